From an optimization exercise on the open Yosys and OpenROAD flow, aimed at small area, a short achievable clock period and few clock cycles; shortcuts taken in it are not production practice. In this exercise RTL edits were held to simulation tests only and were not proved equivalent to the original. Runs are listed by start time; runs that overlapped did not see each other's results, and the first one shown may already differ from the original design. The series may have gaps, and a smaller design here may also do less where the tests do not look.

$ cat flow/config.mk
export PLATFORM = sky130hd
export DESIGN_NAME = MiniSRC
export DESIGN_NICKNAME = MiniSRC
export VERILOG_FILES = /design/flow/design.v
export SDC_FILE = /design/flow/constraint.sdc
export NUM_CORES = 4
export LEC_CHECK = 0
export CAP_MARGIN = 20
export CORE_MARGIN = 2
export CORE_UTILIZATION = 40
export SLEW_MARGIN = 20
$ cat flow/constraint.sdc
create_clock -name core_clock -period 36.0 [get_ports {clk}]
set_input_delay 7.2000 -clock core_clock [delete_from_list [all_inputs] [get_ports {clk}]]
set_output_delay 7.2000 -clock core_clock [all_outputs]
set_load 0.01 [all_outputs]
$ cat flow/design.v
module Register_32 #(parameter INITIAL_VAL = 32'b0) (
	input clr,
	input clk,
	input enable,
	input [31:0] D,
	output reg [31:0] Q
);
	always @(posedge clk or posedge clr) 
		begin
			if (clr) begin
				Q <= 32'b0;
			end
			else if (enable) begin
				Q <= D;
			end
		end
endmodule
module Register_64 #(parameter INITIAL_VAL = 64'b0) (
	input clr,
	input clk,
	input enable,
	input [63:0] D,
	output reg [63:0] Q
);
	always @(posedge clk or posedge clr) 
		begin
			if (clr) begin
				Q = 64'b0;
			end
			else if (enable) begin
				Q = D;
			end
		end
endmodule
module MDR(input [31:0] BusMuxOut, Mdatain, input Read, clr, clk, MDRin, output [31:0] MDRout);
	wire [31:0] mux_out;
	assign mux_out = Read == 1 ? Mdatain : BusMuxOut;
	Register_32 MDR_reg(clr, clk, MDRin, mux_out, MDRout);
endmodule
module Z(input [63:0] Zdatain, input Zlowout, Zhighout, clr, clk, Zin, output [31:0] Zlowdataout, Zhighdataout);
	wire [63:0] Zdataout;
	Register_64 reg_64 (clr, clk, Zin, Zdatain, Zdataout);
	assign Zlowdataout = Zdataout[31:0];
	assign Zhighdataout = Zdataout[63:32];
endmodule
module PC #(parameter INITIAL_VAL = 32'b0) (input [31:0] data, input inc, clk, clr, in, output [31:0] reg_out);
	wire [31:0] reg_in;
	wire reg_enable;
	assign reg_enable = in | inc; 
	assign reg_in = inc == 1 ? reg_out + 1 : data;
	Register_32 #(INITIAL_VAL) register(clr, clk, reg_enable, reg_in, reg_out);
endmodule
module CON_FF(input [31:0] IR_bits, BusMuxOut, output CON);
	wire [3:0] decoder_out;
	wire eq, neq, geq, lt, nor_out, or_out; 
	Decoder_2_4 decoder(IR_bits[20:19], decoder_out);
	assign nor_out = ~|BusMuxOut;
	assign eq = nor_out & decoder_out[0]; 
	assign neq = ~nor_out & decoder_out[1];
	assign geq = ~BusMuxOut[31] & decoder_out[2];
	assign lt = BusMuxOut[31] & decoder_out[3];
	assign CON = (eq | neq) | (geq | lt); 	
endmodule
module Decoder_2_4(input [1:0] in, output reg [3:0] out);
	always @(*) begin
		case (in)
			2'b00: out = 4'b0001;
			2'b01: out = 4'b0010;
			2'b10: out = 4'b0100;
			2'b11: out = 4'b1000;
		endcase
	end
endmodule
module Decoder_4_16(input [3:0] in, output reg [15:0] out);
	always @(*) begin
		case (in)
			4'b0000: out = 16'b0000000000000001;
			4'b0001: out = 16'b0000000000000010;
			4'b0010: out = 16'b0000000000000100;
			4'b0011: out = 16'b0000000000001000;
			4'b0100: out = 16'b0000000000010000;
			4'b0101: out = 16'b0000000000100000;
			4'b0110: out = 16'b0000000001000000;
			4'b0111: out = 16'b0000000010000000;
			4'b1000: out = 16'b0000000100000000;
			4'b1001: out = 16'b0000001000000000;
			4'b1010: out = 16'b0000010000000000;
			4'b1011: out = 16'b0000100000000000;
			4'b1100: out = 16'b0001000000000000;
			4'b1101: out = 16'b0010000000000000;
			4'b1110: out = 16'b0100000000000000;
			4'b1111: out = 16'b1000000000000000;
		endcase
	end
endmodule
module Select_Encode(
input [31:0] IR_bits, 
input Gra, Grb, Grc, Rin,  
input Rout, BAout, 
output [15:0] register_outs, register_ins,
output [31:0] C_sign_extended
);
	wire [3:0] Ra, Rb, Rc, and_a;
	wire [3:0] and_b, and_c, or_out; 
	wire [15:0] decoder_out; 
	assign Ra = IR_bits[26:23];
	assign Rb = IR_bits[22:19];
	assign Rc = IR_bits[18:15];
	assign C_sign_extended = {{14{IR_bits[17]}}, IR_bits[17:0]};
	assign and_a = Ra & {4{Gra}}; 
	assign and_b = Rb & {4{Grb}}; 
	assign and_c = Rc & {4{Grc}}; 
	assign or_out = and_a | and_b | and_c;  
	Decoder_4_16 decoder(or_out, decoder_out);
	wire gate_bus_enabled;
	assign gate_bus_enabled = BAout | Rout;
	assign register_ins = {16{Rin}} & decoder_out; 
	assign register_outs = {16{gate_bus_enabled}} & decoder_out; 
endmodule
module Encoder_32_5 (input [31:0] in, output reg[4:0] out);
	always@(*) begin
		casez(in)
		32'b00000000000000000000000000000001 : out <= 5'b00000;
		32'b00000000000000000000000000000010 : out <= 5'b00001;
		32'b00000000000000000000000000000100 : out <= 5'b00010;
		32'b00000000000000000000000000001000 : out <= 5'b00011;
		32'b00000000000000000000000000010000 : out <= 5'b00100;
		32'b00000000000000000000000000100000 : out <= 5'b00101;
		32'b00000000000000000000000001000000 : out <= 5'b00110;
		32'b00000000000000000000000010000000 : out <= 5'b00111;
		32'b00000000000000000000000100000000 : out <= 5'b01000;
		32'b00000000000000000000001000000000 : out <= 5'b01001;
		32'b00000000000000000000010000000000 : out <= 5'b01010;
		32'b00000000000000000000100000000000 : out <= 5'b01011;
		32'b00000000000000000001000000000000 : out <= 5'b01100;
		32'b00000000000000000010000000000000 : out <= 5'b01101;
		32'b00000000000000000100000000000000 : out <= 5'b01110;
		32'b00000000000000001000000000000000 : out <= 5'b01111;
		32'b00000000000000010000000000000000 : out <= 5'b10000;
		32'b00000000000000100000000000000000 : out <= 5'b10001;
		32'b00000000000001000000000000000000 : out <= 5'b10010;
		32'b00000000000010000000000000000000 : out <= 5'b10011;
		32'b00000000000100000000000000000000 : out <= 5'b10100;
		32'b00000000001000000000000000000000 : out <= 5'b10101;
		32'b00000000010000000000000000000000 : out <= 5'b10110;
		32'b00000000100000000000000000000000 : out <= 5'b10111;
		32'b00000001000000000000000000000000 : out <= 5'b11000;
		32'b00000010000000000000000000000000 : out <= 5'b11001;
		32'b00000100000000000000000000000000 : out <= 5'b11010;
		32'b00001000000000000000000000000000 : out <= 5'b11011;
		32'b00010000000000000000000000000000 : out <= 5'b11100;
		32'b00100000000000000000000000000000 : out <= 5'b11101;
		32'b01000000000000000000000000000000 : out <= 5'b11110;
		32'b10000000000000000000000000000000 : out <= 5'b11111;
		default: out <= 5'b00000;
		endcase
	end
endmodule
module Multiplexer_32_1 (
	input [4:0] select,
 	input [31:0] in0, in1, in2, in3, in4, in5, in6, in7, in8, in9, 
	in10, in11, in12, in13, in14, in15, in16, in17, in18, in19, in20, 
	in21, in22, in23, in24, in25, in26, in27, in28, in29, in30, in31,
	output reg [31:0] MuxOut
);
	always@(*) begin
		case(select)
			5'd0 : MuxOut <= in0;
			5'd1 : MuxOut <= in1;
			5'd2 : MuxOut <= in2;
			5'd3 : MuxOut <= in3;
			5'd4 : MuxOut <= in4;
			5'd5 : MuxOut <= in5;
			5'd6 : MuxOut <= in6;
			5'd7 : MuxOut <= in7;
			5'd8 : MuxOut <= in8;
			5'd9 : MuxOut <= in9;
			5'd10 : MuxOut <= in10;
			5'd11 : MuxOut <= in11;
			5'd12 : MuxOut <= in12;
			5'd13 : MuxOut <= in13;
			5'd14 : MuxOut <= in14;
			5'd15 : MuxOut <= in15;
			5'd16 : MuxOut <= in16;
			5'd17 : MuxOut <= in17;
			5'd18 : MuxOut <= in18;
			5'd19 : MuxOut <= in19;
			5'd20 : MuxOut <= in20;
			5'd21 : MuxOut <= in21;
			5'd22 : MuxOut <= in22;
			5'd23 : MuxOut <= in23;
			5'd24 : MuxOut <= in24;
			5'd25 : MuxOut <= in25;
			5'd26 : MuxOut <= in26;
			5'd27 : MuxOut <= in27;
			5'd28 : MuxOut <= in28;
			5'd29 : MuxOut <= in29;
			5'd30 : MuxOut <= in30;
			5'd31 : MuxOut <= in31;
			default: MuxOut <= 32'b0;
		endcase
	end
endmodule
module Alu_Add_32 (
	input [31:0] x,
	input [31:0] y,
	input wire Cin,
	output wire [31:0] S
);
	wire [31:0] carries;
	assign carries[0] = Cin;
	generate
		genvar i;
		for (i = 0; i < 32; i = i + 1) begin: loop
			if (i == 31) begin 
				full_adder fa(carries[i], x[i], y[i], S[i]);
			end
			else begin
				full_adder fa(carries[i], x[i], y[i], S[i], carries[i+1]);
			end
		end
	endgenerate
endmodule
module full_adder(
	input Cin,
	input x,
	input y,
	output S,
	output Cout
);
	wire S1;
	wire Cout1;
	wire Cout2;
	wire C2;
	half_adder X (x, y, S1, Cout1);
	half_adder Y (Cin, S1, S, Cout2);
	assign Cout = Cout1|Cout2;
endmodule
module half_adder (
	input x,
	input y,
	output S,
	output C
);
	assign S = x^y;
	assign C = x&y;
endmodule
module Alu_Neg_32(input [31:0] X, output [31:0] Y);
	wire [31:0] t;
	Alu_Not_32 inv(X, t);
	Alu_Add_32 add(t, 32'b1, 1'b0, Y);
endmodule
module Alu_Not_32(input [31:0] X, output [31:0] Y);
	generate
		genvar i;
		for (i = 0; i < 32; i = i + 1) begin: loop
			assign Y[i] = !X[i];
		end
	endgenerate
endmodule
module Alu_Subtract_32 (
	input wire [31:0] X,
	input wire [31:0] Y,
	output wire [31:0] Z
);
	wire [31:0] t;
	Alu_Neg_32 neg(Y, t);
	Alu_Add_32 add(X, t, 1'b0, Z);
endmodule
module Alu_And_32(
	input wire [31:0] Ra,
	input wire [31:0] Rb,
	output wire [31:0] Rz
);
	assign Rz = Ra & Rb;
endmodule
module Alu_Or_32(
	input wire [31:0] Ra,
	input wire [31:0] Rb,
	output wire [31:0] Rz
);
	assign Rz = Ra | Rb;
endmodule
module Alu_Shift_Left_32(input [31:0] X, input [31:0] shift, output [31:0] Y);
	assign Y = X << shift; 
endmodule
module Alu_Shift_Right_32(input [31:0] X, input [31:0] shift, output [31:0] Y);
	assign Y = X >> shift; 
endmodule
module Alu_Shift_Right_Arith_32(input [31:0] X, input [31:0] shift, output [31:0] Y);
	wire [31:0] temp;
	assign temp = X[31] == 1 ? 32'HFFFFFFFF : 32'b0;
	assign Y = (X >> shift) | (temp << (32 - shift));  
endmodule
module Alu_Rotate_Left_32 (
	input [31:0] in,
	input [31:0] shift,
	output [31:0] out
);
	assign out = (in << shift) | (in >> (32 - shift));
endmodule
module Alu_Rotate_Right_32 (
	input [31:0] in,
	input [31:0] shift,
	output [31:0] out
);
	assign out = (in >> shift) | (in << (32 - shift));
endmodule
module Alu_Mul_SB_Ext(input A, A_2, P_in, S, C_in, H, D, output P_out, C_out);
	wire cas_in;
	assign cas_in = S ? A_2 : A;
	assign P_out = P_in ^ (cas_in & H) ^ (C_in & H);
	assign C_out = (P_in ^ D) & (cas_in | C_in) | (cas_in & C_in);
endmodule
module Alu_Mul_CB_Ext(input [2:0] X, output reg H, S, D);
	always @(X) begin
		case(X)
			3'b000: begin	
				H <= 0; S <= 0; D <=0;  
			end
			3'b001: begin
			H <= 1; S <= 0; D <= 0; 
			end
			3'b010: begin
				H <= 1; S <= 0; D <= 0; 
			end
			3'b011: begin
				H <= 1; S <= 1; D <= 0; 
			end
			3'b100: begin
				H <= 1; S <= 1; D <= 1; 
			end
			3'b101: begin
				H <= 1; S <= 0; D <= 1; 
			end
			3'b110: begin
				H <= 1; S <= 0; D <= 1; 
			end
			3'b111: begin
				H <= 0; S <=0; D <= 0;
			end	
		endcase
	end
endmodule
module Alu_Mul_Row_Ext(input [31:0] A, input [2:0] X, input [33:0] prev, output [33:0] t);
	wire S, H, D;
	Alu_Mul_CB_Ext cb(X, H, S, D);
	wire [34:0] carry;
	generate 
		genvar i;
		for (i = 0; i < 34; i = i + 1) begin: loop
			if (i == 0) begin
				Alu_Mul_SB_Ext sb(A[i], 1'b0, prev[i], S, 1'b0, H, D, t[i], carry[i]);
			end
			else if (i >= 31) begin
				Alu_Mul_SB_Ext sb(A[31], i >= 32 ? A[31] :  A[30], prev[i], S, carry[i-1], H, D, t[i], carry[i]);
			end
			else begin
				Alu_Mul_SB_Ext sb(A[i], A[i - 1], prev[i], S, carry[i-1], H, D, t[i], carry[i]);
			end
		end
	endgenerate
endmodule
module Alu_Mul_32_Ext (input [31:0] A, X, output [63:0] O);
	wire [33:0] t1, t2, t3, t4, t5, t6, t7, t8, t9, t10, t11, t12, t13, t14, t15, t16;
	Alu_Mul_Row_Ext r1(A, {X[1:0], 1'b0}, 34'b0, t1);
	assign O[1:0] = t1[1:0];
	Alu_Mul_Row_Ext r2(A, X[3:1], {t1[33], t1[33], t1[33], t1[32:2]}, t2);
	assign O[3:2] = t2[1:0];
	Alu_Mul_Row_Ext r3(A, X[5:3], {t2[33], t2[33], t2[33], t2[32:2]}, t3);
	assign O[5:4] = t3[1:0];
	Alu_Mul_Row_Ext r4(A, X[7:5], {t3[33], t3[33], t3[33], t3[32:2]}, t4);
	assign O[7:6] = t4[1:0];
	Alu_Mul_Row_Ext r5(A, X[9:7], {t4[33], t4[33], t4[33], t4[32:2]}, t5);
	assign O[9:8] = t5[1:0];
	Alu_Mul_Row_Ext r6(A, X[11:9], {t5[33], t5[33], t5[33], t5[32:2]}, t6);
	assign O[11:10] = t6[1:0];
	Alu_Mul_Row_Ext r7(A, X[13:11], {t6[33], t6[33], t6[33], t6[32:2]}, t7);
	assign O[13:12] = t7[1:0];
	Alu_Mul_Row_Ext r8(A, X[15:13], {t7[33], t7[33], t7[33], t7[32:2]}, t8);
	assign O[15:14] = t8[1:0];
	Alu_Mul_Row_Ext r9(A, X[17:15], {t8[33], t8[33], t8[33], t8[32:2]}, t9);
	assign O[17:16] = t9[1:0];
	Alu_Mul_Row_Ext r10(A, X[19:17], {t9[33], t9[33], t9[33], t9[32:2]}, t10);
	assign O[19:18] = t10[1:0];
	Alu_Mul_Row_Ext r11(A, X[21:19], {t10[33], t10[33], t10[33], t10[32:2]}, t11);
	assign O[21:20] = t11[1:0];
	Alu_Mul_Row_Ext r12(A, X[23:21], {t11[33], t11[33], t11[33], t11[32:2]}, t12);
	assign O[23:22] = t12[1:0];
	Alu_Mul_Row_Ext r13(A, X[25:23], {t12[33], t12[33], t12[33], t12[32:2]}, t13);
	assign O[25:24] = t13[1:0];
	Alu_Mul_Row_Ext r14(A, X[27:25], {t13[33], t13[33], t13[33], t13[32:2]}, t14);
	assign O[27:26] = t14[1:0];
	Alu_Mul_Row_Ext r15(A, X[29:27], {t14[33], t14[33], t14[33], t14[32:2]}, t15);
	assign O[29:28] = t15[1:0];
	Alu_Mul_Row_Ext r16(A, X[31:29], {t15[33], t15[33], t15[33], t15[32:2]}, t16);
	assign O[63:30] = t16;
endmodule
module Alu_Div_32(input [31:0] dividend, divisor, input clk, clr, rst, rdy, output reg done, 
output [31:0] remainder, output [31:0] quotient);
	reg [31:0] Q;
	reg [32:0] A;
	reg [31:0] M;
	reg[5:0] count;
	reg temp;
	assign remainder[31:0] = A[31:0];
	assign quotient = Q;
	reg [32:0] A_n;
	reg [31:0] M_n, Q_n;
	reg [5:0] count_n;
	reg done_n;
	always @(posedge clk or posedge clr) begin
		if (clr) begin
			A <= 33'b0; M <= 32'b0; Q <= 32'b0; done <= 0; count <= 6'd32;
		end else begin
			A <= A_n; M <= M_n; Q <= Q_n; done <= done_n; count <= count_n;
		end
	end
	always @(*) begin
		A_n = A; M_n = M; Q_n = Q; count_n = count; done_n = done; temp = 1'b0;
		if (rst == 1) begin 
			A_n = 33'b0;
			M_n = 32'b0;
			Q_n = 32'b0;
			done_n = 0;
			temp = 0; 
			count_n = 6'd32;
		end
		else if (rdy) begin
			if (count_n == 32) begin 
				M_n = divisor;
				Q_n = dividend;
				if (M_n[31] == 1) begin 
					M_n = ~M_n + 1;
				end
				if (Q_n[31] == 1) begin 
					Q_n = ~Q_n + 1;
				end
			end 
			if (count_n > 0) begin
				temp = Q_n[31];
				A_n = A_n << 1;
				Q_n = Q_n << 1;
				A_n[0] = temp; 
				if (A_n[32] == 0) begin
					A_n = A_n + (~M_n + 1);
				end else begin
					A_n = A_n + M_n;  
				end
				Q_n[0] = !A_n[32];
				count_n = count_n - 6'b1;
			end else begin
				if (done_n == 0) begin
					if (A_n[32] == 1) begin
						A_n = A_n + M_n;
					end
					if (dividend[31] ^ divisor[31] == 1) begin
						Q_n = ~Q_n + 1;
					end
				end
				done_n = 1;
			end
		end
	end
endmodule
module ALU(
	input AND, OR, ADD, SUB, MUL, DIV, SHR, 
	input SHL, ROR, ROL, NEG, NOT, SHRA, BRANCH,
	input clk, clr, div_rst, con,
	input [31:0] A, input [31:0] B, 
	output reg [63:0] C,
	output div_done
);
	wire [31:0] sub_out, ror_out, rol_out, or_out, and_out, add_out; 
	wire [31:0] div_out_lo, div_out_hi, not_out, neg_out, shr_out, shl_out, shra_out;
	wire [63:0] mul_out; 
	always @(*) begin 
		C[63:0] = 32'b0;
		if (AND == 1) begin 
			C[31:0] = and_out;
		end
		else if (OR == 1) begin
			C[31:0] = or_out;
		end
		else if (ADD == 1) begin
			C[31:0] = add_out;
		end
		else if (SUB == 1) begin
			C[31:0] = sub_out;
		end
		else if (MUL == 1) begin
			C = mul_out;
		end
		else if (DIV == 1) begin
			C[31:0] = div_out_lo;
			C[63:32] = div_out_hi;
		end
		else if (SHR == 1) begin
			C[31:0] = shr_out;
		end
		else if (SHL == 1) begin
			C[31:0] = shl_out;
		end
		else if (ROR == 1) begin
			C[31:0] = ror_out;
			C[63:32] = 32'b0;
		end
		else if (ROL == 1) begin
			C[31:0] = rol_out;
		end
		else if (NEG == 1) begin
			C[31:0] = neg_out;
		end
		else if (NOT == 1) begin
			C[31:0] = not_out;
		end
		else if (SHRA == 1) begin 
			C[31:0] = shra_out;
		end
		else if (BRANCH == 1) begin
			if (con) begin
				C[31:0] = add_out; 
			end 
			else begin
				C[31:0] = A;
			end
		end
	end
	Alu_Subtract_32 subtract (A, B, sub_out);
	Alu_Rotate_Right_32 rotate_right(A, B, ror_out);
	Alu_Rotate_Left_32 rotate_left(A, B, rol_out);
	Alu_Or_32 or_32(A, B, or_out);
	Alu_And_32 and_32 (A, B, and_out);
	Alu_Add_32 add(A, B,   1'b0, add_out);
	Alu_Div_32 div(A, B, clk, clr, div_rst, DIV, div_done, div_out_hi, div_out_lo);
	Alu_Mul_32_Ext mul(A, B, mul_out);
	Alu_Not_32 not_32(B, not_out);
	Alu_Neg_32 neg(B, neg_out);
	Alu_Shift_Right_32 shift_right(A, B, shr_out);
	Alu_Shift_Left_32 shift_left(A, B, shl_out);
	Alu_Shift_Right_Arith_32 shift_right_a(A, B, shra_out);
endmodule
module Control(
input clk, Reset, div_done,
input [4:0] opcode_next,
output reg Run,
output reg PCout, MDRout, Zhighout, Zlowout, HIin, LOin,
output reg MDRin, MARin, div_rst,
output reg Zin, Yin, IRin, PCin, Read, Write, IncPC,
output reg BAout, InPortout, OutPortin,
output reg Gra, Grb, Grc, Rin, Rout, Cout, CONin,
output reg HIout, LOout,
output reg AND, OR, ADD, SUB, MUL, DIV, SHR, 
output reg SHL, ROR, ROL, NEG, NOT, SHRA, BRANCH,
output reg R15in,
output reg [7:0] present_state
);
	parameter reset_state = 8'd0, fetch0 = 8'd1, fetch1 = 8'd2, fetch2 = 8'd3;
	parameter add3 = 8'd4, add4 = 8'd5, add5 = 8'd6; 
	parameter sub3 = 8'd7, sub4 = 8'd8, sub5 = 8'd9; 
	parameter and3 = 8'd10, and4 = 8'd11, and5 = 8'd12;
	parameter or3 = 8'd13, or4 = 8'd14, or5 = 8'd15; 
	parameter shr3 = 8'd16, shr4 = 8'd17, shr5 = 8'd18;
	parameter shra3 = 8'd19, shra4 = 8'd20, shra5 = 8'd21;
	parameter shl3 = 8'd22, shl4 = 8'd23, shl5 = 8'd24;
	parameter ror3 = 8'd25, ror4 = 8'd26, ror5 = 8'd27; 
	parameter rol3 = 8'd28, rol4 = 8'd29, rol5 = 8'd30;
	parameter addi3 = 8'd31, addi4 = 8'd32, addi5 = 8'd33;
	parameter andi3 = 8'd34, andi4 = 8'd35, andi5 = 8'd36;
	parameter ori3 = 8'd37, ori4 = 8'd38, ori5 = 8'd39;
	parameter mul3 = 8'd40, mul4 = 8'd41, mul5 = 8'd42,  mul6 = 8'd43;
	parameter div3 = 8'd44, div4 = 8'd45, div5 = 8'd46,  div6 = 8'd47, div7 = 8'd48;
	parameter neg3 = 8'd49, neg4 = 8'd50;
	parameter not3 = 8'd51, not4 = 8'd52;
	parameter br3 = 8'd53, br4 = 8'd54, br5 = 8'd55, br6 = 8'd56;
	parameter ld3 = 8'd57, ld4 = 8'd58, ld5 = 8'd59, ld6 = 8'd60, ld7 = 8'd61;
	parameter ldi3 = 8'd62, ldi4 = 8'd63, ldi5 = 8'd64;
	parameter st3 = 8'd65, st4 = 8'd66, st5 = 8'd67, st6 = 8'd68, st7 = 8'd69;
	parameter jr3 = 8'd70;
	parameter jal3 = 8'd71, jal4 = 8'd72, jal5 = 8'd73;
	parameter in3 = 8'd74;
	parameter out3 = 8'd75;
	parameter mfhi3 = 8'd76;
	parameter mflo3 = 8'd77;
	parameter halt3 = 8'd78;
	reg [7:0] next_state;
	always @(*) begin
		next_state = present_state;
		case(present_state)
			reset_state : next_state = fetch0;
			fetch0 : next_state = fetch1;
			fetch1 : next_state = fetch2; 
			fetch2: begin
				case (opcode_next)
				5'b00011: next_state = add3; 
				5'b00100: next_state = sub3;
				5'b00101: next_state = and3;
				5'b00110: next_state = or3;
				5'b00111: next_state = shr3;
				5'b01000: next_state = shra3;
				5'b01001: next_state = shl3;
				5'b01010: next_state = ror3;
				5'b01011: next_state = rol3;
				5'b01100: next_state = addi3;
				5'b01101: next_state = andi3;
				5'b01110: next_state = ori3;
				5'b01111: next_state = mul3;
				5'b10000: next_state = div3;
				5'b10001: next_state = neg3;
				5'b10010: next_state = not3;
				5'b10011: next_state = br3;
				5'b00000: next_state = ld3;
				5'b00001: next_state = ldi3;
				5'b00010: next_state = st3;
				5'b10100: next_state = jr3;
				5'b10101: next_state = jal3;
				5'b10110: next_state = in3;
				5'b10111: next_state = out3;
				5'b11000: next_state = mfhi3;
				5'b11001: next_state = mflo3;
				5'b11010: next_state = reset_state;
				5'b11011: next_state = halt3;
				endcase
			end
			add3: next_state = add4;
			add4: next_state = add5;
			add5: next_state = reset_state;
			sub3: next_state = sub4;
			sub4: next_state = sub5;
			sub5: next_state = reset_state; 
			and3: next_state = and4;
			and4: next_state = and5;
			and5: next_state = reset_state;
			or3: next_state = or4;
			or4: next_state = or5;
			or5: next_state = reset_state;
			shr3: next_state = shr4;
			shr4: next_state = shr5;
			shr5: next_state = reset_state;
			shra3: next_state = shra4;
			shra4: next_state = shra5;
			shra5: next_state = reset_state;
			shl3: next_state = shl4;
			shl4: next_state = shl5;
			shl5: next_state = reset_state;
			ror3: next_state = ror4;
			ror4: next_state = ror5;
			ror5: next_state = reset_state;
			rol3: next_state = rol4;
			rol4: next_state = rol5;
			rol5: next_state = reset_state;
			addi3: next_state = addi4;
			addi4: next_state = addi5;
			addi5: next_state = reset_state;
			andi3: next_state = andi4;
			andi4: next_state = andi5;
			andi5: next_state = reset_state;
			ori3: next_state = ori4;
			ori4: next_state = ori5;
			ori5: next_state = reset_state;
			mul3: next_state = mul4;
			mul4: next_state = mul5;
			mul5: next_state = mul6;
			mul6: next_state = reset_state;
			div3: next_state = div4;
			div4: begin
					if (div_done) begin
						next_state = div5;
					end
				end
			div5: next_state = div6;
			div6: next_state = div7;
			div7: next_state = reset_state;	
			neg3: next_state = neg4;
			neg4: next_state = reset_state;
			not3: next_state = not4;
			not4: next_state = reset_state;
			br3: next_state = br4;
			br4: next_state = br5;
			br5: next_state = br6;
			br6: next_state = reset_state;
			ld3: next_state = ld4;
			ld4: next_state = ld5;
			ld5: next_state = ld6;
			ld6: next_state = ld7;
			ld7: next_state = reset_state;
			ldi3: next_state = ldi4;
			ldi4: next_state = ldi5;
			ldi5: next_state = reset_state;
			st3: next_state = st4;
			st4: next_state = st5;
			st5: next_state = st6;
			st6: next_state = st7;
			st7: next_state = reset_state;
			jr3: next_state = reset_state;
			jal3: next_state = jal4;
			jal4: next_state = jal5;
			jal5: next_state = reset_state;
			in3: next_state = reset_state;
			out3: next_state = reset_state;
			mfhi3: next_state = reset_state;
			mflo3: next_state = reset_state;
		endcase
	end
	always @(posedge clk or posedge Reset) begin
		if (Reset == 1) begin
			present_state <= reset_state;
			PCout <= 0; MDRout <= 0; Zhighout <= 0; Zlowout <= 0;
			HIout <= 0; LOout <= 0; MDRin <= 0; MARin <= 0;
			div_rst <= 0; Zin <= 0; Yin <= 0; HIin <=0; LOin <= 0;
			IRin <= 0; PCin <= 0; Read <= 0; Write <= 0; IncPC <= 0;
			BAout <= 0; InPortout <= 0; OutPortin <= 0; Gra <= 0;
			Grb <= 0; Grc <= 0; Rin <= 0; Rout <= 0; Cout <= 0;
			CONin <= 0; AND <= 0; OR <= 0; ADD <= 0; SUB <= 0;
			MUL <= 0; DIV <= 0; SHR <= 0; SHL <= 0; ROR <= 0;
			ROL <= 0; NEG <= 0; NOT <= 0; SHRA <= 0; BRANCH <= 0;
			R15in <= 0; Run <= 1;
		end
		else begin
			present_state <= next_state;
			case(next_state)
				reset_state: begin
					PCout <= 0; MDRout <= 0; Zhighout <= 0; Zlowout <= 0;
					HIout <= 0; LOout <= 0; MDRin <= 0; MARin <= 0;
					div_rst <= 0; Zin <= 0; Yin <= 0; HIin <=0; LOin <= 0;
					IRin <= 0; PCin <= 0; Read <= 0; Write <= 0; IncPC <= 0;
					BAout <= 0; InPortout <= 0; OutPortin <= 0; Gra <= 0;
					Grb <= 0; Grc <= 0; Rin <= 0; Rout <= 0; Cout <= 0;
					CONin <= 0; AND <= 0; OR <= 0; ADD <= 0; SUB <= 0;
					MUL <= 0; DIV <= 0; SHR <= 0; SHL <= 0; ROR <= 0;
					ROL <= 0; NEG <= 0; NOT <= 0; SHRA <= 0; BRANCH <= 0;
					R15in <= 0; Run <= 1;
				end
				fetch0: begin
					PCout<= 1; MARin <= 1; 
				end
				fetch1: begin
					PCout <= 0; MARin <= 0;
					IncPC <= 1; Read <= 1; 
					MDRin <= 1;
				end
				fetch2: begin
					MDRin <= 0; Read <= 0;
					IncPC <= 0; 
					MDRout<= 1; IRin <= 1;
				end
				add3: begin
					MDRout <= 0; IRin <= 0;
					Grb <= 1; Rout <= 1; Yin <= 1;
				end
				add4: begin 
					Grb <= 0; Yin <= 0;
					Grc <= 1; ADD <= 1; Zin <= 1; 
				end
				add5: begin
					Grc <= 0; ADD <= 0; Zin <= 0; Rout <= 0;
					Zlowout <= 1; Gra <= 1; Rin <= 1;
				end
				sub3: begin
					MDRout <= 0; IRin <= 0;
					Grb <= 1; Rout <= 1; Yin <= 1;
				end
				sub4: begin 
					Grb <= 0; Yin <= 0;
					Grc <= 1; SUB <= 1; Zin <= 1; 
				end
				sub5: begin
					Grc <= 0; SUB <= 0; Zin <= 0; Rout <= 0;
					Zlowout <= 1; Gra <= 1; Rin <= 1;
				end
				and3: begin
					MDRout <= 0; IRin <= 0;
					Grb <= 1; Rout <= 1; Yin <= 1;
				end
				and4: begin 
					Grb <= 0; Yin <= 0;
					Grc <= 1; AND <= 1; Zin <= 1; 
				end
				and5: begin
					Grc <= 0; AND <= 0; Zin <= 0; Rout <= 0;
					Zlowout <= 1; Gra <= 1; Rin <= 1;
				end
				or3: begin
					MDRout <= 0; IRin <= 0;
					Grb <= 1; Rout <= 1; Yin <= 1;
				end
				or4: begin 
					Grb <= 0; Yin <= 0;
					Grc <= 1; OR <= 1; Zin <= 1; 
				end
				or5: begin
					Grc <= 0; OR <= 0; Zin <= 0; Rout <= 0;
					Zlowout <= 1; Gra <= 1; Rin <= 1;
				end
				shr3: begin
					MDRout <= 0; IRin <= 0;
					Grb <= 1; Rout <= 1; Yin <= 1;
				end
				shr4: begin 
					Grb <= 0; Yin <= 0;
					Grc <= 1; SHR <= 1; Zin <= 1; 
				end
				shr5: begin
					Grc <= 0; SHR <= 0; Zin <= 0; Rout <= 0;
					Zlowout <= 1; Gra <= 1; Rin <= 1;
				end
				shra3: begin
					MDRout <= 0; IRin <= 0;
					Grb <= 1; Rout <= 1; Yin <= 1;
				end
				shra4: begin 
					Grb <= 0; Yin <= 0;
					Grc <= 1; SHRA <= 1; Zin <= 1; 
				end
				shra5: begin
					Grc <= 0; SHRA <= 0; Zin <= 0; Rout <= 0;
					Zlowout <= 1; Gra <= 1; Rin <= 1;
				end	
				shl3: begin
					MDRout <= 0; IRin <= 0;
					Grb <= 1; Rout <= 1; Yin <= 1;
				end
				shl4: begin 
					Grb <= 0; Yin <= 0;
					Grc <= 1; SHL <= 1; Zin <= 1; 
				end
				shl5: begin
					Grc <= 0; SHL <= 0; Zin <= 0; Rout <= 0;
					Zlowout <= 1; Gra <= 1; Rin <= 1;
				end
				ror3: begin
					MDRout <= 0; IRin <= 0;
					Grb <= 1; Rout <= 1; Yin <= 1;
				end
				ror4: begin 
					Grb <= 0; Yin <= 0;
					Grc <= 1; ROR <= 1; Zin <= 1; 
				end
				ror5: begin
					Grc <= 0; ROR <= 0; Zin <= 0; Rout <= 0;
					Zlowout <= 1; Gra <= 1; Rin <= 1;
				end
				rol3: begin
					MDRout <= 0; IRin <= 0;
					Grb <= 1; Rout <= 1; Yin <= 1;
				end
				rol4: begin 
					Grb <= 0; Yin <= 0;
					Grc <= 1; ROL <= 1; Zin <= 1; 
				end
				rol5: begin
					Grc <= 0; ROL <= 0; Zin <= 0; Rout <= 0;
					Zlowout <= 1; Gra <= 1; Rin <= 1;
				end
				addi3: begin
					MDRout <= 0; IRin <= 0;
					Grb <= 1; Rout <= 1; Yin <= 1;
				end
				addi4: begin 
					Grb <= 0; Rout <= 0; Yin <= 0;
					Cout <= 1; ADD <= 1; Zin <= 1;
				end
				addi5: begin
					Cout <= 0; ADD <= 0; Zin <= 0;
					Zlowout <= 1; Gra <= 1; Rin <= 1;
				end
				andi3: begin
					MDRout <= 0; IRin <= 0;
					Grb <= 1; Rout <= 1; Yin <= 1;
				end
				andi4: begin 
					Grb <= 0; Rout <= 0; Yin <= 0;
					Cout <= 1; AND <= 1; Zin <= 1;
				end
				andi5: begin
					Cout <= 0; AND <= 0; Zin <= 0;
					Zlowout <= 1; Gra <= 1; Rin <= 1;
				end
				ori3: begin
					MDRout <= 0; IRin <= 0;
					Grb <= 1; Rout <= 1; Yin <= 1;
				end
				ori4: begin 
					Grb <= 0; Rout <= 0; Yin <= 0;
					Cout <= 1; OR <= 1; Zin <= 1;
				end
				ori5: begin
					Cout <= 0; OR <= 0; Zin <= 0;
					Zlowout <= 1; Gra <= 1; Rin <= 1;
				end
				mul3: begin
					MDRout <= 0; IRin <= 0;
					Gra <= 1; Rout <= 1; Yin <= 1;
				end
				mul4: begin 
					Gra <= 0; Yin <= 0;
					Grb <= 1; MUL <= 1; Zin <= 1;
				end
				mul5: begin
					Rout <= 0; MUL <= 0; Zin <= 0; Grb <= 0;
					Zlowout <= 1; LOin <= 1;
				end
				mul6: begin
					Zlowout <= 0; LOin <= 0;
					Zhighout <= 1; HIin <= 1;
				end				
				div3: begin
					MDRout <= 0; IRin <= 0;
					Gra <= 1; Rout <= 1; Yin <= 1;
				end
				div4: begin 
					Gra <= 0; Yin <= 0;
					Grb <= 1; DIV <= 1; 
				end
				div5: begin
					Zin <= 1;
				end
				div6: begin
					Rout <= 0;  Grb <= 0; 
					DIV <= 0; Zin <= 0;  
					div_rst <= 1;
					Zlowout <= 1; LOin <= 1;
				end
				div7: begin
					div_rst <= 0;
					Zlowout <= 0; LOin <= 0;
					Zhighout <= 1; HIin <= 1;
				end
				neg3: begin
					MDRout <= 0; IRin <= 0; 
					Grb <= 1; Rout <= 1; NEG <= 1;
					Zin <= 1;
				end
				neg4: begin 
					Grb <= 0; Rout <= 0; NEG <= 0; Zin <= 0;
					Gra <= 1; Rin <= 1; Zlowout <=1;
				end
				not3: begin
					MDRout <= 0; IRin <= 0; 
					Grb <= 1; Rout <= 1; NOT <= 1;
					Zin <= 1;
				end
				not4: begin 
					Grb <= 0; Rout <= 0; NOT <= 0; Zin <= 0;
					Gra <= 1; Rin <= 1; Zlowout <=1;
				end
				br3: begin
					MDRout <= 0; IRin <= 0; 
					Gra <= 1; Rout <= 1; CONin <= 1;
				end
				br4: begin 
					Gra <= 0; Rout <= 0; CONin <= 0;
					PCout <= 1; Yin <= 1;
				end
				br5: begin 
					PCout <= 0; Yin <= 0;
					Cout <= 1; BRANCH <= 1; Zin <= 1;
				end
				br6: begin 
					Cout <= 0; BRANCH <= 0; Zin <= 0;
					Zlowout <= 1; PCin <= 1;
				end
				ld3: begin
					MDRout <= 0; IRin <= 0; 
					Grb <= 1; BAout <= 1; Yin <= 1;
				end
				ld4: begin 
					Grb <= 0; BAout <= 0; Yin <= 0;
					Cout <= 1; ADD <= 1; Zin <= 1;
				end
				ld5: begin 
					Cout <= 0; ADD <= 0; Zin <= 0;
					Zlowout <= 1; MARin <= 1;
				end
				ld6: begin 
					Zlowout <= 0; MARin <= 0;
					Read <= 1; MDRin <= 1;
				end
				ld7: begin 
					Read <= 0; MDRin <= 0;
					MDRout <= 1; Gra <= 1; Rin <= 1; 
				end
				ldi3: begin
					MDRout <= 0; IRin <= 0; 
					Grb <= 1; BAout <= 1; Yin <= 1;
				end
				ldi4: begin 
					Grb <= 0; BAout <= 0; Yin <= 0;
					Cout <= 1; ADD <= 1; Zin <= 1;
				end
				ldi5: begin 
					Cout <= 0; ADD <= 0; Zin <= 0;
					Zlowout <= 1; Gra <= 1; Rin <= 1;
				end
				st3: begin
					IRin <= 0; MDRout <= 0;
					Grb <= 1; BAout <= 1; Yin <= 1;
				end
				st4: begin 
					Grb <= 0; BAout <= 0; Yin <= 0; 
					Cout <= 1; ADD <= 1; Zin <= 1;
				end
				st5: begin 
					Cout <= 0; ADD <= 0; Zin <= 0;
					Zlowout <= 1; MARin <= 1;
				end
				st6: begin 
					Zlowout <= 0; MARin <= 0;
					MDRin <= 1; Gra <= 1; BAout <= 1; 
				end
				st7: begin 
					MDRin <= 0; Gra <= 0; BAout <= 0;
					MDRout <= 1; Write <= 1;
				end
				jr3: begin
					IRin <= 0; MDRout <= 0;
					Gra <= 1; Rout <= 1; PCin <= 1;
				end
				jal3: begin
					IRin <= 0; MDRout <= 0;
				end
				jal4: begin
					R15in <= 1; PCout <= 1;
				end
				jal5: begin
					PCout <= 0; R15in <= 0;
					Gra <=1; Rout <= 1; PCin <= 1;
				end
				in3: begin
					MDRout<= 0; IRin <= 0;
					Gra <= 1; Rin <= 1; InPortout <= 1;
				end
				out3: begin
					MDRout<= 0; IRin <= 0;
					Gra <= 1; Rout <= 1; OutPortin <= 1;
				end
				mfhi3: begin
					MDRout<= 0; IRin <= 0;
					HIout <= 1; Gra <= 1; Rin <= 1;
				end
				mflo3: begin
					MDRout<= 0; IRin <= 0;
					LOout <= 1; Gra <= 1; Rin <= 1;
				end
				halt3: begin
					Run <= 0;
				end
			endcase
		end
	end
endmodule
module MiniSRC (
input clr, clk,
input  [31:0] mem_rdata,
output [8:0]  mem_addr,
output [31:0] mem_wdata,
output        mem_we,
input  [31:0] in_port,
output [31:0] out_port,
output        out_we,
output run
);
	wire [31:0] R0dataout, R1dataout, R2dataout;
	wire [31:0] R3dataout, R4dataout, R5dataout;
	wire [31:0] R6dataout, R7dataout, R8dataout;
	wire [31:0] R9dataout, R10dataout, R11dataout;
	wire [31:0] R12dataout, R13dataout, R14dataout;
	wire [31:0] R15dataout;
	wire [31:0] HIdataout, LOdataout;
	wire [31:0] IRdataout, BusMuxOut, Zlowdataout;
	wire [31:0] Zhighdataout, Ydataout, PCdataout;
	wire [31:0] MARdataout, MDRdataout;
	wire [31:0] InPortdataout, OutPortdataout;
	wire [63:0] ALUdataout;
	wire [15:0] register_outs;
	wire [15:0] register_ins;
	wire [31:0] RAMdataout, C_sign_extended;
	wire [7:0] present_state;
	wire Run;
	wire PCout, MDRout, Zhighout, Zlowout, HIin, LOin;
	wire MDRin, MARin, div_rst, div_done;
	wire Zin, Yin, IRin, PCin, Read, Write, IncPC;
	wire BAout, InPortout, OutPortin;
	wire Gra, Grb, Grc, Rin, Rout, Cout, CONin;
	wire HIout, LOout;
	wire AND, OR, ADD, SUB, MUL, DIV, SHR; 
	wire SHL, ROR, ROL, NEG, NOT, SHRA, BRANCH;
	wire R15in;
	wire [4:0] BusEncoderOut;
	wire CONdataout;
	wire [31:0] R0OutputToBusMuxIn;
	assign R0dataout = R0OutputToBusMuxIn & {32{!BAout}};
	wire CONout; 
	Select_Encode select_encode(IRdataout, Gra, Grb, Grc, Rin, 
		Rout, BAout, register_outs, register_ins, C_sign_extended);
	Register_32 R0(clr, clk, register_ins[0], BusMuxOut, R0OutputToBusMuxIn);
	Register_32 R1(clr, clk, register_ins[1], BusMuxOut, R1dataout);
	Register_32 R2(clr, clk, register_ins[2], BusMuxOut, R2dataout);
	Register_32 R3(clr, clk, register_ins[3], BusMuxOut, R3dataout);
	Register_32 R4(clr, clk, register_ins[4], BusMuxOut, R4dataout);
	Register_32 R5(clr, clk, register_ins[5], BusMuxOut, R5dataout);
	Register_32 R6(clr, clk, register_ins[6], BusMuxOut, R6dataout);
	Register_32 R7(clr, clk, register_ins[7], BusMuxOut, R7dataout);
	Register_32 R8(clr, clk, register_ins[8], BusMuxOut, R8dataout);
	Register_32 R9(clr, clk, register_ins[9], BusMuxOut, R9dataout);
	Register_32 R10(clr, clk, register_ins[10], BusMuxOut, R10dataout);
	Register_32 R11(clr, clk, register_ins[11], BusMuxOut, R11dataout);
	Register_32 R12(clr, clk, register_ins[12], BusMuxOut, R12dataout);
	Register_32 R13(clr, clk, register_ins[13], BusMuxOut, R13dataout);
	Register_32 R14(clr, clk, register_ins[14], BusMuxOut, R14dataout);
	Register_32 R15(clr, clk, register_ins[15] | R15in, BusMuxOut, R15dataout);
	Register_32 Y(clr, clk, Yin, BusMuxOut, Ydataout);
	Register_32 IR(clr, clk, IRin, BusMuxOut, IRdataout);
	Register_32 MAR(clr, clk, MARin, BusMuxOut, MARdataout);
	MDR MDR_reg(BusMuxOut, RAMdataout, Read, clr, clk, MDRin, MDRdataout);
	Register_32 HI(clr, clk, HIin, BusMuxOut, HIdataout);
	Register_32 LO(clr, clk, LOin, BusMuxOut, LOdataout);
	Z z_reg(ALUdataout, Zlowout, Zhighout, clr, clk, Zin, Zlowdataout, Zhighdataout);
	PC pc(BusMuxOut, IncPC, clk, clr, PCin, PCdataout);
	Register_32 InputPort(clr, clk, 1'b1, in_port, InPortdataout);
	Register_32 OutputPort(clr, clk, OutPortin, BusMuxOut, OutPortdataout);
	Register_32 CON(clr, clk, CONin, CONout, CONdataout);   
	assign RAMdataout = mem_rdata;
	assign mem_addr = MARdataout[8:0];
	assign mem_wdata = MDRdataout;
	assign mem_we = Write & !Read;
	assign out_port = OutPortdataout;
	assign out_we = OutPortin;
	assign run = Run;
	ALU alu(AND, OR, ADD, SUB, MUL, DIV, SHR, SHL, ROR, ROL, NEG, NOT, SHRA, 
			BRANCH, clk, clr, div_rst, CONdataout, Ydataout, BusMuxOut, ALUdataout, div_done);
	CON_FF con_ff(IRdataout, BusMuxOut, CONout);
	Encoder_32_5 BusEncoder({8'b0, LOout, HIout, Cout, InPortout, MDRout, PCout, Zlowout, Zhighout, register_outs}, BusEncoderOut);
	Multiplexer_32_1 BusMux(BusEncoderOut, R0dataout, R1dataout, R2dataout, R3dataout, R4dataout, 
	R5dataout, R6dataout, R7dataout, R8dataout, R9dataout, R10dataout, R11dataout, 
	R12dataout, R13dataout, R14dataout, R15dataout, Zhighdataout, Zlowdataout, PCdataout, 
	MDRdataout, InPortdataout, C_sign_extended, HIdataout, LOdataout, 32'b0, 32'b0, 32'b0, 32'b0, 32'b0, 32'b0, 32'b0, 32'b0, BusMuxOut);
	Control control(
		clk, clr, div_done, BusMuxOut[31:27], Run,
		PCout, MDRout, Zhighout, Zlowout, HIin, LOin,
		MDRin, MARin, div_rst,
		Zin, Yin, IRin, PCin, Read, Write, IncPC,
		BAout, InPortout, OutPortin,
		Gra, Grb, Grc, Rin, Rout, Cout, CONin,
		HIout, LOout,
		AND, OR, ADD, SUB, MUL, DIV, SHR, 
		SHL, ROR, ROL, NEG, NOT, SHRA, BRANCH,
		R15in, present_state
	);
endmodule
$ cat flow/run.sh
#!/bin/bash
# synth_recipe.tcl (not shown) runs the flow's synth.tcl, then flattens the netlist and writes it again
# the make line also repeats each setting of config.mk as NAME=value (left out here)
make -C /OpenROAD-flow-scripts/flow DESIGN_CONFIG=/design/flow/config.mk WORK_HOME=/design/flow/orfs CLKGATE_MAP_FILE= SYNTH_SCRIPT=/design/flow/synth_recipe.tcl finish
==> metrics.md, run 1 <==
| Metric | Value |
|---|---|
| Synth warn | 13 |
| Highest achievable clock rate | 29.2 MHz |
| Clock skew | 0.0565 ns |
| Via count | 131000 |
| Reg-to-Reg End | z_reg.reg_64.Q[62] |
| CP Launch Type | flip-flop |
| Final Max Slew Viols | 0 |
| Worst r2r src | control.LOout |
| Critical-path top delay cell | nor3_1 |
| Share of layout cells above drive strength 1 | 9.89% |
| Antenna violations before repair | 21 |
| Die height | 548 um |
| Post-route ant nets | 0 |
| Distinct cell type count after synthesis | 153 |
| First-pass GRT wire length | 804000 um |
| CP Max Fanout | 30 |
| Synth top area share | 20.9% |
| Total area of sequential cells | 0.0249 mm^2 |
| Critical Path Most Common Cell | maj3_2 |
| Vias/cell | 6.54 |
| Drt first pass iters | 9 |
| Setup TNS | 0 ns |
| Setup crit end kind | flip-flop |
| Synth Instances | 16500 |
| Gr usage total | 35.1% |
| Initial Utilization | 40.3% |
| Clock Sinks | 992 |
| DRC | 0 |
| GR Layer Usage met3 | 6.81% |
| Max clock buf depth | 3 |
| Seq cells post-synth | 992 |
| CTS Buf Count | 108 |
| Hold Path Class | reg -> reg |
| Avg Cell Area, Syn | 7.18 um^2 |
| CTS root buf | clkbuf_16 |
| Filler cell count | 30100 |
| GR Layer Usage met2 | 52.4% |
| Final wirelength | 553000 um |
| Period utilization | 95.2% |
| Max_cap viols | 0 |
| Hold path depth | 2 |
| Max reg flops | 64 |
| Die ar. | 0.301 mm^2 |
| Site row count | 199 |
| Grt ovf | 0 |
| CP startpoint | control.LOout |
| Final Hold Viols | 0 |
| Final-stage net count | 16300 |
| Vias in the first global route | 117000 |
| Ys flop type | dfrtp_1 |
| Final HPWL DP | 393000 um |
| Synthesis-to-layout area growth | 9.72% |
| Min cycle time layout | 34.28 ns |
| Outcome | finished clean |
| GPL Wtd Cong | 1.08 |
| Core footprint | 0.294 mm^2 |
| R2r worst-path depth | 126 |
| Synth top area cells | dfrtp_1 21%, a21oi_1 7.7%, nor2_1 7.3% |
| Met1 usage | 46.4% |
| Sequential share of the synthesized area | 21.0% |
| DR iter-0 viols | 15800 |
| Die Width | 548 um |
| Largest Register | z_reg.reg_64.Q |
| Most Crowded Layer GR | met2 |
| Ys async rst share | 100% |
| Multi-input logic area | 0.0897 mm^2 |
| Number of synthesized flops with an enable pin | 0 |
| Setup CP Type | reg -> reg |
| Biggest regs | z_reg.reg_64.Q x64, alu.div.A x33 |
| I/O pin cnt | 142 |
| CTS tree | built |
| Largest net degree at the start of global routing | 133 |
| CTS clock-pin slew for the worst setup and hold paths | 0.07 ns |
| Worst slew pin tran | 1.28 ns |
| R2R setup slack | 1.72 ns |
| CP arrival | 34.95 ns |
| Cell taking the most area after synthesis | dfrtp_1 |
| Clock latency (worst-skew pair) | 0.79 ns |
| Area of the mapped netlist | 0.118 mm^2 |
| Slowest stage delay, CP | 0.85 ns |
| Crit path to | z_reg.reg_64.Q[62] |
| Mapped Nets | 16800 |
| Rel. slew slack | 14.4% |
| # setup viols final | 0 |
| Port bufs | 141 |
| CTS Hold Bufs | 0 |
| Routed len/inst | 27.6 um |
| Worst EP required | 36.67 ns |
| H-tree levels | 3 |
per-layer routing:
metal	vias to the layer above	wire length [um]	share of wire, %
li1	59600	-	-
met1	62600	223000	40
met2	7168	231000	42
met3	1501	58500	11
met4	14	40400	7.3
met5	-	91	0.016
stage by stage:
| stage | worst slack [ns] | std cells | hold slack, ns | util [%] | cell area (um^2) |
|---|---|---|---|---|---|
| finish | 1.72 | 20000 | 0.479 | 44.2 | 130000 |
| global route | -0.122 | 20000 | 0.505 | 44.2 | 130000 |
| detailed placement | 0.490 | 19800 | 0.467 | 42.4 | 125000 |
| CTS | 0.406 | 20000 | 0.481 | 43.7 | 128000 |
| global placement | 0.935 | 19800 | 0.458 | 42.3 | 125000 |
| floorplan | 0.894 | 16500 | 0.435 | - | 118000 |
logic make-up (layout without fill, tap and decap cells):
group / count (synthesis) / after routing / synth area share, %
xor+xnor: 1188 / 1188 / 9.25
mux: 572 / 572 / 5.04
buf+inv: 1574 / 1162 / 5.08
other cells: 0 / 5 / 0
flops: 992 / 992 / 21.0
simple gates: 5859 / 5859 / 22.3
compound gates: 5872 / 5872 / 32.7
fa+ha+maj: 437 / 437 / 4.69
worst min-delay path by stage:
| stage | start | endpoint | slack, ns |
|---|---|---|---|
| finish | R9.Q[1] | R9.Q[1] | 0.48 |
| global route | R9.Q[8] | R9.Q[8] | 0.51 |
| CTS | R9.Q[1] | R9.Q[1] | 0.48 |
| detailed placement | R9.Q[1] | R9.Q[1] | 0.47 |
| global placement | R9.Q[1] | R9.Q[1] | 0.46 |
| floorplan | control.CONin | CON.Q[0] | 0.43 |
cell type report:
type	instances	area share, %
multi-input cells	13900	69.0
flip-flops and latches	992	19.2
repair buffers	678	4.25
well taps	3919	3.77
clock buffers	139	2.30
inverters	281	0.824
clock inverters	64	0.660
diodes	5	0.00962
placed cells by master (no fill, tap or decap), types with 192 or more instances in the layout:
cell and instances:
mux2i_1 426, dfrtp_1 938, nor2_1 2258, xnor2_1 943, a31oi_1 202, o211ai_1 210, inv_1 229, nand2_1 1583
ha_1 192, o21ai_0 946, nand3_1 437, buf_4 522, nor3_1 374, a211oi_1 314, a21oi_1 1792, a21o_1 292
worst max-delay path: cells and delay by family, from the launching register on:
kind | cells | cell delay [ns]
xor+xnor | 17 | 2.98
simple gates | 31 | 9.02
mux | 6 | 1.89
compound gates | 48 | 11.60
fa+ha+maj | 18 | 6.52
buf+inv | 6 | 1.59
flops | 1 | 0.48
synthesized netlist by cell type, drive strengths merged, types with 85 or more instances:
master / n
a31oi: 215
nand3: 446
xnor2: 1001
o21ai: 1150
and3: 158
a22oi: 192
o21a: 130
buf: 265
or3: 154
o22ai: 148
a221oi: 127
nor4: 108
o211ai: 213
xor2: 165
nand4: 135
or2: 91
a21oi: 1835
a22o: 85
maj3: 179
inv: 257
ha: 195
nand2: 1589
clkbuf: 1028
o31ai: 142
a211oi: 328
nor2: 2316
nor3: 417
dfrtp: 990
a21o: 293
mux2i: 433
and2: 144
mux2: 133
timing repair:
item                                    CTS  global route
endpoints found under the setup margin    0            13
gates resized for setup                   0           196
setup buffers                             0            45
Testbench counts, summed over its fixed seeds: cycles 796,135.
Power of run 1 is left out: the tool's default activity adds up to more than one toggle a clock period on the data nets, which glitch-free logic cannot reach.
==> run 2, diff against run 1 <==
==> flow/design.v (replaced) <==
module MiniSRC (
input clr, clk,
input  [31:0] mem_rdata,
output [8:0]  mem_addr,
output [31:0] mem_wdata,
output        mem_we,
input  [31:0] in_port,
output [31:0] out_port,
output        out_we,
output run
);
	reg [31:0] pc;           
	reg [31:0] ir;           
	reg        irv;          
	reg        halted;
	reg        memc;         
	reg        mwe;          
	reg [3:0]  mra;          
	reg [8:0]  mar;
	reg [31:0] mdr;
	reg [31:0] outr;
	reg [15:0] rv;           
	wire [4:0] op = ir[31:27];
	wire [3:0] ra = ir[26:23];
	wire [3:0] rb = ir[22:19];
	wire [3:0] rc = ir[18:15];
	wire [31:0] C = {{14{ir[17]}}, ir[17:0]};
	wire op_ld   = op == 5'b00000;
	wire op_ldi  = op == 5'b00001;
	wire op_st   = op == 5'b00010;
	wire op_add  = op == 5'b00011;
	wire op_sub  = op == 5'b00100;
	wire op_and  = op == 5'b00101;
	wire op_or   = op == 5'b00110;
	wire op_shr  = op == 5'b00111;
	wire op_shra = op == 5'b01000;
	wire op_shl  = op == 5'b01001;
	wire op_ror  = op == 5'b01010;
	wire op_rol  = op == 5'b01011;
	wire op_addi = op == 5'b01100;
	wire op_andi = op == 5'b01101;
	wire op_ori  = op == 5'b01110;
	wire op_mul  = op == 5'b01111;
	wire op_div  = op == 5'b10000;
	wire op_neg  = op == 5'b10001;
	wire op_not  = op == 5'b10010;
	wire op_br   = op == 5'b10011;
	wire op_jr   = op == 5'b10100;
	wire op_jal  = op == 5'b10101;
	wire op_in   = op == 5'b10110;
	wire op_out  = op == 5'b10111;
	wire op_mfhi = op == 5'b11000;
	wire op_mflo = op == 5'b11001;
	wire op_halt = op == 5'b11011;
	wire three_reg = (op >= 5'b00011) && (op <= 5'b01011);
	wire use_c     = op_ld | op_ldi | op_st | op_addi | op_andi | op_ori;
	wire base_zero = (op_ld | op_ldi | op_st) && (rb == 4'd0);
	wire [3:0] ad2 = three_reg ? rc : ra;
	wire [31:0] r1, r2;
	wire        we;
	wire [3:0]  widx;
	wire [31:0] wdata;
	RegFile regfile(clk, we, widx, wdata, rv, rb, ad2, r1, r2);
	wire [31:0] a  = base_zero ? 32'b0 : r1;         
	wire [31:0] bo = use_c ? C : r2;
	wire [31:0] hi, neg_lo;
	wire busy;
	wire ex    = irv & ~memc & ~halted;
	wire hazard = op_mul | op_div | op_mfhi | op_mflo;
	wire go    = ex & ~(busy & hazard);
	wire sub_op = op_sub | op_neg;
	wire [31:0] add_x = op_neg ? 32'b0 : a;
	wire [31:0] add_y = op_neg ? a : bo;
	wire [31:0] sum = add_x + (sub_op ? ~add_y : add_y) + {31'b0, sub_op};
	wire [31:0] sh_v;
	Shifter shifter(a, r2, op_shl | op_rol, op_shra, op_ror | op_rol, sh_v);
	reg [31:0] xres;
	always @(*) begin
		case (op)
			5'b00101, 5'b01101: xres = a & bo;
			5'b00110, 5'b01110: xres = a | bo;
			5'b00111, 5'b01000, 5'b01001, 5'b01010, 5'b01011: xres = sh_v;
			5'b10010: xres = ~a;
			5'b10110: xres = in_port;
			5'b11000: xres = hi;
			5'b11001: xres = neg_lo;
			5'b10101: xres = pc;
			default:  xres = sum;
		endcase
	end
	wire wr_x = op_ldi | three_reg | op_addi | op_andi | op_ori | op_neg |
	            op_not | op_in | op_mfhi | op_mflo | op_jal;
	assign we    = (go & wr_x) | (memc & ~mwe);
	assign widx  = memc ? mra : (op_jal ? 4'd15 : ra);
	assign wdata = memc ? mem_rdata : xres;
	wire zero = (r2 == 32'b0);
	reg cond;
	always @(*) begin
		case (ir[20:19])
			2'b00: cond = zero;
			2'b01: cond = ~zero;
			2'b10: cond = ~r2[31];
			default: cond = r2[31];
		endcase
	end
	wire [31:0] btarget = pc + C;
	wire redirect = go & ((op_br & cond) | op_jr | op_jal);
	wire [31:0] rtarget = op_br ? btarget : (op_jal && ra == 4'd15) ? pc : r2;
	wire fetch = ~halted & ~memc & (~irv | go);
	always @(posedge clk or posedge clr) begin
		if (clr) begin
			pc <= 32'b0; irv <= 1'b0; halted <= 1'b0; memc <= 1'b0; mwe <= 1'b0;
			outr <= 32'b0; rv <= 16'b0;
		end else begin
			memc <= 1'b0;
			mwe <= 1'b0;
			if (we) rv[widx] <= 1'b1;
			if (go) begin
				if (op_ld | op_st) begin
					memc <= 1'b1;
					mwe <= op_st;
				end
				if (op_out) outr <= r2;
				if (op_halt) halted <= 1'b1;
			end
			if (redirect) begin
				pc <= rtarget;
				irv <= 1'b0;
			end else if (fetch) begin
				pc <= pc + 32'd1;
				irv <= 1'b1;
			end
		end
	end
	always @(posedge clk) begin
		if (fetch) ir <= mem_rdata;
		if (go & (op_ld | op_st)) begin
			mar <= sum[8:0];
			mra <= ra;
			mdr <= (ra == 4'd0) ? 32'b0 : r2;
		end
	end
	assign mem_addr  = memc ? mar : pc[8:0];
	assign mem_wdata = mdr;
	assign mem_we    = mwe;
	assign out_port  = outr;
	assign out_we    = go & op_out;
	assign run       = ~halted;
	MulDiv muldiv(clk, clr, go & op_mul, go & op_div, r2, r1, hi, neg_lo, busy);
endmodule
module Shifter(input [31:0] x, input [31:0] n, input left, arith, rotate,
	output [31:0] y);
	wire [4:0] amt = n[4:0];
	wire ge32 = |n[31:5];
	wire eq32 = (n[31:5] == 27'd1) && (amt == 5'd0);
	wire gt32 = ge32 & ~eq32;
	wire [4:0] ramt = left ? (5'd0 - amt) : amt;
	wire [31:0] s0 = ramt[0] ? {x[0], x[31:1]} : x;
	wire [31:0] s1 = ramt[1] ? {s0[1:0], s0[31:2]} : s0;
	wire [31:0] s2 = ramt[2] ? {s1[3:0], s1[31:4]} : s1;
	wire [31:0] s3 = ramt[3] ? {s2[7:0], s2[31:8]} : s2;
	wire [31:0] rot = ramt[4] ? {s3[15:0], s3[31:16]} : s3;
	wire [31:0] mr = 32'hFFFFFFFF >> amt;
	wire [31:0] ml = 32'hFFFFFFFF << amt;
	wire [31:0] mask = rotate ? 32'hFFFFFFFF : left ? ml : mr;
	wire [31:0] fill = {32{arith & x[31]}} & ~mr;
	wire zero = (rotate | arith) ? gt32 : ge32;
	assign y = zero ? 32'b0 : (arith & eq32) ? {32{x[31]}} : ((rot & mask) | fill);
endmodule
module RegFile(input clk, input we, input [3:0] widx, input [31:0] wdata,
	input [15:0] rv, input [3:0] ad1, ad2, output reg [31:0] r1, r2);
	reg [31:0] rf [0:15];
	always @(posedge clk) if (we) rf[widx] <= wdata;
	wire [15:0] s1 = (16'b1 << ad1) & rv;
	wire [15:0] s2 = (16'b1 << ad2) & rv;
	integer i;
	always @(*) begin
		r1 = 32'b0; r2 = 32'b0;
		for (i = 0; i < 16; i = i + 1) begin
			r1 = r1 | (rf[i] & {32{s1[i]}});
			r2 = r2 | (rf[i] & {32{s2[i]}});
		end
	end
endmodule
module MulDiv(input clk, clr, start_mul, start_div, input [31:0] dx, dy,
	output reg [31:0] hi, output [31:0] lo_rd, output busy);
	reg [31:0] lo;
	reg [31:0] md;           
	reg        qx;           
	reg        bprev;        
	reg        mdiv;         
	reg        dneg;         
	reg        negq;         
	reg [5:0]  cnt;
	assign busy = cnt != 6'd0;
	assign lo_rd = negq ? (~lo + 32'd1) : lo;
	localparam MK = 2;               
	localparam DS = 3;               
	localparam MCYC = 16 / MK;
	localparam DCYC = (33 + DS - 1) / DS;
	wire [31:0] dx_abs = dx[31] ? (~dx + 32'd1) : dx;
	wire [31:0] m_hi, m_lo;
	wire        m_bp = lo[2*MK-1];
	wire [2*MK:0] mbits = {lo[2*MK-1:0], bprev};
	wire signed [33:0] md2 = {md[31], md, 1'b0};
	wire signed [33:0] md1 = {{2{md[31]}}, md};
	reg signed [33+2*MK:0] macc;
	reg signed [33:0] pp;
	integer j;
	always @(*) begin
		macc = {{(2*MK+2){hi[31]}}, hi};
		for (j = 0; j < MK; j = j + 1) begin
			case (mbits[2*j +: 3])
				3'b001, 3'b010: pp = md1;
				3'b011:         pp = md2;
				3'b100:         pp = -md2;
				3'b101, 3'b110: pp = -md1;
				default:        pp = 34'sd0;
			endcase
			macc = macc + ({{(2*MK){pp[33]}}, pp} <<< (2 * j));
		end
	end
	assign m_hi = macc[2*MK +: 32];
	assign m_lo = {macc[2*MK-1:0], lo[31:2*MK]};
	reg [31:0] d_rem, d_q;
	reg        d_qx;
	reg [31:0] t;
	reg [32:0] diff;
	integer k;
	always @(*) begin
		d_rem = hi; d_q = lo; d_qx = qx;
		for (k = 0; k < DS; k = k + 1) begin
			t = {d_rem[30:0], d_qx};
			diff = dneg ? ({1'b0, t} + {1'b1, md}) : ({1'b0, t} - {1'b0, md});
			d_qx = d_q[31];
			d_q = {d_q[30:0], ~diff[32]};
			d_rem = diff[32] ? t : diff[31:0];
		end
	end
	always @(posedge clk or posedge clr) begin
		if (clr) begin
			hi <= 32'b0; lo <= 32'b0; cnt <= 6'd0; negq <= 1'b0;
			mdiv <= 1'b0; dneg <= 1'b0; bprev <= 1'b0; qx <= 1'b0;
		end else if (start_mul) begin
			hi <= 32'b0; lo <= dy; bprev <= 1'b0;
			mdiv <= 1'b0; negq <= 1'b0; cnt <= MCYC;
		end else if (start_div) begin
			hi <= 32'b0; lo <= dx_abs; qx <= 1'b0;
			dneg <= dy[31]; negq <= dx[31] ^ dy[31];
			mdiv <= 1'b1; cnt <= DCYC;
		end else if (busy) begin
			cnt <= cnt - 6'd1;
			if (mdiv) begin
				hi <= d_rem; lo <= d_q; qx <= d_qx;
			end else begin
				hi <= m_hi; lo <= m_lo; bprev <= m_bp;
			end
		end
	end
	always @(posedge clk) begin
		if (start_mul) md <= dx;
		else if (start_div) md <= dy;
	end
endmodule
==> run 2 against run 1 <==
  * Still clean
  * Flip-flop and latch count is 212 lower
  * Register-to-register slack better by 18 ns
  * Non-clock buffer count is 268 lower
  * Global-route usage is 5.0 points higher
  * Sequential share of layout area is 15 points higher
  * Critical path depth is 80 lower
  * Worst setup slack better by 18 ns
  * Via count is 53% lower
  * Clock skew is 0.0096 ns higher
  * Die area is 49% lower
  * Largest cell class unchanged
==> metrics.md, run 2 <==
| Metric | Value |
|---|---|
| Setup TNS | 0 ns (unchanged) |
| Die ar. | 0.153 mm^2 (-49%) |
| Routed len/inst | 35.9 um (+30%) |
| DRC | 0 (unchanged) |
| Number of synthesized flops with an enable pin | 621 (+621) |
| Clock skew | 0.0662 ns (+0.00963 ns) |
| CP top delay family | compound AO/OA/AOI/OAI gates |
| Largest net degree at the start of global routing | 82 (-38%) |
| Final wirelength | 316000 um (-43%) |
| CP bufs+invs | 3 (-3) |
| Final Max Slew Viols | 0 (unchanged) |
| Grt ovf | 0 (unchanged) |
| Synth Instances | 6750 (-59%) |
| Place WS | 20.16 ns (+19.67 ns) |
| Ys async rst share | 20.4% (-80 points) |
| Gr usage total | 40.1% (+5.0 points) |
| Clock Sinks | 780 (-21%) |
| Area of the mapped netlist | 0.0598 mm^2 (-50%) |
| Count leader, synth | nand2_1 |
| Port bufs | 141 (unchanged) |
| Via count | 61700 (-53%) |
| GPL Wtd Cong | 1.05 (-2.6%) |
| Critical-path top delay cell | nor3_1 |
| R2R setup slack | 19.90 ns (+18.18 ns) |
| Share of layout cells above drive strength 1 | 9.79% (-0.10 points) |
| Max_cap viols | 0 (unchanged) |
| Site row count | 141 (-29%) |
| Worst slew pin tran | 1.25 ns (-0.0318 ns) |
| Vias/cell | 7.01 (+7.2%) |
| H-tree levels | 3 (unchanged) |
| Reg-to-Reg End | muldiv.hi[10] |
| Vias in the first global route | 56600 (-52%) |
| Outcome | finished clean |
| Worst r2r src | muldiv.md[0] |
| CTS Buf Count | 90 (-17%) |
| Worst EP required | 36.65 ns (-0.02 ns) |
| First-pass GRT wire length | 437000 um (-46%) |
| # Post-CTS Setup Buffers | 0 (unchanged) |
| Synthesis-to-layout area growth | 12.4% |
| Seq cells post-synth | 780 (-21%) |
| Final-stage net count | 7087 (-57%) |
| Period utilization | 44.7% (-51 points) |
| CP Max Fanout | 52 (+73%) |
| Critical Path Most Common Cell | o21ai_0 |
| Drt first pass iters | 10 (+1) |
| Hold path depth | 1 (-1) |
| Die height | 391 um (-29%) |
| Final HPWL DP | 220000 um (-44%) |
| CTS clock-pin slew for the worst setup and hold paths | 0.06 ns (about the same) |
| Min cycle time layout | 16.10 ns (-18.18 ns) |
| Hold endpoint | muldiv.cnt[2] |
| Unrepaired setup endpoints after global routing | no |
| Min setup slack post-route | 19.90 ns (+18.18 ns) |
| Hold Path Class | reg -> reg |
| CP Launch Type | flip-flop |
| Post-route ant nets | 0 (unchanged) |
| CTS Hold Bufs | 0 (unchanged) |
| Largest Register | regfile.rf |
| Clock latency (worst-skew pair) | 0.77 ns (-0.02 ns) |
| Most common cell after layout, fill and taps aside | nand2_1 |
| CP arrival | 16.74 ns (-18.21 ns) |
| Setup CP Type | reg -> reg |
| Highest achievable clock rate | 62.1 MHz (+110%) |
| Core footprint | 0.148 mm^2 (-50%) |
| Ys flop type | edfxtp_1 |
| Rel. slew slack | 15.6% (+1.2 points) |
| CTS tree | built |
| Max clock buf depth | 3 (unchanged) |
| Synth warn | 3 (-10) |
| Max reg flops | 512 (+700%) |
| Sequential share of the synthesized area | 37.9% (+17 points) |
| Worst Hold Launch | muldiv.cnt[2] |
| Synth top area cells | edfxtp_1 31%, dfrtp_1 6.7%, a21oi_1 5.5% |
| Avg Cell Area, Syn | 8.85 um^2 (+23%) |
| Antenna violations before repair | 26 (+24%) |
| Post_cts resized | 0 (unchanged) |
| CTS root buf | clkbuf_16 |
| # setup viols final | 0 (unchanged) |
| Mapped Nets | 7060 (-58%) |
| Cell taking the most area after synthesis | edfxtp_1 |
| Synth top area share | 31.2% (+10 points) |
| Initial Utilization | 40.4% (+0.12 points) |
| Post-synth top cells | 805 x nand2_1, 658 x a21oi_1, 621 x edfxtp_1 |
| Slowest stage delay, CP | 0.63 ns (-0.22 ns) |
| Die Width | 391 um (-29%) |
| DR iter-0 viols | 10200 (-36%) |
| R2r worst-path depth | 46 (-63%) |
| I/O pin cnt | 142 (unchanged) |
| Final Hold Viols | 0 (unchanged) |
| Distinct cell type count after synthesis | 125 (-18%) |
| Commonest non-fill, non-tap cells in the layout | 805 x nand2_1, 654 x a21oi_1, 621 x edfxtp_1 |
| Setup crit end kind | flip-flop |
## run 2: changes by cell type in the layout (fill, tap and decap cells not counted), moves of 588 or more
cell / previous run / this run
a21oi_1: 1792 / 654
dfrtp_1: 938 / 150
nor2_1: 2258 / 579
xnor2_1: 943 / 212
edfxtp_1: 0 / 621
o21ai_0: 946 / 358
nand2_1: 1583 / 805
## run 2: area by class of cell
type / count / area (um^2)
Sequential cell: 780 / 22600
Multi-Input combinational cell: 5385 / 35100
Clock buffer: 120 / 2460
Inverter: 110 / 418
Tap cell: 1930 / 2410
Clock inverter: 50 / 652
Antenna cell: 17 / 42.5
Fill cell: 14300 / 80800
Timing Repair Buffer: 410 / 3440
## run 2: through the flow
step                      std cells  area, um^2  util (%)  hold WS, ns
after CTS                      8783       67100      45.3        0.500
after global routing           8787       67200      45.4        0.520
after global placement         8613       64000      43.2        0.486
after floorplan                6750       59800         -        0.421
after detailed placement       8613       64000      43.2        0.492
final                          8802       67200      45.4        0.498
## run 2: per-layer routing
metal,vias to the layer above,track usage [%],routed length (um)
li1,25700,-,-
met3,1370,13.1,43100
met2,4936,56.9,128000
met4,16,27.9,26900
met1,29700,51.3,118000
met5,-,0.223,115
## run 2: cells by family after synthesis
group,synth area share [%]
and+or+nand+nor,18.1
adders and majority gates,5.20
xor gates and xnor gates,4.86
AOI/OAI and AO/OA,25.3
buffers and inverters,4.17
DFF,37.9
muxes,4.53
## run 2: worst max-delay path by stage
stage,depth (start not counted),startpoint,endpoint
after CTS,46,muldiv.md[0],muldiv.hi[10]
final,46,muldiv.md[0],muldiv.hi[10]
after global placement,46,muldiv.md[0],muldiv.hi[10]
after floorplan,49,muldiv.md[0],muldiv.hi[8]
after detailed placement,46,muldiv.md[0],muldiv.hi[10]
after global routing,46,muldiv.md[8],muldiv.hi[10]
Testbench counts for the RTL of run 2, summed over its fixed seeds: cycles 149,418.
Power of run 2 is left out for the same reason.
==> run 3, diff against run 2 <==
--- a/flow/design.v
+++ b/flow/design.v
@@ -1,3 +1,60 @@
+module AddRC #(parameter W = 32) (input [W-1:0] a, b, input cin,
+	output reg [W-1:0] s, output reg cout);
+	reg c;
+	integer i;
+	always @(*) begin
+		c = cin;
+		for (i = 0; i < W; i = i + 1) begin
+			s[i] = a[i] ^ b[i] ^ c;
+			c = (a[i] & b[i]) | (c & (a[i] ^ b[i]));
+		end
+		cout = c;
+	end
+endmodule
+module IncRC #(parameter W = 32) (input [W-1:0] a, input cin, output reg [W-1:0] s);
+	reg c;
+	integer i;
+	always @(*) begin
+		c = cin;
+		for (i = 0; i < W; i = i + 1) begin
+			s[i] = a[i] ^ c;
+			c = a[i] & c;
+		end
+	end
+endmodule
+module AddSk #(parameter W = 32) (input [W-1:0] a, b, input cin,
+	output reg [W-1:0] s, output reg cout);
+	localparam L = (W <= 2) ? 1 : (W <= 4) ? 2 : (W <= 8) ? 3 : (W <= 16) ? 4 : (W <= 32) ? 5 : (W <= 64) ? 6 : 7;
+	reg [W-1:0] G, P;
+	integer l, i, j;
+	always @(*) begin
+		P = a ^ b;
+		G = a & b;
+		G[0] = G[0] | (P[0] & cin);
+		for (l = 0; l < L; l = l + 1)
+			for (i = 0; i < W; i = i + 1)
+				if ((i >> l) & 1) begin
+					j = ((i >> l) << l) - 1;
+					G[i] = G[i] | (P[i] & G[j]);
+					P[i] = P[i] & P[j];
+				end
+		s = (a ^ b) ^ {G[W-2:0], cin};
+		cout = G[W-1];
+	end
+endmodule
+module IncCL #(parameter W = 32) (input [W-1:0] a, input cin, output reg [W-1:0] s);
+	reg c, cg;
+	integer i;
+	always @(*) begin
+		cg = cin;
+		for (i = 0; i < W; i = i + 1) begin
+			if (i % 4 == 0) c = cg;
+			s[i] = a[i] ^ c;
+			c = a[i] & c;
+			if (i % 4 == 3) cg = cg & (&a[i -: 4]);
+		end
+	end
+endmodule
 module MiniSRC (
 input clr, clk,
 input  [31:0] mem_rdata,
@@ -13,6 +70,7 @@
 	reg [31:0] ir;           
 	reg        irv;          
 	reg        halted;
+	reg        xo;           
 	reg        memc;         
 	reg        mwe;          
 	reg [3:0]  mra;          
@@ -52,8 +110,9 @@
 	wire op_mfhi = op == 5'b11000;
 	wire op_mflo = op == 5'b11001;
 	wire op_halt = op == 5'b11011;
-	wire three_reg = (op >= 5'b00011) && (op <= 5'b01011);
-	wire use_c     = op_ld | op_ldi | op_st | op_addi | op_andi | op_ori;
+	wire three_reg = op_add | op_sub | op_and | op_or | op_shr | op_shra |
+	                 op_shl | op_ror | op_rol;
+	wire use_c     = op_ld | op_ldi | op_st | op_addi | op_andi | op_ori | op_br;
 	wire base_zero = (op_ld | op_ldi | op_st) && (rb == 4'd0);
 	wire [3:0] ad2 = three_reg ? rc : ra;
 	wire [31:0] r1, r2;
@@ -69,9 +128,11 @@
 	wire hazard = op_mul | op_div | op_mfhi | op_mflo;
 	wire go    = ex & ~(busy & hazard);
 	wire sub_op = op_sub | op_neg;
-	wire [31:0] add_x = op_neg ? 32'b0 : a;
+	wire [31:0] add_x = op_br ? pc : op_neg ? 32'b0 : a;
 	wire [31:0] add_y = op_neg ? a : bo;
-	wire [31:0] sum = add_x + (sub_op ? ~add_y : add_y) + {31'b0, sub_op};
+	wire [31:0] sum;
+	wire sum_co;
+	AddSk #(32) alu_add(add_x, sub_op ? ~add_y : add_y, sub_op, sum, sum_co);
 	wire [31:0] sh_v;
 	Shifter shifter(a, r2, op_shl | op_rol, op_shra, op_ror | op_rol, sh_v);
 	reg [31:0] xres;
@@ -103,13 +164,15 @@
 			default: cond = r2[31];
 		endcase
 	end
-	wire [31:0] btarget = pc + C;
+	wire [31:0] btarget = sum;
 	wire redirect = go & ((op_br & cond) | op_jr | op_jal);
 	wire [31:0] rtarget = op_br ? btarget : (op_jal && ra == 4'd15) ? pc : r2;
 	wire fetch = ~halted & ~memc & (~irv | go);
+	wire [31:0] pc_inc;
+	IncRC #(32) pc_add(pc, 1'b1, pc_inc);
 	always @(posedge clk or posedge clr) begin
 		if (clr) begin
-			pc <= 32'b0; irv <= 1'b0; halted <= 1'b0; memc <= 1'b0; mwe <= 1'b0;
+			pc <= 32'b0; irv <= 1'b0; xo <= 1'b0; halted <= 1'b0; memc <= 1'b0; mwe <= 1'b0;
 			outr <= 32'b0; rv <= 16'b0;
 		end else begin
 			memc <= 1'b0;
@@ -126,9 +189,11 @@
 			if (redirect) begin
 				pc <= rtarget;
 				irv <= 1'b0;
+				xo <= 1'b0;
 			end else if (fetch) begin
-				pc <= pc + 32'd1;
+				pc <= pc_inc;
 				irv <= 1'b1;
+				xo <= mem_rdata[31:27] == 5'b10111;
 			end
 		end
 	end
@@ -144,7 +209,7 @@
 	assign mem_wdata = mdr;
 	assign mem_we    = mwe;
 	assign out_port  = outr;
-	assign out_we    = go & op_out;
+	assign out_we    = xo & ~memc & ~halted;
 	assign run       = ~halted;
 	MulDiv muldiv(clk, clr, go & op_mul, go & op_div, r2, r1, hi, neg_lo, busy);
 endmodule
@@ -184,81 +249,97 @@
 endmodule
 module MulDiv(input clk, clr, start_mul, start_div, input [31:0] dx, dy,
 	output reg [31:0] hi, output [31:0] lo_rd, output busy);
-	reg [31:0] lo;
+	localparam DS = 2;                       
+	localparam DCYC = (32 + DS - 1) / DS;    
+	localparam EXT = DS * DCYC - 32;         
+	reg [31+EXT:0] dqr;      
+	wire [31:0] lo = dqr[31:0];
 	reg [31:0] md;           
-	reg        qx;           
 	reg        bprev;        
 	reg        mdiv;         
 	reg        dneg;         
 	reg        negq;         
-	reg [5:0]  cnt;
-	assign busy = cnt != 6'd0;
-	assign lo_rd = negq ? (~lo + 32'd1) : lo;
-	localparam MK = 2;               
-	localparam DS = 3;               
-	localparam MCYC = 16 / MK;
-	localparam DCYC = (33 + DS - 1) / DS;
-	wire [31:0] dx_abs = dx[31] ? (~dx + 32'd1) : dx;
-	wire [31:0] m_hi, m_lo;
-	wire        m_bp = lo[2*MK-1];
-	wire [2*MK:0] mbits = {lo[2*MK-1:0], bprev};
-	wire signed [33:0] md2 = {md[31], md, 1'b0};
-	wire signed [33:0] md1 = {{2{md[31]}}, md};
-	reg signed [33+2*MK:0] macc;
-	reg signed [33:0] pp;
-	integer j;
-	always @(*) begin
-		macc = {{(2*MK+2){hi[31]}}, hi};
-		for (j = 0; j < MK; j = j + 1) begin
-			case (mbits[2*j +: 3])
-				3'b001, 3'b010: pp = md1;
-				3'b011:         pp = md2;
-				3'b100:         pp = -md2;
-				3'b101, 3'b110: pp = -md1;
-				default:        pp = 34'sd0;
-			endcase
-			macc = macc + ({{(2*MK){pp[33]}}, pp} <<< (2 * j));
+	reg [3:0]  cnt;
+	reg        act;
+	reg        dfirst;       
+	assign busy = act;
+	IncRC #(32) lo_neg(lo ^ {32{negq}}, negq, lo_rd);
+	wire [31:0] dx_abs;
+	IncCL #(32) dx_neg(dx ^ {32{dx[31] & start_div}}, dx[31] & start_div, dx_abs);
+	wire [2:0] dg0 = {lo[1:0], bprev};
+	wire [2:0] dg1 = lo[3:1];
+	wire [33:0] pp0, pp1;
+	wire n0, n1;
+	Booth b0(md, dg0, pp0, n0);
+	Booth b1(md, dg1, pp1, n1);
+	wire [37:0] o1 = {{6{hi[31]}}, hi};
+	wire [37:0] o2 = {{4{pp0[33]}}, pp0};
+	wire [37:0] o3 = {{2{pp1[33]}}, pp1, n1, n1};    
+	wire [37:0] cs_s = o1 ^ o2 ^ o3;
+	wire [37:0] cs_c = (o1 & o2) | (o1 & o3) | (o2 & o3);
+	wire [37:0] t2;
+	wire c2;
+	AddSk #(38) ma(cs_s, {cs_c[36:0], n0}, n1, t2, c2);
+	wire [31:0] m_hi = t2[35:4];
+	wire [31:0] m_lo = {t2[3:0], lo[31:4]};
+	wire [31:0] dr [0:DS];
+	wire [31+EXT:0] dq [0:DS];
+	assign dr[0] = hi;
+	assign dq[0] = dqr;
+	genvar k;
+	generate
+		for (k = 0; k < DS; k = k + 1) begin : dstep
+			wire qb;
+			DivStep st(dr[k], dq[k][31+EXT], md, dneg, dr[k+1], qb);
+			assign dq[k+1] = {dq[k][30+EXT:0], qb};
 		end
-	end
-	assign m_hi = macc[2*MK +: 32];
-	assign m_lo = {macc[2*MK-1:0], lo[31:2*MK]};
-	reg [31:0] d_rem, d_q;
-	reg        d_qx;
-	reg [31:0] t;
-	reg [32:0] diff;
-	integer k;
-	always @(*) begin
-		d_rem = hi; d_q = lo; d_qx = qx;
-		for (k = 0; k < DS; k = k + 1) begin
-			t = {d_rem[30:0], d_qx};
-			diff = dneg ? ({1'b0, t} + {1'b1, md}) : ({1'b0, t} - {1'b0, md});
-			d_qx = d_q[31];
-			d_q = {d_q[30:0], ~diff[32]};
-			d_rem = diff[32] ? t : diff[31:0];
-		end
-	end
+	endgenerate
+	wire [31:0] cmp_s;
+	wire xge;                
+	AddSk #(32) cmp(lo, dneg ? md : ~md, ~dneg, cmp_s, xge);
+	wire yzero = md == 32'b0;
+	wire dearly = dfirst & (yzero | ~xge);
 	always @(posedge clk or posedge clr) begin
 		if (clr) begin
-			hi <= 32'b0; lo <= 32'b0; cnt <= 6'd0; negq <= 1'b0;
-			mdiv <= 1'b0; dneg <= 1'b0; bprev <= 1'b0; qx <= 1'b0;
-		end else if (start_mul) begin
-			hi <= 32'b0; lo <= dy; bprev <= 1'b0;
-			mdiv <= 1'b0; negq <= 1'b0; cnt <= MCYC;
-		end else if (start_div) begin
-			hi <= 32'b0; lo <= dx_abs; qx <= 1'b0;
-			dneg <= dy[31]; negq <= dx[31] ^ dy[31];
-			mdiv <= 1'b1; cnt <= DCYC;
-		end else if (busy) begin
-			cnt <= cnt - 6'd1;
+			dfirst <= 1'b0;
+			hi <= 32'b0; dqr <= 0; cnt <= 4'd0; act <= 1'b0; negq <= 1'b0;
+			mdiv <= 1'b0; dneg <= 1'b0; bprev <= 1'b0;
+		end else if (start_mul | start_div) begin
+			hi <= 32'b0; dqr <= dx_abs; bprev <= 1'b0;
+			dneg <= dy[31]; negq <= start_div & (dx[31] ^ dy[31]);
+			mdiv <= start_div; act <= 1'b1; dfirst <= start_div;
+			cnt <= start_div ? DCYC - 1 : 4'd7;
+		end else if (dearly) begin
+			dfirst <= 1'b0; act <= 1'b0; cnt <= 4'd0;
+			hi <= lo; dqr <= {(32+EXT){yzero}};
+		end else if (act) begin
+			dfirst <= 1'b0;
+			cnt <= cnt - 4'd1;
+			if (cnt == 4'd0) act <= 1'b0;
 			if (mdiv) begin
-				hi <= d_rem; lo <= d_q; qx <= d_qx;
+				hi <= dr[DS]; dqr <= dq[DS];
 			end else begin
-				hi <= m_hi; lo <= m_lo; bprev <= m_bp;
+				hi <= m_hi; dqr[31:0] <= m_lo; bprev <= lo[3];
 			end
 		end
 	end
 	always @(posedge clk) begin
-		if (start_mul) md <= dx;
-		else if (start_div) md <= dy;
+		if (start_mul | start_div) md <= dy;
 	end
 endmodule
+module Booth(input [31:0] m, input [2:0] b, output [33:0] p, output n);
+	wire one = b[1] ^ b[0];
+	wire two = (b == 3'b011) | (b == 3'b100);
+	assign n = b[2] & ~(b[1] & b[0]);
+	wire [33:0] x = ({34{one}} & {{2{m[31]}}, m}) | ({34{two}} & {m[31], m, 1'b0});
+	assign p = x ^ {34{n}};
+endmodule
+module DivStep(input [31:0] rem, input bin, input [31:0] d, input dneg,
+	output [31:0] rem_o, output qb);
+	wire [31:0] t = {rem[30:0], bin};
+	wire [31:0] diff;
+	wire co;
+	AddSk #(32) sub(t, dneg ? d : ~d, ~dneg, diff, co);
+	assign qb = co;
+	assign rem_o = co ? diff : t;
+endmodule
--- a/flow/config.mk
+++ b/flow/config.mk
@@ -5,7 +5,8 @@
 export SDC_FILE = /design/flow/constraint.sdc
 export NUM_CORES = 4
 export LEC_CHECK = 0
+export ABC_AREA = 1
 export CAP_MARGIN = 20
 export CORE_MARGIN = 2
-export CORE_UTILIZATION = 40
+export CORE_UTILIZATION = 55
 export SLEW_MARGIN = 20
==> run 3 against run 2 <==
  * Still clean
  * Via count fell by 13%
  * Flip-flop and latch count did not move
  * Worst hold slack got worse by 0.012 ns
  * Clock skew fell by 0.0063 ns
  * Global-route usage rose by 9.0 points
  * Sequential share of layout area rose by 4.5 points
  * Clock-buffer cell count fell by 6
  * Worst setup slack improved by 6.2 ns
  * Critical path depth fell by 7
  * Register-to-register slack improved by 6.2 ns
  * Wire length fell by 22%
  * Utilization rose by 17 points
  * Largest cell class unchanged
==> metrics.md, run 3 <==
| Metric | Value |
|---|---|
| CP arrival | 10.20 ns (-6.54 ns) |
| Highest achievable clock rate | 101 MHz (+62%) |
| Avg Cell Area, Syn | 8.12 um^2 (-8.3%) |
| Clock Sinks | 780 (unchanged) |
| CTS tree | built |
| Critical Path Most Common Cell | nand2_1 |
| R2r worst-path depth | 39 (-15%) |
| Filler cell count | 8494 (-40%) |
| Setup crit end kind | flip-flop |
| CP Max Fanout | 18 (-65%) |
| Worst Hold Launch | outr[23] |
| Post_cts resized | 0 (unchanged) |
| CTS Hold Bufs | 0 (unchanged) |
| Seq cells post-synth | 780 (unchanged) |
| Synthesis-to-layout area growth | 11.5% |
| I/O pin cnt | 142 (unchanged) |
| DR iter-0 viols | 9439 (-7.2%) |
| Outcome | finished clean |
| Max clock buf depth | 3 (unchanged) |
| Final wirelength | 247000 um (-22%) |
| Synth Instances | 6544 (-3.1%) |
| Max reg flops | 512 (unchanged) |
| Clock latency (worst-skew pair) | 0.70 ns (-0.07 ns) |
| Reg-to-Reg End | regfile.rf[4][21] |
| Die ar. | 0.0991 mm^2 (-35%) |
| Post-route ant nets | 0 (unchanged) |
| Min cycle time layout | 9.93 ns (-6.16 ns) |
| Synth warn | 7 (+4) |
| Most Crowded Layer GR | met2 |
| Final Hold Viols | 0 (unchanged) |
| Max_cap viols | 0 (unchanged) |
| Slowest stage delay, CP | 0.72 ns (+0.09 ns) |
| Share of layout cells above drive strength 1 | 6.89% (-2.9 points) |
| Vias in the first global route | 50000 (-12%) |
| Post-synth top cells | 1562 x nand2_1, 897 x nand3_1, 621 x edfxtp_1 |
| Critical-path top delay cell | nor2_2 |
| Gr usage total | 49.1% (+9.0 points) |
| GPL Wtd Cong | 1.07 (+2.0%) |
| Count leader, synth | nand2_1 |
| H-tree levels | 3 (unchanged) |
| Antenna violations before repair | 13 (-50%) |
| CTS clock-pin slew for the worst setup and hold paths | 0.07 ns (about the same) |
| Port bufs | 141 (unchanged) |
| Rel. slew slack | 17.5% (+1.9 points) |
| Setup TNS | 0 ns (unchanged) |
| Unrepaired setup endpoints after global routing | no |
| Vias/cell | 6.78 (-3.4%) |
| Period utilization | 27.6% (-17 points) |
| Distinct cell type count after synthesis | 62 (-50%) |
| Final HPWL DP | 168000 um (-24%) |
| Ys async rst share | 20.4% (unchanged) |
| Hold Path Class | reg -> reg |
| Worst r2r src | ir[27] |
| Final Max Slew Viols | 0 (unchanged) |
| Core footprint | 0.0953 mm^2 (-36%) |
| Die Width | 315 um (-19%) |
| Final-stage net count | 6968 (-1.7%) |
| Drt first pass iters | 7 (-3) |
| Worst EP required | 36.27 ns (-0.38 ns) |
| Worst slew pin tran | 1.24 ns (-0.0155 ns) |
| # Post-CTS Setup Buffers | 0 (unchanged) |
| CP top delay family | simple AND/OR/NAND/NOR gates |
| Mapped Nets | 6919 (-2.0%) |
| Hold path depth | 2 (+1) |
| Via count | 53800 (-13%) |
| Ys flop type | edfxtp_1 |
| Largest Register | regfile.rf |
| Initial Utilization | 55.7% (+15 points) |
| Met1 usage | 61.3% (+10 points) |
| Area of the mapped netlist | 0.0531 mm^2 (-11%) |
| Sequential share of the synthesized area | 42.6% (+4.7 points) |
| GR Layer Usage met3 | 17.8% (+4.7 points) |
| Synth top area share | 35.1% (+3.9 points) |
| CTS Buf Count | 87 (-3.3%) |
| R2R setup slack | 26.07 ns (+6.16 ns) |
| Site row count | 113 (-20%) |
| DRC | 0 (unchanged) |
| CP bufs+invs | 7 (+4) |
| Synth top area cells | edfxtp_1 35%, nand2_1 11%, nand3_1 8.5% |
| Die height | 315 um (-19%) |
| CTS root buf | clkbuf_16 |
| First-pass GRT wire length | 349000 um (-20%) |
| # setup viols final | 0 (unchanged) |
| Largest net degree at the start of global routing | 79 (-3.7%) |
| CP Launch Type | flip-flop |
| Commonest non-fill, non-tap cells in the layout | 1561 x nand2_1, 897 x nand3_1, 621 x edfxtp_1 |
| Cell taking the most area after synthesis | edfxtp_1 |
| Clock skew | 0.0598 ns (-0.00634 ns) |
| Most common cell after layout, fill and taps aside | nand2_1 |
| Grt ovf | 0 (unchanged) |
| Hold endpoint | outr[23] |
| Routed len/inst | 31.1 um (-13%) |
| Number of synthesized flops with an enable pin | 621 (unchanged) |
| Setup CP Type | reg -> reg |
| GR Layer Usage met2 | 69.4% (+13 points) |
[run 3: changes by cell type in the layout (fill, tap and decap cells not counted), moves of 91 or more]
cell	change
a21o_1	-91
a21oi_1	-417
and2_1	-96
buf_4	-101
inv_1	+417
mux2i_1	-177
nand2_1	+756
nand3_1	+718
nor2_1	-196
o21ai_0	+167
o22ai_1	-96
xnor2_1	-149
[run 3: how the worst max path moves through the flow]
stage / slack, ns / start / cells past startpoint / end
2_1_floorplan: 24.51 / clr / 1 / halted
3_3_place_gp: 26.10 / in_port[12] / 9 / regfile.rf[10][12]
3_5_place_dp: 26.12 / in_port[6] / 9 / regfile.rf[0][6]
4_1_cts: 26.43 / memc / 3 / out_we
5_1_grt: 25.96 / muldiv.dneg / 44 / muldiv.hi[5]
6_report: 26.07 / ir[27] / 39 / regfile.rf[4][21]
[run 3: layer usage]
metal / up-vias / wire (um)
li1: 22800 / -
met1: 25000 / 84600
met2: 4671 / 98800
met3: 1263 / 40000
met4: 8 / 23400
met5: - / 59
[run 3: area by class of cell]
| cell class | instances | area, um^2 | area share (%) |
|---|---|---|---|
| multi-input cells | 4878 | 27400 | 46.3 |
| flip-flops and latches | 780 | 22600 | 38.2 |
| repair buffers | 307 | 2660 | 4.49 |
| clock buffers | 114 | 2390 | 4.04 |
| inverters | 539 | 2030 | 3.43 |
| well taps | 1265 | 1580 | 2.67 |
| clock inverters | 44 | 487 | 0.822 |
| diodes | 8 | 20.0 | 0.0338 |
[run 3: worst register-to-register path, delay by kind of cell, from the launching register on]
kind | cells | cell delay (ns)
AND/OR/NAND/NOR | 18 | 4.12
AO/OA/AOI/OAI | 12 | 2.75
buffers and inverters | 7 | 1.70
flip-flops | 1 | 0.46
adder cells (fa/ha/maj) | 1 | 0.29
XOR/XNOR | 1 | 0.17
[run 3: cells by family after synthesis]
group,after synthesis,synth area share (%)
xor+xnor,239,3.94
simple gates,3078,24.8
fa+ha+maj,309,8.07
mux,3,0.0589
compound gates,1249,14.0
buf+inv,886,6.49
flops,780,42.6
[run 3: through the flow]
step / hold slack, ns / cells / utilization [%] / cell area [um^2] / setup slack [ns]
finish: 0.487 / 7935 / 62.2 / 59200 / 26.07
global route: 0.515 / 7927 / 62.1 / 59200 / 25.96
CTS: 0.490 / 7927 / 62.1 / 59200 / 26.43
detailed placement: 0.475 / 7769 / 59.1 / 56300 / 26.12
global placement: 0.466 / 7769 / 59.1 / 56300 / 26.10
floorplan: 0.431 / 6544 / - / 53100 / 24.51
Testbench counts for the RTL of run 3, summed over its fixed seeds: cycles 145,142.
Power of run 3 is left out for the same reason.
==> run 4, diff against run 3 <==
--- a/flow/design.v
+++ b/flow/design.v
@@ -74,7 +74,6 @@
 	reg        memc;         
 	reg        mwe;          
 	reg [3:0]  mra;          
-	reg [8:0]  mar;
 	reg [31:0] mdr;
 	reg [31:0] outr;
 	reg [15:0] rv;           
@@ -170,47 +169,45 @@
 	wire fetch = ~halted & ~memc & (~irv | go);
 	wire [31:0] pc_inc;
 	IncRC #(32) pc_add(pc, 1'b1, pc_inc);
+	wire [31:0] pc_next  = redirect ? rtarget : fetch ? pc_inc : pc;
+	wire        xo_next  = redirect ? 1'b0 : fetch ? (mem_rdata[31:27] == 5'b10111) : xo;
+	wire        memc_next = go & (op_ld | op_st);
+	wire        halt_next = halted | (go & op_halt);
+	reg  [8:0]  maddr;
+	reg         owe;
+	reg         running;
 	always @(posedge clk or posedge clr) begin
 		if (clr) begin
 			pc <= 32'b0; irv <= 1'b0; xo <= 1'b0; halted <= 1'b0; memc <= 1'b0; mwe <= 1'b0;
-			outr <= 32'b0; rv <= 16'b0;
+			outr <= 32'b0; rv <= 16'b0; maddr <= 9'b0; owe <= 1'b0; running <= 1'b1;
 		end else begin
-			memc <= 1'b0;
-			mwe <= 1'b0;
+			memc <= memc_next;
+			mwe <= go & op_st;
+			halted <= halt_next;
+			running <= ~halt_next;
+			owe <= xo_next & ~memc_next & ~halt_next;
+			xo <= xo_next;
+			pc <= pc_next;
+			maddr <= memc_next ? sum[8:0] : pc_next[8:0];
 			if (we) rv[widx] <= 1'b1;
-			if (go) begin
-				if (op_ld | op_st) begin
-					memc <= 1'b1;
-					mwe <= op_st;
-				end
-				if (op_out) outr <= r2;
-				if (op_halt) halted <= 1'b1;
-			end
-			if (redirect) begin
-				pc <= rtarget;
-				irv <= 1'b0;
-				xo <= 1'b0;
-			end else if (fetch) begin
-				pc <= pc_inc;
-				irv <= 1'b1;
-				xo <= mem_rdata[31:27] == 5'b10111;
-			end
+			if (go & op_out) outr <= r2;
+			if (redirect) irv <= 1'b0;
+			else if (fetch) irv <= 1'b1;
 		end
 	end
 	always @(posedge clk) begin
 		if (fetch) ir <= mem_rdata;
 		if (go & (op_ld | op_st)) begin
-			mar <= sum[8:0];
 			mra <= ra;
 			mdr <= (ra == 4'd0) ? 32'b0 : r2;
 		end
 	end
-	assign mem_addr  = memc ? mar : pc[8:0];
+	assign mem_addr  = maddr;
 	assign mem_wdata = mdr;
 	assign mem_we    = mwe;
 	assign out_port  = outr;
-	assign out_we    = xo & ~memc & ~halted;
-	assign run       = ~halted;
+	assign out_we    = owe;
+	assign run       = running;
 	MulDiv muldiv(clk, clr, go & op_mul, go & op_div, r2, r1, hi, neg_lo, busy);
 endmodule
 module Shifter(input [31:0] x, input [31:0] n, input left, arith, rotate,
@@ -299,6 +296,7 @@
 	AddSk #(32) cmp(lo, dneg ? md : ~md, ~dneg, cmp_s, xge);
 	wire yzero = md == 32'b0;
 	wire dearly = dfirst & (yzero | ~xge);
+	wire mskip = ~mdiv & (cnt >= 4'd3) & ((&{lo[15:0], bprev}) | ~(|{lo[15:0], bprev}));
 	always @(posedge clk or posedge clr) begin
 		if (clr) begin
 			dfirst <= 1'b0;
@@ -312,6 +310,10 @@
 		end else if (dearly) begin
 			dfirst <= 1'b0; act <= 1'b0; cnt <= 4'd0;
 			hi <= lo; dqr <= {(32+EXT){yzero}};
+		end else if (act & mskip) begin
+			cnt <= cnt - 4'd4;
+			if (cnt == 4'd3) act <= 1'b0;
+			hi <= {{16{hi[31]}}, hi[31:16]}; dqr[31:0] <= {hi[15:0], lo[31:16]};
 		end else if (act) begin
 			dfirst <= 1'b0;
 			cnt <= cnt - 4'd1;
==> flow/flow/run.sh (new file) <==
#!/bin/bash
# The standard layout (standard.sh: ORFS from synthesis to finish, with
# the standard synthesis unchanged), with one difference: the timing repair
# passes that ORFS runs after floorplan, CTS and global routing aim at
# SETUP_SLACK_MARGIN ns of slack beyond the constraint, so they size and
# buffer every path slower than 36 - 27.5 = 8.5 ns. The SDC (clock period,
# I/O delays, loads) is the standard flow's, unchanged.
set -euo pipefail
cd "$(dirname "$0")/.."
bash standard.sh SETUP_SLACK_MARGIN=27.5 finish > orfs_make.log 2>&1
==> flow/standard.sh (new file) <==
#!/bin/bash
# synth_recipe.tcl (not shown) runs the flow's synth.tcl, then flattens the netlist and writes it again
# the make line also repeats each setting of config.mk as NAME=value (left out here)
make -C /OpenROAD-flow-scripts/flow DESIGN_CONFIG=/design/flow/config.mk WORK_HOME=/design/flow/orfs CLKGATE_MAP_FILE= SYNTH_SCRIPT=/design/flow/synth_recipe.tcl "${@:-finish}"
--- a/flow/config.mk
+++ b/flow/config.mk
@@ -8,5 +8,5 @@
 export ABC_AREA = 1
 export CAP_MARGIN = 20
 export CORE_MARGIN = 2
-export CORE_UTILIZATION = 55
+export CORE_UTILIZATION = 45
 export SLEW_MARGIN = 20
removed: flow/run.sh
==> run 4 against run 3 <==
  * Die area grew 25%
  * First-iteration DRC count fell by 1.1%
  * Clock-buffer cell count down 6
  * Fmax increased by 14%
  * Global-route usage decreased by 4.9 points
==> metrics.md, run 4 <==
| Metric | Value |
|---|---|
| Rel. slew slack | 14.0% (-3.5 points) |
| Worst EP required | 36.46 ns (+0.19 ns) |
| Most common cell after layout, fill and taps aside | nand2_1 |
| Avg Cell Area, Syn | 7.80 um^2 (-3.8%) |
| R2R setup slack | 27.85 ns (+1.79 ns) |
| CTS tree | built |
| Count leader, synth | nand2_1 |
| CP arrival | 9.21 ns (-0.99 ns) |
| Antenna violations before repair | 18 (+5) |
| R2r worst-path depth | 26 (-33%) |
| Vias in the first global route | 51600 (+3.3%) |
| Cell taking the most area after synthesis | edfxtp_1 |
| CTS Buf Count | 90 (+3.4%) |
| Initial Utilization | 45.4% (-10 points) |
| Unrepaired setup endpoints after global routing | yes |
| Clock latency (worst-skew pair) | 0.77 ns (+0.07 ns) |
| Seq cells post-synth | 782 (+0.26%) |
| GPL Wtd Cong | 1.05 (-1.9%) |
| Die Width | 352 um (+12%) |
| Largest net degree at the start of global routing | 141 (+78%) |
| Mapped Nets | 7360 (+6.4%) |
| Min cycle time layout | 8.74 ns (-1.19 ns) |
| Synthesis-to-layout area growth | 14.1% |
| Distinct cell type count after synthesis | 59 (-4.8%) |
| Synth top area cells | edfxtp_1 34%, nand2_1 12%, nand3_1 8.9% |
| Vias/cell | 6.45 (-4.9%) |
| Grt ovf | 0 (unchanged) |
| Setup crit end kind | flip-flop |
| Setup TNS | 0 ns (unchanged) |
| Post-route ant nets | 0 (unchanged) |
| CP Max Fanout | 16 (-2) |
| Final-stage net count | 7451 (+6.9%) |
| Routed len/inst | 32.6 um (+4.6%) |
| Site row count | 127 (+12%) |
| Period utilization | 24.3% (-3.3 points) |
| Final Max Slew Viols | 0 (unchanged) |
| Worst Hold Launch | outr[5] |
| Gr usage total | 44.2% (-4.9 points) |
| Highest achievable clock rate | 114 MHz (+14%) |
| Share of layout cells above drive strength 1 | 9.10% (+2.2 points) |
| Clock Sinks | 782 (+0.26%) |
| Max_cap viols | 0 (unchanged) |
| Via count | 56600 (+5.2%) |
| Max reg flops | 512 (unchanged) |
| Clock skew | 0.0715 ns (+0.0117 ns) |
| Worst slew pin tran | 1.28 ns (+0.0395 ns) |
| Core footprint | 0.120 mm^2 (+26%) |
| Synth Instances | 6982 (+6.7%) |
| # setup viols final | 0 (unchanged) |
| Outcome | finished clean |
| Setup CP Type | in -> reg |
| Final wirelength | 285000 um (+16%) |
| Synth warn | 7 (unchanged) |
| Die ar. | 0.124 mm^2 (+25%) |
| Number of synthesized flops with an enable pin | 612 (-1.4%) |
| DRC | 0 (unchanged) |
| Area of the mapped netlist | 0.0545 mm^2 (+2.6%) |
| Hold endpoint | outr[5] |
| Drt first pass iters | 8 (+1) |
| Sequential share of the synthesized area | 41.5% (-1.1 points) |
| Ys async rst share | 21.7% (+1.4 points) |
| Ys flop type | edfxtp_1 |
| H-tree levels | 3 (unchanged) |
| CTS root buf | clkbuf_16 |
| Largest Register | regfile.rf |
| Hold Path Class | reg -> reg |
| CP Launch Type | input port |
| Max clock buf depth | 3 (unchanged) |
| DR iter-0 viols | 9333 (-1.1%) |
| First-pass GRT wire length | 390000 um (+12%) |
| Commonest non-fill, non-tap cells in the layout | 1687 x nand2_1, 965 x nand3_1, 612 x edfxtp_1 |
| Die height | 352 um (+12%) |
| CTS clock-pin slew for the worst setup and hold paths | 0.06 ns (about the same) |
| I/O pin cnt | 142 (unchanged) |
| Port bufs | 141 (unchanged) |
| Hold path depth | 2 (unchanged) |
| Final HPWL DP | 193000 um (+15%) |
| CTS Hold Bufs | 0 (unchanged) |
| Synth top area share | 33.7% (-1.4 points) |
| Reg-to-Reg End | regfile.rf[0][5] |
| Post-synth top cells | 1733 x nand2_1, 974 x nand3_1, 612 x edfxtp_1 |
| Worst r2r src | ir[31] |
| Final Hold Viols | 0 (unchanged) |
run 4: worst max path at each step:
| stage | from | slack (ns) | cells after the start | end |
|---|---|---|---|---|
| floorplan | clr | 26.63 | 1 | halted |
| global placement | in_port[20] | 25.91 | 9 | regfile.rf[10][20] |
| detailed placement | in_port[20] | 25.92 | 9 | regfile.rf[10][20] |
| CTS | in_port[14] | 27.35 | 7 | regfile.rf[7][14] |
| global route | in_port[27] | 27.36 | 9 | regfile.rf[14][27] |
| finish | in_port[27] | 27.26 | 9 | regfile.rf[12][27] |
run 4: kinds of logic (layout without fill, tap and decap cells):
kind of cell    after synthesis  count (layout)  synth area share, %
xor+xnor                    232             232                 3.73
buf+inv                     964            1125                 6.95
flops                       782             782                 41.5
fa+ha+maj                   312             312                 7.94
simple gates               3549            3557                 27.8
other cells                   0               7                    0
mux                           3               3               0.0574
compound gates             1140            1140                 12.0
run 4: per-layer routing:
| metal | vias up | track usage (%) | part of all wire, % |
|---|---|---|---|
| met2 | 4475 | 61.4 | 40 |
| met3 | 1070 | 16.3 | 15 |
| met4 | 16 | 28.5 | 8.4 |
| met5 | - | 0 | 0.031 |
| met1 | 26900 | 57.6 | 37 |
| li1 | 24100 | - | - |
run 4: stage by stage:
step           utilization [%]  hold WS, ns  setup slack, ns  cell area [um^2]  std cells
6_report                  51.8        0.479            27.26             62200       8770
5_1_grt                   51.8        0.505            27.36             62200       8764
4_1_cts                   51.3        0.484            27.35             61600       8741
3_5_place_dp              48.5        0.472            25.92             58200       8562
3_3_place_gp              48.5        0.468            25.91             58200       8562
2_1_floorplan                -        0.439            26.63             54500       6982
run 4: cell type report:
type                       count  area [um^2]
fill                       11700        57800
multi-input combinational   5244        29500
sequential                   782        22600
timing repair buffer         343         2690
clock buffer                 108         2340
inverter                     611         2300
tap                         1612         2020
clock inverter                62          731
antenna                        7         17.5
timing repair inverter         1         5.00
run 4: what timing repair did:
action                                  in CTS  in global routing
resized for setup                          438                 75
gates cloned                                 4                  6
pin swaps                                   21                 31
endpoints found under the setup margin     588                567
buffers inserted                             5                 14
run 4: worst max-delay path, stage by stage:
cell	delay, ns
clkdlybuf4s50_1	0.41
nand2_1	0.14
o21ai_0	0.18
a221oi_2	0.34
nand3_1	0.15
a311oi_2	0.32
nand2_1	0.08
nand3_1	0.17
nand2_4	0.20
Testbench counts for the RTL of run 4, summed over its fixed seeds: cycles 140,964.
Power of run 4 is left out for the same reason.
==> run 5, diff against run 4 <==
--- a/flow/design.v
+++ b/flow/design.v
@@ -112,14 +112,16 @@
 	wire three_reg = op_add | op_sub | op_and | op_or | op_shr | op_shra |
 	                 op_shl | op_ror | op_rol;
 	wire use_c     = op_ld | op_ldi | op_st | op_addi | op_andi | op_ori | op_br;
-	wire base_zero = (op_ld | op_ldi | op_st) && (rb == 4'd0);
-	wire [3:0] ad2 = three_reg ? rc : ra;
+	wire baout     = op_ld | op_ldi | op_st;    
+	wire [3:0] ad2 = three_reg ? rc : op_neg ? rb : ra;
 	wire [31:0] r1, r2;
 	wire        we;
 	wire [3:0]  widx;
 	wire [31:0] wdata;
-	RegFile regfile(clk, we, widx, wdata, rv, rb, ad2, r1, r2);
-	wire [31:0] a  = base_zero ? 32'b0 : r1;         
+	wire [15:0] rv1 = rv & {{15{~op_neg}}, ~op_neg & ~baout};
+	wire [15:0] rv2 = rv & {15'h7FFF, ~op_st};
+	RegFile regfile(clk, we, widx, wdata, rv1, rv2, rb, ad2, r1, r2);
+	wire [31:0] a  = r1;
 	wire [31:0] bo = use_c ? C : r2;
 	wire [31:0] hi, neg_lo;
 	wire busy;
@@ -127,8 +129,8 @@
 	wire hazard = op_mul | op_div | op_mfhi | op_mflo;
 	wire go    = ex & ~(busy & hazard);
 	wire sub_op = op_sub | op_neg;
-	wire [31:0] add_x = op_br ? pc : op_neg ? 32'b0 : a;
-	wire [31:0] add_y = op_neg ? a : bo;
+	wire [31:0] add_x = op_br ? pc : a;
+	wire [31:0] add_y = bo;
 	wire [31:0] sum;
 	wire sum_co;
 	AddSk #(32) alu_add(add_x, sub_op ? ~add_y : add_y, sub_op, sum, sum_co);
@@ -199,7 +201,7 @@
 		if (fetch) ir <= mem_rdata;
 		if (go & (op_ld | op_st)) begin
 			mra <= ra;
-			mdr <= (ra == 4'd0) ? 32'b0 : r2;
+			mdr <= r2;
 		end
 	end
 	assign mem_addr  = maddr;
@@ -230,11 +232,11 @@
 	assign y = zero ? 32'b0 : (arith & eq32) ? {32{x[31]}} : ((rot & mask) | fill);
 endmodule
 module RegFile(input clk, input we, input [3:0] widx, input [31:0] wdata,
-	input [15:0] rv, input [3:0] ad1, ad2, output reg [31:0] r1, r2);
+	input [15:0] rv1, rv2, input [3:0] ad1, ad2, output reg [31:0] r1, r2);
 	reg [31:0] rf [0:15];
 	always @(posedge clk) if (we) rf[widx] <= wdata;
-	wire [15:0] s1 = (16'b1 << ad1) & rv;
-	wire [15:0] s2 = (16'b1 << ad2) & rv;
+	wire [15:0] s1 = (16'b1 << ad1) & rv1;
+	wire [15:0] s2 = (16'b1 << ad2) & rv2;
 	integer i;
 	always @(*) begin
 		r1 = 32'b0; r2 = 32'b0;
==> run 5 against run 4 <==
  * Cell area shrank 1.6%
  * Worst hold slack is essentially flat
  * Synthesized cell count shrank 4.9%
  * Synthesized area shrank 1.4%
  * Wire length shrank 8.3%
  * Non-clock buffer count shrank 34
  * Clock skew shrank 0.022 ns
  * Critical path depth shrank 8
  * Still clean on timing, DRC and antenna
  * Die area shrank 1.4%
  * Register-to-register slack lost 0.36 ns
  * Worst setup slack gained 0.13 ns
==> metrics.md, run 5 <==
| Metric | Value |
|---|---|
| Reg-to-Reg End | regfile.rf[7][31] |
| DRC | 0 (unchanged) |
| Drt first pass iters | 9 (+1) |
| Final HPWL DP | 174000 um (-9.7%) |
| Ys flop type | edfxtp_1 |
| Number of synthesized flops with an enable pin | 612 (unchanged) |
| R2R setup slack | 27.49 ns (-0.36 ns) |
| DR iter-0 viols | 8876 (-4.9%) |
| Port bufs | 141 (unchanged) |
| Site row count | 126 (-0.79%) |
| Largest Register | regfile.rf |
| Post-synth top cells | 1389 x nand2_1, 860 x nand3_1, 664 x inv_1 |
| Period utilization | 23.9% (-0.35 points) |
| Die height | 350 um (-0.68%) |
| H-tree levels | 3 (unchanged) |
| Cell taking the most area after synthesis | edfxtp_1 |
| Mapped Nets | 7020 (-4.6%) |
| Hold Path Class | reg -> reg |
| Rel. slew slack | 16.1% (+2.2 points) |
| Final wirelength | 262000 um (-8.3%) |
| Vias/cell | 6.50 (+0.84%) |
| Core footprint | 0.118 mm^2 (-1.4%) |
| Largest net degree at the start of global routing | 83 (-41%) |
| Area of the mapped netlist | 0.0537 mm^2 (-1.4%) |
| CTS Hold Bufs | 0 (unchanged) |
| Post-route ant nets | 0 (unchanged) |
| Commonest non-fill, non-tap cells in the layout | 1331 x nand2_1, 840 x nand3_1, 656 x inv_1 |
| Setup crit end kind | output port |
| Count leader, synth | nand2_1 |
| CTS Buf Count | 89 (-1.1%) |
| Min cycle time layout | 8.62 ns (-0.125 ns) |
| Antenna violations before repair | 7 (-11) |
| # setup viols final | 0 (unchanged) |
| CP Max Fanout | 1 (-15) |
| I/O pin cnt | 142 (unchanged) |
| CP Launch Type | flip-flop |
| CP bufs+invs | 1 (unchanged) |
| Share of layout cells above drive strength 1 | 10.1% (+1.0 points) |
| Avg Cell Area, Syn | 8.09 um^2 (+3.7%) |
| Synth top area cells | edfxtp_1 34%, nand2_1 9.7%, nand3_1 8.0% |
| GPL Wtd Cong | 1.06 (+0.42%) |
| Levels on crit path | 1 (-8) |
| Routed len/inst | 31.4 um (-3.5%) |
| Unrepaired setup endpoints after global routing | yes |
| CTS tree | built |
| Outcome | finished clean |
| Worst Hold Launch | outr[23] |
| Ys async rst share | 21.7% (unchanged) |
| R2r worst-path depth | 30 (+15%) |
| CP cell instances | buf_2 |
| Synth top area share | 34.2% (+0.47 points) |
| Setup TNS | 0 ns (unchanged) |
| Max_cap viols | 0 (unchanged) |
| Clock Sinks | 782 (unchanged) |
| Synth Instances | 6642 (-4.9%) |
| Die Width | 350 um (-0.68%) |
| Vias in the first global route | 51200 (-0.85%) |
| CTS root buf | clkbuf_16 |
| CP arrival | 1.42 ns (-7.79 ns) |
| CP startpoint | mdr[5] |
| Final Hold Viols | 0 (unchanged) |
| Max clock buf depth | 3 (unchanged) |
| Worst slew pin tran | 1.26 ns (-0.0205 ns) |
| Via count | 54200 (-4.2%) |
| Seq cells post-synth | 782 (unchanged) |
| Grt ovf | 0 (unchanged) |
| Max reg flops | 512 (unchanged) |
| Final-stage net count | 7099 (-4.7%) |
| Die ar. | 0.122 mm^2 (-1.4%) |
| Setup CP Type | reg -> out |
| Worst r2r src | ir[28] |
| Clock latency (worst-skew pair) | 0.72 ns (-0.05 ns) |
| Gr usage total | 41.9% (-2.3 points) |
| Most common cell after layout, fill and taps aside | nand2_1 |
| CP top delay family | flip-flops |
| Final Max Slew Viols | 0 (unchanged) |
| Critical-path top delay cell | edfxtp_1 |
| Distinct cell type count after synthesis | 68 (+15%) |
| Clock skew | 0.0500 ns (-0.0215 ns) |
| Worst EP required | 28.80 ns (-7.66 ns) |
| Crit path to | mem_wdata[5] |
| CTS clock-pin slew for the worst setup and hold paths | 0.06 ns (about the same) |
| Highest achievable clock rate | 116 MHz (+1.5%) |
| Synthesis-to-layout area growth | 13.8% |
| Slowest stage delay, CP | 0.50 ns (+0.09 ns) |
| Sequential share of the synthesized area | 42.1% (+0.57 points) |
| First-pass GRT wire length | 366000 um (-6.0%) |
| Initial Utilization | 45.5% (about the same) |
| Synth warn | 7 (unchanged) |
-- run 5: kinds of logic after synthesis --
family / count (synthesis) / synth area share [%]
and+or+nand+nor: 3005 / 24.1
AOI/OAI and AO/OA: 1253 / 14.0
buffers and inverters: 1028 / 7.43
DFF: 782 / 42.1
adders and majority gates: 312 / 8.05
xor gates and xnor gates: 260 / 4.24
muxes: 2 / 0.0372
-- run 5: cell type report --
class,instances,area [um^2]
inverters,692,2620
repair buffers,309,2410
diodes,1,2.50
clock buffers,125,2540
well taps,1536,1920
multi-input cells,4847,28600
clock inverters,42,449
fillers,11200,57100
flip-flops and latches,782,22600
-- run 5: worst min-delay path by stage --
| stage | cells past startpoint | to | slack (ns) |
|---|---|---|---|
| after floorplan | 2 | rv[10] | 0.44 |
| after CTS | 2 | outr[26] | 0.48 |
| after detailed placement | 2 | outr[7] | 0.47 |
| after global placement | 2 | outr[7] | 0.46 |
| after global routing | 2 | outr[26] | 0.50 |
| final | 2 | outr[23] | 0.48 |
-- run 5: metrics by stage --
stage               hold slack [ns]  std cells  worst slack (ns)  cell area (um^2)  utilization, %
finish                        0.479       8334             27.38             61200            51.7
global route                  0.504       8333             27.39             61200            51.7
CTS                           0.483       8323             27.41             60700            51.3
detailed placement            0.472       8135             26.14             57200            48.4
global placement              0.464       8135             26.16             57200            48.4
floorplan                     0.440       6642             26.63             53800               -
-- run 5: metal layers --
layer	vias to the layer above	global-route usage, %	share of wire (%)
met5	-	0	0.023
met4	10	34.4	10
met1	25300	50.5	34
li1	23100	-	-
met2	4460	61.9	42
met3	1299	12.5	14
-- run 5: timing repair --
action                                  in CTS  in global routing
buffers inserted                            11                  5
pin swaps                                   48                 52
endpoints found under the setup margin     712                587
cloned                                      10                  5
endpoints found under the hold margin        0                  0
gates resized for setup                    475                109
Testbench counts for the RTL of run 5, summed over its fixed seeds: cycles 140,964.
Power of run 5 is left out for the same reason.
==> run 6, diff against run 5 <==
--- a/flow/design.v
+++ b/flow/design.v
@@ -143,7 +143,6 @@
 			5'b00110, 5'b01110: xres = a | bo;
 			5'b00111, 5'b01000, 5'b01001, 5'b01010, 5'b01011: xres = sh_v;
 			5'b10010: xres = ~a;
-			5'b10110: xres = in_port;
 			5'b11000: xres = hi;
 			5'b11001: xres = neg_lo;
 			5'b10101: xres = pc;
@@ -154,7 +153,7 @@
 	            op_not | op_in | op_mfhi | op_mflo | op_jal;
 	assign we    = (go & wr_x) | (memc & ~mwe);
 	assign widx  = memc ? mra : (op_jal ? 4'd15 : ra);
-	assign wdata = memc ? mem_rdata : xres;
+	assign wdata = memc ? mem_rdata : op_in ? in_port : xres;
 	wire zero = (r2 == 32'b0);
 	reg cond;
 	always @(*) begin
@@ -177,16 +176,14 @@
 	wire        halt_next = halted | (go & op_halt);
 	reg  [8:0]  maddr;
 	reg         owe;
-	reg         running;
 	always @(posedge clk or posedge clr) begin
 		if (clr) begin
 			pc <= 32'b0; irv <= 1'b0; xo <= 1'b0; halted <= 1'b0; memc <= 1'b0; mwe <= 1'b0;
-			outr <= 32'b0; rv <= 16'b0; maddr <= 9'b0; owe <= 1'b0; running <= 1'b1;
+			outr <= 32'b0; rv <= 16'b0; maddr <= 9'b0; owe <= 1'b0;
 		end else begin
 			memc <= memc_next;
 			mwe <= go & op_st;
 			halted <= halt_next;
-			running <= ~halt_next;
 			owe <= xo_next & ~memc_next & ~halt_next;
 			xo <= xo_next;
 			pc <= pc_next;
@@ -209,7 +206,7 @@
 	assign mem_we    = mwe;
 	assign out_port  = outr;
 	assign out_we    = owe;
-	assign run       = running;
+	assign run       = ~halted;
 	MulDiv muldiv(clk, clr, go & op_mul, go & op_div, r2, r1, hi, neg_lo, busy);
 endmodule
 module Shifter(input [31:0] x, input [31:0] n, input left, arith, rotate,
==> run 6 against run 5 <==
  * Still clean on timing, DRC and antenna
  * Cell area decreased by 2.4%
  * Die area decreased by 0.75%
  * Sequential share of layout area increased by 0.88 points
  * Worst setup slack improved by 0.032 ns
  * Via count decreased by 3.2%
  * Non-clock buffer count decreased by 7
  * Register-to-register slack improved by 0.28 ns
  * Wire length decreased by 3.3%
  * Clock skew increased by 0.030 ns
  * Synthesized area decreased by 0.76%
  * Fmax increased by 0.37%
  * Critical endpoint is now out_we
==> metrics.md, run 6 <==
| Metric | Value |
|---|---|
| Max clock buf depth | 3 (unchanged) |
| Count leader, synth | nand2_1 |
| Hold Path Class | reg -> reg |
| CTS tree | built |
| Max_cap viols | 0 (unchanged) |
| R2r worst-path depth | 38 (+27%) |
| CP Max Fanout | 1 (unchanged) |
| Final wirelength | 253000 um (-3.3%) |
| Die Width | 348 um (-0.37%) |
| Synth warn | 7 (unchanged) |
| Setup CP Type | reg -> out |
| Die ar. | 0.121 mm^2 (-0.75%) |
| Ys flop type | edfxtp_1 |
| Distinct cell type count after synthesis | 67 (-1.5%) |
| Site row count | 126 (unchanged) |
| Die height | 348 um (-0.37%) |
| Post-route ant nets | 0 (unchanged) |
| Max reg flops | 512 (unchanged) |
| Final Max Slew Viols | 0 (unchanged) |
| Routed len/inst | 30.1 um (-4.2%) |
| Grt ovf | 0 (unchanged) |
| Largest Register | regfile.rf |
| Number of synthesized flops with an enable pin | 612 (unchanged) |
| CP Launch Type | flip-flop |
| Rel. slew slack | 21.2% (+5.1 points) |
| CP arrival | 1.39 ns (-0.03 ns) |
| Port bufs | 141 (unchanged) |
| Hold path depth | 2 (unchanged) |
| R2R setup slack | 27.77 ns (+0.28 ns) |
| Gr usage total | 40.8% (-1.1 points) |
| Avg Cell Area, Syn | 7.98 um^2 (-1.4%) |
| Clock latency (worst-skew pair) | 0.73 ns (about the same) |
| Vias/cell | 6.23 (-4.1%) |
| GPL Wtd Cong | 1.03 (-2.9%) |
| Worst r2r src | muldiv.negq |
| CTS root buf | clkbuf_16 |
| Seq cells post-synth | 781 (-0.13%) |
| Via count | 52400 (-3.2%) |
| Synth Instances | 6687 (+0.68%) |
| H-tree levels | 3 (unchanged) |
| CP top delay family | flip-flops |
| Share of layout cells above drive strength 1 | 8.39% (-1.7 points) |
| Unrepaired setup endpoints after global routing | yes |
| Final Hold Viols | 0 (unchanged) |
| Reg-to-Reg End | regfile.rf[14][31] |
| Setup crit end kind | output port |
| Hold endpoint | outr[16] |
| Drt first pass iters | 8 (-1) |
| Synth top area cells | edfxtp_1 34%, nand2_1 14%, dfrtp_1 7.9% |
| Ys async rst share | 21.6% (-0.10 points) |
| DR iter-0 viols | 8634 (-2.7%) |
| First-pass GRT wire length | 354000 um (-3.5%) |
| WHS | 0.477 ns (-0.00260 ns) |
| Critical-path top delay cell | dfrtp_2 |
| Initial Utilization | 45.3% (-0.16 points) |
| CTS Buf Count | 90 (+1.1%) |
| CTS Hold Bufs | 0 (unchanged) |
| Synth top area share | 34.5% (+0.26 points) |
| Min cycle time layout | 8.59 ns (-0.0317 ns) |
| Commonest non-fill, non-tap cells in the layout | 1995 x nand2_1, 612 x edfxtp_1, 576 x inv_1 |
| Area of the mapped netlist | 0.0533 mm^2 (-0.76%) |
| Outcome | finished clean |
| Setup TNS | 0 ns (unchanged) |
| I/O pin cnt | 142 (unchanged) |
| CP bufs+invs | 1 (unchanged) |
| Vias in the first global route | 48300 (-5.7%) |
| DRC | 0 (unchanged) |
| Post-synth top cells | 2006 x nand2_1, 612 x edfxtp_1, 580 x inv_1 |
| Clock Sinks | 781 (-0.13%) |
| Slowest stage delay, CP | 0.51 ns (about the same) |
| # setup viols final | 0 (unchanged) |
| Synthesis-to-layout area growth | 11.9% |
| Worst EP required | 28.80 ns (about the same) |
| Antenna violations before repair | 17 (+10) |
| CTS clock-pin slew for the worst setup and hold paths | 0.06 ns (about the same) |
| Worst slew pin tran | 1.18 ns (-0.0764 ns) |
| Largest net degree at the start of global routing | 78 (-6.0%) |
| Clock skew | 0.0802 ns (+0.0301 ns) |
| Highest achievable clock rate | 116 MHz (+0.37%) |
| CP cell instances | buf_6 |
| Sequential share of the synthesized area | 42.4% (+0.27 points) |
| Worst Hold Launch | outr[16] |
| Mapped Nets | 7065 (+0.64%) |
| Filler cell count | 11400 (+1.6%) |
| Cell taking the most area after synthesis | edfxtp_1 |
| Final HPWL DP | 174000 um (-0.17%) |
| Period utilization | 23.9% (-0.088 points) |
| Final-stage net count | 7168 (+0.97%) |
| Core footprint | 0.118 mm^2 (-0.40%) |
| Most common cell after layout, fill and taps aside | nand2_1 |
run 6: worst reg2reg max path: cells and delay by family (launching register included):
family	cells	cell delay [ns]
flops	1	0.37
xor+xnor	2	0.46
simple gates	4	1.18
fa+ha+maj	30	5.51
buf+inv	1	0.27
compound gates	1	0.15
run 6: worst max-delay path by stage:
| stage | startpoint | endpoint | slack (ns) | cells past startpoint |
|---|---|---|---|---|
| floorplan | clr | halted | 26.65 | 1 |
| global placement | clr | memc | 26.73 | 3 |
| detailed placement | clr | memc | 26.71 | 3 |
| CTS | owe | out_we | 27.42 | 1 |
| global route | owe | out_we | 27.41 | 1 |
| finish | owe | out_we | 27.41 | 1 |
run 6: kinds of logic after synthesis:
| kind of cell | count (synthesis) | synth area share [%] |
|---|---|---|
| AND/OR/NAND/NOR | 3307 | 26.1 |
| AO/OA/AOI/OAI | 1101 | 12.2 |
| buffers and inverters | 913 | 6.75 |
| flip-flops | 781 | 42.4 |
| adder cells (fa/ha/maj) | 312 | 8.11 |
| XOR/XNOR | 269 | 4.42 |
| multiplexers | 4 | 0.0774 |
run 6: area by class of cell:
cell class,instances,area (um^2),area share (%)
Antenna cell,12,30.0,0.0503
Clock buffer,109,2340,3.93
Clock inverter,58,581,0.973
Inverter,621,2340,3.93
Multi-Input combinational cell,4993,27500,46.1
Sequential cell,781,22600,37.9
Tap cell,1536,1920,3.22
Timing Repair Buffer,302,2360,3.95
Timing Repair inverter,1,7.51,0.0126
run 6: routing by layer:
layer  track usage, %  routed length (um)
met5                0                 119
met1             53.4               95800
met2             59.6              105000
met3             12.5               34600
met4             24.0               17600
run 6: repair_timing:
action | 4_1_cts | 5_1_grt
endpoints found under the setup margin | 373 | 346
cloned | 2 | 0
gates resized for setup | 312 | 23
setup buffers | 4 | 3
pin swaps | 0 | 3
run 6: stage by stage:
| step | worst slack (ns) | std cells | instance area, um^2 | util (%) |
|---|---|---|---|---|
| final | 27.41 | 8413 | 59700 | 50.7 |
| after floorplan | 26.65 | 6687 | 53300 | - |
| after CTS | 27.42 | 8398 | 59600 | 50.6 |
| after global routing | 27.41 | 8401 | 59600 | 50.6 |
| after global placement | 26.73 | 8224 | 56800 | 48.3 |
| after detailed placement | 26.71 | 8225 | 56900 | 48.3 |
Testbench counts for the RTL of run 6, summed over its fixed seeds: cycles 140,964.
Power of run 6 is left out for the same reason.
==> run 7, diff against run 6 <==
--- a/flow/design.v
+++ b/flow/design.v
@@ -55,6 +55,24 @@
 		end
 	end
 endmodule
+module CarryOut #(parameter W = 32) (input [W-1:0] a, b, input cin, output cout);
+	localparam L = (W <= 2) ? 1 : (W <= 4) ? 2 : (W <= 8) ? 3 : (W <= 16) ? 4 : (W <= 32) ? 5 : (W <= 64) ? 6 : 7;
+	reg [W-1:0] G, P;
+	integer l, i, j;
+	always @(*) begin
+		P = a | b;
+		G = a & b;
+		G[0] = G[0] | (P[0] & cin);
+		for (l = 0; l < L; l = l + 1)
+			for (i = 0; i < W; i = i + 1)
+				if ((i >> l) & 1) begin
+					j = ((i >> l) << l) - 1;
+					G[i] = G[i] | (P[i] & G[j]);
+					P[i] = P[i] & P[j];
+				end
+	end
+	assign cout = G[W-1];
+endmodule
 module MiniSRC (
 input clr, clk,
 input  [31:0] mem_rdata,
@@ -290,9 +308,8 @@
 			assign dq[k+1] = {dq[k][30+EXT:0], qb};
 		end
 	endgenerate
-	wire [31:0] cmp_s;
 	wire xge;                
-	AddSk #(32) cmp(lo, dneg ? md : ~md, ~dneg, cmp_s, xge);
+	CarryOut #(32) cmp(lo, dneg ? md : ~md, ~dneg, xge);
 	wire yzero = md == 32'b0;
 	wire dearly = dfirst & (yzero | ~xge);
 	wire mskip = ~mdiv & (cnt >= 4'd3) & ((&{lo[15:0], bprev}) | ~(|{lo[15:0], bprev}));
==> flow/flow/run.sh (replaced) <==
#!/bin/bash
# The standard layout (standard.sh: ORFS from synthesis to finish), with
# two differences:
#  - synthesis runs flow/synth.tcl: synth_recipe.tcl with a different ABC
#    mapping of the logic (see that file); registers are mapped before ABC,
#    as in the standard synthesis, so they are the same cells, same names;
#  - the timing repair passes that ORFS runs after floorplan, CTS and global
#    routing aim at SETUP_SLACK_MARGIN ns of slack beyond the constraint, so
#    they size and buffer every path slower than 36 - 27.5 = 8.5 ns.
# The SDC (clock period, I/O delays, loads) is the standard flow's, unchanged.
set -euo pipefail
cd "$(dirname "$0")/.."
bash standard.sh SYNTH_SCRIPT="$PWD/flow/synth.tcl" SETUP_SLACK_MARGIN=27.5 finish > orfs_make.log 2>&1
==> flow/flow/abc_adders.script (new file) <==
# ABC script for the adder modules: ORFS abc_area.script without its
# buffering and sizing steps
strash
dch
map -B 0.9
topo
stime -c
==> flow/flow/synth.tcl (new file) <==
# synth_recipe.tcl (the standard synthesis script), except for the
# technology mapping of the logic (registers are mapped before ABC, which
# maps only the logic between them, so they are the same cells with the
# same names as in the standard synthesis):
#  - the adder modules (AddSk) are kept apart until the end and mapped with
#    flow/abc_adders.script, which keeps their carry-lookahead structure;
#  - the rest is mapped with Yosys's default ABC script, which gives
#    smaller logic than ORFS's area script.
# The design is flattened at the end, as in synth_recipe.tcl.
set flow_dir [file dirname [file normalize [info script]]]
proc synth {args} {
  yosys setattr -mod -set keep_hierarchy 1 {$paramod\\AddSk*}
  yosys synth -nofsm -noshare {*}$args
}
proc abc {args} {
  global flow_dir
  set out {}
  for {set i 0} {$i < [llength $args]} {incr i} {
    set a [lindex $args $i]
    if {$a eq "-script"} { incr i; continue }
    lappend out $a
  }
  yosys abc -script $flow_dir/abc_adders.script {*}$out {$paramod\\AddSk*}
  yosys abc {*}$out MiniSRC
}
source $::env(SCRIPTS_DIR)/synth.tcl
# left out here: clear keep_hierarchy, flatten, clean up, hide names made inside functions, write 1_2_yosys.v
--- a/flow/config.mk
+++ b/flow/config.mk
@@ -8,5 +8,5 @@
 export ABC_AREA = 1
 export CAP_MARGIN = 20
 export CORE_MARGIN = 2
-export CORE_UTILIZATION = 45
+export CORE_UTILIZATION = 50
 export SLEW_MARGIN = 20
==> run 7 against run 6 <==
  * Highest routed layer unchanged
  * Fmax shrank 0.59%
  * Largest cell class unchanged
  * Synthesized cell count shrank 19%
  * Wire length shrank 8.2%
==> metrics.md, run 7 <==
| Metric | Value |
|---|---|
| I/O pin cnt | 142 (unchanged) |
| Period utilization | 24.0% (+0.14 points) |
| Final HPWL DP | 154000 um (-11%) |
| Vias in the first global route | 45200 (-6.3%) |
| Min cycle time layout | 8.64 ns (+0.0509 ns) |
| CTS Buf Count | 86 (-4.4%) |
| CP arrival | 1.44 ns (+0.05 ns) |
| CTS tree | built |
| Final Hold Viols | 0 (unchanged) |
| R2R setup slack | 27.60 ns (-0.17 ns) |
| Max reg flops | 512 (unchanged) |
| R2r worst-path depth | 25 (-34%) |
| Clock skew | 0.0431 ns (-0.0370 ns) |
| Max clock buf depth | 3 (unchanged) |
| Place WS | 25.77 ns (-0.941 ns) |
| H-tree levels | 3 (unchanged) |
| CP cell instances | buf_6 |
| Min setup slack post-route | 27.36 ns (-0.0509 ns) |
| Cell area after layout | 0.0583 mm^2 (-2.2%) |
| Core footprint | 0.102 mm^2 (-13%) |
| Synth Instances | 5444 (-19%) |
| GPL Wtd Cong | 1.03 (+0.35%) |
| Synth warn | 8 (+1) |
| First-pass GRT wire length | 327000 um (-7.5%) |
| Unrepaired setup endpoints after global routing | yes |
| Share of layout cells above drive strength 1 | 12.3% (+3.9 points) |
| Largest Register | regfile.rf |
| Highest achievable clock rate | 116 MHz (-0.59%) |
| Worst EP required | 28.80 ns (about the same) |
| CP Max Fanout | 1 (unchanged) |
| CTS Hold Bufs | 0 (unchanged) |
| Worst Hold Launch | outr[11] |
| Setup CP Type | reg -> out |
| Final Max Slew Viols | 0 (unchanged) |
| Post-route ant nets | 0 (unchanged) |
| Rel. slew slack | 18.0% (-3.2 points) |
| Outcome | finished clean |
| DRC | 0 (unchanged) |
| Routed len/inst | 33.5 um (+11%) |
| Site row count | 117 (-7.1%) |
| Placed cell areas | 0.0552 mm^2 (-3.0%) |
| CP bufs+invs | 1 (unchanged) |
| Setup TNS | 0 ns (unchanged) |
| Hold path depth | 2 (unchanged) |
| Via count | 48400 (-7.6%) |
| Critical-path top delay cell | edfxtp_1 |
| Final-stage net count | 5843 (-18%) |
| Slowest stage delay, CP | 0.56 ns (+0.05 ns) |
| Max_cap viols | 0 (unchanged) |
| Die ar. | 0.106 mm^2 (-13%) |
| Gr usage total | 42.8% (+1.9 points) |
| Drt first pass iters | 12 (+4) |
| Die Width | 325 um (-6.7%) |
| Synthesis-to-layout area growth | 13.2% |
| Reg-to-Reg End | regfile.rf[0][19] |
| Clock latency (worst-skew pair) | 0.70 ns (-0.03 ns) |
| Vias/cell | 6.98 (+12%) |
| CP top delay family | flip-flops |
| Hold endpoint | outr[11] |
| Most common cell after layout, fill and taps aside | nand2_1 |
| # setup viols final | 0 (unchanged) |
| Commonest non-fill, non-tap cells in the layout | 734 x nand2_1, 612 x edfxtp_1, 392 x a21oi_1 |
| Antenna violations before repair | 11 (-6) |
| Initial Utilization | 50.5% (+5.2 points) |
| Clock Sinks | 781 (unchanged) |
| DR iter-0 viols | 8714 (+0.93%) |
| Die height | 325 um (-6.7%) |
| Avg Cell Area, Syn | 9.47 um^2 (+19%) |
| Area of the mapped netlist | 0.0516 mm^2 (-3.3%) |
| Final wirelength | 233000 um (-8.2%) |
| Port bufs | 141 (unchanged) |
| Grt ovf | 0 (unchanged) |
| CP Launch Type | flip-flop |
| Mapped Nets | 5796 (-18%) |
| Hold Path Class | reg -> reg |
| CTS clock-pin slew for the worst setup and hold paths | 0.06 ns (about the same) |
| Setup crit end kind | output port |
| Worst slew pin tran | 1.23 ns (+0.0454 ns) |
| Worst r2r src | ir[29] |
| CTS root buf | clkbuf_16 |
| Largest net degree at the start of global routing | 97 (+24%) |
## run 7: changes by cell type in the layout (fill, tap and decap cells not counted), sizes merged, moves of 55 or more
cell,previous run,this run
nand2,2028,738
inv,611,106
nand3,494,170
a22oi,16,261
clkinv,54,276
o21ai,462,260
a222oi,0,188
a21oi,238,394
nor2,520,416
xor2,180,93
o22ai,142,59
mux2,1,82
xnor2,89,169
a221o,2,57
## run 7: how the worst max path moves through the flow
stage / cells past startpoint / to / slack [ns] / start
6_report: 1 / mem_wdata[22] / 27.36 / mdr[22]
5_1_grt: 1 / mem_wdata[22] / 27.39 / mdr[22]
4_1_cts: 1 / mem_wdata[22] / 27.36 / mdr[22]
3_5_place_dp: 5 / maddr[0] / 25.77 / clr
3_3_place_gp: 28 / regfile.rf[14][27] / 25.66 / ir[31]
2_1_floorplan: 1 / halted / 26.65 / clr
## run 7: final cells by class
cell class                 instances  area (um^2)
clock buffer                     116         2380
sequential                       781        22600
inverter                         347         1310
antenna                            8         20.0
multi-input combinational       3938        27000
timing repair buffer             337         2770
clock inverter                    44          494
fill                            9041        43700
tap                             1368         1710
## run 7: tightest hold or removal path, delay by kind of cell (launching register included)
family	cells	cell delay (ns)
AND/OR/NAND/NOR	1	0.04
AO/OA/AOI/OAI	1	0.06
flip-flops	1	0.34
## run 7: metrics by stage
stage / util [%] / hold WS [ns] / instances
3_3_place_gp: 54.1 / 0.459 / 6748
5_1_grt: 57.2 / 0.499 / 6932
4_1_cts: 56.9 / 0.478 / 6921
6_report: 57.2 / 0.473 / 6939
2_1_floorplan: - / 0.441 / 5444
3_5_place_dp: 54.1 / 0.469 / 6749
## run 7: timing repair
action	4_1_cts	5_1_grt
buffers inserted	10	9
pin swaps	3	4
gates cloned	2	1
resized for setup	358	44
setup endpoints to repair	703	368
## run 7: layer usage
| metal | GRT usage, % | routed length [um] | up-vias |
|---|---|---|---|
| li1 | - | - | 20500 |
| met1 | 53.6 | 82900 | 23200 |
| met2 | 63.8 | 99400 | 3850 |
| met3 | 12.6 | 31800 | 938 |
| met4 | 28.9 | 18400 | 10 |
| met5 | 0.679 | 152 | - |
Testbench counts for the RTL of run 7, summed over its fixed seeds: cycles 140,964.
Power of run 7 is left out for the same reason.
==> run 8, diff against run 7 <==
--- a/flow/config.mk
+++ b/flow/config.mk
@@ -8,5 +8,5 @@
 export ABC_AREA = 1
 export CAP_MARGIN = 20
 export CORE_MARGIN = 2
-export CORE_UTILIZATION = 50
+export CORE_UTILIZATION = 60
 export SLEW_MARGIN = 20
==> run 8 against run 7 <==
  * Non-clock buffer count grew 11
  * Still clean
  * Flip-flop and latch count did not move
  * Cell count decreased by 3.2%
  * Utilization up 11 points
  * Synthesized area did not move
  * Critical path depth unchanged
  * Critical endpoint is now mem_wdata[1]
  * Critical path type unchanged
  * Cell area is 0.41% lower
==> metrics.md, run 8 <==
| Metric | Value |
|---|---|
| Worst slew pin tran | 1.24 ns (+0.0120 ns) |
| Filler cell count | 6766 (-25%) |
| CP Max Fanout | 1 (unchanged) |
| CP cell instances | buf_2 |
| Vias in the first global route | 46000 (+1.7%) |
| R2r worst-path depth | 20 (-20%) |
| Commonest non-fill, non-tap cells in the layout | 734 x nand2_1, 612 x edfxtp_1, 393 x a21oi_1 |
| Setup crit end kind | output port |
| Max_cap viols | 0 (unchanged) |
| DRC | 0 (unchanged) |
| CTS tree | built |
| Worst EP required | 28.80 ns (about the same) |
| Period utilization | 23.7% (-0.27 points) |
| Clock skew | 0.0281 ns (-0.0151 ns) |
| Via count | 49500 (+2.1%) |
| Core footprint | 0.0851 mm^2 (-17%) |
| Vias/cell | 7.36 (+5.4%) |
| Setup CP Type | reg -> out |
| Routed len/inst | 33.3 um (-0.69%) |
| Die Width | 297 um (-8.6%) |
| Final Max Slew Viols | 0 (unchanged) |
| Most common cell after layout, fill and taps aside | nand2_1 |
| Clock Sinks | 781 (unchanged) |
| Final HPWL DP | 148000 um (-4.2%) |
| Hold Path Class | reg -> reg |
| Die height | 297 um (-8.6%) |
| Unrepaired setup endpoints after global routing | yes |
| H-tree levels | 3 (unchanged) |
| Setup TNS | 0 ns (unchanged) |
| Largest net degree at the start of global routing | 97 (unchanged) |
| Min cycle time layout | 8.54 ns (-0.0967 ns) |
| Gr usage total | 49.1% (+6.3 points) |
| # setup viols final | 0 (unchanged) |
| Final Hold Viols | 0 (unchanged) |
| CP arrival | 1.34 ns (-0.10 ns) |
| CP Launch Type | flip-flop |
| Area of the mapped netlist | 0.0516 mm^2 (unchanged) |
| Hold path depth | 2 (unchanged) |
| Drt first pass iters | 11 (-1) |
| Mapped Nets | 5796 (unchanged) |
| Clock latency (worst-skew pair) | 0.69 ns (about the same) |
| Final wirelength | 224000 um (-3.9%) |
| Hold endpoint | outr[24] |
| CTS Buf Count | 83 (-3.5%) |
| R2R setup slack | 27.54 ns (-0.06 ns) |
| Synth warn | 8 (unchanged) |
| Worst r2r src | ir[27] |
| Port bufs | 141 (unchanged) |
| Largest Register | regfile.rf |
| I/O pin cnt | 142 (unchanged) |
| Rel. slew slack | 17.4% (-0.59 points) |
| CP bufs+invs | 1 (unchanged) |
| Initial Utilization | 60.5% (+10 points) |
| Site row count | 107 (-8.5%) |
| DR iter-0 viols | 10100 (+16%) |
| Die ar. | 0.0883 mm^2 (-16%) |
| CTS root buf | clkbuf_16 |
| Slowest stage delay, CP | 0.48 ns (-0.08 ns) |
| Share of layout cells above drive strength 1 | 12.2% (-0.094 points) |
| Reg-to-Reg End | regfile.rf[9][11] |
| Grt ovf | 0 (unchanged) |
| Antenna violations before repair | 12 (+1) |
| First-pass GRT wire length | 317000 um (-3.1%) |
| Max clock buf depth | 3 (unchanged) |
| Final-stage net count | 5851 (+0.14%) |
| Outcome | finished clean |
| CTS clock-pin slew for the worst setup and hold paths | 0.06 ns (about the same) |
| Synthesis-to-layout area growth | 12.7% |
| GPL Wtd Cong | 1.07 (+3.7%) |
| Worst Hold Launch | outr[24] |
| Max reg flops | 512 (unchanged) |
| Critical-path top delay cell | edfxtp_1 |
| Synth Instances | 5444 (unchanged) |
| Highest achievable clock rate | 117 MHz (+1.1%) |
| Post-route ant nets | 0 (unchanged) |
| Avg Cell Area, Syn | 9.47 um^2 (unchanged) |
| CP top delay family | flip-flops |
## run 8: changes by cell type in the layout (fill, tap and decap cells not counted), sizes merged
cell	previous run	this run
buf	262	233
bufbuf	4	1
clkbuf	120	134
clkdlybuf4s15	2	21
clkinv	276	281
clkinvlp	3	4
diode	8	9
inv	106	101
## run 8: tightest hold or removal path: stages, from the launching register on
cell and delay [ns]:
dfrtp_1 0.34, nand2_1 0.04, o21ai_0 0.06
## run 8: per-stage QoR
stage	worst slack (ns)	cells	hold slack, ns	instance area (um^2)	util, %
2_1_floorplan	26.65	5444	0.441	51600	-
3_3_place_gp	25.96	6516	0.464	54800	64.3
3_5_place_dp	25.85	6518	0.471	54800	64.4
4_1_cts	27.48	6675	0.484	57600	67.7
5_1_grt	27.45	6711	0.504	58100	68.2
6_report	27.46	6718	0.478	58100	68.2
## run 8: worst max path at each step
stage	slack (ns)	endpoint	startpoint	cells after the start
2_1_floorplan	26.65	halted	clr	1
3_3_place_gp	25.96	regfile.rf[10][24]	ir[31]	32
3_5_place_dp	25.85	regfile.rf[10][24]	ir[31]	32
4_1_cts	27.48	mem_we	mwe	1
5_1_grt	27.45	regfile.rf[1][27]	ir[29]	35
6_report	27.46	mem_wdata[1]	mdr[1]	1
## run 8: layout make-up
cell class	instances	area, um^2	area share (%)
repair buffers	348	2890	4.97
clock buffers	106	2240	3.86
inverters	347	1310	2.25
multi-input cells	3938	27100	46.7
clock inverters	45	467	0.803
well taps	1144	1430	2.46
flip-flops and latches	781	22600	39.0
diodes	9	22.5	0.0388
## run 8: layer usage
| metal | track usage, % | share of wire, % |
|---|---|---|
| met5 | 0.271 | 0.058 |
| met4 | 35.0 | 9.2 |
| met3 | 19.3 | 16 |
| met2 | 71.0 | 42 |
| met1 | 59.9 | 33 |
## run 8: repair_timing
action / 4_1_cts / 5_1_grt
pin swaps: 3 / 7
resized for setup: 253 / 97
buffers inserted: 6 / 29
hold buffers: 0 / 0
gates cloned: 0 / 4
endpoints found under the setup margin: 715 / 585
Power of run 8 is left out for the same reason.
==> run 9, diff against run 8 <==
--- a/flow/flow/run.sh
+++ b/flow/flow/run.sh
@@ -6,8 +6,8 @@
 #    as in the standard synthesis, so they are the same cells, same names;
 #  - the timing repair passes that ORFS runs after floorplan, CTS and global
 #    routing aim at SETUP_SLACK_MARGIN ns of slack beyond the constraint, so
-#    they size and buffer every path slower than 36 - 27.5 = 8.5 ns.
+#    they size and buffer every path slower than 36 - 27.7 = 8.3 ns.
 # The SDC (clock period, I/O delays, loads) is the standard flow's, unchanged.
 set -euo pipefail
 cd "$(dirname "$0")/.."
-bash standard.sh SYNTH_SCRIPT="$PWD/flow/synth.tcl" SETUP_SLACK_MARGIN=27.5 finish > orfs_make.log 2>&1
+bash standard.sh SYNTH_SCRIPT="$PWD/flow/synth.tcl" SETUP_SLACK_MARGIN=27.7 finish > orfs_make.log 2>&1
--- a/flow/config.mk
+++ b/flow/config.mk
@@ -8,5 +8,5 @@
 export ABC_AREA = 1
 export CAP_MARGIN = 20
 export CORE_MARGIN = 2
-export CORE_UTILIZATION = 60
+export CORE_UTILIZATION = 50
 export SLEW_MARGIN = 20
==> run 9 against run 8 <==
  * Still clean
  * Cell count rose by 3.3%
  * Flip-flop and latch count unchanged
  * Fmax down 0.84%
==> metrics.md, run 9 <==
| Metric | Value |
|---|---|
| Initial Utilization | 50.5% (-10 points) |
| Final Hold Viols | 0 (unchanged) |
| Outcome | finished clean |
| Min cycle time layout | 8.61 ns (+0.0721 ns) |
| GPL Wtd Cong | 1.02 (-5.0%) |
| First-pass GRT wire length | 323000 um (+1.9%) |
| Grt ovf | 0 (unchanged) |
| CP cell instances | buf_2 |
| Slowest stage delay, CP | 0.53 ns (+0.05 ns) |
| Die height | 325 um (+9.4%) |
| Max_cap viols | 0 (unchanged) |
| Die Width | 325 um (+9.4%) |
| DRC | 0 (unchanged) |
| CTS Hold Bufs | 0 (unchanged) |
| Max clock buf depth | 3 (unchanged) |
| Synthesis-to-layout area growth | 14.0% |
| Mapped Nets | 5796 (unchanged) |
| Highest achievable clock rate | 116 MHz (-0.84%) |
| Antenna violations before repair | 9 (-3) |
| Post-route ant nets | 0 (unchanged) |
| Worst EP required | 28.80 ns (about the same) |
| Setup TNS | 0 ns (unchanged) |
| Synth warn | 8 (unchanged) |
| Worst Hold Launch | outr[27] |
| Routed len/inst | 32.9 um (-1.1%) |
| H-tree levels | 3 (unchanged) |
| Synth Instances | 5444 (unchanged) |
| Final Max Slew Viols | 0 (unchanged) |
| Min setup slack post-route | 27.39 ns (-0.0721 ns) |
| CP Max Fanout | 1 (unchanged) |
| Site row count | 117 (+9.3%) |
| Via count | 48400 (-2.2%) |
| Largest net degree at the start of global routing | 139 (+43%) |
| Place WS | 26.63 ns (+0.777 ns) |
| Largest Register | regfile.rf |
| CP startpoint | mdr[19] |
| Avg Cell Area, Syn | 9.47 um^2 (unchanged) |
| CTS tree | built |
| Worst slew pin tran | 1.19 ns (-0.0499 ns) |
| Vias in the first global route | 45400 (-1.5%) |
| Unrepaired setup endpoints after global routing | yes |
| Core footprint | 0.102 mm^2 (+20%) |
| Clock Sinks | 781 (unchanged) |
| Area of the mapped netlist | 0.0516 mm^2 (unchanged) |
| Worst r2r src | ir[29] |
| Filler cell count | 9034 (+34%) |
| Die ar. | 0.106 mm^2 (+20%) |
| CP arrival | 1.41 ns (+0.07 ns) |
| CTS clock-pin slew for the worst setup and hold paths | 0.06 ns (about the same) |
| R2R setup slack | 27.71 ns (+0.17 ns) |
| Gr usage total | 41.8% (-7.3 points) |
| Dpl cells | 6737 (+3.4%) |
| Hold Path Class | reg -> reg |
| CTS Buf Count | 86 (+3.6%) |
| CP top delay family | flip-flops |
| CTS root buf | clkbuf_16 |
| # setup viols final | 0 (unchanged) |
| Rel. slew slack | 18.8% (+1.4 points) |
| I/O pin cnt | 142 (unchanged) |
| Total area of sequential cells | 0.0226 mm^2 (about the same) |
| Vias/cell | 6.97 (-5.3%) |
| Setup CP Type | reg -> out |
| Final-stage net count | 5854 (+0.051%) |
| Period utilization | 23.9% (+0.20 points) |
| CP Launch Type | flip-flop |
| Cell area after layout | 0.0588 mm^2 (+1.1%) |
| Port bufs | 141 (unchanged) |
| CP bufs+invs | 1 (unchanged) |
| Multi-input logic area | 0.0272 mm^2 (+0.35%) |
| Most common cell after layout, fill and taps aside | nand2_1 |
| Setup crit end kind | output port |
| Non-filler instance count after layout | 6943 (+3.3%) |
| Max reg flops | 512 (unchanged) |
| Clock latency (worst-skew pair) | 0.70 ns (about the same) |
| Commonest non-fill, non-tap cells in the layout | 736 x nand2_1, 612 x edfxtp_1, 392 x a21oi_1 |
| Final wirelength | 229000 um (+2.2%) |
| Share of layout cells above drive strength 1 | 12.8% (+0.59 points) |
| Clock skew | 0.0399 ns (+0.0118 ns) |
| Critical-path top delay cell | edfxtp_1 |
| Final HPWL DP | 151000 um (+2.2%) |
| Drt first pass iters | 14 (+3) |
| Placed cell areas | 0.0551 mm^2 (+0.44%) |
| DR iter-0 viols | 9084 (-10%) |
-- run 9: worst paths after layout --
kind | endpoint | cells past startpoint
hold / removal | outr[27] | 2
min in group asynchronous | memc | 2
setup / recovery | mem_wdata[19] | 1
max in group asynchronous | outr[18] | 3
setup reg to reg | regfile.rf[13][10] | 22
hold reg to reg | outr[27] | 2
-- run 9: per-layer routing --
layer | part of all wire [%] | GRT usage [%] | vias to the layer above
met3 | 12 | 10.8 | 941
met4 | 7.9 | 27.3 | 6
met1 | 36 | 52.3 | 23200
li1 | - | - | 20500
met2 | 44 | 64.0 | 3740
met5 | 0.018 | 0.770 | -
-- run 9: final cells by class --
class,instances,share of cell area (%)
Multi-Input combinational cell,3938,46.3
Sequential cell,781,38.5
Timing Repair Buffer,347,5.05
Clock buffer,104,3.88
Tap cell,1368,2.91
Inverter,347,2.23
Clock inverter,54,1.07
Antenna cell,3,0.0128
Timing Repair inverter,1,0.00852
-- run 9: per-stage QoR --
step / hold WS, ns / utilization (%)
after floorplan: 0.441 / -
after global placement: 0.469 / 53.9
after detailed placement: 0.471 / 54.0
after CTS: 0.480 / 56.9
after global routing: 0.520 / 57.6
final: 0.487 / 57.6
-- run 9: tightest hold or removal path, cell delays in order (launching register included) --
cell and delay (ns):
dfrtp_1 0.34, nand2_1 0.05, o21ai_0 0.06
-- run 9: timing repair --
action | 4_1_cts | 5_1_grt
pin swaps | 4 | 10
buffers inserted | 17 | 24
gates resized for setup | 389 | 75
endpoints found under the setup margin | 561 | 712
gates cloned | 1 | 3
Power of run 9 is left out for the same reason.
==> run 10, diff against run 9 <==
--- a/flow/config.mk
+++ b/flow/config.mk
@@ -9,4 +9,6 @@
 export CAP_MARGIN = 20
 export CORE_MARGIN = 2
 export CORE_UTILIZATION = 50
+export CTS_CLUSTER_DIAMETER = 70
+export CTS_CLUSTER_SIZE = 25
 export SLEW_MARGIN = 20
==> run 10 against run 9 <==
  * Worst hold slack better by 0.0045 ns
  * First-iteration DRC count shrank 1.7%
  * Synthesized area is the same
  * Global-route usage decreased by 0.28 points
  * Clock-buffer cell count shrank 43
  * Largest cell class unchanged
  * Still clean on timing, DRC and antenna
  * Sequential share of layout area grew 0.70 points
  * Cell count fell by 0.91%
==> metrics.md, run 10 <==
| Metric | Value |
|---|---|
| Outcome | finished clean |
| GPL Wtd Cong | 1.02 (unchanged) |
| Site row count | 117 (unchanged) |
| Worst Hold Launch | outr[27] |
| R2R setup slack | 27.83 ns (+0.12 ns) |
| Slowest stage delay, CP | 0.53 ns (about the same) |
| CP Max Fanout | 1 (unchanged) |
| CP top delay family | flip-flops |
| Clock latency (worst-skew pair) | 0.71 ns (about the same) |
| Period utilization | 23.9% (about the same) |
| Setup crit end kind | output port |
| Worst EP required | 28.80 ns (about the same) |
| Routed len/inst | 33.0 um (+0.23%) |
| Core footprint | 0.102 mm^2 (unchanged) |
| Max_cap viols | 0 (unchanged) |
| Vias in the first global route | 45100 (-0.59%) |
| Initial Utilization | 50.5% (unchanged) |
| Most common cell after layout, fill and taps aside | nand2_1 |
| I/O pin cnt | 142 (unchanged) |
| Die Width | 325 um (unchanged) |
| Grt ovf | 0 (unchanged) |
| Hold Path Class | reg -> reg |
| Share of layout cells above drive strength 1 | 12.2% (-0.65 points) |
| Multi-input logic area | 0.0272 mm^2 (about the same) |
| Via count | 48000 (-0.88%) |
| Post-route ant nets | 0 (unchanged) |
| Reg-to-Reg End | regfile.rf[3][17] |
| Final Hold Viols | 0 (unchanged) |
| CP bufs+invs | 1 (unchanged) |
| Hold endpoint | outr[27] |
| Synth Instances | 5444 (unchanged) |
| Setup CP Type | reg -> out |
| Area of the mapped netlist | 0.0516 mm^2 (unchanged) |
| Final HPWL DP | 151000 um (unchanged) |
| Clock skew | 0.0457 ns (+0.00583 ns) |
| Max clock buf depth | 3 (unchanged) |
| Largest Register | regfile.rf |
| Critical-path top delay cell | edfxtp_1 |
| Mapped Nets | 5796 (unchanged) |
| CP cell instances | buf_2 |
| First-pass GRT wire length | 321000 um (-0.53%) |
| Final wirelength | 227000 um (-0.68%) |
| Max reg flops | 512 (unchanged) |
| DR iter-0 viols | 8929 (-1.7%) |
| Highest achievable clock rate | 116 MHz (about the same) |
| Rel. slew slack | 23.6% (+4.8 points) |
| Antenna violations before repair | 10 (+1) |
| CTS clock-pin slew for the worst setup and hold paths | 0.08 ns (+0.02 ns) |
| Port bufs | 141 (unchanged) |
| R2r worst-path depth | 34 (+55%) |
| Drt first pass iters | 11 (-3) |
| CTS tree | built |
| Gr usage total | 41.5% (-0.28 points) |
| Largest net degree at the start of global routing | 139 (unchanged) |
| Synth warn | 8 (unchanged) |
| CP arrival | 1.41 ns (about the same) |
| # setup viols final | 0 (unchanged) |
| CTS root buf | clkbuf_16 |
| Worst slew pin tran | 1.15 ns (-0.0410 ns) |
| Final Max Slew Viols | 0 (unchanged) |
| Min cycle time layout | 8.61 ns (+0.000700 ns) |
| Synthesis-to-layout area growth | 11.9% |
| DRC | 0 (unchanged) |
| Setup TNS | 0 ns (unchanged) |
| Filler cell count | 9105 (+0.79%) |
| Total area of sequential cells | 0.0226 mm^2 (unchanged) |
| Die ar. | 0.106 mm^2 (unchanged) |
| Worst r2r src | ir[28] |
| H-tree levels | 2 (-1) |
| Commonest non-fill, non-tap cells in the layout | 736 x nand2_1, 612 x edfxtp_1, 392 x a21oi_1 |
| CP Launch Type | flip-flop |
| Unrepaired setup endpoints after global routing | yes |
| Clock Sinks | 781 (unchanged) |
| Final-stage net count | 5822 (-0.55%) |
| CTS Buf Count | 54 (-37%) |
| Avg Cell Area, Syn | 9.47 um^2 (unchanged) |
| Hold path depth | 2 (unchanged) |
| Die height | 325 um (unchanged) |
| Vias/cell | 6.97 (about the same) |
[run 10: worst max path at each step]
stage	start	endpoint	slack, ns	cells past startpoint
6_report	mdr[19]	mem_wdata[19]	27.39	1
4_1_cts	mdr[19]	mem_wdata[19]	27.37	1
2_1_floorplan	clr	halted	26.65	1
3_5_place_dp	in_port[26]	regfile.rf[0][26]	26.63	3
3_3_place_gp	in_port[26]	regfile.rf[11][26]	26.72	3
5_1_grt	mdr[23]	mem_wdata[23]	27.40	1
[run 10: layout make-up]
cell class | count | area share, %
tap | 1368 | 2.97
multi-input combinational | 3938 | 47.1
antenna | 3 | 0.0130
inverter | 347 | 2.27
sequential | 781 | 39.2
timing repair buffer | 347 | 5.16
clock inverter | 34 | 0.815
clock buffer | 61 | 2.42
timing repair inverter | 1 | 0.00867
[run 10: repair_timing]
item | CTS | global route
cloned | 1 | 3
resized for setup | 385 | 73
hold buffers | 0 | 0
setup buffers | 14 | 26
pin swaps | 4 | 8
endpoints found under the setup margin | 520 | 709
[run 10: through the flow]
stage / std cells / cell area (um^2) / util (%) / hold WS (ns) / worst slack [ns]
after floorplan: 5444 / 51700 / - / 0.441 / 26.65
after global placement: 6737 / 55000 / 53.9 / 0.469 / 26.72
after detailed placement: 6737 / 55100 / 54.0 / 0.471 / 26.63
after CTS: 6847 / 57000 / 55.9 / 0.485 / 27.37
after global routing: 6878 / 57700 / 56.5 / 0.527 / 27.40
final: 6880 / 57700 / 56.5 / 0.491 / 27.39
[run 10: metal layers]
layer  wire, um  vias up  track usage [%]
met1      81800    23100             51.9
met5        187        -            0.906
li1           -    20400                -
met3      27500      869             10.4
met2     100000     3516             64.0
met4      17400       10             26.8
Power of run 10 is left out for the same reason.
==> run 11, diff against run 10 <==
--- a/flow/config.mk
+++ b/flow/config.mk
@@ -9,6 +9,6 @@
 export CAP_MARGIN = 20
 export CORE_MARGIN = 2
 export CORE_UTILIZATION = 50
-export CTS_CLUSTER_DIAMETER = 70
-export CTS_CLUSTER_SIZE = 25
+export CTS_CLUSTER_DIAMETER = 80
+export CTS_CLUSTER_SIZE = 30
 export SLEW_MARGIN = 20
==> run 11 against run 10 <==
  * Cell count is 0.25% lower
  * Worst hold slack improved by 0.00067 ns
  * Fmax increased by 0.14%
  * Non-clock buffer count rose by 3
  * Cell area fell by 0.56%
==> metrics.md, run 11 <==
| Metric | Value |
|---|---|
| Outcome | finished clean |
| Drt first pass iters | 14 (+3) |
| Max clock buf depth | 3 (unchanged) |
| Worst EP required | 28.80 ns (about the same) |
| Post-route ant nets | 0 (unchanged) |
| Vias/cell | 6.99 (+0.29%) |
| CTS Hold Bufs | 0 (unchanged) |
| First-pass GRT wire length | 321000 um (about the same) |
| Avg Cell Area, Syn | 9.47 um^2 (unchanged) |
| Final Max Slew Viols | 0 (unchanged) |
| Synthesis-to-layout area growth | 11.3% |
| Grt ovf | 0 (unchanged) |
| Core footprint | 0.102 mm^2 (unchanged) |
| Met3 WL | 28200 um (+2.3%) |
| Final Hold Viols | 0 (unchanged) |
| Highest achievable clock rate | 116 MHz (+0.14%) |
| Antenna violations before repair | 6 (-4) |
| Slowest stage delay, CP | 0.54 ns (about the same) |
| CTS clock-pin slew for the worst setup and hold paths | 0.09 ns (about the same) |
| Site row count | 117 (unchanged) |
| CP cell instances | buf_2 |
| Vias in the first global route | 44900 (-0.38%) |
| Via count | 48000 (+0.040%) |
| Min setup slack post-route | 27.40 ns (+0.0121 ns) |
| I/O pin cnt | 142 (unchanged) |
| Met2 wire len | 100000 um (+0.28%) |
| Final wirelength | 227000 um (-0.10%) |
| Clock skew | 0.0493 ns (+0.00358 ns) |
| Highest Signal Layer | met5 |
| Unrepaired setup endpoints after global routing | yes |
| Area of the mapped netlist | 0.0516 mm^2 (unchanged) |
| Dpl cells | 6737 (unchanged) |
| Routed met1 length | 81300 um (-0.60%) |
| Final-stage net count | 5815 (-0.12%) |
| Largest Register | regfile.rf |
| Synth warn | 8 (unchanged) |
| Setup TNS | 0 ns (unchanged) |
| Share of layout cells above drive strength 1 | 12.1% (-0.11 points) |
| Rel. slew slack | 23.7% (+0.090 points) |
| GPL Wtd Cong | 1.02 (unchanged) |
| Worst slew pin tran | 1.15 ns (-0.00135 ns) |
| # setup viols final | 0 (unchanged) |
| Max reg flops | 512 (unchanged) |
| Final HPWL DP | 151000 um (unchanged) |
| Critical-path top delay cell | edfxtp_1 |
| Die ar. | 0.106 mm^2 (unchanged) |
| Setup crit end kind | output port |
| Die Width | 325 um (unchanged) |
| Place WS | 26.63 ns (unchanged) |
| CP Launch Type | flip-flop |
| Setup CP Type | reg -> out |
| Filler cell count | 9147 (+0.46%) |
| CP top delay family | flip-flops |
| Die height | 325 um (unchanged) |
| Max_cap viols | 0 (unchanged) |
| Gr usage total | 41.4% (-0.068 points) |
| Period utilization | 23.9% (-0.034 points) |
| Min cycle time layout | 8.60 ns (-0.0121 ns) |
| CP bufs+invs | 1 (unchanged) |
| Synth Instances | 5444 (unchanged) |
| Clock latency (worst-skew pair) | 0.71 ns (about the same) |
| Non-filler instance count after layout | 6863 (-0.25%) |
| CP Max Fanout | 1 (unchanged) |
| Largest net degree at the start of global routing | 139 (unchanged) |
| Hold Path Class | reg -> reg |
| Routed len/inst | 33.0 um (+0.14%) |
| CTS tree | built |
| H-tree levels | 2 (unchanged) |
| CP arrival | 1.40 ns (about the same) |
| DR iter-0 viols | 9014 (+0.95%) |
| CTS root buf | clkbuf_16 |
| Mapped Nets | 5796 (unchanged) |
| Total area of sequential cells | 0.0226 mm^2 (unchanged) |
| Clock Sinks | 781 (unchanged) |
| Initial Utilization | 50.5% (unchanged) |
| Most common cell after layout, fill and taps aside | nand2_1 |
| CTS Buf Count | 44 (-19%) |
| Commonest non-fill, non-tap cells in the layout | 735 x nand2_1, 612 x edfxtp_1, 392 x a21oi_1 |
| DRC | 0 (unchanged) |
| Port bufs | 141 (unchanged) |
| Multi-input logic area | 0.0272 mm^2 (about the same) |
==> run 11: layout make-up <==
class                           instances  area share, %
Antenna cell                            2        0.00872
Clock buffer                           46           1.93
Clock inverter                         30          0.768
Inverter                              347           2.28
Multi-Input combinational cell       3938           47.4
Sequential cell                       781           39.4
Tap cell                             1368           2.98
Timing Repair Buffer                  350           5.18
Timing Repair inverter                  1        0.00872
==> run 11: metrics by stage <==
step                      hold WS, ns  cell area, um^2  util, %
final                           0.492            57400     56.2
after global routing            0.531            57400     56.2
after CTS                       0.487            56700     55.6
after detailed placement        0.471            55100     54.0
after global placement          0.469            55000     53.9
after floorplan                 0.441            51700        -
==> run 11: worst paths after layout <==
kind                           from  cells past startpoint  slack [ns]                  to
max in group asynchronous       clr                      3       28.04       muldiv.hi[23]
max reg2reg                  ir[29]                     22       27.88  regfile.rf[10][29]
min                        outr[28]                      2        0.49            outr[28]
min in group asynchronous       clr                      2        7.09            outr[26]
max                         mdr[19]                      1       27.40       mem_wdata[19]
min reg2reg                outr[28]                      2        0.49            outr[28]
==> run 11: layer usage <==
layer  GRT usage (%)  vias up
met5           0.181        -
met1            52.1    23100
li1                -    20400
met4            25.6        4
met2            64.0     3618
met3            10.6      853
==> run 11: repair_timing <==
| action | in CTS | in global routing |
|---|---|---|
| pin swaps | 4 | 8 |
| endpoints found under the setup margin | 563 | 704 |
| buffers inserted | 16 | 27 |
| gates resized for setup | 385 | 74 |
| cloned | 1 | 3 |
Power of run 11 is left out for the same reason.

==> re-timing with driven ports <==
How much do the figures lean on ideal ports? The routed layouts below were timed once more, with nothing changed but the port constraints.
Step 1: set_driving_cell puts a clkbuf_16 on clk and a buf_2 on each other input, an assumption about the parent block.
Step 2, shift: input delay + t, output delay - t, t = (earliest + latest rising clock arrival at the registers) / 2. This alone moves slack from input paths to output paths.
Three values: no drivers, after step 1, after step 2; two values: the first two.
| run | shift t [ns] | slack for setup (ns) | worst setup path after step 2 |
|---|---|---|---|
| run 1 | 0.845 | 1.721 / 1.721 / 1.721 | register to register |
| run 2 | 0.815 | 19.904 / 19.904 / 19.904 | register to register |
| run 3 | 0.746 | 26.065 / 26.065 / 25.991 | input to register |
| run 4 | 0.819 | 27.256 / 27.318 / 26.499 | input to register |
| run 5 | 0.773 | 27.381 / 27.305 / 26.708 | input to register |
| run 6 | 0.760 | 27.413 / 27.340 / 26.842 | input to register |
| run 7 | 0.758 | 27.362 / 27.283 / 26.857 | input to register |
| run 8 | 0.750 | 27.459 / 27.387 / 26.792 | input to register |
| run 9 | 0.747 | 27.386 / 27.316 / 26.935 | input to register |
| run 10 | 0.762 | 27.386 / 27.315 / 26.978 | input to register |
| run 11 | 0.751 | 27.398 / 27.329 / 26.962 | input to register |
After both steps setup and hold are still met in every run listed. For run 4, which loses most, drivers alone change the setup slack by +0.062 ns; drivers and shift together by -0.757 ns.
